Context: an optimization exercise on an open-source flow, tuned for small area and a short achievable clock period. The choices shown serve that exercise and are no tape-out recipe.
Where RTL was checked, it was by simulation tests only, not by an equivalence proof against the original.
Order is by start time. A run may have started before the one above it ended, and the first run may already hold edits.
Some runs may be left out. An edit can pass the tests and still lose a function that they never use.
Only the layout flow was run in runs 2 to 4 and 8; the RTL was not checked for function there.
The clock input has no modelled driver; a real chip could not lean on it and would need a root buffer or a full tree.
Power and IR drop assume default switching activity.

<file path="flow/run.sh">
#!/bin/bash
# synth_recipe.tcl (not shown) runs the flow's synth.tcl, then flattens the netlist and writes it again
# the make line also repeats each setting of config.mk as NAME=value (left out here)
make -C /OpenROAD-flow-scripts/flow DESIGN_CONFIG=/design/flow/config.mk WORK_HOME=/design/flow/orfs CLKGATE_MAP_FILE= SYNTH_SCRIPT=/design/flow/synth_recipe.tcl finish
</file>
<file path="flow/config.mk">
export PLATFORM = sky130hd
export DESIGN_NAME = principal
export DESIGN_NICKNAME = principal
export VERILOG_FILES = /design/flow/design.v
export SDC_FILE = /design/flow/constraint.sdc
export NUM_CORES = 4
export LEC_CHECK = 0
export CAP_MARGIN = 20
export CORE_MARGIN = 2
export CORE_UTILIZATION = 40
export SLEW_MARGIN = 20
</file>
<file path="flow/constraint.sdc">
create_clock -name core_clock -period 100.0 [get_ports {clk}]
set_input_delay 20.0000 -clock core_clock [delete_from_list [all_inputs] [get_ports {clk}]]
set_output_delay 20.0000 -clock core_clock [all_outputs]
set_load 0.01 [all_outputs]
</file>
<file path="flow/design.v">
module divisor_frecuencia(
    input clk,
    input rst,
    input wire signed [31:0] freq,	
    output reg clk_out
    );
parameter freq_in = 50000000;
reg [25:0] cuenta;
always @(posedge clk) begin
    if (rst)
    begin
	cuenta <= 26'b0;
	clk_out <= 1'b0;
    end
    else if (freq != 32'b0)
    begin
	    if(cuenta>=(freq_in/(2*freq)))
	    begin
		clk_out <= ~clk_out;
		cuenta <= 0;
	    end
	    else
	    begin
		cuenta <= cuenta + 1;
	    end
    end
    else
    begin 
    	clk_out <= 0;
    end
end
endmodule
`timescale 1ns / 1ps
module principal (
	input clk,
	input reset,
	input [6:0] teclas,
   	output clk_out
	);
parameter freq_DO = 1046;
wire senal_do;
parameter freq_RE = 1174;
wire senal_re;
parameter freq_MI = 1318;
wire senal_mi;
parameter freq_FA = 1396;
wire senal_fa;
parameter freq_SOL = 1567;
wire senal_sol;
parameter freq_LA = 1760;
wire senal_la;
parameter freq_SI = 1975;
wire senal_si;
reg signed [31:0] s_freq;
wire senal_divisor;
divisor_frecuencia divisor(.clk(clk), .rst(reset), .freq(s_freq), .clk_out(senal_divisor));
always @(*)
if(reset == 1'b0)
begin
	if(teclas[0]==1'b1)
	begin
		s_freq <= 1046;
	end
	else if (teclas[1]==1'b1)
	begin
		s_freq <= 1174;
	end
	else if (teclas[2]==1'b1)
	begin
		s_freq <= 1318;
	end
	else if (teclas[3]==1'b1)
	begin
		s_freq <= 1396;
	end
	else if (teclas[4]==1'b1)
	begin
		s_freq <= 1567;
	end
	else if (teclas[5]==1'b1)
	begin
		s_freq <= 1760;
	end
	else if (teclas[6]==1'b1)
	begin
		s_freq <= 1975;
	end
	else
	begin
		s_freq <= 0;			
	end
end
else 
begin 
	s_freq <= 0;	
end
assign clk_out	 = senal_divisor;
endmodule
</file>
==> flow_metrics.env, run 1 <==
export IMPL_status="no timing/DRC/antenna violations"
export IMPL_area_growth_pct=11.31
export IMPL_cp_depth=418
export IMPL_cp_slowest_cell="or4_4"
export IMPL_ant_nets=0
export IMPL_crit_type="in2reg"
export IMPL_vias=27336
export IMPL_holdBufCountCts=0
export IMPL_synth_compound_area_frac=0.3592
export IMPL_grt_busiest_layer="met2"
export IMPL_tightest_slew_ns=1.177
export IMPL_setup_viol=0
export IMPL_cts_tree="done"
export IMPL_reg2reg_slack_ns=94.70
export IMPL_dp_cells=4353
export IMPL_setup_worst_path_start_class="input pin"
export IMPL_max_stage_delay_ns=0.60
export IMPL_io_buffers=9
export IMPL_finalCriticalPeriod_ns=93.87
export IMPL_min_period_over_period=0.9387
export IMPL_grtUsageMet2=0.4004
export IMPL_crit_start="teclas[4]"
export IMPL_grt_pass1_vias=24321
export IMPL_die_x_um=249.3
export IMPL_io_pins=10
export IMPL_cp_top_family="compound AO/OA/AOI/OAI gates"
export IMPL_critPathCaptureType="register"
export IMPL_required_ns=100.12
export IMPL_cts_sinks=27
export IMPL_synth_xor_area_share=0.09097
export IMPL_place_congestion=0.9259
export IMPL_final_nets=3950
export IMPL_track_usage=0.2395
export IMPL_postLayoutCoreUtil=0.4522
export IMPL_drive_above_1_share=0.1249
export IMPL_skew_ns=0.004218
export IMPL_yosys_area_share_simple=0.3032
export IMPL_die_area_um2=62160
export IMPL_seq_area_frac_synth=0.02246
export IMPL_slew_headroom=0.1953
export IMPL_grt_max_degree=49
export IMPL_core_um2=59240
export IMPL_avgSynthCellArea_um2=6.733
export IMPL_cp_endpoint="divisor.clk_out$_SDFFE_PP0P_"
export IMPL_cp_max_fo=30
export IMPL_ys_types=133
export IMPL_grt_overflow_total=0
export IMPL_ff_latch_area_um2=540.5
export IMPL_dpl_hpwl_um=61340
export IMPL_synth_edff_count=0
export IMPL_arrival_ns=93.99
export IMPL_antenna_found_initial=1
export IMPL_hold_viol=0
export IMPL_synth_area_mux_share=0.03867
export IMPL_wire_per_inst_um=18.03
export IMPL_use_met3=0.01108
export IMPL_timing_critical_path_mode_cell="nor2_1"
export IMPL_drt_iter0_drc=2049
export IMPL_syn_cell_area_um2=24070
export IMPL_grt_pass1_wl_um=127500
export IMPL_yosysTopAreaCellShare=0.1455
export IMPL_synth_area_leaders="ha_1 15%, a21oi_1 6.7%, nor2_1 6.5%"
export IMPL_diodes=0
export IMPL_yosysWarnings=2
export IMPL_regToRegEndpoint="divisor.clk_out$_SDFFE_PP0P_"
export IMPL_clock_fmax_mhz=10.65
export IMPL_fin_cells=4433
export IMPL_start_util=0.4063
export IMPL_synth_adder_area_share=0.1455
export IMPL_reg2regPathDepth=39
export IMPL_ys_ff_latch=27
export IMPL_drt_total_wl_um=79910
export IMPL_dr_pass1_iters=5
export IMPL_grt_use_met1=0.3475
export IMPL_synth_main_ff_cell="dfxtp_1"
export IMPL_clock_path_buffers=2
export IMPL_clkTransAtPathRegs_ns=0.06
export IMPL_yosys_area_top_type="ha_1"
export IMPL_die_y_um=249.3
export IMPL_synth_top_family_by_area="compound AO/OA/AOI/OAI gates"
export IMPL_htree_levels=1
export IMPL_cap_violations=0
export IMPL_num_fill_cells=6175
export IMPL_drcViolationCount=0
export IMPL_routed_via_density=6.166
export IMPL_root_buffer="clkbuf_16"
export IMPL_synthArstFlopShare=0
export IMPL_numCtsBuffers=3
export IMPL_cp_num_buf_inv=28
export IMPL_hold_class="reg2reg"
export IMPL_num_rows=89
export IMPL_clock_latency_ns=0.26
export IMPL_synthCells=3575
export IMPL_reg2reg_from="divisor.cuenta[0]$_SDFFE_PP0N_"
export IMPL_multi_input_comb_area_um2=23340
export IMPL_slew_violations=0
## area by class of cell
| class | count | share of cell area |
|---|---|---|
| multi-input combinational | 3321 | 0.8713 |
| clock buffer | 4 | 0.002942 |
| inverter | 140 | 0.02097 |
| tap | 773 | 0.03610 |
| sequential | 27 | 0.02017 |
| timing repair buffer | 168 | 0.04848 |
## cell families (layout without fill, tap and decap cells)
logic type | after synthesis | count (layout)
AO/OA/AOI/OAI | 1262 | 1263
XOR/XNOR | 250 | 250
adder cells (fa/ha/maj) | 280 | 280
buffers and inverters | 239 | 312
flip-flops | 27 | 27
multiplexers | 87 | 87
other | 2 | 10
AND/OR/NAND/NOR | 1428 | 1431
## how the worst min path moves through the flow
| stage | slack, ns | to | depth (start not counted) | from |
|---|---|---|---|---|
| 6_report | 0.55 | divisor.cuenta[25]$_SDFFE_PP0N_ | 2 | divisor.cuenta[25]$_SDFFE_PP0N_ |
| 5_1_grt | 0.58 | divisor.cuenta[14]$_SDFFE_PP0N_ | 2 | divisor.cuenta[14]$_SDFFE_PP0N_ |
| 4_1_cts | 0.54 | divisor.cuenta[25]$_SDFFE_PP0N_ | 2 | divisor.cuenta[25]$_SDFFE_PP0N_ |
| 3_5_place_dp | 0.52 | divisor.cuenta[25]$_SDFFE_PP0N_ | 2 | divisor.cuenta[25]$_SDFFE_PP0N_ |
| 3_3_place_gp | 0.51 | divisor.cuenta[25]$_SDFFE_PP0N_ | 2 | divisor.cuenta[25]$_SDFFE_PP0N_ |
| 2_1_floorplan | 0.49 | divisor.cuenta[25]$_SDFFE_PP0N_ | 2 | divisor.cuenta[25]$_SDFFE_PP0N_ |
## Yosys cell counts, types with 11 or more instances
| master | number |
|---|---|
| nor2_1 | 419 |
| a21oi_1 | 320 |
| ha_1 | 280 |
| nand2_1 | 264 |
| o21ai_0 | 205 |
| xnor2_1 | 161 |
| nand3_1 | 126 |
| nor3_1 | 124 |
| inv_1 | 123 |
| o21a_1 | 103 |
| xor2_1 | 89 |
| a21o_1 | 85 |
| nand2b_1 | 72 |
| o31ai_1 | 63 |
| nor2b_1 | 58 |
| clkbuf_1 | 56 |
| nand4_1 | 55 |
| a31oi_1 | 53 |
| and2_1 | 52 |
| o211ai_1 | 47 |
| and3_1 | 46 |
| mux2_2 | 45 |
| or3_1 | 41 |
| mux2i_1 | 39 |
| a211oi_1 | 37 |
| o21bai_1 | 36 |
| or2_2 | 29 |
| dfxtp_1 | 27 |
| o21ai_1 | 27 |
| nor4_1 | 26 |
| o2111ai_1 | 26 |
| buf_2 | 20 |
| buf_1 | 18 |
| or4_1 | 16 |
| o2111a_1 | 15 |
| a211o_1 | 13 |
| nand3b_1 | 12 |
| o22ai_1 | 12 |
| o31a_1 | 12 |
| a2111oi_0 | 11 |
| inv_2 | 11 |
## layer usage
layer | wire (um) | up-vias
met4 | 992 | 2
met5 | 14 | -
met2 | 36320 | 776
met1 | 38730 | 12711
li1 | - | 13772
met3 | 3854 | 75
## per-stage QoR
stage	setup slack (ns)	TNS, ns	hold WS (ns)	area, um2
after global routing	-0.6111	-15.48	0.5821	26790
final	6.127	0	0.5502	26790
after global placement	-1.576	-42.00	0.5085	25460
after CTS	0.04305	0	0.5399	25620
after floorplan	1.352	0	0.4855	24100
after detailed placement	-2.335	-62.31	0.5220	25460
## placed cells by master (no fill, tap or decap), types with 69 or more instances in the layout
cell type	synthesis	routed
nor2_1	419	413
a21oi_1	320	295
ha_1	280	275
nand2_1	264	259
o21ai_0	205	181
xnor2_1	161	161
buf_4	4	157
nor3_1	124	122
nand3_1	126	121
inv_1	123	119
o21a_1	103	101
xor2_1	89	89
a21o_1	85	85
nand2b_1	72	69
## what timing repair did
item	in CTS	in global routing
pin swaps	1	27
buffers inserted	0	72
resized for setup	21	160
setup endpoints to repair	27	27
cloned	0	4
## state kept, by name (all words and copies together) (netlist names)
signal	cells
divisor.cuenta	26
divisor.clk_out	1
## tightest hold or removal path: cells and delay by family, from the launching register on
| kind | cells | cell delay, ns |
|---|---|---|
| flip-flops | 1 | 0.36 |
| XOR/XNOR | 1 | 0.08 |
| AND/OR/NAND/NOR | 1 | 0.07 |
Power of run 1 is not shown: default switching activity piles up to over one toggle a cycle in this logic, so the estimate is an artifact.
==> run 2, diff against run 1 <==
==> flow/design.v (replaced) <==
module divisor_frecuencia(
    input clk,
    input rst,
    input [6:0] teclas,
    output reg clk_out
    );
reg [14:0] cuenta;
wire [12:0] lo = cuenta[12:0];
wire [6:0] lt;
assign lt[0] = ~cuenta[14] | (lo < 13'd7516);
assign lt[1] = ~cuenta[14] | (lo < 13'd4910);
assign lt[2] = ~cuenta[14] | (lo < 13'd2584);
assign lt[3] = ~cuenta[14] | (lo < 13'd1524);
assign lt[4] = ~cuenta[14] & (cuenta[13:0] < 14'd15954);
assign lt[5] = ~cuenta[14] & (cuenta[13:0] < 14'd14204);
assign lt[6] = ~cuenta[14] & (cuenta[13:0] < 14'd12658);
wire tecla = |teclas;
wire debajo = |(teclas & lt);
wire [14:0] lleva;
assign lleva[0] = tecla;
genvar i;
generate for (i = 1; i < 15; i = i + 1) begin : g_lleva
    assign lleva[i] = lleva[i-1] & cuenta[i-1];
end endgenerate
wire sigue = ~rst & (~tecla | debajo);
always @(posedge clk) begin
    cuenta <= {15{sigue}} & (cuenta ^ lleva);
    clk_out <= ~rst & tecla & (clk_out ^ ~debajo);
end
endmodule
`timescale 1ns / 1ps
module principal (
	input clk,
	input reset,
	input [6:0] teclas,
	output clk_out
	);
divisor_frecuencia divisor(.clk(clk), .rst(reset), .teclas(teclas), .clk_out(clk_out));
endmodule
==> flow/flow/run.sh (new file) <==
#!/bin/bash
# Layout flow: the standard ORFS flow with two changes.
#  - Synthesis is the standard flow's own synthesis script with only the ABC script
#    swapped for an area-oriented one (flow/abc_area.script); every other
#    step, including flip-flop mapping and register naming, is unchanged.
#  - Port buffers use the smallest buffer (buf_1).
# Each tool's full output goes to a log file in this folder and under
# orfs/logs as ORFS writes them.
set -euo pipefail
W=$(pwd)

cat > "$W/own_synth.tcl" <<EOF
proc abc {args} {
  set i [lsearch -exact \$args -script]
  if {\$i >= 0} { lset args [expr {\$i + 1}] $W/flow/abc_area.script }
  yosys abc {*}\$args
}
source $W/synth_recipe.tcl
EOF

sed "s#SYNTH_SCRIPT=[^ ]*#SYNTH_SCRIPT=$W/own_synth.tcl#" standard.sh > own_standard.sh
grep -q "SYNTH_SCRIPT=$W/own_synth.tcl" own_standard.sh

export BUFFER_PORTS_ARGS="-buffer_cell sky130_fd_sc_hd__buf_1"
bash own_standard.sh finish > "$W/flow_make.log" 2>&1
==> flow/flow/abc_area.script (new file) <==
strash
&get -n
&fraig -x
&put
dc2
dch -f
amap
topo
==> flow/standard.sh (new file) <==
#!/bin/bash
# synth_recipe.tcl (not shown) runs the flow's synth.tcl, then flattens the netlist and writes it again
# the make line also repeats each setting of config.mk as NAME=value (left out here)
make -C /OpenROAD-flow-scripts/flow DESIGN_CONFIG=/design/flow/config.mk WORK_HOME=/design/flow/orfs CLKGATE_MAP_FILE= SYNTH_SCRIPT=/design/flow/synth_recipe.tcl "${@:-finish}"
--- a/flow/config.mk
+++ b/flow/config.mk
@@ -6,6 +6,6 @@
 export NUM_CORES = 4
 export LEC_CHECK = 0
 export CAP_MARGIN = 20
-export CORE_MARGIN = 2
-export CORE_UTILIZATION = 40
+export CORE_AREA = 4 4 76 76
+export DIE_AREA = 0 0 80 80
 export SLEW_MARGIN = 20
removed: flow/run.sh
==> run 2 against run 1 <==
  * Still clean on timing, DRC and antenna
  * Area after synthesis fell by 96%
  * Synthesized cell count fell by 97%
  * Via count fell by 97%
  * Sequential share of layout area rose by 28 points
  * Die area fell by 90%
  * Register-to-register slack improved by 2.2 ns
  * First-iteration DRC count fell by 98%
  * Critical path depth fell by 399
==> flow_metrics.env, run 2 <==
export IMPL_status="no timing/DRC/antenna violations"
export IMPL_place_congestion=0.8821
export IMPL_synth_main_ff_cell="dfxtp_1"
export IMPL_slew_violations=0
export IMPL_postCtsSetupBuffers=0
export IMPL_syn_cell_area_um2=884.6
export IMPL_drive_above_1_share=0.03509
export IMPL_skew_ns=0.001062
export IMPL_wire_per_inst_um=9.735
export IMPL_yosys_area_top_type="dfxtp_1"
export IMPL_max_stage_delay_ns=0.26
export IMPL_synth_commonest_cells="16 x dfxtp_1, 14 x ha_1, 14 x nor2b_1, 10 x clkinv_1, 10 x nor2_1"
export IMPL_ctsResizeCount=0
export IMPL_hold_class="reg2reg"
export IMPL_dpl_hpwl_um=1430
export IMPL_critPathCaptureType="register"
export IMPL_cp_slowest_cell="ha_1"
export IMPL_yosysMostFrequentCell="dfxtp_1"
export IMPL_root_buffer="clkbuf_8"
export IMPL_pwr_density_cell_nw_per_um2=12.23
export IMPL_cts_tree="done"
export IMPL_num_fill_cells=567
export IMPL_required_ns=100.13
export IMPL_hold_viol=0
export IMPL_holdBufCountCts=0
export IMPL_die_y_um=80
export IMPL_synth_area_leaders="dfxtp_1 36%, ha_1 20%, nor2b_1 9.9%"
export IMPL_seq_area_frac_synth=0.3621
export IMPL_rsz0062_at_grt="no"
export IMPL_synthCells=101
export IMPL_clock_latency_ns=0.25
export IMPL_setup_tns_ns=0
export IMPL_final_nets=138
export IMPL_cp_cell_sequence="buf_1 -> or2_0 -> nor3_1 -> nand3_1 -> ha_1 -> ha_1 -> ha_1 -> ha_1 -> ha_1 -> ha_1 -> ha_1 -> ha_1 -> ha_1 -> ha_1 -> ha_1 -> ha_1 -> ha_1 -> ha_1 -> nor2b_1"
export IMPL_vdd_ir_drop_max_mv=0.003539
export IMPL_p_comb_frac=0.050
export IMPL_slew_headroom=0.4816
export IMPL_cp_max_fo=3
export IMPL_dp_cells=177
export IMPL_min_period_over_period=0.2325
export IMPL_finalCriticalPeriod_ns=23.25
export IMPL_die_x_um=80
export IMPL_drcViolationCount=0
export IMPL_io_pins=10
export IMPL_largest_reg_flops=15
export IMPL_netSwitchingPower_uw=2.665
export IMPL_grt_max_degree=16
export IMPL_timing_critical_path_mode_cell="ha_1"
export IMPL_cap_violations=0
export IMPL_start_util=0.1813
export IMPL_vias=712
export IMPL_clock_path_buffers=2
export IMPL_num_rows=25
export IMPL_setup_viol=0
export IMPL_synthArstFlopShare=0
export IMPL_cts_sinks=16
export IMPL_final_cell_mix="16 x dfxtp_1, 14 x nor2b_1, 14 x ha_1"
export IMPL_drt_total_wl_um=1762
export IMPL_tightest_slew_ns=0.7580
export IMPL_numCtsBuffers=3
export IMPL_grt_overflow_total=0
export IMPL_final_common_cell="dfxtp_1"
export IMPL_largestRegisters="divisor.cuenta: 15 flops, divisor.clk_out: 1 flops"
export IMPL_die_area_um2=6400
export IMPL_cp_num_buf_inv=1
export IMPL_area_growth_pct=19.52
export IMPL_regMostFlops="divisor.cuenta"
export IMPL_ant_nets=0
export IMPL_yosysTopAreaCellShare=0.3621
export IMPL_grt_pass1_wl_um=3084
export IMPL_power_uw=12.93
export IMPL_track_usage=0.06338
export IMPL_setup_worst_path_start_class="input pin"
export IMPL_dr_pass1_iters=4
export IMPL_core_um2=4880
export IMPL_grt_pass1_vias=726
export IMPL_clkTransAtPathRegs_ns=0.06
export IMPL_avgSynthCellArea_um2=8.758
export IMPL_drt_iter0_drc=47
export IMPL_io_buffers=9
export IMPL_crit_type="in2reg"
export IMPL_antenna_found_initial=0
export IMPL_cp_top_family="adder cells"
export IMPL_synth_edff_count=0
export IMPL_arrival_ns=23.38
export IMPL_seqPwrFrac=0.506
export IMPL_clock_fmax_mhz=43.01
export IMPL_power_leakage_nw=0.4376
export IMPL_htree_levels=1
export IMPL_ys_ff_latch=16
export IMPL_clockPowerShare=0.444
export IMPL_sw_frac_of_total=0.2061
export IMPL_ys_types=25
export IMPL_diodes=0
export IMPL_intPower_uw=10.26
export IMPL_routed_via_density=3.934
export IMPL_yosysWarnings=1
export IMPL_fin_cells=181
## run 2: cell types whose count changed in the layout (fill, tap and decap cells not counted), sizes merged, moves of 84 or more
| cell | change |
|---|---|
| nor3 | -122 |
| o21ai | -233 |
| a21o | -84 |
| nor2 | -410 |
| inv | -134 |
| nand3 | -127 |
| ha | -266 |
| o21a | -102 |
| nand2 | -261 |
| xnor2 | -161 |
| buf | -150 |
| a21oi | -324 |
| xor2 | -89 |
## run 2: final timing paths
kind | from | end | slack (ns) | cells after the start
worst max-delay path | teclas[2] | divisor.cuenta[13]$_DFF_P_ | 76.75 | 19
worst max register to register | divisor.cuenta[0]$_DFF_P_ | divisor.cuenta[13]$_DFF_P_ | 96.87 | 15
worst min register to register | divisor.clk_out$_DFF_P_ | divisor.clk_out$_DFF_P_ | 0.45 | 1
worst min-delay path | divisor.clk_out$_DFF_P_ | divisor.clk_out$_DFF_P_ | 0.45 | 1
## run 2: layout make-up
cell class | count | area [um2] | share of cell area
tap | 67 | 83.83 | 0.07929
multi-input combinational | 75 | 526.8 | 0.4982
sequential | 16 | 320.3 | 0.3030
timing repair buffer | 9 | 33.78 | 0.03195
inverter | 10 | 37.54 | 0.03550
clock buffer | 4 | 55.05 | 0.05207
## run 2: logic make-up after synthesis
family,share of synthesized area
flip-flops,0.3621
AO/OA/AOI/OAI,0.1471
adder cells (fa/ha/maj),0.1980
AND/OR/NAND/NOR,0.2504
buffers and inverters,0.04244
## run 2: per-stage QoR
stage	cell area, um2	utilization	hold WS [ns]	setup WS [ns]
3_5_place_dp	1002	0.2054	0.4461	76.45
6_report	1057	0.2167	0.4533	76.75
2_1_floorplan	884.6	-	0.4531	76.79
4_1_cts	1057	0.2167	0.4575	76.70
3_3_place_gp	1002	0.2054	0.4428	76.46
5_1_grt	1057	0.2167	0.5079	76.49
## run 2: layer usage
metal	vias up	track usage	wire (um)
li1	385	-	-
met2	20	0.09603	675
met1	302	0.07095	868
met3	5	0.02935	167
met5	-	0	0
met4	0	0.04054	51
## run 2: power by group through the flow
| stage | sequential, mW | clock, mW | combinational, mW |
|---|---|---|---|
| detailed placement | 0.00669 | 0 | 0.000643 |
| global placement | 0.00668 | 0 | 0.000643 |
| CTS | 0.00654 | 0.00603 | 0.000655 |
| finish | 0.00654 | 0.00574 | 0.000642 |
| global route | 0.00655 | 0.00618 | 0.000758 |
| floorplan | 0.00668 | 0 | 0.000398 |
==> run 3, diff against run 2 <==
--- a/flow/design.v
+++ b/flow/design.v
@@ -17,14 +17,14 @@
 wire tecla = |teclas;
 wire debajo = |(teclas & lt);
 wire [14:0] lleva;
-assign lleva[0] = tecla;
+assign lleva[0] = 1'b1;
 genvar i;
 generate for (i = 1; i < 15; i = i + 1) begin : g_lleva
     assign lleva[i] = lleva[i-1] & cuenta[i-1];
 end endgenerate
 wire sigue = ~rst & (~tecla | debajo);
 always @(posedge clk) begin
-    cuenta <= {15{sigue}} & (cuenta ^ lleva);
+    cuenta <= {15{sigue}} & (cuenta ^ ({15{tecla}} & lleva));
     clk_out <= ~rst & tecla & (clk_out ^ ~debajo);
 end
 endmodule
--- a/flow/flow/run.sh
+++ b/flow/flow/run.sh
@@ -22,4 +22,7 @@
 grep -q "SYNTH_SCRIPT=$W/own_synth.tcl" own_standard.sh
 
 export BUFFER_PORTS_ARGS="-buffer_cell sky130_fd_sc_hd__buf_1"
+# optimisation target only: ask timing repair for this much setup slack at
+# the design's period, so it speeds up the input and output paths
+export SETUP_SLACK_MARGIN=$(cat flow/setup_margin)
 bash own_standard.sh finish > "$W/flow_make.log" 2>&1
==> flow/flow/setup_margin (new file) <==
79.0
==> run 3 against run 2 <==
  * Final cell count grew 17%
  * Critical path type unchanged
  * Fmax grew 9.0%
  * Register-to-register slack gained 0.64 ns
  * Largest cell class unchanged
  * Clock skew is essentially flat
  * Critical path depth shrank 9
  * Wire length grew 37%
  * Sequential cell count is the same
  * Non-clock buffer count grew 14
  * Global-route usage grew 1.8 points
  * Worst hold slack gained 0.029 ns
  * Setup slack gained 1.9 ns
  * Die area is the same
==> flow_metrics.env, run 3 <==
export IMPL_yosysWarnings=1
export IMPL_cp_max_fo=4
export IMPL_rsz0062_at_grt="yes"
export IMPL_vdd_ir_drop_max_mv=0.003275
export IMPL_min_to="divisor.clk_out$_DFF_P_"
export IMPL_regMostFlops="divisor.cuenta"
export IMPL_place_congestion=0.7752
export IMPL_regToRegEndpoint="divisor.clk_out$_DFF_P_"
export IMPL_slew_violations=0
export IMPL_clock_fmax_mhz=46.90
export IMPL_io_buffers=9
export IMPL_ys_types=21
export IMPL_yosysTopAreaCellShare=0.3844
export IMPL_core_um2=4880
export IMPL_postLayoutCoreUtil=0.2777
export IMPL_numCtsBuffers=3
export IMPL_setup_viol=0
export IMPL_synthArstFlopShare=0
export IMPL_tightest_slew_ns=0.4353
export IMPL_setup_worst_path_start_class="input pin"
export IMPL_synth_area_leaders="dfxtp_1 38%, nor2_1 14%, clkinv_1 6.8%"
export IMPL_setup_tns_ns=0
export IMPL_die_y_um=80
export IMPL_grt_overflow_total=0
export IMPL_fin_area_um2=1355
export IMPL_grt_pass1_wl_um=4036
export IMPL_num_rows=25
export IMPL_required_ns=100.14
export IMPL_drcViolationCount=0
export IMPL_hold_viol=0
export IMPL_placed_area_um2=1018
export IMPL_reg2reg_from="divisor.cuenta[5]$_DFF_P_"
export IMPL_largest_reg_flops=15
export IMPL_cts_sinks=16
export IMPL_die_x_um=80
export IMPL_finalCriticalPeriod_ns=21.32
export IMPL_grt_max_degree=9
export IMPL_drt_iter0_drc=45
export IMPL_start_util=0.1708
export IMPL_drive_above_1_share=0.3931
export IMPL_root_buffer="clkbuf_8"
export IMPL_drt_total_wl_um=2417
export IMPL_post_place_ws_ns=78.08
export IMPL_wire_per_inst_um=11.40
export IMPL_min_path_cells=1
export IMPL_synth_main_ff_cell="dfxtp_1"
export IMPL_area_growth_pct=62.61
export IMPL_arrival_ns=21.46
export IMPL_syn_cell_area_um2=833.3
export IMPL_track_usage=0.08117
export IMPL_reg2reg_slack_ns=97.51
export IMPL_grt_pass1_vias=892
export IMPL_final_cell_mix="21 x nor2_1, 16 x dfxtp_1, 14 x buf_4"
export IMPL_synth_edff_count=0
export IMPL_cts_tree="done"
export IMPL_slew_headroom=0.7023
export IMPL_seq_area_frac_synth=0.3844
export IMPL_clock_latency_ns=0.25
export IMPL_cap_violations=0
export IMPL_dp_cells=194
export IMPL_crit_type="in2reg"
export IMPL_routed_via_density=4.297
export IMPL_ys_ff_latch=16
export IMPL_dpl_hpwl_um=1525
export IMPL_die_area_um2=6400
export IMPL_fin_cells=212
export IMPL_antenna_found_initial=0
export IMPL_skew_ns=0.0009305
export IMPL_avgSynthCellArea_um2=7.062
export IMPL_ant_nets=0
export IMPL_critPathCaptureType="register"
export IMPL_synthCells=118
export IMPL_holdCritStartpoint="divisor.clk_out$_DFF_P_"
export IMPL_reg2regPathDepth=10
export IMPL_pwr_density_cell_nw_per_um2=9.360
export IMPL_yosys_area_top_type="dfxtp_1"
export IMPL_clock_path_buffers=2
export IMPL_final_nets=157
export IMPL_min_period_over_period=0.2132
export IMPL_diodes=0
export IMPL_yosysMostFrequentCell="nor2_1"
export IMPL_largestRegisters="divisor.cuenta: 15 flops, divisor.clk_out: 1 flops"
export IMPL_vias=911
export IMPL_final_common_cell="nor2_1"
export IMPL_status="no timing/DRC/antenna violations"
export IMPL_clkTransAtPathRegs_ns=0.06
export IMPL_dr_pass1_iters=4
export IMPL_htree_levels=1
export IMPL_layout_setup_ws_ns=78.68
export IMPL_synth_commonest_cells="31 x nor2_1, 16 x dfxtp_1, 15 x clkinv_1, 11 x nor3_1"
export IMPL_io_pins=10
export IMPL_hold_class="reg2reg"
export IMPL_power_leakage_nw=0.4092
## run 3: routing by layer
metal	up-vias	global-route usage	routed length, um
li1	481	-	-
met3	3	0.02709	97
met2	15	0.1366	1176
met5	-	0	0
met1	412	0.09466	1110
met4	0	0.03041	32
## run 3: cell families after synthesis
kind of cell	synth area share
buffers and inverters	0.06756
and+or+nand+nor	0.3408
AOI/OAI and AO/OA	0.1922
DFF	0.3844
adders and majority gates	0.01501
## run 3: worst max-delay path by stage
stage	end	start	slack, ns	cells past startpoint
global placement	divisor.cuenta[13]$_DFF_P_	teclas[1]	78.10	16
global route	divisor.cuenta[12]$_DFF_P_	teclas[0]	78.55	15
CTS	divisor.cuenta[14]$_DFF_P_	teclas[3]	78.72	17
detailed placement	divisor.cuenta[14]$_DFF_P_	teclas[1]	78.08	17
floorplan	divisor.cuenta[14]$_DFF_P_	teclas[1]	78.54	16
finish	divisor.clk_out$_DFF_P_	teclas[2]	78.68	10
## run 3: critical path: stages
cell	delay [ns]
buf_8	0.10
nor2_4	0.14
nand2_4	0.08
buf_4	0.14
nor2_4	0.09
a311oi_2	0.10
nor4_2	0.29
buf_4	0.18
nor2_1	0.04
a2111oi_0	0.30
## run 3: stage by stage
stage	hold WS, ns	power (mW)
CTS	0.4833	0.01270
finish	0.4819	0.01268
floorplan	0.4576	0.007106
global route	0.5209	0.01307
global placement	0.4602	0.007403
detailed placement	0.4746	0.007419
## run 3: area by class of cell
class,count,area [um2]
fillers,522,3525
inverters,15,66.31
multi-input cells,88,655.6
repair buffers,23,187.7
well taps,67,83.83
clock buffers,3,41.29
flip-flops and latches,16,320.3
## run 3: report_power, final
part	switching, mW	total (mW)	internal (mW)
Sequential	0.000117	0.00659	0.00647
Combinational	0.000636	0.00129	0.000658
Clock	0.00213	0.00480	0.00267
Total	0.00288	0.0127	0.00980
## run 3: timing repair
item / 4_1_cts / 5_1_grt
gates resized for setup: 30 / 17
setup buffers: 7 / 7
hold buffers: 0 / 0
cloned: 1 / 0
endpoints found under the setup margin: 16 / 16
pin swaps: 13 / 11
==> run 4, diff against run 3 <==
==> flow/flow/setup_margin (replaced) <==
79.4
==> run 4 against run 3 <==
  * Sequential cell count unchanged
  * Fmax about the same
  * Synthesized cell count unchanged
  * Setup slack better by 0.015 ns
  * Critical path depth down 1
  * Clock-buffer cell count unchanged
  * Critical endpoint unchanged
  * Largest power group unchanged
  * Non-clock buffer count down 2
  * Clock power about the same
==> flow_metrics.env, run 4 <==
export IMPL_status="no timing/DRC/antenna violations"
export IMPL_required_ns=100.13
export IMPL_final_nets=155
export IMPL_grt_max_degree=9
export IMPL_synth_xor_area_share=0
export IMPL_largestRegisters="divisor.cuenta: 15 flops, divisor.clk_out: 1 flops"
export IMPL_largest_reg_flops=15
export IMPL_synthCells=118
export IMPL_cts_tree="done"
export IMPL_post_place_ws_ns=78.08
export IMPL_io_pins=10
export IMPL_synthArstFlopShare=0
export IMPL_start_util=0.1708
export IMPL_yosysTopAreaCellShare=0.3844
export IMPL_yosys_area_share_simple=0.3408
export IMPL_grt_overflow_total=0
export IMPL_ant_nets=0
export IMPL_io_buffers=9
export IMPL_critPathCaptureType="register"
export IMPL_synth_edff_count=0
export IMPL_wire_per_inst_um=12.00
export IMPL_hold_viol=0
export IMPL_area_growth_pct=61.86
export IMPL_final_cell_mix="22 x nor2_1, 15 x dfxtp_1, 12 x buf_4"
export IMPL_power_uw=12.74
export IMPL_dr_pass1_iters=4
export IMPL_clock_path_buffers=2
export IMPL_power_leakage_nw=0.4075
export IMPL_arrival_ns=21.44
export IMPL_diodes=0
export IMPL_hold_class="reg2reg"
export IMPL_drt_iter0_drc=75
export IMPL_slew_headroom=0.7089
export IMPL_finalCriticalPeriod_ns=21.31
export IMPL_regMostFlops="divisor.cuenta"
export IMPL_synth_area_mux_share=0
export IMPL_clkTransAtPathRegs_ns=0.06
export IMPL_vias=906
export IMPL_min_period_over_period=0.2131
export IMPL_setup_viol=0
export IMPL_setup_tns_ns=0
export IMPL_die_x_um=80
export IMPL_reg2reg_slack_ns=97.45
export IMPL_grt_pass1_wl_um=4146
export IMPL_slew_violations=0
export IMPL_fin_area_um2=1349
export IMPL_cp_max_fo=4
export IMPL_crit_type="in2reg"
export IMPL_synth_compound_area_frac=0.1922
export IMPL_core_um2=4880
export IMPL_ys_types=21
export IMPL_rsz0062_at_grt="yes"
export IMPL_clock_fmax_mhz=46.93
export IMPL_layout_setup_ws_ns=78.69
export IMPL_synth_adder_area_share=0.01502
export IMPL_multi_input_comb_area_um2=655.6
export IMPL_synth_area_leaders="dfxtp_1 38%, nor2_1 14%, clkinv_1 6.8%"
export IMPL_yosysWarnings=1
export IMPL_avgSynthCellArea_um2=7.062
export IMPL_clock_latency_ns=0.25
export IMPL_placed_area_um2=1018
export IMPL_htree_levels=1
export IMPL_root_buffer="clkbuf_8"
export IMPL_holdBufCountCts=0
export IMPL_holdWs_ns=0.5184
export IMPL_die_area_um2=6400
export IMPL_routed_via_density=4.314
export IMPL_yosys_area_top_type="dfxtp_1"
export IMPL_cts_sinks=16
export IMPL_synth_top_family_by_area="simple AND/OR/NAND/NOR gates"
export IMPL_place_congestion=0.7752
export IMPL_die_y_um=80
export IMPL_vdd_ir_drop_max_mv=0.003496
export IMPL_syn_cell_area_um2=833.3
export IMPL_setup_worst_path_start_class="input pin"
export IMPL_dpl_hpwl_um=1525
export IMPL_cp_endpoint="divisor.clk_out$_DFF_P_"
export IMPL_drcViolationCount=0
export IMPL_track_usage=0.08398
export IMPL_seq_area_frac_synth=0.3844
export IMPL_grt_pass1_vias=894
export IMPL_crit_start="teclas[2]"
export IMPL_antenna_found_initial=0
export IMPL_numCtsBuffers=3
export IMPL_regToRegEndpoint="divisor.clk_out$_DFF_P_"
export IMPL_reg2regPathDepth=9
export IMPL_reg2reg_from="divisor.cuenta[5]$_DFF_P_"
export IMPL_synth_commonest_cells="31 x nor2_1, 16 x dfxtp_1, 15 x clkinv_1, 11 x nor3_1"
export IMPL_num_fill_cells=524
export IMPL_tightest_slew_ns=0.4257
export IMPL_cap_violations=0
export IMPL_drive_above_1_share=0.3776
export IMPL_skew_ns=0.002524
export IMPL_synth_main_ff_cell="dfxtp_1"
export IMPL_ys_ff_latch=16
export IMPL_min_path_cells=2
export IMPL_yosysMostFrequentCell="nor2_1"
export IMPL_pwr_density_cell_nw_per_um2=9.442
export IMPL_ff_latch_area_um2=321.6
export IMPL_drt_total_wl_um=2519
export IMPL_final_common_cell="nor2_1"
export IMPL_num_rows=25
run 4: timing repair:
action / 4_1_cts / 5_1_grt
endpoints found under the setup margin: 17 / 17
buffers inserted: 8 / 4
cloned: 1 / 0
pin swaps: 13 / 8
resized for setup: 33 / 15
run 4: through the flow:
stage | instances | utilization
4_1_cts | 206 | 0.2562
6_report | 210 | 0.2764
3_5_place_dp | 194 | 0.2087
5_1_grt | 210 | 0.2764
2_1_floorplan | 118 | -
3_3_place_gp | 194 | 0.2087
run 4: cell families (layout without fill, tap and decap cells):
| family | Yosys count | count (layout) |
|---|---|---|
| buf+inv | 15 | 39 |
| compound gates | 22 | 23 |
| flops | 16 | 16 |
| simple gates | 64 | 64 |
| fa+ha+maj | 1 | 1 |
run 4: area by class of cell:
| cell class | instances | share of cell area |
|---|---|---|
| Sequential cell | 16 | 0.2384 |
| Clock buffer | 3 | 0.03061 |
| Inverter | 15 | 0.04917 |
| Timing Repair Buffer | 21 | 0.1336 |
| Multi-Input combinational cell | 88 | 0.4861 |
| Tap cell | 67 | 0.06215 |
run 4: routing by layer:
metal | track usage | wire length (um)
met1 | 0.09533 | 1128
met2 | 0.1457 | 1267
met3 | 0.02709 | 89
met4 | 0.03041 | 34
met5 | 0 | 0
run 4: critical path, stage by stage:
cell	delay, ns
buf_8	0.10
nor2_4	0.14
nand2_4	0.08
buf_4	0.14
nor3_2	0.12
a311oi_2	0.08
nor4_4	0.38
nor2_1	0.08
a2111oi_0	0.32
run 4: where the power goes:
part / switching (mW) / internal (mW)
Sequential: 0.000118 / 0.00647
Clock: 0.00215 / 0.00267
Combinational: 0.000678 / 0.000650
Total: 0.00294 / 0.00979
run 4: worst min-delay path by stage:
stage	from	to	slack, ns
after CTS	divisor.cuenta[13]$_DFF_P_	divisor.cuenta[13]$_DFF_P_	0.52
after global placement	divisor.clk_out$_DFF_P_	divisor.clk_out$_DFF_P_	0.46
after detailed placement	divisor.clk_out$_DFF_P_	divisor.clk_out$_DFF_P_	0.47
after floorplan	divisor.cuenta[14]$_DFF_P_	divisor.cuenta[14]$_DFF_P_	0.46
final	divisor.cuenta[14]$_DFF_P_	divisor.cuenta[14]$_DFF_P_	0.52
after global routing	divisor.cuenta[14]$_DFF_P_	divisor.cuenta[14]$_DFF_P_	0.54
==> run 5, diff against run 4 <==
==> flow/design.v (replaced) <==
module divisor_frecuencia(
    input clk,
    input rst,
    input [6:0] teclas,
    output reg clk_out
    );
localparam [14:0] BASE = 15'd324;
localparam [14:0] INV = 15'd0;
reg [14:0] cuenta_q;
wire [14:0] cuenta = cuenta_q ^ INV;
wire [6:0] lt;
wire c0 = ~cuenta[5];
wire c1 = ~cuenta[7];
wire c2 = c1 | c0;
wire c3 = ~cuenta[9];
wire c4 = c3 | c2;
wire c5 = ~cuenta[10];
wire c6 = c5 | c4;
wire c7 = ~cuenta[11];
wire c8 = c7 | c6;
wire c9 = ~cuenta[12];
wire c10 = c9 | c8;
wire c11 = ~cuenta[14];
wire c12 = c11 | c10;
wire c13 = ~cuenta[1];
wire c14 = ~cuenta[2];
wire c15 = c14 & c13;
wire c16 = ~cuenta[3];
wire c17 = c16 & c15;
wire c18 = ~cuenta[4];
wire c19 = c18 | c17;
wire c20 = c0 | c19;
wire c21 = ~cuenta[6];
wire c22 = c21 | c20;
wire c23 = c1 & c22;
wire c24 = ~cuenta[8];
wire c25 = c24 & c23;
wire c26 = c3 & c25;
wire c27 = c5 | c26;
wire c28 = c7 & c27;
wire c29 = c9 | c28;
wire c30 = c11 | c29;
wire c31 = c16 | c14;
wire c32 = c18 | c31;
wire c33 = c0 & c32;
wire c34 = c21 | c33;
wire c35 = c1 & c34;
wire c36 = c24 | c35;
wire c37 = c3 | c36;
wire c38 = c5 & c37;
wire c39 = c7 | c38;
wire c40 = c9 & c39;
wire c41 = c11 | c40;
wire c42 = c18 | c16;
wire c43 = c0 | c42;
wire c44 = c21 & c43;
wire c45 = c1 & c44;
wire c46 = c24 | c45;
wire c47 = c3 | c46;
wire c48 = c5 | c47;
wire c49 = c7 & c48;
wire c50 = c9 & c49;
wire c51 = c11 | c50;
wire c52 = c14 | c13;
wire c53 = c16 & c52;
wire c54 = c18 | c53;
wire c55 = c0 & c54;
wire c56 = c21 & c55;
wire c57 = c1 | c56;
wire c58 = c24 | c57;
wire c59 = c3 | c58;
wire c60 = c5 | c59;
wire c61 = c7 | c60;
wire c62 = c9 | c61;
wire c63 = ~cuenta[13];
wire c64 = c63 | c62;
wire c65 = c11 & c64;
wire c66 = c1 | c21;
wire c67 = c24 & c66;
wire c68 = c3 & c67;
wire c69 = c5 & c68;
wire c70 = c7 | c69;
wire c71 = c9 | c70;
wire c72 = c63 | c71;
wire c73 = c11 & c72;
wire c74 = c0 | c54;
wire c75 = c21 & c74;
wire c76 = c1 | c75;
wire c77 = c24 & c76;
wire c78 = c3 | c77;
wire c79 = c5 & c78;
wire c80 = c7 & c79;
wire c81 = c9 | c80;
wire c82 = c63 | c81;
wire c83 = c11 & c82;
assign lt[0] = c12;
assign lt[1] = c30;
assign lt[2] = c41;
assign lt[3] = c51;
assign lt[4] = c65;
assign lt[5] = c73;
assign lt[6] = c83;
wire tecla = |teclas;
wire debajo = |(teclas & lt);
wire [14:0] lleva;
assign lleva[0] = 1'b1;
genvar i;
generate for (i = 1; i < 15; i = i + 1) begin : g_lleva
    assign lleva[i] = lleva[i-1] & cuenta[i-1];
end endgenerate
wire sigue = ~rst & (~tecla | debajo);
always @(posedge clk) begin
    cuenta_q <= INV ^ (({15{sigue}} & (cuenta ^ ({15{tecla}} & lleva))) | ({15{~sigue}} & BASE));
    clk_out <= ~rst & tecla & (clk_out ^ ~debajo);
end
endmodule
`timescale 1ns / 1ps
module principal (
	input clk,
	input reset,
	input [6:0] teclas,
	output clk_out
	);
divisor_frecuencia divisor(.clk(clk), .rst(reset), .teclas(teclas), .clk_out(clk_out));
endmodule
--- a/flow/flow/run.sh
+++ b/flow/flow/run.sh
@@ -24,5 +24,5 @@
 export BUFFER_PORTS_ARGS="-buffer_cell sky130_fd_sc_hd__buf_1"
 # optimisation target only: ask timing repair for this much setup slack at
 # the design's period, so it speeds up the input and output paths
-export SETUP_SLACK_MARGIN=$(cat flow/setup_margin)
+if [[ -f flow/setup_margin ]]; then export SETUP_SLACK_MARGIN=$(cat flow/setup_margin); fi
 bash own_standard.sh finish > "$W/flow_make.log" 2>&1
--- a/flow/config.mk
+++ b/flow/config.mk
@@ -7,5 +7,9 @@
 export LEC_CHECK = 0
 export CAP_MARGIN = 20
 export CORE_AREA = 4 4 76 76
+export CTS_BUF_LIST = sky130_fd_sc_hd__clkbuf_4
+export CTS_CLUSTER_DIAMETER = 100
+export CTS_CLUSTER_SIZE = 30
 export DIE_AREA = 0 0 80 80
 export SLEW_MARGIN = 20
+export SYNTH_HIERARCHICAL = 0
removed: flow/flow/setup_margin
==> run 5 against run 4 <==
  * Final cell count shrank 10%
  * Register-to-register slack improved by 0.09 ns
  * Sequential share of layout area grew 10 points
  * Power down 17%
  * Still clean on timing, DRC and antenna
  * Synthesized cell count decreased by 7.6%
  * Critical path depth rose by 4
  * Cell area is 30% lower
  * Critical endpoint is now divisor.cuenta_q[14]$_DFF_P_
  * Global-route usage is 2.2 points lower
==> flow_metrics.env, run 5 <==
export IMPL_status="no timing/DRC/antenna violations"
export IMPL_cap_violations=0
export IMPL_largest_reg_flops=15
export IMPL_grt_max_degree=14
export IMPL_synth_edff_count=0
export IMPL_htree_levels=1
export IMPL_synth_commonest_cells="22 x nor2_1, 17 x clkinv_1, 16 x dfxtp_1, 8 x a21oi_1, 7 x a211oi_1"
export IMPL_postCtsSetupBuffers=0
export IMPL_num_fill_cells=565
export IMPL_wire_per_inst_um=9.277
export IMPL_core_um2=4880
export IMPL_ys_ff_latch=16
export IMPL_die_area_um2=6400
export IMPL_yosysMostFrequentCell="nor2_1"
export IMPL_cp_max_fo=4
export IMPL_routed_via_density=4.128
export IMPL_final_nets=133
export IMPL_hold_class="reg2reg"
export IMPL_power_leakage_nw=0.2706
export IMPL_drive_above_1_share=0.02479
export IMPL_ys_types=23
export IMPL_finalCriticalPeriod_ns=21.86
export IMPL_setup_tns_ns=0
export IMPL_skew_ns=0.003239
export IMPL_regMostFlops="divisor.cuenta_q"
export IMPL_crit_type="in2reg"
export IMPL_setup_worst_path_start_class="input pin"
export IMPL_dpl_hpwl_um=1392
export IMPL_grt_pass1_wl_um=3029
export IMPL_clock_latency_ns=0.28
export IMPL_clkTransAtPathRegs_ns=0.08
export IMPL_largestRegisters="divisor.cuenta_q: 15 flops, divisor.clk_out: 1 flops"
export IMPL_clock_fmax_mhz=45.75
export IMPL_reg2regPathDepth=8
export IMPL_clock_path_buffers=2
export IMPL_vdd_ir_drop_max_mv=0.002194
export IMPL_final_cell_mix="22 x nor2_1, 17 x clkinv_1, 16 x dfxtp_1"
export IMPL_root_buffer="clkbuf_4"
export IMPL_slew_violations=0
export IMPL_setup_viol=0
export IMPL_grt_pass1_vias=698
export IMPL_multi_input_comb_area_um2=416.7
export IMPL_min_path_cells=1
export IMPL_power_uw=10.56
export IMPL_synthArstFlopShare=0
export IMPL_numCtsBuffers=3
export IMPL_drt_total_wl_um=1744
export IMPL_hold_viol=0
export IMPL_arrival_ns=22.05
export IMPL_tightest_slew_ns=0.5845
export IMPL_io_buffers=9
export IMPL_cts_tree="done"
export IMPL_avgSynthCellArea_um2=7.346
export IMPL_track_usage=0.06173
export IMPL_syn_cell_area_um2=800.8
export IMPL_ant_nets=0
export IMPL_diodes=0
export IMPL_holdWs_ns=0.4833
export IMPL_die_x_um=80
export IMPL_dr_pass1_iters=4
export IMPL_holdBufCountCts=0
export IMPL_io_pins=10
export IMPL_yosysTopAreaCellShare=0.4000
export IMPL_seq_area_frac_synth=0.4000
export IMPL_yosysWarnings=1
export IMPL_cts_sinks=16
export IMPL_postLayoutCoreUtil=0.1928
export IMPL_yosys_area_top_type="dfxtp_1"
export IMPL_required_ns=100.20
export IMPL_pwr_density_cell_nw_per_um2=11.22
export IMPL_slew_headroom=0.6067
export IMPL_area_growth_pct=17.50
export IMPL_die_y_um=80
export IMPL_critPathCaptureType="register"
export IMPL_place_congestion=0.8667
export IMPL_synth_main_ff_cell="dfxtp_1"
export IMPL_ff_latch_area_um2=320.3
export IMPL_antenna_found_initial=0
export IMPL_grt_overflow_total=0
export IMPL_synth_area_leaders="dfxtp_1 40%, nor2_1 10%, clkinv_1 8.0%"
export IMPL_min_period_over_period=0.2186
export IMPL_synthCells=109
export IMPL_vias=776
export IMPL_num_rows=25
export IMPL_start_util=0.1641
export IMPL_final_common_cell="nor2_1"
export IMPL_rsz0062_at_grt="no"
export IMPL_ctsResizeCount=0
export IMPL_drt_iter0_drc=50
export IMPL_drcViolationCount=0
==> run 5: changes by cell type after synthesis, moves of 2 or more <==
cell	before	now
nor4_1	4	1
clkinv_1	15	17
o31ai_1	3	0
nand2_1	7	4
o21a_1	2	0
nor3_1	11	5
o221ai_1	0	2
nor2_1	31	22
a21oi_1	0	8
o21ai_0	3	6
o311ai_0	0	2
==> run 5: layer usage <==
metal,routed length [um],vias up,global-route usage
li1,-,420,-
met1,894,336,0.08035
met3,117,4,0.02709
met2,697,16,0.08526
met5,0,-,0
met4,36,0,0.03041
==> run 5: cell type report <==
| cell class | count | area share |
|---|---|---|
| Inverter | 17 | 0.06782 |
| Multi-Input combinational cell | 76 | 0.4428 |
| Timing Repair Buffer | 9 | 0.03590 |
| Clock buffer | 3 | 0.02394 |
| Sequential cell | 16 | 0.3404 |
| Tap cell | 67 | 0.08910 |
==> run 5: logic make-up (layout without fill, tap and decap cells) <==
| family | Yosys count | in the layout | share of synthesized area |
|---|---|---|---|
| simple gates | 42 | 42 | 0.2297 |
| flops | 16 | 16 | 0.4000 |
| fa+ha+maj | 1 | 1 | 0.01562 |
| compound gates | 33 | 33 | 0.2750 |
| buf+inv | 17 | 29 | 0.07969 |
==> run 5: report_power, final <==
part           total, mW  switching [mW]  leakage (nW)  internal, mW
Combinational   0.000645        0.000398         0.127      0.000247
Sequential       0.00661        0.000125         0.130       0.00648
Clock            0.00330         0.00191        0.0138       0.00140
Total             0.0106         0.00243         0.271       0.00813
==> run 5: worst paths after layout <==
check | startpoint | endpoint | slack (ns)
worst min-delay path | divisor.cuenta_q[14]$_DFF_P_ | divisor.cuenta_q[14]$_DFF_P_ | 0.48
worst max-delay path | teclas[2] | divisor.cuenta_q[14]$_DFF_P_ | 78.14
worst max register to register | divisor.cuenta_q[3]$_DFF_P_ | divisor.cuenta_q[2]$_DFF_P_ | 97.54
worst min register to register | divisor.cuenta_q[14]$_DFF_P_ | divisor.cuenta_q[14]$_DFF_P_ | 0.48
==> run 5: per-stage QoR <==
stage | setup WS [ns] | area (um2) | instances
CTS | 78.11 | 940.9 | 188
finish | 78.14 | 940.9 | 188
global placement | 77.87 | 918.4 | 185
detailed placement | 77.83 | 918.4 | 185
global route | 77.79 | 940.9 | 188
floorplan | 78.38 | 800.8 | 109
==> run 5: worst max-delay path, stage by stage <==
cell,delay [ns]
buf_1,0.15
nor2_1,0.07
nand2_1,0.07
nor2_1,0.05
clkinv_1,0.07
nand3_1,0.11
nor2_1,0.18
nand3_1,0.17
nor4_1,0.48
nand3_1,0.23
nor2_1,0.21
nor2_1,0.06
a211oi_1,0.19
==> run 6, diff against run 5 <==
==> flow/flow/setup_margin (new file) <==
78.4
==> run 6 against run 5 <==
  * Register-to-register slack gained 0.05 ns
  * Non-clock buffer count grew 5
  * Worst hold slack gained 0.0096 ns
  * First-iteration DRC count shrank 24%
  * Sequential power grew 0.8%
  * Sequential share of layout area shrank 5.1 points
  * Sequential cell count is the same
  * Cell area grew 18%
  * Highest routed layer unchanged
==> flow_metrics.env, run 6 <==
export IMPL_drt_iter0_drc=38
export IMPL_seq_area_frac_synth=0.4000
export IMPL_arrival_ns=21.71
export IMPL_clkTransAtPathRegs_ns=0.10
export IMPL_syn_cell_area_um2=800.8
export IMPL_synth_commonest_cells="22 x nor2_1, 17 x clkinv_1, 16 x dfxtp_1, 8 x a21oi_1, 7 x a211oi_1"
export IMPL_setup_tns_ns=0
export IMPL_die_x_um=80
export IMPL_tightest_slew_ns=0.3673
export IMPL_hold_viol=0
export IMPL_largest_reg_flops=15
export IMPL_finalCriticalPeriod_ns=21.49
export IMPL_die_y_um=80
export IMPL_start_util=0.1641
export IMPL_power_leakage_nw=0.3379
export IMPL_layout_setup_ws_ns=78.51
export IMPL_yosys_area_top_type="dfxtp_1"
export IMPL_cp_depth=13
export IMPL_ant_nets=0
export IMPL_rsz0062_at_grt="no"
export IMPL_root_buffer="clkbuf_4"
export IMPL_post_place_ws_ns=77.89
export IMPL_setup_worst_path_start_class="input pin"
export IMPL_num_rows=25
export IMPL_vdd_ir_drop_max_mv=0.002724
export IMPL_dpl_hpwl_um=1667
export IMPL_io_buffers=9
export IMPL_yosysWarnings=1
export IMPL_avgSynthCellArea_um2=7.346
export IMPL_critPathCaptureType="register"
export IMPL_wire_per_inst_um=12.00
export IMPL_hold_class="reg2reg"
export IMPL_crit_type="in2reg"
export IMPL_die_area_um2=6400
export IMPL_final_nets=138
export IMPL_cp_top_family="simple AND/OR/NAND/NOR gates"
export IMPL_dp_cells=185
export IMPL_dr_pass1_iters=4
export IMPL_ys_types=23
export IMPL_clock_latency_ns=0.29
export IMPL_yosysTopAreaCellShare=0.4000
export IMPL_num_fill_cells=568
export IMPL_fin_cells=193
export IMPL_io_pins=10
export IMPL_area_growth_pct=38.28
export IMPL_regMostFlops="divisor.cuenta_q"
export IMPL_clock_fmax_mhz=46.53
export IMPL_grt_overflow_total=0
export IMPL_clock_path_buffers=2
export IMPL_cp_max_fo=4
export IMPL_cts_tree="done"
export IMPL_cap_violations=0
export IMPL_reg2regPathDepth=8
export IMPL_cts_sinks=16
export IMPL_ys_ff_latch=16
export IMPL_drt_total_wl_um=2316
export IMPL_synthArstFlopShare=0
export IMPL_grt_pass1_vias=837
export IMPL_postLayoutCoreUtil=0.2269
export IMPL_status="no timing/DRC/antenna violations"
export IMPL_grt_pass1_wl_um=3774
export IMPL_antenna_found_initial=0
export IMPL_required_ns=100.22
export IMPL_min_period_over_period=0.2149
export IMPL_cp_cell_sequence="buf_2 -> nor2_1 -> nand2_1 -> nor2_2 -> inv_2 -> nand3_4 -> nor2_4 -> nand3_4 -> nor4_4 -> nand3_2 -> nor2_4 -> nor2_1 -> a211oi_2"
export IMPL_vias=836
export IMPL_slew_violations=0
export IMPL_min_path_cells=1
export IMPL_synth_edff_count=0
export IMPL_htree_levels=1
export IMPL_track_usage=0.07606
export IMPL_final_cell_mix="18 x nor2_1, 16 x dfxtp_1, 13 x clkinv_1"
export IMPL_pwr_density_cell_nw_per_um2=9.946
export IMPL_synth_area_leaders="dfxtp_1 40%, nor2_1 10%, clkinv_1 8.0%"
export IMPL_largestRegisters="divisor.cuenta_q: 15 flops, divisor.clk_out: 1 flops"
export IMPL_yosysMostFrequentCell="nor2_1"
export IMPL_skew_ns=0.005410
export IMPL_grt_max_degree=14
export IMPL_cp_num_buf_inv=2
export IMPL_diodes=0
export IMPL_setup_viol=0
export IMPL_place_congestion=0.8396
export IMPL_synthCells=109
export IMPL_drcViolationCount=0
export IMPL_slew_headroom=0.7521
export IMPL_routed_via_density=4.332
export IMPL_drive_above_1_share=0.2540
export IMPL_synth_main_ff_cell="dfxtp_1"
export IMPL_cp_slowest_cell="nor4_4"
export IMPL_numCtsBuffers=3
export IMPL_final_common_cell="nor2_1"
export IMPL_max_stage_delay_ns=0.34
export IMPL_core_um2=4880
-- run 6: cell counts after synthesis --
Identical to the previous run, type by type.
-- run 6: cells by family (layout without fill, tap and decap cells) --
| group | Yosys count | after routing | synth area share |
|---|---|---|---|
| adders and majority gates | 1 | 1 | 0.01562 |
| and+or+nand+nor | 42 | 42 | 0.2297 |
| DFF | 16 | 16 | 0.4000 |
| buffers and inverters | 17 | 34 | 0.07969 |
| AOI/OAI and AO/OA | 33 | 33 | 0.2750 |
-- run 6: layout make-up --
class / count / area, um2 / area share
Clock buffer: 3 / 22.52 / 0.02034
Timing Repair Buffer: 14 / 77.57 / 0.07006
Inverter: 17 / 77.57 / 0.07006
Sequential cell: 16 / 320.3 / 0.2893
Multi-Input combinational cell: 76 / 525.5 / 0.4746
Tap cell: 67 / 83.83 / 0.07571
-- run 6: worst register-to-register path: cells and delay by family (launching register included) --
family	cells	cell delay (ns)
compound gates	6	1.35
buf+inv	2	0.50
flops	1	0.45
-- run 6: final timing paths --
| check | startpoint | end | slack, ns |
|---|---|---|---|
| setup / recovery | teclas[2] | divisor.cuenta_q[14]$_DFF_P_ | 78.51 |
| hold / removal | divisor.cuenta_q[14]$_DFF_P_ | divisor.cuenta_q[14]$_DFF_P_ | 0.49 |
| setup reg to reg | divisor.cuenta_q[7]$_DFF_P_ | divisor.cuenta_q[1]$_DFF_P_ | 97.59 |
| hold reg to reg | divisor.cuenta_q[14]$_DFF_P_ | divisor.cuenta_q[14]$_DFF_P_ | 0.49 |
-- run 6: repair_timing --
item,in CTS,in global routing
buffers inserted,0,5
resized for setup,5,28
cloned,0,0
endpoints found under the setup margin,9,14
pin swaps,0,10
hold buffers,0,0
-- run 6: report_power, final --
part           switching, mW  internal [mW]
Combinational       0.000492       0.000393
Sequential          0.000178        0.00649
Clock                0.00206        0.00140
-- run 6: per-stage QoR --
step,power (mW),cell area [um2],hold slack (ns)
6_report,0.01101,1107,0.4929
5_1_grt,0.01141,1107,0.5138
4_1_cts,0.01092,967.2,0.4821
3_5_place_dp,0.007431,924.6,0.4650
3_3_place_gp,0.007423,924.6,0.4628
2_1_floorplan,0.007124,807.0,0.4449
-- run 6: layer usage --
layer  vias up  part of all wire  global-route usage
met5         -                 0                   0
met4         0             0.042             0.05912
met3         7             0.033            0.009029
met2        19              0.46              0.1134
met1       379              0.47             0.09817
li1        431                 -                   -
==> run 7, diff against run 6 <==
==> flow/flow/setup_margin (replaced) <==
78.7
==> run 7 against run 6 <==
  * Still clean on timing, DRC and antenna
  * Final cell count is 3.6% higher
  * Synthesized cell count stayed put
  * Clock power is 4% lower
  * Sequential power hardly changed
  * Die area stayed put
  * Worst hold slack worse by 0.018 ns
  * Area after synthesis stayed put
  * Sequential share of layout area is 3.0 points lower
  * Fmax is 0.77% higher
  * Critical endpoint is now divisor.cuenta_q[10]$_DFF_P_
  * Largest cell class unchanged
==> flow_metrics.env, run 7 <==
export IMPL_synth_main_ff_cell="dfxtp_1"
export IMPL_core_um2=4880
export IMPL_crit_type="in2reg"
export IMPL_syn_cell_area_um2=800.8
export IMPL_synth_area_leaders="dfxtp_1 40%, nor2_1 10%, clkinv_1 8.0%"
export IMPL_die_x_um=80
export IMPL_grt_max_degree=14
export IMPL_htree_levels=1
export IMPL_slew_headroom=0.7447
export IMPL_critPathCaptureType="register"
export IMPL_pwr_density_cell_nw_per_um2=9.003
export IMPL_regMostFlops="divisor.cuenta_q"
export IMPL_num_fill_cells=546
export IMPL_largestRegisters="divisor.cuenta_q: 15 flops, divisor.clk_out: 1 flops"
export IMPL_clockPowerShare=0.298
export IMPL_yosysMostFrequentCell="nor2_1"
export IMPL_clock_latency_ns=0.28
export IMPL_vdd_ir_drop_max_mv=0.002856
export IMPL_holdCritStartpoint="divisor.clk_out$_DFF_P_"
export IMPL_cts_tree="done"
export IMPL_required_ns=100.19
export IMPL_hold_viol=0
export IMPL_postLayoutCoreUtil=0.2528
export IMPL_regToRegEndpoint="divisor.cuenta_q[8]$_DFF_P_"
export IMPL_drt_total_wl_um=2275
export IMPL_final_cell_mix="16 x nor2_1, 16 x dfxtp_1, 13 x clkinv_1, 13 x buf_4, 7 x a21oi_1"
export IMPL_cp_slowest_cell="a21oi_4"
export IMPL_hold_class="reg2reg"
export IMPL_cp_cell_sequence="buf_8 -> o32ai_4 -> o221ai_2 -> o211ai_1 -> a21oi_1 -> o21ai_1 -> o311a_1 -> buf_6 -> a21oi_4 -> clkinv_2 -> a211oi_1"
export IMPL_reg2reg_from="divisor.cuenta_q[7]$_DFF_P_"
export IMPL_num_rows=25
export IMPL_synth_commonest_cells="22 x nor2_1, 17 x clkinv_1, 16 x dfxtp_1, 8 x a21oi_1, 7 x a211oi_1"
export IMPL_layout_setup_ws_ns=78.67
export IMPL_min_period_over_period=0.2133
export IMPL_die_area_um2=6400
export IMPL_setup_tns_ns=0
export IMPL_cts_sinks=16
export IMPL_die_y_um=80
export IMPL_clock_path_buffers=2
export IMPL_seqPwrFrac=0.600
export IMPL_clock_fmax_mhz=46.89
export IMPL_grt_pass1_vias=867
export IMPL_grt_overflow_total=0
export IMPL_yosysTopAreaCellShare=0.4000
export IMPL_dp_cells=185
export IMPL_io_pins=10
export IMPL_antenna_found_initial=0
export IMPL_skew_ns=0.01557
export IMPL_area_growth_pct=54.06
export IMPL_routed_via_density=4.390
export IMPL_min_path_cells=1
export IMPL_finalCriticalPeriod_ns=21.33
export IMPL_post_place_ws_ns=78.15
export IMPL_sw_frac_of_total=0.2444
export IMPL_max_stage_delay_ns=0.22
export IMPL_setup_worst_path_start_class="input pin"
export IMPL_synthArstFlopShare=0
export IMPL_grt_pass1_wl_um=3843
export IMPL_cap_violations=0
export IMPL_largest_reg_flops=15
export IMPL_clkTransAtPathRegs_ns=0.10
export IMPL_start_util=0.1641
export IMPL_cp_max_fo=6
export IMPL_final_nets=145
export IMPL_synth_edff_count=0
export IMPL_reg2regPathDepth=9
export IMPL_arrival_ns=21.51
export IMPL_tightest_slew_ns=0.3782
export IMPL_reg2reg_slack_ns=97.68
export IMPL_netSwitchingPower_uw=2.714
export IMPL_seq_area_frac_synth=0.4000
export IMPL_synthCells=109
export IMPL_ys_types=23
export IMPL_setup_viol=0
export IMPL_vias=878
export IMPL_yosys_area_top_type="dfxtp_1"
export IMPL_holdBufCountCts=0
export IMPL_ant_nets=0
export IMPL_ys_ff_latch=16
export IMPL_dr_pass1_iters=4
export IMPL_drt_iter0_drc=62
export IMPL_min_to="divisor.clk_out$_DFF_P_"
export IMPL_io_buffers=9
export IMPL_p_comb_frac=0.102
export IMPL_power_leakage_nw=0.3865
export IMPL_dpl_hpwl_um=1579
export IMPL_avgSynthCellArea_um2=7.346
export IMPL_power_uw=11.11
export IMPL_intPower_uw=8.393
export IMPL_slew_violations=0
export IMPL_diodes=0
export IMPL_wire_per_inst_um=11.38
export IMPL_numCtsBuffers=3
export IMPL_status="no timing/DRC/antenna violations"
export IMPL_drcViolationCount=0
export IMPL_rsz0062_at_grt="yes"
export IMPL_track_usage=0.07613
export IMPL_drive_above_1_share=0.3459
export IMPL_fin_cells=200
export IMPL_root_buffer="clkbuf_4"
export IMPL_place_congestion=0.8830
export IMPL_yosysWarnings=1
[run 7: cell counts after synthesis]
Identical to the previous run, type by type.
[run 7: metrics by stage]
stage / hold WS, ns / instance area, um2
floorplan: 0.4449 / 878.3
global placement: 0.4617 / 996.0
detailed placement: 0.4663 / 996.0
CTS: 0.4804 / 1156
global route: 0.5288 / 1234
finish: 0.4753 / 1234
[run 7: what timing repair did]
item	CTS	global route
setup endpoints to repair	14	16
setup buffers	10	1
cloned	0	1
pin swaps	12	15
resized for setup	17	18
[run 7: layout make-up]
class | count | area [um2] | share of cell area
Timing Repair Buffer | 20 | 145.1 | 0.1176
Inverter | 17 | 75.07 | 0.06085
Multi-Input combinational cell | 76 | 581.8 | 0.4716
Clock buffer | 3 | 22.52 | 0.01826
Sequential cell | 16 | 320.3 | 0.2596
Tap cell | 67 | 83.83 | 0.06795
Timing Repair inverter | 1 | 5.005 | 0.004057
[run 7: logic make-up (layout without fill, tap and decap cells)]
family                     after synthesis  after routing  synth area share
buffers and inverters                   17             41           0.07969
and+or+nand+nor                         42             42            0.2297
AOI/OAI and AO/OA                       33             33            0.2750
DFF                                     16             16            0.4000
adders and majority gates                1              1           0.01562
[run 7: worst max path at each step]
stage | from | end | slack [ns] | depth (start not counted)
detailed placement | teclas[2] | divisor.cuenta_q[2]$_DFF_P_ | 78.15 | 10
global placement | teclas[2] | divisor.cuenta_q[2]$_DFF_P_ | 78.17 | 10
global route | teclas[2] | divisor.cuenta_q[2]$_DFF_P_ | 78.58 | 11
finish | teclas[2] | divisor.cuenta_q[10]$_DFF_P_ | 78.67 | 11
CTS | teclas[2] | divisor.cuenta_q[2]$_DFF_P_ | 78.67 | 11
floorplan | teclas[5] | divisor.cuenta_q[14]$_DFF_P_ | 78.64 | 11
[run 7: power by group through the flow]
| stage | clock (mW) | sequential (mW) | combinational (mW) |
|---|---|---|---|
| after global routing | 0.00388 | 0.00669 | 0.00126 |
| after CTS | 0.00352 | 0.00666 | 0.00101 |
| after detailed placement | 0 | 0.00679 | 0.000825 |
| after global placement | 0 | 0.00678 | 0.000819 |
| final | 0.00331 | 0.00666 | 0.00113 |
| after floorplan | 0 | 0.00675 | 0.000516 |
[run 7: critical path, delay by kind of cell]
family                 cells  cell delay [ns]
AOI/OAI and AO/OA          8             1.12
buffers and inverters      3             0.38
[run 7: per-layer routing]
metal | vias to the layer above | global-route usage | share of wire
met1 | 412 | 0.09572 | 0.46
met4 | 0 | 0.03209 | 0.0062
met5 | - | 0 | 0
met3 | 2 | 0.02257 | 0.045
li1 | 453 | - | -
met2 | 11 | 0.1200 | 0.49
==> run 8, diff against run 7 <==
==> flow/design.v (replaced) <==
module divisor_frecuencia(
    input clk,
    input rst,
    input [6:0] teclas,
    output reg clk_out
    );
localparam [14:0] BASE = 15'd420;
localparam [14:0] INV = 15'd0;
reg [14:0] cuenta_q;
wire [14:0] cuenta = cuenta_q ^ INV;
wire [6:0] lt;
wire c0 = ~cuenta[8];
wire c1 = ~cuenta[9];
wire c2 = c1 | c0;
wire c3 = ~cuenta[10];
wire c4 = c3 | c2;
wire c5 = ~cuenta[11];
wire c6 = c5 | c4;
wire c7 = ~cuenta[12];
wire c8 = c7 | c6;
wire c9 = ~cuenta[14];
wire c10 = c9 | c8;
wire c11 = ~cuenta[1];
wire c12 = ~cuenta[2];
wire c13 = c12 & c11;
wire c14 = ~cuenta[3];
wire c15 = c14 & c13;
wire c16 = ~cuenta[4];
wire c17 = c16 | c15;
wire c18 = ~cuenta[5];
wire c19 = c18 & c17;
wire c20 = ~cuenta[6];
wire c21 = c20 | c19;
wire c22 = ~cuenta[7];
wire c23 = c22 | c21;
wire c24 = c0 & c23;
wire c25 = c1 & c24;
wire c26 = c3 | c25;
wire c27 = c5 & c26;
wire c28 = c7 | c27;
wire c29 = c9 | c28;
wire c30 = c14 | c12;
wire c31 = c16 | c30;
wire c32 = c18 | c31;
wire c33 = c20 & c32;
wire c34 = c22 | c33;
wire c35 = c0 | c34;
wire c36 = c1 | c35;
wire c37 = c3 & c36;
wire c38 = c5 | c37;
wire c39 = c7 & c38;
wire c40 = c9 | c39;
wire c41 = c16 | c14;
wire c42 = c18 & c41;
wire c43 = c20 & c42;
wire c44 = c22 | c43;
wire c45 = c0 | c44;
wire c46 = c1 | c45;
wire c47 = c3 | c46;
wire c48 = c5 & c47;
wire c49 = c7 & c48;
wire c50 = c9 | c49;
wire c51 = c12 | c11;
wire c52 = c14 & c51;
wire c53 = c16 | c52;
wire c54 = c18 | c53;
wire c55 = c20 | c54;
wire c56 = c22 | c55;
wire c57 = c0 | c56;
wire c58 = c1 | c57;
wire c59 = c3 | c58;
wire c60 = c5 | c59;
wire c61 = c7 | c60;
wire c62 = ~cuenta[13];
wire c63 = c62 | c61;
wire c64 = c9 & c63;
wire c65 = c20 & c18;
wire c66 = c22 & c65;
wire c67 = c0 | c66;
wire c68 = c1 & c67;
wire c69 = c3 & c68;
wire c70 = c5 | c69;
wire c71 = c7 | c70;
wire c72 = c62 | c71;
wire c73 = c9 & c72;
wire c74 = c18 & c53;
wire c75 = c20 & c74;
wire c76 = c22 & c75;
wire c77 = c0 | c76;
wire c78 = c1 | c77;
wire c79 = c3 & c78;
wire c80 = c5 & c79;
wire c81 = c7 | c80;
wire c82 = c62 | c81;
wire c83 = c9 & c82;
assign lt[0] = c10;
assign lt[1] = c29;
assign lt[2] = c40;
assign lt[3] = c50;
assign lt[4] = c64;
assign lt[5] = c73;
assign lt[6] = c83;
wire tecla = |teclas;
wire debajo = |(teclas & lt);
wire [14:0] lleva;
assign lleva[0] = 1'b1;
genvar i;
generate for (i = 1; i < 15; i = i + 1) begin : g_lleva
    assign lleva[i] = lleva[i-1] & cuenta[i-1];
end endgenerate
wire sigue = ~rst & (~tecla | debajo);
always @(posedge clk) begin
    cuenta_q <= INV ^ (({15{sigue}} & (cuenta ^ ({15{tecla}} & lleva))) | ({15{~sigue}} & BASE));
    clk_out <= ~rst & tecla & (clk_out ^ ~debajo);
end
endmodule
`timescale 1ns / 1ps
module principal (
	input clk,
	input reset,
	input [6:0] teclas,
	output clk_out
	);
divisor_frecuencia divisor(.clk(clk), .rst(reset), .teclas(teclas), .clk_out(clk_out));
endmodule
removed: flow/flow/setup_margin
==> run 8 against run 7 <==
  * Clock skew shrank 0.015 ns
  * Global-route usage shrank 1.6 points
  * Non-clock buffer count fell by 11
  * Die area stayed put
  * Sequential cell count unchanged
  * Fmax shrank 2.8%
  * Critical endpoint is now divisor.cuenta_q[14]$_DFF_P_
  * Highest routed layer unchanged
==> flow_metrics.env, run 8 <==
export IMPL_status="no timing/DRC/antenna violations"
export IMPL_die_y_um=80
export IMPL_yosys_area_top_type="dfxtp_1"
export IMPL_core_um2=4880
export IMPL_drcViolationCount=0
export IMPL_routed_via_density=3.963
export IMPL_track_usage=0.06028
export IMPL_antenna_found_initial=0
export IMPL_skew_ns=0.0005530
export IMPL_drt_iter0_drc=29
export IMPL_grt_overflow_total=0
export IMPL_final_nets=134
export IMPL_setup_worst_path_start_class="input pin"
export IMPL_cts_sinks=16
export IMPL_die_area_um2=6400
export IMPL_placed_area_um2=907.1
export IMPL_power_uw=10.80
export IMPL_grt_busiest_layer="met2"
export IMPL_num_rows=25
export IMPL_finalCriticalPeriod_ns=21.95
export IMPL_io_pins=10
export IMPL_cap_violations=0
export IMPL_slew_headroom=0.7548
export IMPL_dr_pass1_iters=4
export IMPL_drt_total_wl_um=1726
export IMPL_synth_edff_count=0
export IMPL_use_met3=0.03160
export IMPL_clock_latency_ns=0.29
export IMPL_die_x_um=80
export IMPL_diodes=0
export IMPL_ant_nets=0
export IMPL_pwr_density_cell_nw_per_um2=11.57
export IMPL_synth_commonest_cells="20 x nor2_1, 17 x clkinv_1, 16 x dfxtp_1, 9 x o21ai_0"
export IMPL_clkTransAtPathRegs_ns=0.09
export IMPL_hold_class="reg2reg"
export IMPL_largestRegisters="divisor.cuenta_q: 15 flops, divisor.clk_out: 1 flops"
export IMPL_synth_main_ff_cell="dfxtp_1"
export IMPL_hold_viol=0
export IMPL_setup_viol=0
export IMPL_area_growth_pct=18.23
export IMPL_numCtsBuffers=3
export IMPL_num_fill_cells=581
export IMPL_drive_above_1_share=0.02439
export IMPL_yosysWarnings=1
export IMPL_ys_ff_latch=16
export IMPL_arrival_ns=22.16
export IMPL_tightest_slew_ns=0.3586
export IMPL_slew_violations=0
export IMPL_grtUsageMet2=0.08858
export IMPL_grt_pass1_wl_um=3001
export IMPL_ctsResizeCount=0
export IMPL_largest_reg_flops=15
export IMPL_clock_path_buffers=2
export IMPL_yosysMostFrequentCell="nor2_1"
export IMPL_fin_area_um2=933.4
export IMPL_io_buffers=9
export IMPL_yosysTopAreaCellShare=0.4057
export IMPL_min_period_over_period=0.2195
export IMPL_syn_cell_area_um2=789.5
export IMPL_cts_tree="done"
export IMPL_htree_levels=1
export IMPL_final_cell_mix="20 x nor2_1, 18 x clkinv_1, 16 x dfxtp_1"
export IMPL_place_congestion=0.7961
export IMPL_synthCells=110
export IMPL_start_util=0.1618
export IMPL_synthArstFlopShare=0
export IMPL_synth_area_leaders="dfxtp_1 41%, nor2_1 9.5%, clkinv_1 8.1%"
export IMPL_critPathCaptureType="register"
export IMPL_ys_types=20
export IMPL_root_buffer="clkbuf_4"
export IMPL_rsz0062_at_grt="no"
export IMPL_final_common_cell="nor2_1"
export IMPL_holdBufCountCts=0
export IMPL_required_ns=100.21
export IMPL_seq_area_frac_synth=0.4057
export IMPL_grt_pass1_vias=716
export IMPL_postCtsSetupBuffers=0
export IMPL_avgSynthCellArea_um2=7.177
export IMPL_setup_tns_ns=0
export IMPL_dpl_hpwl_um=1369
export IMPL_vias=753
export IMPL_grt_use_met1=0.07278
export IMPL_wire_per_inst_um=9.084
export IMPL_grt_max_degree=13
export IMPL_regMostFlops="divisor.cuenta_q"
export IMPL_power_leakage_nw=0.2760
export IMPL_crit_type="in2reg"
export IMPL_clock_fmax_mhz=45.56
export IMPL_cp_max_fo=5
export IMPL_vdd_ir_drop_max_mv=0.004617
## run 8: metal layers
metal | vias to the layer above | wire (um)
met1 | 335 | 863
li1 | 409 | -
met4 | 0 | 29
met3 | 2 | 87
met5 | - | 0
met2 | 7 | 744
## run 8: path summary, 6_finish.rpt
check | startpoint | to | slack (ns) | depth (start not counted)
worst max-delay path | teclas[4] | divisor.cuenta_q[14]$_DFF_P_ | 78.05 | 14
worst min-delay path | divisor.clk_out$_DFF_P_ | divisor.clk_out$_DFF_P_ | 0.46 | 1
worst max register to register | divisor.cuenta_q[4]$_DFF_P_ | divisor.cuenta_q[2]$_DFF_P_ | 97.54 | 11
worst min register to register | divisor.clk_out$_DFF_P_ | divisor.clk_out$_DFF_P_ | 0.46 | 1
## run 8: cell type report
cell class	instances	area, um2	share of cell area
Sequential cell	16	320.3	0.3432
Tap cell	67	83.83	0.08981
Clock inverter	1	3.754	0.004021
Clock buffer	3	22.52	0.02413
Inverter	17	63.81	0.06836
Multi-Input combinational cell	77	405.4	0.4343
Timing Repair Buffer	9	33.78	0.03619
## run 8: through the flow
| stage | hold slack, ns | cells | util | worst slack [ns] |
|---|---|---|---|---|
| detailed placement | 0.4483 | 186 | 0.1859 | 77.73 |
| CTS | 0.4651 | 190 | 0.1913 | 78.03 |
| finish | 0.4586 | 190 | 0.1913 | 78.05 |
| floorplan | 0.4423 | 110 | - | 78.26 |
| global route | 0.4981 | 190 | 0.1913 | 77.76 |
| global placement | 0.4469 | 186 | 0.1859 | 77.80 |
## run 8: cell families after synthesis
family / after synthesis / synth area share
AND/OR/NAND/NOR: 44 / 0.2456
AO/OA/AOI/OAI: 32 / 0.2520
flip-flops: 16 / 0.4057
adder cells (fa/ha/maj): 1 / 0.01585
buffers and inverters: 17 / 0.08082
## run 8: critical path, stage by stage
cell	delay [ns]
buf_1	0.09
clkinv_1	0.11
nand3_1	0.13
or3_1	0.18
nand3_1	0.13
nor3_1	0.23
clkinv_1	0.12
nor2_1	0.25
nand3_1	0.17
nor2_1	0.18
clkinv_1	0.12
nor2_1	0.18
nor2_1	0.06
a211oi_1	0.20
## run 8: power breakdown
part / internal (mW) / switching, mW / total [mW]
Combinational: 0.000272 / 0.000398 / 0.000671
Clock: 0.00145 / 0.00209 / 0.00355
Sequential: 0.00648 / 0.0000927 / 0.00658
Total: 0.00821 / 0.00259 / 0.0108
==> run 9, diff against run 8 <==
==> flow/design.v (replaced) <==
module divisor_frecuencia(
    input clk,
    input rst,
    input [6:0] teclas,
    output reg clk_out
    );
localparam [14:0] BASE = 15'd1796;
localparam [14:0] INV = 15'd0;
reg [14:0] cuenta_q;
wire [14:0] cuenta = cuenta_q ^ INV;
wire [6:0] lt;
wire c0 = ~cuenta[5];
wire c1 = ~cuenta[6];
wire c2 = c1 | c0;
wire c3 = ~cuenta[10];
wire c4 = c3 | c2;
wire c5 = ~cuenta[13];
wire c6 = c5 | c4;
wire c7 = ~cuenta[14];
wire c8 = c7 | c6;
wire c9 = ~cuenta[1];
wire c10 = ~cuenta[2];
wire c11 = c10 & c9;
wire c12 = ~cuenta[3];
wire c13 = c12 & c11;
wire c14 = ~cuenta[4];
wire c15 = c14 | c13;
wire c16 = c0 | c15;
wire c17 = c1 & c16;
wire c18 = ~cuenta[7];
wire c19 = c18 & c17;
wire c20 = ~cuenta[8];
wire c21 = c20 & c19;
wire c22 = ~cuenta[9];
wire c23 = c22 | c21;
wire c24 = c3 & c23;
wire c25 = ~cuenta[11];
wire c26 = c25 | c24;
wire c27 = ~cuenta[12];
wire c28 = c27 | c26;
wire c29 = c5 & c28;
wire c30 = c7 | c29;
wire c31 = c12 | c10;
wire c32 = c14 | c31;
wire c33 = c0 & c32;
wire c34 = c1 & c33;
wire c35 = c18 & c34;
wire c36 = c20 | c35;
wire c37 = c22 & c36;
wire c38 = c3 & c37;
wire c39 = c25 & c38;
wire c40 = c27 | c39;
wire c41 = c5 & c40;
wire c42 = c7 | c41;
wire c43 = c14 | c12;
wire c44 = c0 | c43;
wire c45 = c1 | c44;
wire c46 = c18 | c45;
wire c47 = c20 & c46;
wire c48 = c22 & c47;
wire c49 = c3 | c48;
wire c50 = c25 | c49;
wire c51 = c27 & c50;
wire c52 = c5 & c51;
wire c53 = c7 | c52;
wire c54 = c10 | c9;
wire c55 = c12 & c54;
wire c56 = c14 | c55;
wire c57 = c0 & c56;
wire c58 = c1 | c57;
wire c59 = c18 & c58;
wire c60 = c20 | c59;
wire c61 = c22 & c60;
wire c62 = c3 | c61;
wire c63 = c25 & c62;
wire c64 = c27 & c63;
wire c65 = c5 & c64;
wire c66 = c7 | c65;
wire c67 = c20 & c18;
wire c68 = c22 | c67;
wire c69 = c3 | c68;
wire c70 = c25 | c69;
wire c71 = c27 | c70;
wire c72 = c5 | c71;
wire c73 = c7 & c72;
wire c74 = c0 | c56;
wire c75 = c1 | c74;
wire c76 = c18 & c75;
wire c77 = c20 & c76;
wire c78 = c22 & c77;
wire c79 = c3 & c78;
wire c80 = c25 | c79;
wire c81 = c27 | c80;
wire c82 = c5 | c81;
wire c83 = c7 & c82;
assign lt[0] = c8;
assign lt[1] = c30;
assign lt[2] = c42;
assign lt[3] = c53;
assign lt[4] = c66;
assign lt[5] = c73;
assign lt[6] = c83;
wire tecla = |teclas;
wire debajo = |(teclas & lt);
wire [14:0] lleva;
assign lleva[0] = 1'b1;
genvar i;
generate for (i = 1; i < 15; i = i + 1) begin : g_lleva
    assign lleva[i] = lleva[i-1] & cuenta[i-1];
end endgenerate
wire sigue = ~rst & (~tecla | debajo);
always @(posedge clk) begin
    cuenta_q <= INV ^ (({15{sigue}} & (cuenta ^ ({15{tecla}} & lleva))) | ({15{~sigue}} & BASE));
    clk_out <= ~rst & tecla & (clk_out ^ ~debajo);
end
endmodule
`timescale 1ns / 1ps
module principal (
	input clk,
	input reset,
	input [6:0] teclas,
	output clk_out
	);
divisor_frecuencia divisor(.clk(clk), .rst(reset), .teclas(teclas), .clk_out(clk_out));
endmodule
==> run 9 against run 8 <==
  * Still clean on timing, DRC and antenna
  * Non-clock buffer count is the same
  * Via count increased by 5.0%
  * Clock skew increased by 0.0023 ns
  * Worst hold slack gained 0.019 ns
  * Critical path depth is 7 lower
  * Die area is the same
  * Largest power group unchanged
  * Highest routed layer unchanged
==> flow_metrics.env, run 9 <==
export IMPL_slew_violations=0
export IMPL_placed_area_um2=914.6
export IMPL_antenna_found_initial=0
export IMPL_dp_cells=185
export IMPL_clkTransAtPathRegs_ns=0.10
export IMPL_synth_area_leaders="dfxtp_1 40%, nor2_1 10%, nor3_1 6.9%"
export IMPL_largest_reg_flops=15
export IMPL_start_util=0.1633
export IMPL_power_leakage_nw=0.2651
export IMPL_grt_pass1_vias=706
export IMPL_root_buffer="clkbuf_4"
export IMPL_synth_xor_area_share=0
export IMPL_yosys_area_share_simple=0.3203
export IMPL_postLayoutCoreUtil=0.1928
export IMPL_synthArstFlopShare=0
export IMPL_track_usage=0.06623
export IMPL_post_place_ws_ns=78.03
export IMPL_holdBufCountCts=0
export IMPL_cp_max_fo=12
export IMPL_ys_types=23
export IMPL_synth_compound_area_frac=0.2104
export IMPL_final_cell_mix="22 x nor2_1, 16 x dfxtp_1, 12 x clkinv_1"
export IMPL_postCtsSetupBuffers=0
export IMPL_grt_max_degree=13
export IMPL_hold_class="reg2reg"
export IMPL_die_area_um2=6400
export IMPL_final_common_cell="nor2_1"
export IMPL_ys_ff_latch=16
export IMPL_htree_levels=1
export IMPL_status="no timing/DRC/antenna violations"
export IMPL_required_ns=100.18
export IMPL_pwr_density_cell_nw_per_um2=11.49
export IMPL_drive_above_1_share=0.02459
export IMPL_seq_area_frac_synth=0.4019
export IMPL_synthCells=109
export IMPL_fin_area_um2=940.9
export IMPL_die_y_um=80
export IMPL_ant_nets=0
export IMPL_yosysTopAreaCellShare=0.4019
export IMPL_synth_commonest_cells="22 x nor2_1, 16 x dfxtp_1, 11 x clkinv_1, 11 x nor3_1, 9 x o21ai_0"
export IMPL_hold_viol=0
export IMPL_drt_iter0_drc=61
export IMPL_syn_cell_area_um2=797.0
export IMPL_yosysMostFrequentCell="nor2_1"
export IMPL_holdWs_ns=0.4772
export IMPL_yosysWarnings=1
export IMPL_routed_via_density=4.185
export IMPL_slew_headroom=0.4973
export IMPL_setup_worst_path_start_class="input pin"
export IMPL_synth_top_family_by_area="simple AND/OR/NAND/NOR gates"
export IMPL_setup_tns_ns=0
export IMPL_grt_overflow_total=0
export IMPL_layout_setup_ws_ns=78.31
export IMPL_clock_latency_ns=0.29
export IMPL_ctsResizeCount=0
export IMPL_drt_total_wl_um=1906
export IMPL_crit_type="in2reg"
export IMPL_synth_area_mux_share=0
export IMPL_cts_sinks=16
export IMPL_power_uw=10.81
export IMPL_vdd_ir_drop_max_mv=0.003125
export IMPL_regMostFlops="divisor.cuenta_q"
export IMPL_avgSynthCellArea_um2=7.312
export IMPL_area_growth_pct=18.05
export IMPL_synth_adder_area_share=0.01570
export IMPL_diodes=0
export IMPL_numCtsBuffers=3
export IMPL_synth_edff_count=0
export IMPL_synth_main_ff_cell="dfxtp_1"
export IMPL_tightest_slew_ns=0.7351
export IMPL_dr_pass1_iters=4
export IMPL_fin_cells=189
export IMPL_wire_per_inst_um=10.08
export IMPL_grt_pass1_wl_um=3277
export IMPL_vias=791
export IMPL_dpl_hpwl_um=1496
export IMPL_drcViolationCount=0
export IMPL_clock_fmax_mhz=46.10
export IMPL_min_period_over_period=0.2169
export IMPL_num_rows=25
export IMPL_cap_violations=0
export IMPL_skew_ns=0.002893
export IMPL_clock_path_buffers=2
export IMPL_cts_tree="done"
export IMPL_place_congestion=0.8354
export IMPL_core_um2=4880
export IMPL_yosys_area_top_type="dfxtp_1"
export IMPL_critPathCaptureType="register"
export IMPL_final_nets=133
export IMPL_setup_viol=0
export IMPL_arrival_ns=21.87
export IMPL_io_buffers=9
export IMPL_rsz0062_at_grt="no"
export IMPL_die_x_um=80
export IMPL_finalCriticalPeriod_ns=21.69
export IMPL_io_pins=10
export IMPL_largestRegisters="divisor.cuenta_q: 15 flops, divisor.clk_out: 1 flops"
run 9: final timing paths:
kind / endpoint / cells after the start / slack, ns / startpoint
hold / removal: divisor.clk_out$_DFF_P_ / 1 / 0.48 / divisor.clk_out$_DFF_P_
setup / recovery: divisor.cuenta_q[7]$_DFF_P_ / 7 / 78.31 / teclas[1]
setup reg to reg: divisor.cuenta_q[7]$_DFF_P_ / 11 / 97.02 / divisor.cuenta_q[5]$_DFF_P_
hold reg to reg: divisor.clk_out$_DFF_P_ / 1 / 0.48 / divisor.clk_out$_DFF_P_
run 9: cell families (layout without fill, tap and decap cells):
group / after synthesis / after routing
simple gates: 55 / 55
buf+inv: 11 / 24
fa+ha+maj: 1 / 1
flops: 16 / 16
compound gates: 26 / 26
run 9: cell type report:
cell class              instances  area, um2
fillers                       569       3939
multi-input cells              82      435.4
flip-flops and latches         16      320.3
well taps                      67      83.83
inverters                      11      41.29
repair buffers                  9      33.78
clock buffers                   3      22.52
clock inverters                 1      3.754
run 9: routing by layer:
metal,global-route usage,vias to the layer above,share of wire
met3,0.03047,2,0.066
met2,0.09023,10,0.42
met4,0.03041,0,0.0068
met1,0.08734,352,0.51
met5,0,-,0
li1,-,427,-
run 9: worst max-delay path, stage by stage:
cell and delay [ns]:
buf_1 0.08, nor3_1 0.32, a31oi_1 0.13, a2111oi_0 0.69, a21oi_1 0.27, clkinv_1 0.29
nor3_1 0.10
run 9: report_power, final:
| group | leakage [nW] | switching (mW) | internal [mW] | total, mW |
|---|---|---|---|---|
| combinational | 0.120 | 0.000404 | 0.000266 | 0.000670 |
| clock | 0.0154 | 0.00210 | 0.00145 | 0.00355 |
| sequential | 0.130 | 0.000104 | 0.00648 | 0.00659 |
==> run 10, diff against run 9 <==
--- a/flow/flow/run.sh
+++ b/flow/flow/run.sh
@@ -25,4 +25,5 @@
 # optimisation target only: ask timing repair for this much setup slack at
 # the design's period, so it speeds up the input and output paths
 if [[ -f flow/setup_margin ]]; then export SETUP_SLACK_MARGIN=$(cat flow/setup_margin); fi
+if [[ -f flow/setup_moves ]]; then export SETUP_MOVE_SEQUENCE=$(cat flow/setup_moves); export SKIP_GATE_CLONING=1; fi
 bash own_standard.sh finish > "$W/flow_make.log" 2>&1
==> flow/flow/setup_margin (new file) <==
78.35
==> flow/flow/setup_moves (new file) <==
sizeup,swap
==> run 10 against run 9 <==
  * Register-to-register slack better by 0.37 ns
  * Sequential share of layout area down 0.84 points
  * Final cell count unchanged
  * Core utilization up 0.49 points
  * Wire length up 3.5%
  * Global-route usage unchanged
  * Critical endpoint is now divisor.cuenta_q[13]$_DFF_P_
  * Largest power group unchanged
==> flow_metrics.env, run 10 <==
export IMPL_status="no timing/DRC/antenna violations"
export IMPL_start_util=0.1633
export IMPL_syn_cell_area_um2=797.0
export IMPL_required_ns=100.22
export IMPL_grt_pass1_wl_um=3277
export IMPL_power_uw=10.91
export IMPL_placed_area_um2=914.6
export IMPL_hold_viol=0
export IMPL_drt_total_wl_um=1973
export IMPL_arrival_ns=21.64
export IMPL_slew_violations=0
export IMPL_cts_sinks=16
export IMPL_setup_viol=0
export IMPL_dpl_hpwl_um=1496
export IMPL_drcViolationCount=0
export IMPL_track_usage=0.06623
export IMPL_largest_reg_flops=15
export IMPL_setup_worst_path_start_class="input pin"
export IMPL_largestRegisters="divisor.cuenta_q: 15 flops, divisor.clk_out: 1 flops"
export IMPL_crit_type="in2reg"
export IMPL_hold_class="reg2reg"
export IMPL_yosysWarnings=1
export IMPL_grt_pass1_vias=706
export IMPL_core_um2=4880
export IMPL_io_buffers=9
export IMPL_final_common_cell="nor2_1"
export IMPL_dr_pass1_iters=4
export IMPL_yosys_area_top_type="dfxtp_1"
export IMPL_grt_max_degree=13
export IMPL_clock_latency_ns=0.29
export IMPL_synthCells=109
export IMPL_drive_above_1_share=0.06557
export IMPL_vias=803
export IMPL_drt_iter0_drc=71
export IMPL_skew_ns=0.004330
export IMPL_final_nets=133
export IMPL_regMostFlops="divisor.cuenta_q"
export IMPL_cts_tree="done"
export IMPL_root_buffer="clkbuf_4"
export IMPL_synth_area_leaders="dfxtp_1 40%, nor2_1 10%, nor3_1 6.9%"
export IMPL_seq_area_frac_synth=0.4019
export IMPL_place_congestion=0.8354
export IMPL_ctsResizeCount=1
export IMPL_yosysMostFrequentCell="nor2_1"
export IMPL_cp_max_fo=4
export IMPL_area_growth_pct=21.04
export IMPL_pwr_density_cell_nw_per_um2=11.31
export IMPL_rsz0062_at_grt="no"
export IMPL_numCtsBuffers=3
export IMPL_tightest_slew_ns=0.3933
export IMPL_routed_via_density=4.249
export IMPL_reg2regPathDepth=11
export IMPL_diodes=0
export IMPL_die_y_um=80
export IMPL_ant_nets=0
export IMPL_die_area_um2=6400
export IMPL_cap_violations=0
export IMPL_synth_commonest_cells="22 x nor2_1, 16 x dfxtp_1, 11 x clkinv_1, 11 x nor3_1, 9 x o21ai_0"
export IMPL_postCtsSetupBuffers=0
export IMPL_post_place_ws_ns=78.03
export IMPL_clock_path_buffers=2
export IMPL_ys_ff_latch=16
export IMPL_layout_setup_ws_ns=78.58
export IMPL_power_leakage_nw=0.2687
export IMPL_vdd_ir_drop_max_mv=0.003148
export IMPL_min_path_cells=1
export IMPL_ys_types=23
export IMPL_num_rows=25
export IMPL_synthArstFlopShare=0
export IMPL_die_x_um=80
export IMPL_clkTransAtPathRegs_ns=0.09
export IMPL_critPathCaptureType="register"
export IMPL_htree_levels=1
export IMPL_synth_edff_count=0
export IMPL_grt_overflow_total=0
export IMPL_holdBufCountCts=0
export IMPL_clock_fmax_mhz=46.69
export IMPL_setup_tns_ns=0
export IMPL_avgSynthCellArea_um2=7.312
export IMPL_holdWs_ns=0.4771
export IMPL_fin_area_um2=964.7
export IMPL_min_period_over_period=0.2142
export IMPL_antenna_found_initial=0
export IMPL_final_cell_mix="22 x nor2_1, 16 x dfxtp_1, 11 x clkinv_1"
export IMPL_synth_main_ff_cell="dfxtp_1"
export IMPL_slew_headroom=0.7373
export IMPL_yosysTopAreaCellShare=0.4019
export IMPL_finalCriticalPeriod_ns=21.42
export IMPL_wire_per_inst_um=10.44
export IMPL_io_pins=10
## run 10: cell counts after synthesis
Identical to the previous run, type by type.
## run 10: layer usage
layer	wire (um)	global-route usage	vias up
met2	832	0.09023	12
met4	31	0.03041	0
met1	982	0.08734	361
met3	126	0.03047	4
met5	0	0	-
li1	-	-	426
## run 10: final cells by class
cell class / count / area (um2)
Fill cell: 569 / 3915
Sequential cell: 16 / 320.3
Clock buffer: 3 / 22.52
Tap cell: 67 / 83.83
Clock inverter: 1 / 3.754
Timing Repair Buffer: 9 / 33.78
Inverter: 11 / 41.29
Multi-Input combinational cell: 82 / 459.2
## run 10: stage by stage
stage | instances | util
6_report | 189 | 0.1977
5_1_grt | 189 | 0.1977
4_1_cts | 189 | 0.1931
3_5_place_dp | 185 | 0.1874
3_3_place_gp | 185 | 0.1874
2_1_floorplan | 109 | -
## run 10: worst paths after layout
kind,startpoint,slack [ns],to
max,teclas[0],78.58,divisor.cuenta_q[13]$_DFF_P_
min,divisor.clk_out$_DFF_P_,0.48,divisor.clk_out$_DFF_P_
max reg2reg,divisor.cuenta_q[5]$_DFF_P_,97.39,divisor.cuenta_q[7]$_DFF_P_
min reg2reg,divisor.clk_out$_DFF_P_,0.48,divisor.clk_out$_DFF_P_
## run 10: logic make-up (layout without fill, tap and decap cells)
family	Yosys count	count (layout)	share of synthesized area
simple gates	55	55	0.3203
compound gates	26	26	0.2104
flops	16	16	0.4019
buf+inv	11	24	0.05181
fa+ha+maj	1	1	0.01570
## run 10: critical path: stages
cell and delay [ns]:
buf_1 0.13, nor4_1 0.07, nand2_1 0.13, nand3_1 0.17
nor3_2 0.26, nand2_1 0.16, nor3_1 0.22, clkinv_1 0.13
nor2_1 0.14, nor2_1 0.06, nor3_1 0.16
## run 10: where the power goes
| group | internal [mW] | switching, mW |
|---|---|---|
| sequential | 0.00648 | 0.000105 |
| combinational | 0.000270 | 0.000431 |
| clock | 0.00145 | 0.00217 |
| total | 0.00821 | 0.00271 |
==> run 11, diff against run 10 <==
==> flow/flow/setup_margin (replaced) <==
78.6
==> run 11 against run 10 <==
  * Area after synthesis is the same
  * Critical path depth unchanged
  * Register-to-register slack worse by 0.02 ns
  * Power rose by 1.6%
  * Critical path type unchanged
==> flow_metrics.env, run 11 <==
export IMPL_status="no timing/DRC/antenna violations"
export IMPL_routed_via_density=4.270
export IMPL_htree_levels=1
export IMPL_slew_violations=0
export IMPL_clock_latency_ns=0.30
export IMPL_regToRegEndpoint="divisor.cuenta_q[5]$_DFF_P_"
export IMPL_core_um2=4880
export IMPL_power_leakage_nw=0.2759
export IMPL_synth_main_ff_cell="dfxtp_1"
export IMPL_clkTransAtPathRegs_ns=0.09
export IMPL_die_x_um=80
export IMPL_min_period_over_period=0.2125
export IMPL_finalCriticalPeriod_ns=21.25
export IMPL_reg2regPathDepth=11
export IMPL_setup_viol=0
export IMPL_yosysWarnings=1
export IMPL_holdBufCountCts=0
export IMPL_place_congestion=0.8451
export IMPL_clock_fmax_mhz=47.07
export IMPL_cp_depth=11
export IMPL_tightest_slew_ns=0.2970
export IMPL_start_util=0.1633
export IMPL_hold_viol=0
export IMPL_vdd_ir_drop_max_mv=0.002813
export IMPL_clock_path_buffers=2
export IMPL_critPathCaptureType="register"
export IMPL_drt_total_wl_um=2042
export IMPL_seq_area_frac_synth=0.4019
export IMPL_root_buffer="clkbuf_4"
export IMPL_reg2reg_slack_ns=97.37
export IMPL_yosysTopAreaCellShare=0.4019
export IMPL_drcViolationCount=0
export IMPL_post_place_ws_ns=78.20
export IMPL_track_usage=0.06952
export IMPL_synthArstFlopShare=0
export IMPL_clockPowerShare=0.332
export IMPL_synthCells=109
export IMPL_rsz0062_at_grt="no"
export IMPL_antenna_found_initial=0
export IMPL_min_to="divisor.clk_out$_DFF_P_"
export IMPL_required_ns=100.23
export IMPL_skew_ns=0.001123
export IMPL_synth_area_leaders="dfxtp_1 40%, nor2_1 10%, nor3_1 6.9%"
export IMPL_regMostFlops="divisor.cuenta_q"
export IMPL_largest_reg_flops=15
export IMPL_slew_headroom=0.8002
export IMPL_diodes=0
export IMPL_cts_sinks=16
export IMPL_yosys_area_top_type="dfxtp_1"
export IMPL_cap_violations=0
export IMPL_max_stage_delay_ns=0.28
export IMPL_min_path_cells=1
export IMPL_synth_commonest_cells="22 x nor2_1, 16 x dfxtp_1, 11 x clkinv_1, 11 x nor3_1, 9 x o21ai_0"
export IMPL_cts_tree="done"
export IMPL_ys_ff_latch=16
export IMPL_vias=807
export IMPL_cp_max_fo=4
export IMPL_seqPwrFrac=0.597
export IMPL_final_nets=133
export IMPL_yosysMostFrequentCell="nor2_1"
export IMPL_arrival_ns=21.48
export IMPL_final_cell_mix="20 x nor2_1, 16 x dfxtp_1, 11 x clkinv_1"
export IMPL_intPower_uw=8.247
export IMPL_cp_num_buf_inv=2
export IMPL_io_buffers=9
export IMPL_ys_types=23
export IMPL_crit_type="in2reg"
export IMPL_die_y_um=80
export IMPL_avgSynthCellArea_um2=7.312
export IMPL_num_rows=25
export IMPL_pwr_density_cell_nw_per_um2=10.63
export IMPL_dpl_hpwl_um=1535
export IMPL_largestRegisters="divisor.cuenta_q: 15 flops, divisor.clk_out: 1 flops"
export IMPL_netSwitchingPower_uw=2.840
export IMPL_cp_cell_sequence="buf_1 -> nor3_2 -> nand2_1 -> nand3_4 -> nor3_4 -> nand2_4 -> nor3_4 -> clkinv_1 -> nor2_2 -> nor2_1 -> nor3_1"
export IMPL_wire_per_inst_um=10.80
export IMPL_hold_class="reg2reg"
export IMPL_p_comb_frac=0.072
export IMPL_grt_max_degree=13
export IMPL_setup_tns_ns=0
export IMPL_area_growth_pct=30.93
export IMPL_synth_edff_count=0
export IMPL_ant_nets=0
export IMPL_cp_top_family="simple AND/OR/NAND/NOR gates"
export IMPL_grt_pass1_wl_um=3332
export IMPL_io_pins=10
export IMPL_sw_frac_of_total=0.2562
export IMPL_drive_above_1_share=0.1311
export IMPL_holdCritStartpoint="divisor.clk_out$_DFF_P_"
export IMPL_dr_pass1_iters=4
export IMPL_setup_worst_path_start_class="input pin"
export IMPL_reg2reg_from="divisor.cuenta_q[5]$_DFF_P_"
export IMPL_drt_iter0_drc=65
export IMPL_cp_slowest_cell="nor3_4"
export IMPL_grt_overflow_total=0
export IMPL_layout_setup_ws_ns=78.75
export IMPL_final_common_cell="nor2_1"
export IMPL_die_area_um2=6400
export IMPL_timing_critical_path_mode_cell="nor3_4"
export IMPL_syn_cell_area_um2=797.0
export IMPL_grt_pass1_vias=756
export IMPL_numCtsBuffers=3
export IMPL_holdWs_ns=0.4824
run 11: cell counts after synthesis:
Identical to the previous run, type by type.
run 11: cell families (layout without fill, tap and decap cells):
family,count (synthesis),count (layout),synth area share
buffers and inverters,11,24,0.05181
AND/OR/NAND/NOR,55,55,0.3203
flip-flops,16,16,0.4019
adder cells (fa/ha/maj),1,1,0.01570
AO/OA/AOI/OAI,26,26,0.2104
run 11: how the worst max path moves through the flow:
stage               startpoint                            to  slack, ns
finish               teclas[2]  divisor.cuenta_q[13]$_DFF_P_      78.75
global route         teclas[5]  divisor.cuenta_q[13]$_DFF_P_      78.61
CTS                  teclas[3]   divisor.cuenta_q[2]$_DFF_P_      78.56
detailed placement   teclas[1]   divisor.cuenta_q[5]$_DFF_P_      78.20
global placement     teclas[1]  divisor.cuenta_q[11]$_DFF_P_      78.13
floorplan            teclas[1]  divisor.cuenta_q[13]$_DFF_P_      78.61
run 11: routing by layer:
| metal | global-route usage | wire length, um | vias to the layer above | share of wire |
|---|---|---|---|---|
| met5 | 0 | 0 | - | 0 |
| met4 | 0.05405 | 68 | 0 | 0.033 |
| met3 | 0.02709 | 142 | 5 | 0.070 |
| met2 | 0.1018 | 928 | 21 | 0.45 |
| met1 | 0.07995 | 903 | 355 | 0.44 |
| li1 | - | - | 426 | - |
run 11: layout make-up:
cell class	instances	area, um2
clock inverters	1	3.754
inverters	11	41.29
flip-flops and latches	16	320.3
fillers	549	3836
clock buffers	3	22.52
well taps	67	83.83
repair buffers	9	35.03
multi-input cells	82	536.8
run 11: power by group through the flow:
| stage | Sequential, mW | Combinational, mW | Clock, mW |
|---|---|---|---|
| final | 0.00662 | 0.000794 | 0.00368 |
| after global routing | 0.00664 | 0.000903 | 0.00405 |
| after CTS | 0.00658 | 0.000703 | 0.00377 |
| after detailed placement | 0.00673 | 0.000679 | 0 |
| after global placement | 0.00673 | 0.000674 | 0 |
| after floorplan | 0.00671 | 0.000416 | 0 |
run 11: timing repair:
action / 4_1_cts / 5_1_grt
gates resized for setup: 4 / 15
setup endpoints to repair: 12 / 12
hold endpoints to repair: 0 / 0
pin swaps: 0 / 3
buffers inserted: 0 / 0
run 11: metrics by stage:
stage               instance area (um2)  instances    util  power (mW)
finish                             1044        189  0.2138     0.01109
global route                       1044        189  0.2138     0.01160
floorplan                         804.5        109       -    0.007126
detailed placement                922.1        185  0.1890    0.007410
CTS                               969.7        189  0.1987     0.01106
global placement                  922.1        185  0.1890    0.007406
==> run 12, diff against run 11 <==
==> flow/flow/abc_area.script (replaced) <==
strash
&get -n
&deepsyn -J 100 -S 6 -T 100
&put
dch -f
&get -n
&dch -f
&nf -R 1000
&put
topo
removed: flow/flow/setup_margin
removed: flow/flow/setup_moves
==> run 12 against run 11 <==
  * Final cell count shrank 6.9%
  * Wire length decreased by 17%
  * Via count fell by 7.6%
  * Synthesized cell count is 12% lower
  * Core utilization decreased by 2.5 points
  * Critical path depth unchanged
  * Die area is the same
  * Critical path type unchanged
  * Critical endpoint unchanged
  * Largest power group unchanged
  * Highest routed layer unchanged
==> flow_metrics.env, run 12 <==
export IMPL_clock_fmax_mhz=46.24
export IMPL_crit_start="teclas[2]"
export IMPL_grt_max_degree=16
export IMPL_ys_ff_latch=16
export IMPL_dr_wl_met3_um=109
export IMPL_drcViolationCount=0
export IMPL_skew_ns=0.001818
export IMPL_regToRegEndpoint="divisor.cuenta_q[4]$_DFF_P_"
export IMPL_route_met2_wl_um=716
export IMPL_antenna_found_initial=0
export IMPL_ys_types=32
export IMPL_crit_type="in2reg"
export IMPL_yosysWarnings=1
export IMPL_grt_pass1_wl_um=2980
export IMPL_core_um2=4880
export IMPL_synthCells=96
export IMPL_root_buffer="clkbuf_4"
export IMPL_status="no timing/DRC/antenna violations"
export IMPL_critPathCaptureType="register"
export IMPL_holdBufCountCts=0
export IMPL_avgSynthCellArea_um2=8.094
export IMPL_seqPwrFrac=0.617
export IMPL_final_cell_mix="16 x nor2_1, 16 x dfxtp_1, 9 x nand2_1, 9 x buf_1"
export IMPL_die_x_um=80
export IMPL_clockPowerShare=0.320
export IMPL_final_nets=120
export IMPL_slew_violations=0
export IMPL_synth_edff_count=0
export IMPL_ctsResizeCount=0
export IMPL_cap_violations=0
export IMPL_p_comb_frac=0.063
export IMPL_setup_viol=0
export IMPL_setup_tns_ns=0
export IMPL_grt_overflow_total=0
export IMPL_vias=746
export IMPL_hold_class="reg2reg"
export IMPL_yosysTopAreaCellShare=0.4122
export IMPL_regMostFlops="divisor.cuenta_q"
export IMPL_synth_area_leaders="dfxtp_1 41%, nor2_1 7.7%, nand2_1 4.3%"
export IMPL_dpl_hpwl_um=1321
export IMPL_tightest_slew_ns=0.4501
export IMPL_yosys_area_top_type="dfxtp_1"
export IMPL_required_ns=100.16
export IMPL_grt_pass1_vias=720
export IMPL_seq_area_frac_synth=0.4122
export IMPL_cp_cell_sequence="buf_1 -> nor3_1 -> nand2_1 -> or3_1 -> nand4_1 -> nor3_1 -> and3_1 -> and3_1 -> nand2_1 -> xnor2_1 -> nor2_1"
export IMPL_arrival_ns=21.79
export IMPL_synth_main_ff_cell="dfxtp_1"
export IMPL_die_y_um=80
export IMPL_intPower_uw=8.279
export IMPL_finalCriticalPeriod_ns=21.63
export IMPL_numCtsBuffers=3
export IMPL_dr_pass1_iters=4
export IMPL_clock_path_buffers=2
export IMPL_min_period_over_period=0.2163
export IMPL_synthArstFlopShare=0
export IMPL_routed_via_density=4.239
export IMPL_io_buffers=9
export IMPL_vdd_ir_drop_max_mv=0.002828
export IMPL_clkTransAtPathRegs_ns=0.09
export IMPL_pwr_density_cell_nw_per_um2=11.76
export IMPL_drive_above_1_share=0.02752
export IMPL_rsz0062_at_grt="no"
export IMPL_reg2regPathDepth=10
export IMPL_num_rows=25
export IMPL_max_stage_delay_ns=0.35
export IMPL_ant_nets=0
export IMPL_drt_iter0_drc=39
export IMPL_sw_frac_of_total=0.2353
export IMPL_io_pins=10
export IMPL_synth_commonest_cells="16 x dfxtp_1, 16 x nor2_1, 9 x nand2_1, 5 x a21oi_1, 5 x nor3_1"
export IMPL_power_leakage_nw=0.3111
export IMPL_slew_headroom=0.6999
export IMPL_largestRegisters="divisor.cuenta_q: 15 flops, divisor.clk_out: 1 flops"
export IMPL_postLayoutCoreUtil=0.1887
export IMPL_setup_worst_path_start_class="input pin"
export IMPL_m1WireLength_um=857
export IMPL_drt_total_wl_um=1702
export IMPL_die_area_um2=6400
export IMPL_reg2reg_slack_ns=97.27
export IMPL_cts_tree="done"
export IMPL_clock_latency_ns=0.28
export IMPL_syn_cell_area_um2=777.0
export IMPL_area_growth_pct=18.52
export IMPL_cp_max_fo=6
export IMPL_place_congestion=0.7735
export IMPL_htree_levels=1
export IMPL_holdWs_ns=0.4697
export IMPL_dr_max_layer_used="met4"
export IMPL_hold_viol=0
export IMPL_postCtsSetupBuffers=0
export IMPL_wire_per_inst_um=9.670
export IMPL_holdCritStartpoint="divisor.clk_out$_DFF_P_"
export IMPL_cts_sinks=16
export IMPL_largest_reg_flops=15
export IMPL_cp_slowest_cell="nor3_1"
export IMPL_reg2reg_from="divisor.cuenta_q[6]$_DFF_P_"
export IMPL_diodes=0
export IMPL_start_util=0.1592
export IMPL_track_usage=0.05819
export IMPL_netSwitchingPower_uw=2.548
export IMPL_cp_endpoint="divisor.cuenta_q[13]$_DFF_P_"
[run 12: cell families (layout without fill, tap and decap cells)]
group,after synthesis,count (layout),share of synthesized area
AOI/OAI and AO/OA,24,24,0.2061
xor gates and xnor gates,4,4,0.04510
adders and majority gates,1,1,0.01610
buffers and inverters,3,16,0.01449
DFF,16,16,0.4122
and+or+nand+nor,48,48,0.3060
[run 12: how the worst min path moves through the flow]
stage	depth (start not counted)	slack (ns)	to
2_1_floorplan	2	0.44	divisor.cuenta_q[14]$_DFF_P_
3_3_place_gp	1	0.45	divisor.clk_out$_DFF_P_
3_5_place_dp	1	0.46	divisor.clk_out$_DFF_P_
4_1_cts	1	0.48	divisor.clk_out$_DFF_P_
5_1_grt	1	0.50	divisor.clk_out$_DFF_P_
6_report	1	0.47	divisor.clk_out$_DFF_P_
[run 12: power by group through the flow]
| stage | clock (mW) | sequential [mW] | combinational (mW) |
|---|---|---|---|
| final | 0.00346 | 0.00668 | 0.000687 |
| after global routing | 0.00395 | 0.00671 | 0.000800 |
| after CTS | 0.00364 | 0.00667 | 0.000703 |
| after detailed placement | 0 | 0.00682 | 0.000695 |
| after global placement | 0 | 0.00681 | 0.000696 |
| after floorplan | 0 | 0.00678 | 0.000453 |
[run 12: cell type report]
type	count	area, um2
sequential	16	320.3
fill	554	3959
timing repair buffer	9	33.78
tap	67	83.83
clock inverter	1	3.754
inverter	3	11.26
clock buffer	3	22.52
multi-input combinational	77	445.4
[run 12: per-stage QoR]
stage | cell area [um2] | cells | setup slack [ns] | total power, mW
after global routing | 920.9 | 176 | 78.21 | 0.01145
after CTS | 920.9 | 176 | 78.41 | 0.01101
after global placement | 894.6 | 172 | 78.12 | 0.007508
final | 920.9 | 176 | 78.37 | 0.01083
after detailed placement | 894.6 | 172 | 78.11 | 0.007512
after floorplan | 777.0 | 96 | 78.43 | 0.007231
[run 12: critical path: cells and delay by family]
| family | cells | cell delay [ns] |
|---|---|---|
| buf+inv | 1 | 0.12 |
| simple gates | 9 | 1.53 |
| xor+xnor | 1 | 0.14 |
[run 12: per-layer routing]
layer	vias up	track usage
met2	15	0.08609
met3	2	0.03047
met4	0	0.01520
li1	382	-
met5	-	0
met1	347	0.07350
==> run 13, diff against run 12 <==
--- a/flow/config.mk
+++ b/flow/config.mk
@@ -6,10 +6,10 @@
 export NUM_CORES = 4
 export LEC_CHECK = 0
 export CAP_MARGIN = 20
-export CORE_AREA = 4 4 76 76
+export CORE_AREA = 4 4 60 60
 export CTS_BUF_LIST = sky130_fd_sc_hd__clkbuf_4
 export CTS_CLUSTER_DIAMETER = 100
 export CTS_CLUSTER_SIZE = 30
-export DIE_AREA = 0 0 80 80
+export DIE_AREA = 0 0 64 64
 export SLEW_MARGIN = 20
 export SYNTH_HIERARCHICAL = 0
==> run 13 against run 12 <==
  * Still clean
  * Power down 0.22%
  * Non-clock buffer count unchanged
  * Synthesized cell count unchanged
  * Register-to-register slack about the same
  * Clock skew up 0.0025 ns
  * Largest cell class unchanged
  * Largest power group unchanged
==> flow_metrics.env, run 13 <==
export IMPL_grt_pass1_wl_um=2967
export IMPL_die_x_um=64
export IMPL_power_leakage_nw=0.3111
export IMPL_routed_via_density=4.758
export IMPL_root_buffer="clkbuf_4"
export IMPL_clkTransAtPathRegs_ns=0.09
export IMPL_ctsResizeCount=0
export IMPL_yosysWarnings=1
export IMPL_synth_area_leaders="dfxtp_1 41%, nor2_1 7.7%, nand2_1 4.3%"
export IMPL_crit_type="in2reg"
export IMPL_tightest_slew_ns=0.4804
export IMPL_setup_worst_path_start_class="input pin"
export IMPL_hold_class="reg2reg"
export IMPL_io_buffers=9
export IMPL_crit_start="teclas[2]"
export IMPL_drive_above_1_share=0.02752
export IMPL_area_growth_pct=14.81
export IMPL_fin_area_um2=892.1
export IMPL_final_nets=120
export IMPL_ant_nets=0
export IMPL_yosys_area_top_type="dfxtp_1"
export IMPL_status="no timing/DRC/antenna violations"
export IMPL_p_comb_frac=0.064
export IMPL_start_util=0.2566
export IMPL_slew_headroom=0.6798
export IMPL_die_y_um=64
export IMPL_holdBufCountCts=0
export IMPL_pwr_density_cell_nw_per_um2=12.11
export IMPL_hold_viol=0
export IMPL_intPower_uw=8.276
export IMPL_synthCells=96
export IMPL_antenna_found_initial=0
export IMPL_clock_latency_ns=0.28
export IMPL_largest_reg_flops=15
export IMPL_sw_frac_of_total=0.2339
export IMPL_synth_commonest_cells="16 x dfxtp_1, 16 x nor2_1, 9 x nand2_1, 5 x a21oi_1, 5 x nor3_1"
export IMPL_clock_path_buffers=2
export IMPL_rsz0062_at_grt="no"
export IMPL_critPathCaptureType="register"
export IMPL_clock_fmax_mhz=46.27
export IMPL_layout_setup_ws_ns=78.39
export IMPL_syn_cell_area_um2=777.0
export IMPL_setup_tns_ns=0
export IMPL_dp_cells=149
export IMPL_io_pins=10
export IMPL_synth_main_ff_cell="dfxtp_1"
export IMPL_cp_max_fo=15
export IMPL_track_usage=0.09054
export IMPL_slew_violations=0
export IMPL_regMostFlops="divisor.cuenta_q"
export IMPL_avgSynthCellArea_um2=8.094
export IMPL_vias=728
export IMPL_finalCriticalPeriod_ns=21.61
export IMPL_synthArstFlopShare=0
export IMPL_fin_cells=153
export IMPL_core_um2=3028
export IMPL_placed_area_um2=865.8
export IMPL_largestRegisters="divisor.cuenta_q: 15 flops, divisor.clk_out: 1 flops"
export IMPL_place_congestion=0.7805
export IMPL_yosysTopAreaCellShare=0.4122
export IMPL_reg2reg_from="divisor.cuenta_q[6]$_DFF_P_"
export IMPL_die_area_um2=4096
export IMPL_setup_viol=0
export IMPL_drcViolationCount=0
export IMPL_final_cell_mix="16 x nor2_1, 16 x dfxtp_1, 9 x nand2_1, 9 x buf_1"
export IMPL_diodes=0
export IMPL_grt_pass1_vias=684
export IMPL_wire_per_inst_um=10.58
export IMPL_htree_levels=1
export IMPL_cts_tree="done"
export IMPL_netSwitchingPower_uw=2.526
export IMPL_ys_ff_latch=16
export IMPL_arrival_ns=21.83
export IMPL_skew_ns=0.004353
export IMPL_min_period_over_period=0.2161
export IMPL_num_rows=20
export IMPL_post_place_ws_ns=78.10
export IMPL_seq_area_frac_synth=0.4122
export IMPL_grt_max_degree=16
export IMPL_ys_types=32
export IMPL_reg2reg_slack_ns=97.28
export IMPL_drt_iter0_drc=47
export IMPL_vdd_ir_drop_max_mv=0.002495
export IMPL_cts_sinks=16
export IMPL_postCtsSetupBuffers=0
export IMPL_clockPowerShare=0.319
export IMPL_seqPwrFrac=0.617
export IMPL_grt_overflow_total=0
export IMPL_numCtsBuffers=3
export IMPL_holdCritStartpoint="divisor.clk_out$_DFF_P_"
export IMPL_cap_violations=0
export IMPL_drt_total_wl_um=1618
export IMPL_synth_edff_count=0
export IMPL_dr_pass1_iters=4
export IMPL_required_ns=100.21
export IMPL_dpl_hpwl_um=1224
==> run 13: cell counts after synthesis <==
Identical to the previous run, type by type.
==> run 13: path summary, 6_finish.rpt <==
check	end	depth (start not counted)
worst max-delay path	divisor.cuenta_q[9]$_DFF_P_	9
worst max register to register	divisor.cuenta_q[9]$_DFF_P_	10
worst min-delay path	divisor.clk_out$_DFF_P_	1
worst min register to register	divisor.clk_out$_DFF_P_	1
==> run 13: logic make-up after synthesis <==
family,count (synthesis),share of synthesized area
xor gates and xnor gates,4,0.04510
DFF,16,0.4122
buffers and inverters,3,0.01449
AOI/OAI and AO/OA,24,0.2061
and+or+nand+nor,48,0.3060
adders and majority gates,1,0.01610
==> run 13: per-layer routing <==
layer	part of all wire	wire length, um	vias to the layer above	GRT usage
li1	-	-	381	-
met3	0.053	86	2	0.02109
met1	0.49	795	333	0.1097
met5	0	0	-	0
met4	0.011	17	0	0.04852
met2	0.44	718	12	0.1471
==> run 13: power by group through the flow <==
stage	sequential (mW)	combinational (mW)	clock, mW
5_1_grt	0.00671	0.000816	0.00384
4_1_cts	0.00667	0.000701	0.00368
3_3_place_gp	0.00681	0.000661	0
6_report	0.00667	0.000692	0.00344
3_5_place_dp	0.00681	0.000690	0
2_1_floorplan	0.00678	0.000453	0
==> run 13: final cells by class <==
class / count / area [um2]
clock buffer: 3 / 22.52
tap: 44 / 55.05
timing repair buffer: 9 / 33.78
fill: 323 / 2136
sequential: 16 / 320.3
multi-input combinational: 77 / 445.4
inverter: 3 / 11.26
clock inverter: 1 / 3.754
==> run 13: stage by stage <==
step	utilization	total power, mW	hold slack (ns)
6_report	0.2946	0.01080	0.4543
3_3_place_gp	0.2860	0.007469	0.4429
4_1_cts	0.2946	0.01105	0.4584
2_1_floorplan	-	0.007231	0.4375
3_5_place_dp	0.2860	0.007501	0.4420
5_1_grt	0.2946	0.01136	0.4798
==> run 13: critical path, stage by stage <==
cell,delay (ns)
buf_1,0.10
nor3_1,0.17
nand2_1,0.09
a21oi_1,0.13
nor4b_1,0.26
nor2_1,0.07
a221oi_1,0.32
a21o_1,0.49
o21bai_1,0.18
==> run 14, diff against run 13 <==
--- a/flow/flow/run.sh
+++ b/flow/flow/run.sh
@@ -26,4 +26,8 @@
 # the design's period, so it speeds up the input and output paths
 if [[ -f flow/setup_margin ]]; then export SETUP_SLACK_MARGIN=$(cat flow/setup_margin); fi
 if [[ -f flow/setup_moves ]]; then export SETUP_MOVE_SEQUENCE=$(cat flow/setup_moves); export SKIP_GATE_CLONING=1; fi
+if [[ -f flow/clock_root_cell ]]; then
+  export CLOCK_ROOT_CELL=$(cat flow/clock_root_cell)
+  export POST_CTS_TCL=$W/flow/post_cts.tcl
+fi
 bash own_standard.sh finish > "$W/flow_make.log" 2>&1
==> flow/flow/clock_root_cell (new file) <==
sky130_fd_sc_hd__clkbuf_8
==> flow/flow/post_cts.tcl (new file) <==
# Runs at the end of ORFS's CTS step (POST_CTS_TCL).  CTS on sky130hd always
# builds a root buffer and two leaf buffers; for this design's 16 flip-flops
# one buffer is enough.  Every flip-flop clock pin moves to the root buffer's
# output net, the leaf buffers are removed and the root buffer is resized to
# a strength that keeps the clock-pin slew low.  All flip-flops keep the same
# clock path (one buffer), so no register's clock is skewed against another.
set block [ord::get_db_block]
set clk_net [$block findNet [get_name [get_nets -of_objects [get_ports clk]]]]
set roots {}
foreach it [$clk_net getITerms] {
  if {[$it isInputSignal]} { lappend roots [$it getInst] }
}
if {[llength $roots] == 1} {
  set root [lindex $roots 0]
  set root_out [[$root findITerm X] getNet]
  set removed 0
  foreach it [$root_out getITerms] {
    set inst [$it getInst]
    if {$inst == $root} continue
    if {![string match *clkbuf* [[$inst getMaster] getName]]} continue
    set leaf_net [[$inst findITerm X] getNet]
    foreach sink [$leaf_net getITerms] {
      if {[$sink getInst] == $inst} continue
      $sink disconnect
      $sink connect $root_out
    }
    odb::dbInst_destroy $inst
    odb::dbNet_destroy $leaf_net
    incr removed
  }
  $root swapMaster [[ord::get_db] findMaster $::env(CLOCK_ROOT_CELL)]
  puts "post_cts: removed $removed clock buffers, root [$root getName] is $::env(CLOCK_ROOT_CELL)"
  detailed_placement
  check_placement -verbose
  estimate_parasitics -placement
  report_clock_skew
} else {
  puts "post_cts: clock port drives [llength $roots] cells, tree left as is"
}
--- a/flow/config.mk
+++ b/flow/config.mk
@@ -6,10 +6,10 @@
 export NUM_CORES = 4
 export LEC_CHECK = 0
 export CAP_MARGIN = 20
-export CORE_AREA = 4 4 60 60
+export CORE_AREA = 4 4 76 76
 export CTS_BUF_LIST = sky130_fd_sc_hd__clkbuf_4
 export CTS_CLUSTER_DIAMETER = 100
 export CTS_CLUSTER_SIZE = 30
-export DIE_AREA = 0 0 64 64
+export DIE_AREA = 0 0 80 80
 export SLEW_MARGIN = 20
 export SYNTH_HIERARCHICAL = 0
==> run 14 against run 13 <==
  * The flow now stops in 4_1_cts
  * Synthesized cell count unchanged
  * Area after synthesis unchanged
==> flow_metrics.env, run 14 <==
export IMPL_status="stopped before the end"
export IMPL_haltStage="4_1_cts"
export IMPL_toolErrorMsg="[ERROR STA-0100] unsupported object type Port."
export IMPL_yosys_area_top_type="dfxtp_1"
export IMPL_dpl_hpwl_um=1321
export IMPL_die_y_um=80
export IMPL_start_util=0.1592
export IMPL_io_pins=10
export IMPL_synth_area_leaders="dfxtp_1 41%, nor2_1 7.7%, nand2_1 4.3%"
export IMPL_synth_edff_count=0
export IMPL_yosysWarnings=1
export IMPL_synthArstFlopShare=0
export IMPL_num_rows=25
export IMPL_die_x_um=80
export IMPL_avgSynthCellArea_um2=8.094
export IMPL_post_place_ws_ns=78.11
export IMPL_cts_sinks=16
export IMPL_synth_commonest_cells="16 x dfxtp_1, 16 x nor2_1, 9 x nand2_1, 5 x a21oi_1, 5 x nor3_1"
export IMPL_place_congestion=0.7735
export IMPL_syn_cell_area_um2=777.0
export IMPL_synthCells=96
export IMPL_ys_ff_latch=16
export IMPL_io_buffers=9
export IMPL_placed_area_um2=894.6
export IMPL_synth_main_ff_cell="dfxtp_1"
export IMPL_yosysTopAreaCellShare=0.4122
export IMPL_seq_area_frac_synth=0.4122
export IMPL_ys_types=32
run 14: cell counts after synthesis:
Identical to the previous run, type by type.
run 14: logic make-up after synthesis:
group | synth area share
adders and majority gates | 0.01610
and+or+nand+nor | 0.3060
buffers and inverters | 0.01449
DFF | 0.4122
AOI/OAI and AO/OA | 0.2061
xor gates and xnor gates | 0.04510
run 14: how the worst min path moves through the flow:
stage                                  from                            to  slack (ns)
3_3_place_gp        divisor.clk_out$_DFF_P_       divisor.clk_out$_DFF_P_        0.45
3_5_place_dp        divisor.clk_out$_DFF_P_       divisor.clk_out$_DFF_P_        0.46
2_1_floorplan  divisor.cuenta_q[14]$_DFF_P_  divisor.cuenta_q[14]$_DFF_P_        0.44
run 14: stage by stage:
step	cells	hold slack, ns
2_1_floorplan	96	0.4375
3_3_place_gp	172	0.4509
3_5_place_dp	172	0.4619
==> run 15, diff against run 14 <==
--- a/flow/flow/post_cts.tcl
+++ b/flow/flow/post_cts.tcl
@@ -5,7 +5,7 @@
 # a strength that keeps the clock-pin slew low.  All flip-flops keep the same
 # clock path (one buffer), so no register's clock is skewed against another.
 set block [ord::get_db_block]
-set clk_net [$block findNet [get_name [get_nets -of_objects [get_ports clk]]]]
+set clk_net [[$block findBTerm clk] getNet]
 set roots {}
 foreach it [$clk_net getITerms] {
   if {[$it isInputSignal]} { lappend roots [$it getInst] }
==> run 15 against run 14 <==
  * Synthesized cell count unchanged
  * Now clean on timing, DRC and antenna
  * Area after synthesis unchanged
==> flow_metrics.env, run 15 <==
export IMPL_synth_edff_count=0
export IMPL_ant_nets=0
export IMPL_grt_max_degree=18
export IMPL_vias=743
export IMPL_avgSynthCellArea_um2=8.094
export IMPL_ys_ff_latch=16
export IMPL_seq_area_frac_synth=0.4122
export IMPL_synthCells=96
export IMPL_synth_main_ff_cell="dfxtp_1"
export IMPL_antenna_found_initial=0
export IMPL_dr_pass1_iters=4
export IMPL_cp_top_family="simple AND/OR/NAND/NOR gates"
export IMPL_drt_total_wl_um=1675
export IMPL_setup_tns_ns=0
export IMPL_ff_latch_area_um2=320.3
export IMPL_slew_headroom=0.6982
export IMPL_die_area_um2=6400
export IMPL_io_pins=10
export IMPL_grt_overflow_total=0
export IMPL_setup_viol=0
export IMPL_core_um2=4880
export IMPL_final_nets=118
export IMPL_cp_num_buf_inv=1
export IMPL_grt_pass1_vias=704
export IMPL_clock_latency_ns=0.16
export IMPL_power_uw=10.10
export IMPL_status="no timing/DRC/antenna violations"
export IMPL_synth_commonest_cells="16 x dfxtp_1, 16 x nor2_1, 9 x nand2_1, 5 x a21oi_1, 5 x nor3_1"
export IMPL_critPathCaptureType="register"
export IMPL_drive_above_1_share=0.009346
export IMPL_clkTransAtPathRegs_ns=0.10
export IMPL_die_x_um=80
export IMPL_start_util=0.1592
export IMPL_routed_via_density=4.270
export IMPL_vdd_ir_drop_max_mv=0.004255
export IMPL_synth_area_leaders="dfxtp_1 41%, nor2_1 7.7%, nand2_1 4.3%"
export IMPL_grt_pass1_wl_um=2953
export IMPL_yosysWarnings=1
export IMPL_pwr_density_cell_nw_per_um2=11.08
export IMPL_power_leakage_nw=0.3045
export IMPL_die_y_um=80
export IMPL_area_growth_pct=17.39
export IMPL_tightest_slew_ns=0.4528
export IMPL_place_congestion=0.7735
export IMPL_arrival_ns=21.78
export IMPL_hold_viol=0
export IMPL_syn_cell_area_um2=777.0
export IMPL_regMostFlops="divisor.cuenta_q"
export IMPL_io_buffers=9
export IMPL_final_cell_mix="16 x nor2_1, 16 x dfxtp_1, 9 x nand2_1, 9 x buf_1"
export IMPL_hold_class="reg2reg"
export IMPL_ys_types=32
export IMPL_drcViolationCount=0
export IMPL_slew_violations=0
export IMPL_required_ns=100.04
export IMPL_skew_ns=0.0007860
export IMPL_drt_iter0_drc=78
export IMPL_diodes=0
export IMPL_track_usage=0.06590
export IMPL_crit_type="in2reg"
export IMPL_min_period_over_period=0.2173
export IMPL_reg2reg_slack_ns=97.26
export IMPL_cts_sinks=16
export IMPL_yosysTopAreaCellShare=0.4122
export IMPL_multi_input_comb_area_um2=445.4
export IMPL_num_fill_cells=556
export IMPL_finalCriticalPeriod_ns=21.73
export IMPL_synthArstFlopShare=0
export IMPL_cp_max_fo=6
export IMPL_cap_violations=0
export IMPL_dpl_hpwl_um=1321
export IMPL_clock_fmax_mhz=46.01
export IMPL_cp_cell_sequence="buf_1 -> nor3_1 -> nand2_1 -> or3_1 -> nand4_1 -> nor3_1 -> and3_1 -> and3_1 -> nand2_1 -> xnor2_1 -> nor2_1"
export IMPL_num_rows=25
export IMPL_setup_worst_path_start_class="input pin"
export IMPL_wire_per_inst_um=9.626
export IMPL_rsz0062_at_grt="no"
export IMPL_largest_reg_flops=15
export IMPL_largestRegisters="divisor.cuenta_q: 15 flops, divisor.clk_out: 1 flops"
export IMPL_cp_slowest_cell="nor3_1"
export IMPL_max_stage_delay_ns=0.34
export IMPL_yosys_area_top_type="dfxtp_1"
-- run 15: cell counts after synthesis --
No cell type changed its count.
-- run 15: final timing paths --
check                                    from                      endpoint  cells after the start
hold reg to reg       divisor.clk_out$_DFF_P_       divisor.clk_out$_DFF_P_                      1
setup / recovery                    teclas[2]  divisor.cuenta_q[13]$_DFF_P_                     11
hold / removal        divisor.clk_out$_DFF_P_       divisor.clk_out$_DFF_P_                      1
setup reg to reg  divisor.cuenta_q[6]$_DFF_P_   divisor.cuenta_q[4]$_DFF_P_                     10
-- run 15: through the flow --
| stage | hold WS [ns] | std cells | setup WS [ns] | cell area [um2] | utilization |
|---|---|---|---|---|---|
| 2_1_floorplan | 0.4375 | 96 | 78.43 | 777.0 | - |
| 3_3_place_gp | 0.4509 | 172 | 78.12 | 894.6 | 0.1833 |
| 3_5_place_dp | 0.4619 | 172 | 78.11 | 894.6 | 0.1833 |
| 5_1_grt | 0.5046 | 174 | 78.08 | 912.1 | 0.1869 |
| 6_report | 0.4712 | 174 | 78.27 | 912.1 | 0.1869 |
-- run 15: where the power goes --
part / total (mW) / switching [mW] / internal [mW]
combinational: 0.000689 / 0.000360 / 0.000329
sequential: 0.00667 / 0.000171 / 0.00650
clock: 0.00274 / 0.00176 / 0.000983
total: 0.0101 / 0.00229 / 0.00781
-- run 15: cells by family after synthesis --
| kind of cell | count (synthesis) | share of synthesized area |
|---|---|---|
| adders and majority gates | 1 | 0.01610 |
| xor gates and xnor gates | 4 | 0.04510 |
| AOI/OAI and AO/OA | 24 | 0.2061 |
| DFF | 16 | 0.4122 |
| and+or+nand+nor | 48 | 0.3060 |
| buffers and inverters | 3 | 0.01449 |
-- run 15: layout make-up --
class,count,share of cell area
multi-input combinational,77,0.4883
sequential,16,0.3512
tap,67,0.09191
timing repair buffer,9,0.03704
clock buffer,1,0.01509
inverter,3,0.01235
clock inverter,1,0.004115
-- run 15: per-layer routing --
layer	up-vias	global-route usage	routed length [um]
met5	-	0	0
met4	0	0.01014	19
met3	2	0.02032	137
met2	25	0.09768	700
met1	343	0.09440	817
li1	373	-	-
==> run 16, diff against run 15 <==
==> flow/design.v (replaced) <==
module divisor_frecuencia(
    input clk,
    input rst,
    input [6:0] teclas,
    output reg clk_out
    );
localparam [14:0] BASE = 15'd3780;
localparam [14:0] INV = 15'd0;
reg [14:0] cuenta_q;
wire [14:0] cuenta = cuenta_q ^ INV;
wire [6:0] lt;
wire c0 = ~cuenta[5];
wire c1 = ~cuenta[10];
wire c2 = c1 | c0;
wire c3 = ~cuenta[11];
wire c4 = c3 | c2;
wire c5 = ~cuenta[13];
wire c6 = c5 | c4;
wire c7 = ~cuenta[14];
wire c8 = c7 | c6;
wire c9 = ~cuenta[1];
wire c10 = ~cuenta[2];
wire c11 = c10 & c9;
wire c12 = ~cuenta[3];
wire c13 = c12 & c11;
wire c14 = ~cuenta[4];
wire c15 = c14 | c13;
wire c16 = c0 | c15;
wire c17 = ~cuenta[6];
wire c18 = c17 | c16;
wire c19 = ~cuenta[7];
wire c20 = c19 | c18;
wire c21 = ~cuenta[8];
wire c22 = c21 | c20;
wire c23 = ~cuenta[9];
wire c24 = c23 & c22;
wire c25 = c1 & c24;
wire c26 = c3 & c25;
wire c27 = c5 | c26;
wire c28 = c7 | c27;
wire c29 = c12 | c10;
wire c30 = c14 | c29;
wire c31 = c0 & c30;
wire c32 = c17 | c31;
wire c33 = c19 | c32;
wire c34 = c21 & c33;
wire c35 = c23 & c34;
wire c36 = c1 & c35;
wire c37 = c3 | c36;
wire c38 = ~cuenta[12];
wire c39 = c38 | c37;
wire c40 = c5 & c39;
wire c41 = c7 | c40;
wire c42 = c14 | c12;
wire c43 = c0 | c42;
wire c44 = c17 & c43;
wire c45 = c19 | c44;
wire c46 = c21 & c45;
wire c47 = c23 & c46;
wire c48 = c1 | c47;
wire c49 = c3 & c48;
wire c50 = c38 | c49;
wire c51 = c5 & c50;
wire c52 = c7 | c51;
wire c53 = c10 | c9;
wire c54 = c12 & c53;
wire c55 = c14 | c54;
wire c56 = c0 & c55;
wire c57 = c17 & c56;
wire c58 = c19 & c57;
wire c59 = c21 | c58;
wire c60 = c23 & c59;
wire c61 = c1 | c60;
wire c62 = c3 | c61;
wire c63 = c38 & c62;
wire c64 = c5 & c63;
wire c65 = c7 | c64;
wire c66 = c19 & c17;
wire c67 = c21 & c66;
wire c68 = c23 | c67;
wire c69 = c1 | c68;
wire c70 = c3 & c69;
wire c71 = c38 & c70;
wire c72 = c5 & c71;
wire c73 = c7 | c72;
wire c74 = c0 | c55;
wire c75 = c17 & c74;
wire c76 = c19 & c75;
wire c77 = c21 & c76;
wire c78 = c23 & c77;
wire c79 = c1 & c78;
wire c80 = c3 & c79;
wire c81 = c38 & c80;
wire c82 = c5 & c81;
wire c83 = c7 | c82;
assign lt[0] = c8;
assign lt[1] = c28;
assign lt[2] = c41;
assign lt[3] = c52;
assign lt[4] = c65;
assign lt[5] = c73;
assign lt[6] = c83;
wire tecla = |teclas;
wire debajo = |(teclas & lt);
wire [14:0] lleva;
assign lleva[0] = 1'b1;
genvar i;
generate for (i = 1; i < 15; i = i + 1) begin : g_lleva
    assign lleva[i] = lleva[i-1] & cuenta[i-1];
end endgenerate
wire sigue = ~rst & (~tecla | debajo);
always @(posedge clk) begin
    cuenta_q <= INV ^ (({15{sigue}} & (cuenta ^ ({15{tecla}} & lleva))) | ({15{~sigue}} & BASE));
    clk_out <= ~rst & tecla & (clk_out ^ ~debajo);
end
endmodule
`timescale 1ns / 1ps
module principal (
	input clk,
	input reset,
	input [6:0] teclas,
	output clk_out
	);
divisor_frecuencia divisor(.clk(clk), .rst(reset), .teclas(teclas), .clk_out(clk_out));
endmodule
==> flow/flow/abc_area.script (replaced) <==
strash
&get -n
&deepsyn -J 100 -S 3 -T 100
&put
dch -f
&get -n
&dch -f
&nf -R 1000
&put
topo
==> run 16 against run 15 <==
  * Critical path depth stayed put
  * Setup slack worse by 0.040 ns
  * Worst hold slack improved by 0.0096 ns
  * Critical endpoint unchanged
  * Highest routed layer unchanged
==> flow_metrics.env, run 16 <==
export IMPL_drcViolationCount=0
export IMPL_synth_area_leaders="dfxtp_1 42%, nor3_1 6.6%, nor2_1 6.4%"
export IMPL_wire_per_inst_um=10.13
export IMPL_finalCriticalPeriod_ns=21.77
export IMPL_clock_latency_ns=0.16
export IMPL_synth_xor_area_share=0.05785
export IMPL_avgSynthCellArea_um2=7.885
export IMPL_grt_max_degree=18
export IMPL_grt_pass1_vias=632
export IMPL_yosysTopAreaCellShare=0.4231
export IMPL_synth_adder_area_share=0.01653
export IMPL_pwr_density_cell_nw_per_um2=11.41
export IMPL_holdWs_ns=0.4808
export IMPL_yosys_area_share_simple=0.2810
export IMPL_dr_wl_met3_um=227
export IMPL_fin_cells=174
export IMPL_setup_tns_ns=0
export IMPL_final_common_cell="dfxtp_1"
export IMPL_dpl_hpwl_um=1316
export IMPL_ant_nets=0
export IMPL_place_congestion=0.7932
export IMPL_min_path_cells=2
export IMPL_crit_type="in2reg"
export IMPL_synthCells=96
export IMPL_antenna_found_initial=0
export IMPL_drt_total_wl_um=1762
export IMPL_arrival_ns=21.83
export IMPL_largest_reg_flops=15
export IMPL_yosysMostFrequentCell="dfxtp_1"
export IMPL_hold_class="reg2reg"
export IMPL_largestRegisters="divisor.cuenta_q: 15 flops, divisor.clk_out: 1 flops"
export IMPL_die_area_um2=6400
export IMPL_ys_ff_latch=16
export IMPL_setup_worst_path_start_class="input pin"
export IMPL_power_leakage_nw=0.2761
export IMPL_start_util=0.1551
export IMPL_clkTransAtPathRegs_ns=0.11
export IMPL_synth_commonest_cells="16 x dfxtp_1, 13 x nor2_1, 10 x nand2_1, 10 x nor3_1, 8 x o21ai_0"
export IMPL_core_um2=4880
export IMPL_tightest_slew_ns=0.5620
export IMPL_holdCritStartpoint="divisor.cuenta_q[14]$_DFF_P_"
export IMPL_rsz0062_at_grt="no"
export IMPL_synth_main_ff_cell="dfxtp_1"
export IMPL_slew_headroom=0.6253
export IMPL_seq_area_frac_synth=0.4231
export IMPL_dr_max_layer_used="met4"
export IMPL_drive_above_1_share=0.009346
export IMPL_vias=749
export IMPL_slew_violations=0
export IMPL_cap_violations=0
export IMPL_io_buffers=9
export IMPL_die_x_um=80
export IMPL_diodes=0
export IMPL_final_cell_mix="16 x dfxtp_1, 13 x nor2_1, 10 x nor3_1, 10 x nand2_1, 9 x buf_1"
export IMPL_reg2regPathDepth=10
export IMPL_regMostFlops="divisor.cuenta_q"
export IMPL_drt_iter0_drc=134
export IMPL_status="no timing/DRC/antenna violations"
export IMPL_area_growth_pct=17.85
export IMPL_cts_sinks=16
export IMPL_yosys_area_top_type="dfxtp_1"
export IMPL_skew_ns=0.002045
export IMPL_track_usage=0.06425
export IMPL_dr_pass1_iters=6
export IMPL_reg2reg_slack_ns=97.53
export IMPL_synthArstFlopShare=0
export IMPL_yosysWarnings=1
export IMPL_hold_viol=0
export IMPL_critPathCaptureType="register"
export IMPL_die_y_um=80
export IMPL_io_pins=10
export IMPL_grt_overflow_total=0
export IMPL_synth_area_mux_share=0
export IMPL_min_to="divisor.cuenta_q[14]$_DFF_P_"
export IMPL_regToRegEndpoint="divisor.cuenta_q[10]$_DFF_P_"
export IMPL_required_ns=100.06
export IMPL_syn_cell_area_um2=757.0
export IMPL_power_uw=10.18
export IMPL_min_period_over_period=0.2177
export IMPL_cp_max_fo=6
export IMPL_m1WireLength_um=803
export IMPL_synth_top_family_by_area="simple AND/OR/NAND/NOR gates"
export IMPL_final_nets=118
export IMPL_dp_cells=172
export IMPL_synth_compound_area_frac=0.2066
export IMPL_vdd_ir_drop_max_mv=0.004261
export IMPL_routed_via_density=4.305
export IMPL_reg2reg_from="divisor.cuenta_q[11]$_DFF_P_"
export IMPL_ys_types=24
export IMPL_grt_pass1_wl_um=2815
export IMPL_clock_fmax_mhz=45.93
export IMPL_synth_edff_count=0
export IMPL_setup_viol=0
export IMPL_num_rows=25
export IMPL_route_met2_wl_um=701
run 16: where the power goes:
group          internal, mW  total, mW  leakage [nW]  switching [mW]
combinational      0.000313   0.000727         0.138        0.000413
sequential          0.00650    0.00666         0.130        0.000160
clock              0.000984    0.00279       0.00876         0.00180
total               0.00780     0.0102         0.276         0.00238
run 16: worst max-delay path, stage by stage:
cell	delay [ns]
buf_1	0.17
nor3_1	0.11
nand2_1	0.15
and4_1	0.26
nand2_1	0.14
nor2_1	0.29
nand2_1	0.10
nor2_1	0.15
and2_0	0.26
xnor2_1	0.15
nor2_1	0.05
run 16: cells by family (layout without fill, tap and decap cells):
logic type | Yosys count | count (layout)
AND/OR/NAND/NOR | 45 | 45
buffers and inverters | 3 | 14
AO/OA/AOI/OAI | 26 | 26
adder cells (fa/ha/maj) | 1 | 1
XOR/XNOR | 5 | 5
flip-flops | 16 | 16
run 16: layer usage:
layer	vias up	global-route usage
li1	374	-
met1	321	0.08895
met2	50	0.09189
met3	4	0.02370
met4	0	0.01858
met5	-	0
run 16: final cells by class:
type / instances / area, um2
clock buffer: 1 / 13.76
sequential: 16 / 320.3
clock inverter: 1 / 3.754
multi-input combinational: 77 / 425.4
fill: 568 / 3988
timing repair buffer: 9 / 33.78
inverter: 3 / 11.26
tap: 67 / 83.83
run 16: how the worst max path moves through the flow:
stage / end / start / depth (start not counted)
2_1_floorplan: divisor.cuenta_q[14]$_DFF_P_ / teclas[5] / 10
3_3_place_gp: divisor.cuenta_q[14]$_DFF_P_ / teclas[5] / 11
3_5_place_dp: divisor.cuenta_q[13]$_DFF_P_ / teclas[2] / 11
5_1_grt: divisor.cuenta_q[14]$_DFF_P_ / teclas[5] / 11
6_report: divisor.cuenta_q[13]$_DFF_P_ / teclas[2] / 11
run 16: stage by stage:
step | area (um2) | setup WS [ns] | utilization
floorplan | 757.0 | 78.44 | -
finish | 892.1 | 78.23 | 0.1828
detailed placement | 874.6 | 78.07 | 0.1792
global route | 892.1 | 77.99 | 0.1828
global placement | 874.6 | 78.13 | 0.1792
==> run 17, diff against run 16 <==
--- a/flow/config.mk
+++ b/flow/config.mk
@@ -11,5 +11,6 @@
 export CTS_CLUSTER_DIAMETER = 100
 export CTS_CLUSTER_SIZE = 30
 export DIE_AREA = 0 0 80 80
+export PLACE_DENSITY = 0.85
 export SLEW_MARGIN = 20
 export SYNTH_HIERARCHICAL = 0
==> run 17 against run 16 <==
  * Register-to-register slack improved by 0.11 ns
  * Wire length increased by 10%
  * Setup slack got worse by 0.069 ns
  * Clock power about the same
  * Synthesized cell count unchanged
  * Area after synthesis unchanged
  * Worst hold slack improved by 0.047 ns
  * Via count increased by 4.3%
  * Core utilization unchanged
  * Sequential cell count unchanged
  * Power increased by 0.64%
  * Largest power group unchanged
==> flow_metrics.env, run 17 <==
export IMPL_antenna_found_initial=0
export IMPL_die_x_um=80
export IMPL_vias=781
export IMPL_regMostFlops="divisor.cuenta_q"
export IMPL_wire_per_inst_um=11.14
export IMPL_ys_ff_latch=16
export IMPL_die_y_um=80
export IMPL_setup_tns_ns=0
export IMPL_clock_latency_ns=0.16
export IMPL_synthArstFlopShare=0
export IMPL_cap_violations=0
export IMPL_ff_latch_area_um2=320.3
export IMPL_multi_input_comb_area_um2=425.4
export IMPL_postLayoutCoreUtil=0.1828
export IMPL_finalCriticalPeriod_ns=21.84
export IMPL_yosysMostFrequentCell="dfxtp_1"
export IMPL_seq_area_frac_synth=0.4231
export IMPL_arrival_ns=21.90
export IMPL_synth_edff_count=0
export IMPL_dpl_hpwl_um=1445
export IMPL_synthCells=96
export IMPL_grt_overflow_total=0
export IMPL_hold_viol=0
export IMPL_pwr_density_cell_nw_per_um2=11.48
export IMPL_ys_types=24
export IMPL_grt_pass1_vias=750
export IMPL_num_fill_cells=557
export IMPL_final_cell_mix="16 x dfxtp_1, 13 x nor2_1, 10 x nor3_1, 10 x nand2_1, 9 x buf_1"
export IMPL_slew_headroom=0.6470
export IMPL_drt_iter0_drc=126
export IMPL_rsz0062_at_grt="no"
export IMPL_drt_total_wl_um=1938
export IMPL_syn_cell_area_um2=757.0
export IMPL_synth_area_leaders="dfxtp_1 42%, nor3_1 6.6%, nor2_1 6.4%"
export IMPL_vdd_ir_drop_max_mv=0.004263
export IMPL_cp_cell_sequence="buf_1 -> nor4_1 -> nand2_1 -> and4_1 -> nand2_1 -> nor2_1 -> nand2_1 -> nor2_1 -> and2_0 -> a21oi_1 -> nor2_1"
export IMPL_status="no timing/DRC/antenna violations"
export IMPL_setup_viol=0
export IMPL_io_buffers=9
export IMPL_clock_fmax_mhz=45.78
export IMPL_tightest_slew_ns=0.5295
export IMPL_track_usage=0.07093
export IMPL_hold_class="reg2reg"
export IMPL_drive_above_1_share=0.009346
export IMPL_dp_cells=172
export IMPL_diodes=0
export IMPL_routed_via_density=4.489
export IMPL_cp_num_buf_inv=1
export IMPL_dr_pass1_iters=8
export IMPL_area_growth_pct=17.85
export IMPL_place_congestion=0.8992
export IMPL_num_rows=25
export IMPL_crit_type="in2reg"
export IMPL_yosys_area_top_type="dfxtp_1"
export IMPL_avgSynthCellArea_um2=7.885
export IMPL_slew_violations=0
export IMPL_skew_ns=0.002167
export IMPL_start_util=0.1551
export IMPL_core_um2=4880
export IMPL_largest_reg_flops=15
export IMPL_min_period_over_period=0.2184
export IMPL_power_leakage_nw=0.2761
export IMPL_synth_main_ff_cell="dfxtp_1"
export IMPL_required_ns=100.06
export IMPL_setup_worst_path_start_class="input pin"
export IMPL_critPathCaptureType="register"
export IMPL_yosysTopAreaCellShare=0.4231
export IMPL_die_area_um2=6400
export IMPL_fin_cells=174
export IMPL_drcViolationCount=0
export IMPL_cp_max_fo=6
export IMPL_cp_top_family="simple AND/OR/NAND/NOR gates"
export IMPL_io_pins=10
export IMPL_max_stage_delay_ns=0.42
export IMPL_post_place_ws_ns=78.04
export IMPL_synth_commonest_cells="16 x dfxtp_1, 13 x nor2_1, 10 x nand2_1, 10 x nor3_1, 8 x o21ai_0"
export IMPL_final_common_cell="dfxtp_1"
export IMPL_clkTransAtPathRegs_ns=0.11
export IMPL_ant_nets=0
export IMPL_grt_max_degree=18
export IMPL_layout_setup_ws_ns=78.16
export IMPL_largestRegisters="divisor.cuenta_q: 15 flops, divisor.clk_out: 1 flops"
export IMPL_cts_sinks=16
export IMPL_yosysWarnings=1
export IMPL_final_nets=118
export IMPL_power_uw=10.24
export IMPL_cp_slowest_cell="nor4_1"
export IMPL_grt_pass1_wl_um=3243
run 17: cell counts after synthesis:
Identical to the previous run, type by type.
run 17: final cells by class:
type,instances,share of cell area
Tap cell,67,0.09397
Clock inverter,1,0.004208
Multi-Input combinational cell,77,0.4769
Clock buffer,1,0.01543
Timing Repair Buffer,9,0.03787
Sequential cell,16,0.3590
Inverter,3,0.01262
run 17: path summary, 6_finish.rpt:
kind,from,endpoint,slack (ns),depth (start not counted)
hold reg to reg,divisor.cuenta_q[14]$_DFF_P_,divisor.cuenta_q[14]$_DFF_P_,0.53,2
setup reg to reg,divisor.cuenta_q[7]$_DFF_P_,divisor.cuenta_q[7]$_DFF_P_,97.64,10
setup / recovery,teclas[5],divisor.cuenta_q[14]$_DFF_P_,78.16,11
hold / removal,divisor.cuenta_q[14]$_DFF_P_,divisor.cuenta_q[14]$_DFF_P_,0.53,2
run 17: kinds of logic after synthesis:
kind of cell / synth area share
and+or+nand+nor: 0.2810
AOI/OAI and AO/OA: 0.2066
DFF: 0.4231
xor gates and xnor gates: 0.05785
buffers and inverters: 0.01487
adders and majority gates: 0.01653
run 17: where the power goes:
part           total [mW]  switching (mW)  internal, mW
clock network     0.00282         0.00183      0.000985
registers         0.00669        0.000188       0.00650
logic            0.000733        0.000420      0.000313
total              0.0102         0.00244       0.00780
run 17: layer usage:
layer,GRT usage,routed length (um)
met5,0,0
met4,0.02027,75
met3,0.02144,168
met2,0.1200,861
met1,0.08604,833
run 17: worst register-to-register path: cells and delay by family, from the launching register on:
| kind | cells | cell delay, ns |
|---|---|---|
| DFF | 1 | 0.37 |
| and+or+nand+nor | 3 | 0.45 |
| AOI/OAI and AO/OA | 7 | 1.42 |
run 17: through the flow:
stage / instance area (um2) / hold slack [ns]
finish: 892.1 / 0.5276
global route: 892.1 / 0.5258
detailed placement: 874.6 / 0.4819
global placement: 874.6 / 0.4687
floorplan: 757.0 / 0.4364
==> run 18, diff against run 17 <==
--- a/flow/config.mk
+++ b/flow/config.mk
@@ -6,11 +6,11 @@
 export NUM_CORES = 4
 export LEC_CHECK = 0
 export CAP_MARGIN = 20
-export CORE_AREA = 4 4 76 76
+export CORE_AREA = 2.5 2.5 57.5 57.5
 export CTS_BUF_LIST = sky130_fd_sc_hd__clkbuf_4
 export CTS_CLUSTER_DIAMETER = 100
 export CTS_CLUSTER_SIZE = 30
-export DIE_AREA = 0 0 80 80
+export DIE_AREA = 0 0 60 60
 export PLACE_DENSITY = 0.85
 export SLEW_MARGIN = 20
 export SYNTH_HIERARCHICAL = 0
==> run 18 against run 17 <==
  * Power decreased by 2.2%
  * Area after synthesis unchanged
  * Worst hold slack got worse by 0.021 ns
  * Largest cell class unchanged
  * Critical path depth unchanged
  * Core utilization increased by 10 points
  * Die area decreased by 44%
  * Sequential cell count did not move
  * Global-route usage is 3.6 points higher
  * Setup slack improved by 0.089 ns
  * Combinational power down 2%
  * Fmax up 0.41%
==> flow_metrics.env, run 18 <==
export IMPL_rsz0062_at_grt="no"
export IMPL_ys_types=24
export IMPL_holdWs_ns=0.5064
export IMPL_grt_overflow_total=0
export IMPL_intPower_uw=7.792
export IMPL_power_leakage_nw=0.2761
export IMPL_vdd_ir_drop_max_mv=0.003977
export IMPL_status="no timing/DRC/antenna violations"
export IMPL_diodes=0
export IMPL_hold_viol=0
export IMPL_setup_worst_path_start_class="input pin"
export IMPL_place_congestion=0.8790
export IMPL_clock_latency_ns=0.16
export IMPL_dpl_hpwl_um=1207
export IMPL_largest_reg_flops=15
export IMPL_die_y_um=60
export IMPL_track_usage=0.1073
export IMPL_synth_commonest_cells="16 x dfxtp_1, 13 x nor2_1, 10 x nand2_1, 10 x nor3_1, 8 x o21ai_0"
export IMPL_finalCriticalPeriod_ns=21.75
export IMPL_yosys_area_top_type="dfxtp_1"
export IMPL_synth_xor_area_share=0.05785
export IMPL_synthCells=96
export IMPL_final_nets=118
export IMPL_synth_edff_count=0
export IMPL_drt_iter0_drc=93
export IMPL_start_util=0.2542
export IMPL_clockPowerShare=0.263
export IMPL_io_buffers=9
export IMPL_synth_area_mux_share=0
export IMPL_drive_above_1_share=0.009346
export IMPL_skew_ns=0.002955
export IMPL_layout_setup_ws_ns=78.25
export IMPL_setup_viol=0
export IMPL_yosysTopAreaCellShare=0.4231
export IMPL_reg2reg_slack_ns=97.67
export IMPL_final_cell_mix="16 x dfxtp_1, 13 x nor2_1, 10 x nor3_1, 10 x nand2_1, 9 x buf_1"
export IMPL_largestRegisters="divisor.cuenta_q: 15 flops, divisor.clk_out: 1 flops"
export IMPL_post_place_ws_ns=78.07
export IMPL_synth_compound_area_frac=0.2066
export IMPL_synth_top_family_by_area="simple AND/OR/NAND/NOR gates"
export IMPL_drcViolationCount=0
export IMPL_cts_sinks=16
export IMPL_clkTransAtPathRegs_ns=0.10
export IMPL_power_uw=10.02
export IMPL_critPathCaptureType="register"
export IMPL_slew_headroom=0.6805
export IMPL_pwr_density_cell_nw_per_um2=11.79
export IMPL_fin_area_um2=849.6
export IMPL_vias=739
export IMPL_placed_area_um2=832.0
export IMPL_regMostFlops="divisor.cuenta_q"
export IMPL_netSwitchingPower_uw=2.225
export IMPL_fin_cells=140
export IMPL_synthArstFlopShare=0
export IMPL_multi_input_comb_area_um2=425.4
export IMPL_required_ns=100.05
export IMPL_yosys_area_share_simple=0.2810
export IMPL_yosysWarnings=1
export IMPL_seqPwrFrac=0.665
export IMPL_dp_cells=138
export IMPL_antenna_found_initial=0
export IMPL_ys_ff_latch=16
export IMPL_cap_violations=0
export IMPL_cp_max_fo=6
export IMPL_ant_nets=0
export IMPL_clock_fmax_mhz=45.97
export IMPL_p_comb_frac=0.072
export IMPL_postLayoutCoreUtil=0.2853
export IMPL_wire_per_inst_um=11.81
export IMPL_syn_cell_area_um2=757.0
export IMPL_yosysMostFrequentCell="dfxtp_1"
export IMPL_num_rows=20
export IMPL_die_area_um2=3600
export IMPL_grt_pass1_wl_um=2442
export IMPL_synth_main_ff_cell="dfxtp_1"
export IMPL_setup_tns_ns=0
export IMPL_seq_area_frac_synth=0.4231
export IMPL_ff_latch_area_um2=320.3
export IMPL_die_x_um=60
export IMPL_io_pins=10
export IMPL_tightest_slew_ns=0.4792
export IMPL_grt_max_degree=18
export IMPL_arrival_ns=21.80
export IMPL_crit_type="in2reg"
export IMPL_core_um2=2978
export IMPL_routed_via_density=5.279
export IMPL_min_period_over_period=0.2175
export IMPL_hold_class="reg2reg"
export IMPL_num_fill_cells=326
export IMPL_grt_pass1_vias=595
export IMPL_slew_violations=0
export IMPL_avgSynthCellArea_um2=7.885
export IMPL_synth_adder_area_share=0.01653
export IMPL_area_growth_pct=12.23
export IMPL_dr_pass1_iters=4
export IMPL_final_common_cell="dfxtp_1"
export IMPL_sw_frac_of_total=0.2221
export IMPL_drt_total_wl_um=1653
export IMPL_synth_area_leaders="dfxtp_1 42%, nor3_1 6.6%, nor2_1 6.4%"
[run 18: cell counts after synthesis]
Identical to the previous run, type by type.
[run 18: worst paths after layout]
check | start | to | cells past startpoint
worst max register to register | divisor.cuenta_q[11]$_DFF_P_ | divisor.cuenta_q[2]$_DFF_P_ | 10
worst min-delay path | divisor.cuenta_q[14]$_DFF_P_ | divisor.cuenta_q[14]$_DFF_P_ | 2
worst min register to register | divisor.cuenta_q[14]$_DFF_P_ | divisor.cuenta_q[14]$_DFF_P_ | 2
worst max-delay path | teclas[2] | divisor.cuenta_q[13]$_DFF_P_ | 11
[run 18: cells by family after synthesis]
logic type / Yosys count
simple gates: 45
compound gates: 26
flops: 16
xor+xnor: 5
buf+inv: 3
fa+ha+maj: 1
[run 18: final cells by class]
type                    instances  area share
clock inverters                 1    0.004418
well taps                      33     0.04860
repair buffers                  9     0.03976
clock buffers                   1     0.01620
multi-input cells              77      0.5007
flip-flops and latches         16      0.3770
inverters                       3     0.01325
[run 18: power by group through the flow]
stage | combinational (mW) | clock, mW | sequential [mW]
2_1_floorplan | 0.000447 | 0 | 0.00677
3_3_place_gp | 0.000707 | 0 | 0.00679
3_5_place_dp | 0.000714 | 0 | 0.00680
5_1_grt | 0.000807 | 0.00307 | 0.00667
6_report | 0.000721 | 0.00264 | 0.00666
[run 18: critical path: stages]
cell     delay [ns]
buf_1          0.16
nor3_1         0.10
nand2_1        0.15
and4_1         0.28
nand2_1        0.15
nor2_1         0.26
nand2_1        0.09
nor2_1         0.19
and2_0         0.24
xnor2_1        0.14
nor2_1         0.05
[run 18: per-layer routing]
layer,part of all wire,vias up,track usage
met2,0.46,29,0.1755
met1,0.46,331,0.1311
met3,0.049,4,0.02381
li1,-,375,-
met5,0,-,0
met4,0.025,0,0.05397
==> run 19, diff against run 18 <==
==> flow/flow/run.sh (replaced) <==
#!/bin/bash
# Layout flow: the standard ORFS flow (standard.sh) with three changes.
#  - Synthesis is the standard flow's own synthesis script (synth_recipe.tcl) with only the
#    ABC script swapped for an area-oriented one (flow/abc_area.script).  Every
#    other step, including flip-flop mapping and register naming, is unchanged.
#  - Port buffers use the smallest buffer, buf_1 (every port still gets one).
#  - After CTS, the clock tree is collapsed to a single clkbuf_8 that drives
#    all 16 flip-flops (flow/post_cts.tcl, run through ORFS's POST_CTS_TCL).
# Each tool's full output goes to flow_make.log in this folder and to the
# per-step logs ORFS writes under orfs/logs.
set -euo pipefail
W=$(pwd)

cat > "$W/own_synth.tcl" <<EOF
proc abc {args} {
  set i [lsearch -exact \$args -script]
  if {\$i >= 0} { lset args [expr {\$i + 1}] $W/flow/abc_area.script }
  yosys abc {*}\$args
}
source $W/synth_recipe.tcl
EOF

sed "s#SYNTH_SCRIPT=[^ ]*#SYNTH_SCRIPT=$W/own_synth.tcl#" standard.sh > own_standard.sh
grep -q "SYNTH_SCRIPT=$W/own_synth.tcl" own_standard.sh

export BUFFER_PORTS_ARGS="-buffer_cell sky130_fd_sc_hd__buf_1"
export CLOCK_ROOT_CELL=sky130_fd_sc_hd__clkbuf_8
export POST_CTS_TCL=$W/flow/post_cts.tcl
bash own_standard.sh finish > "$W/flow_make.log" 2>&1
--- a/flow/config.mk
+++ b/flow/config.mk
@@ -6,11 +6,10 @@
 export NUM_CORES = 4
 export LEC_CHECK = 0
 export CAP_MARGIN = 20
-export CORE_AREA = 2.5 2.5 57.5 57.5
+export CORE_AREA = 4 4 76 76
 export CTS_BUF_LIST = sky130_fd_sc_hd__clkbuf_4
 export CTS_CLUSTER_DIAMETER = 100
 export CTS_CLUSTER_SIZE = 30
-export DIE_AREA = 0 0 60 60
-export PLACE_DENSITY = 0.85
+export DIE_AREA = 0 0 80 80
 export SLEW_MARGIN = 20
 export SYNTH_HIERARCHICAL = 0
removed: flow/flow/clock_root_cell
==> run 19 against run 18 <==
  * Still clean
  * Synthesized cell count did not move
  * Clock-buffer cell count unchanged
  * Clock skew fell by 0.00091 ns
  * Wire length rose by 6.6%
  * Critical path depth is the same
  * Largest cell class unchanged
  * Highest routed layer unchanged
==> flow_metrics.env, run 19 <==
export IMPL_status="no timing/DRC/antenna violations"
export IMPL_cp_slowest_cell="nor2_1"
export IMPL_yosysMostFrequentCell="dfxtp_1"
export IMPL_synthCells=96
export IMPL_io_buffers=9
export IMPL_yosys_area_top_type="dfxtp_1"
export IMPL_slew_violations=0
export IMPL_synth_area_leaders="dfxtp_1 42%, nor3_1 6.6%, nor2_1 6.4%"
export IMPL_io_pins=10
export IMPL_syn_cell_area_um2=757.0
export IMPL_routed_via_density=4.305
export IMPL_largestRegisters="divisor.cuenta_q: 15 flops, divisor.clk_out: 1 flops"
export IMPL_wire_per_inst_um=10.13
export IMPL_synth_edff_count=0
export IMPL_tightest_slew_ns=0.5620
export IMPL_cap_violations=0
export IMPL_critPathCaptureType="register"
export IMPL_clock_fmax_mhz=45.93
export IMPL_postLayoutCoreUtil=0.1828
export IMPL_antenna_found_initial=0
export IMPL_regMostFlops="divisor.cuenta_q"
export IMPL_cts_sinks=16
export IMPL_slew_headroom=0.6253
export IMPL_final_common_cell="dfxtp_1"
export IMPL_place_congestion=0.7932
export IMPL_arrival_ns=21.83
export IMPL_die_area_um2=6400
export IMPL_final_nets=118
export IMPL_dpl_hpwl_um=1316
export IMPL_required_ns=100.06
export IMPL_power_uw=10.18
export IMPL_grt_pass1_wl_um=2815
export IMPL_vdd_ir_drop_max_mv=0.004261
export IMPL_yosysTopAreaCellShare=0.4231
export IMPL_cp_max_fo=6
export IMPL_core_um2=4880
export IMPL_grt_overflow_total=0
export IMPL_dr_pass1_iters=6
export IMPL_drt_iter0_drc=134
export IMPL_max_stage_delay_ns=0.29
export IMPL_ant_nets=0
export IMPL_grt_pass1_vias=632
export IMPL_min_to="divisor.cuenta_q[14]$_DFF_P_"
export IMPL_reg2regPathDepth=10
export IMPL_area_growth_pct=17.85
export IMPL_num_rows=25
export IMPL_track_usage=0.06425
export IMPL_min_period_over_period=0.2177
export IMPL_avgSynthCellArea_um2=7.885
export IMPL_crit_type="in2reg"
export IMPL_synth_commonest_cells="16 x dfxtp_1, 13 x nor2_1, 10 x nand2_1, 10 x nor3_1, 8 x o21ai_0"
export IMPL_start_util=0.1551
export IMPL_power_leakage_nw=0.2761
export IMPL_hold_class="reg2reg"
export IMPL_vias=749
export IMPL_finalCriticalPeriod_ns=21.77
export IMPL_largest_reg_flops=15
export IMPL_setup_worst_path_start_class="input pin"
export IMPL_reg2reg_from="divisor.cuenta_q[11]$_DFF_P_"
export IMPL_setup_viol=0
export IMPL_synthArstFlopShare=0
export IMPL_hold_viol=0
export IMPL_skew_ns=0.002045
export IMPL_ys_types=24
export IMPL_reg2reg_slack_ns=97.53
export IMPL_holdCritStartpoint="divisor.cuenta_q[14]$_DFF_P_"
export IMPL_regToRegEndpoint="divisor.cuenta_q[10]$_DFF_P_"
export IMPL_drcViolationCount=0
export IMPL_diodes=0
export IMPL_yosysWarnings=1
export IMPL_ys_ff_latch=16
export IMPL_grt_max_degree=18
export IMPL_rsz0062_at_grt="no"
export IMPL_drive_above_1_share=0.009346
export IMPL_drt_total_wl_um=1762
export IMPL_final_cell_mix="16 x dfxtp_1, 13 x nor2_1, 10 x nor3_1, 10 x nand2_1, 9 x buf_1"
export IMPL_die_y_um=80
export IMPL_min_path_cells=2
export IMPL_setup_tns_ns=0
export IMPL_seq_area_frac_synth=0.4231
export IMPL_cp_cell_sequence="buf_1 -> nor3_1 -> nand2_1 -> and4_1 -> nand2_1 -> nor2_1 -> nand2_1 -> nor2_1 -> and2_0 -> xnor2_1 -> nor2_1"
export IMPL_clkTransAtPathRegs_ns=0.11
export IMPL_holdWs_ns=0.4808
export IMPL_die_x_um=80
export IMPL_clock_latency_ns=0.16
export IMPL_pwr_density_cell_nw_per_um2=11.41
export IMPL_synth_main_ff_cell="dfxtp_1"
run 19: cell counts after synthesis:
Identical to the previous run, type by type.
run 19: metrics by stage:
step / instances / area [um2] / worst slack (ns)
2_1_floorplan: 96 / 757.0 / 78.44
3_3_place_gp: 172 / 874.6 / 78.13
3_5_place_dp: 172 / 874.6 / 78.07
5_1_grt: 174 / 892.1 / 77.99
6_report: 174 / 892.1 / 78.23
run 19: final cells by class:
type	instances	area [um2]
Timing Repair Buffer	9	33.78
Tap cell	67	83.83
Inverter	3	11.26
Fill cell	568	3988
Clock inverter	1	3.754
Sequential cell	16	320.3
Multi-Input combinational cell	77	425.4
Clock buffer	1	13.76
run 19: cells by family after synthesis:
family,after synthesis,share of synthesized area
compound gates,26,0.2066
xor+xnor,5,0.05785
fa+ha+maj,1,0.01653
buf+inv,3,0.01487
flops,16,0.4231
simple gates,45,0.2810
run 19: layer usage:
layer  vias to the layer above  track usage  share of wire
li1                        374            -              -
met1                       321      0.08895           0.46
met2                        50      0.09189           0.40
met3                         4      0.02370           0.13
met4                         0      0.01858          0.016
met5                         -            0              0
run 19: how the worst max path moves through the flow:
stage	start	endpoint	slack [ns]
6_report	teclas[2]	divisor.cuenta_q[13]$_DFF_P_	78.23
3_5_place_dp	teclas[2]	divisor.cuenta_q[13]$_DFF_P_	78.07
2_1_floorplan	teclas[5]	divisor.cuenta_q[14]$_DFF_P_	78.44
5_1_grt	teclas[5]	divisor.cuenta_q[14]$_DFF_P_	77.99
3_3_place_gp	teclas[5]	divisor.cuenta_q[14]$_DFF_P_	78.13
run 19: where the power goes:
group	switching (mW)	internal [mW]	leakage (nW)	total, mW
sequential	0.000160	0.00650	0.130	0.00666
clock	0.00180	0.000984	0.00876	0.00279
combinational	0.000413	0.000313	0.138	0.000727
run 19: worst max-delay path: cells and delay by family:
kind | cells | cell delay [ns]
XOR/XNOR | 1 | 0.15
buffers and inverters | 1 | 0.17
AND/OR/NAND/NOR | 9 | 1.51

==> static timing again, ports no longer ideal <==
The results above use ideal ports. As a check the final layouts listed here were re-extracted and re-timed, cells and wires unchanged.
Step 1 assumes that a clkbuf_16 drives the clock port and a buf_2 every other input.
Step 2 times the ports against the registers' clock, not the clock port: input delays grow and output delays shrink by t, the midpoint of the rising clock arrivals with the driver on.
Slacks: ideal / step 1 / step 2; pairs: ideal / step 1.
| run | shift t [ns] | slack for setup (ns) | worst slew at a driven data input, ns | pins driven straight from the clock port |
|---|---|---|---|---|
| run 1 | 0.307 | 6.127 / 6.096 / 5.789 | 0.08 | 1 |
| run 2 | 0.276 | 76.751 / 76.750 / 76.474 | 0.04 | 1 |
| run 3 | 0.273 | 78.677 / 78.657 / 78.385 | 0.06 | 1 |
| run 4 | 0.274 | 78.691 / 78.672 / 78.398 | 0.06 | 1 |
| run 5 | 0.304 | 78.143 / 78.143 / 77.838 | 0.03 | 1 |
| run 6 | 0.309 | 78.509 / 78.505 / 78.196 | 0.03 | 1 |
| run 7 | 0.299 | 78.673 / 78.643 / 78.343 | 0.05 | 1 |
| run 8 | 0.315 | 78.053 / 78.050 / 77.735 | 0.03 | 1 |
| run 9 | 0.306 | 78.310 / 78.304 / 77.998 | 0.04 | 1 |
| run 10 | 0.314 | 78.581 / 78.580 / 78.266 | 0.04 | 1 |
| run 11 | 0.324 | 78.754 / 78.748 / 78.425 | 0.04 | 1 |
| run 12 | 0.305 | 78.372 / 78.365 / 78.060 | 0.04 | 1 |
| run 13 | 0.301 | 78.386 / 78.387 / 78.086 | 0.03 | 1 |
| run 15 | 0.183 | 78.268 / 78.262 / 78.079 | 0.04 | 1 |
| run 16 | 0.188 | 78.228 / 78.232 / 78.044 | 0.04 | 1 |
| run 17 | 0.185 | 78.159 / 78.156 / 77.971 | 0.04 | 1 |
| run 18 | 0.180 | 78.248 / 78.247 / 78.067 | 0.03 | 1 |
| run 19 | 0.188 | 78.228 / 78.232 / 78.044 | 0.04 | 1 |
After both steps setup and hold are still met in every run listed. For run 1, which loses most, drivers alone change the setup slack by -0.031 ns; drivers and shift together by -0.338 ns.
